Context: an optimization exercise on an open-source flow, tuned for small area, a short achievable clock period and few clock cycles. The choices shown serve that exercise and are no tape-out recipe. Function was checked by simulation only, so behaviour that the tests miss may differ from the original. Runs are listed by start time; runs that overlapped did not see each other's results, and the first one shown may already differ from the original design. The series may have gaps, and a smaller design here may also do less where the tests do not look. Power is estimated from default activity; no workload was simulated.

===== run.sh =====
#!/bin/bash
# synth_recipe.tcl (not shown) runs the flow's synth.tcl, then flattens the netlist and writes it again
# the make line also repeats each setting of config.mk as NAME=value (left out here)
make -C /OpenROAD-flow-scripts/flow DESIGN_CONFIG=/design/flow/config.mk WORK_HOME=/design/flow/orfs CLKGATE_MAP_FILE= SYNTH_SCRIPT=/design/flow/synth_recipe.tcl finish

===== config.mk =====
export PLATFORM = sky130hd
export DESIGN_NAME = jzjpcc
export DESIGN_NICKNAME = jzjpcc
export VERILOG_FILES = /design/flow/design.v
export SDC_FILE = /design/flow/constraint.sdc
export NUM_CORES = 4
export LEC_CHECK = 0
export CAP_MARGIN = 20
export CORE_MARGIN = 2
export CORE_UTILIZATION = 35
export PLACE_DENSITY = 0.55
export SETUP_SLACK_MARGIN = 0.2
export SLEW_MARGIN = 20

===== constraint.sdc =====
create_clock -name core_clock -period 12.5 [get_ports {clock}]
set_input_delay 2.5000 -clock core_clock [delete_from_list [all_inputs] [get_ports {clock}]]
set_output_delay 2.5000 -clock core_clock [all_outputs]
set_load 0.01 [all_outputs]

===== design.v =====
module jzjpcc_alu
(
	input logic [2:0] aluOperation, 
	input logic aluMod, 
	input logic [31:0] aluOperandA, 
	input logic [31:0] aluOperandB, 
	output logic [31:0] aluResult_execute
);
logic [31:0] a;
logic [31:0] b;
assign a = aluOperandA;
assign b = aluOperandB;
always_comb
begin
	unique case (aluOperation)
		3'b000: aluResult_execute = a + (aluMod ? (~b) : b) + 32'(aluMod); 
		3'b001: aluResult_execute = a << b[4:0]; 
		3'b010: aluResult_execute = (signed'(a) < signed'(b)) ? 32'd1 : 32'd0; 
		3'b011: aluResult_execute = (a < b) ? 32'd1 : 32'd0; 
		3'b100: aluResult_execute = a ^ b; 
		3'b101: aluResult_execute = aluMod ? unsigned'(signed'(a) >>> b[4:0]) : (a >> b[4:0]); 
		3'b110: aluResult_execute = a | b;
		3'b111: aluResult_execute = a & b;
	endcase
end
endmodule
module jzjpcc_alumux
#(
	parameter int PC_MAX_B
)
(
	input logic [1:0] aluMuxMode, 
	input logic [31:0] rs1,
	input logic [PC_MAX_B:2] currentPC,
	input logic [31:0] rs2,
	input logic [31:0] immediate,
	input logic [31:0] bypassValueRS1_execute,
	input logic [31:0] bypassValueRS2_execute,
	input logic bypassRS1_execute,
	input logic bypassRS2_execute,
	output logic [31:0] aluOperandA, 
	output logic [31:0] aluOperandB 
);
logic [31:0] realRS1, realRS2;
assign realRS1 = bypassRS1_execute ? bypassValueRS1_execute : rs1;
assign realRS2 = bypassRS2_execute ? bypassValueRS2_execute : rs2;
always_comb 
begin
	unique case (aluMuxMode)
		2'b00: 
		begin
			aluOperandA = realRS1;
			aluOperandB = realRS2;
		end
		2'b01: 
		begin
			aluOperandA = realRS1;
			aluOperandB = immediate;
		end
		2'b10: 
		begin
			aluOperandA = 32'({currentPC, 2'b00});
			aluOperandB = 4;
		end
		2'b11: 
		begin
			aluOperandA = 32'({currentPC, 2'b00});
			aluOperandB = immediate;
		end
	endcase
end
endmodule
module jzjpcc_mem_processor
(
	input logic [2:0] funct3,
	input logic [31:0] rs2,
	input logic [31:0] rs1,
	input logic [31:0] immediateI,
	output logic [31:0] memDataToWrite_execute,
	output logic [31:2] memAddress_execute,
	output logic [3:0] memByteMask_execute
);
logic [31:0] bytewiseAddress;
assign bytewiseAddress = rs1 + immediateI;
assign memAddress_execute = bytewiseAddress[31:2];
logic [1:0] byteOffset;
assign byteOffset = bytewiseAddress[1:0];
always_comb
begin
	unique case (funct3[1:0]) 
		2'b00: 
		begin
			unique case (byteOffset)
				2'b00: memByteMask_execute = 4'b1000; 
				2'b01: memByteMask_execute = 4'b0100; 
				2'b10: memByteMask_execute = 4'b0010; 
				2'b11: memByteMask_execute = 4'b0001; 
			endcase
		end
		2'b01: 
		begin
			memByteMask_execute = byteOffset[1] ? 4'b0011 : 4'b1100; 
		end
		2'b10:
		begin
			memByteMask_execute = 4'b1111; 
		end
		default:
		begin
			memByteMask_execute = '0;
		end
	endcase
end
always_comb
begin
	unique case (funct3[1:0]) 
		2'b00: 
		begin
			unique case (byteOffset)
				2'b00: memDataToWrite_execute = {rs2[7:0], 24'h0}; 
				2'b01: memDataToWrite_execute = {8'h0, rs2[7:0], 16'h0}; 
				2'b10: memDataToWrite_execute = {16'h0, rs2[7:0], 8'h0}; 
				2'b11: memDataToWrite_execute = {24'h0, rs2[7:0]}; 
			endcase
		end
		2'b01: 
		begin
			memDataToWrite_execute = byteOffset[1] ? {16'h0, {rs2[7:0], rs2[15:8]}} : {{rs2[7:0], rs2[15:8]}, 16'h0}; 
		end
		2'b10: 
		begin
			memDataToWrite_execute = {rs2[7:0], rs2[15:8], rs2[23:16], rs2[31:24]}; 
		end
		default:
		begin
			memDataToWrite_execute = '0;
		end
	endcase
end
endmodule
module jzjpcc_execute
#(
	parameter int PC_MAX_B
)
(
	input logic clock,
	input logic reset,
	input logic [31:0] executeIF_immediate,
	input logic [31:0] executeIF_rs1,
	input logic [31:0] executeIF_rs2,
	input logic [PC_MAX_B:2] executeIF_currentPC,
	input logic [4:0] executeIF_rdAddr,
	input logic [2:0] executeIF_aluOperation,
	input logic executeIF_aluMod,
	input logic [1:0] executeIF_aluMuxMode,
	input logic [2:0] executeIF_funct3,
	input logic executeIF_memoryWriteEnable,
	input logic executeIF_rdSource,
	input logic executeIF_rdWriteEnable,
	output logic [31:2] memoryIF_memAddress,
	output logic [31:0] memoryIF_memDataToWrite,
	output logic [31:0] memoryIF_aluResult,
	output logic [4:0] memoryIF_rdAddr,
	output logic [3:0] memoryIF_memByteMask,
	output logic memoryIF_memoryWriteEnable,
	output logic memoryIF_rdSource,
	output logic memoryIF_rdWriteEnable,
	output logic [2:0] memoryIF_funct3,
	input logic [31:0] bypassValueRS1_execute,
	input logic [31:0] bypassValueRS2_execute,
	input logic bypassRS1_execute,
	input logic bypassRS2_execute
);
logic [31:2] memAddress_execute;
assign memoryIF_memoryWriteEnable = executeIF_memoryWriteEnable;
assign memoryIF_memAddress = memAddress_execute;
logic [31:0] aluOperandA;
logic [31:0] aluOperandB;
logic [31:0] aluResult_execute;
always_ff @(posedge clock, posedge reset)
begin
	if (reset)
	begin
		memoryIF_rdWriteEnable <= 1'b0;
	end
	else if (clock)
	begin
		memoryIF_aluResult <= aluResult_execute;
		memoryIF_rdAddr <= executeIF_rdAddr;
		memoryIF_rdSource <= executeIF_rdSource;
		memoryIF_rdWriteEnable <= executeIF_rdWriteEnable;
		memoryIF_funct3 <= executeIF_funct3;
	end
end
logic [31:0] realRS1_execute, realRS2_execute;
assign realRS1_execute = bypassRS1_execute ? bypassValueRS1_execute : executeIF_rs1;
assign realRS2_execute = bypassRS2_execute ? bypassValueRS2_execute : executeIF_rs2;
jzjpcc_alu alu (.*, .aluOperation(executeIF_aluOperation), .aluMod(executeIF_aluMod));
jzjpcc_alumux #(.PC_MAX_B(PC_MAX_B)) aluMultiplexer 	(.*, .aluMuxMode(executeIF_aluMuxMode), .rs1(executeIF_rs1), .currentPC(executeIF_currentPC),
																		.rs2(executeIF_rs2), .immediate(executeIF_immediate));
jzjpcc_mem_processor memOperandProcessor (.*, .funct3(executeIF_funct3), .rs2(realRS2_execute), .rs1(realRS1_execute), .immediateI(executeIF_immediate),
														.memDataToWrite_execute(memoryIF_memDataToWrite), .memByteMask_execute(memoryIF_memByteMask));
endmodule
module jzjpcc_immediateFormer
(
	input logic [31:2] instruction_decode,
	output logic [31:0] immediateI, 
	output logic [31:0] immediateB, 
	output logic [31:0] immediateJ, 
	output logic [31:0] immediate
);
logic signBit;
assign signBit = instruction_decode[31];
logic [31:0] immediateS;
logic [31:0] immediateU;
assign immediateI = {{21{signBit}}, instruction_decode[30:20]};
assign immediateS = {{21{signBit}}, instruction_decode[30:25], instruction_decode[11:7]};
assign immediateB = {{20{signBit}}, instruction_decode[7], instruction_decode[30:25], instruction_decode[11:8], 1'b0};
assign immediateU = {signBit, instruction_decode[30:12], 12'b0};
assign immediateJ = {{12{signBit}}, instruction_decode[19:12], instruction_decode[20], instruction_decode[30:21], 1'b0};
typedef enum logic[4:0] {LOAD = 5'b00000, OP_IMM = 5'b00100, AUIPC = 5'b00101, STORE = 5'b01000, LUI = 5'b01101} opcode_t;
opcode_t opcode;
assign opcode = opcode_t'(instruction_decode[6:2]);
always_comb
begin
	unique case (opcode)
		OP_IMM, LOAD: immediate = immediateI; 
		LUI, AUIPC: immediate = immediateU; 
		STORE: immediate = immediateS; 
		default: immediate = '0; 
	endcase
end
endmodule
module jzjpcc_control
(
	input logic [31:2] instruction_decode,
	output logic [2:0] aluOperation_decode,
	output logic aluMod_decode,
	output logic [1:0] aluMuxMode_decode, 
	output logic memoryWriteEnable_decode,
	output logic rdSource_decode,
	output logic rdWriteEnable_decode
);
logic [2:0] funct3;
logic [6:0] funct7;
assign funct3 = instruction_decode[14:12];
assign funct7 = instruction_decode[31:25];
typedef enum logic[4:0]
{
	LOAD = 5'b00000, MISC_MEM = 5'b00011, OP_IMM = 5'b00100, AUIPC = 5'b00101,
	STORE = 5'b01000, OP = 5'b01100, LUI = 5'b01101, BRANCH = 5'b11000,
	JALR = 5'b11001, JAL = 5'b11011, SYSTEM = 5'b11100
} opcode_t;
opcode_t opcode;
assign opcode = opcode_t'(instruction_decode[6:2]);
always_comb
begin
	unique case (opcode)
		LOAD:
		begin
			aluOperation_decode = 3'b000; 
			aluMod_decode = 0;
			aluMuxMode_decode = '0;
			memoryWriteEnable_decode = 1'b0;
			rdSource_decode = 1'b1; 
			rdWriteEnable_decode = 1'b1;
		end
		MISC_MEM:
		begin
			aluOperation_decode = '0;
			aluMod_decode = '0;
			aluMuxMode_decode = '0;
			memoryWriteEnable_decode = 1'b0;
			rdSource_decode = '0;
			rdWriteEnable_decode = 1'b0;
		end
		OP_IMM:
		begin
			aluOperation_decode = funct3;
			if (funct3 == 3'b101) 
				aluMod_decode = funct7[5];
			else
				aluMod_decode = 1'b0; 
			aluMuxMode_decode = 2'b01;
			memoryWriteEnable_decode = 1'b0;
			rdSource_decode = 1'b0; 
			rdWriteEnable_decode = 1'b1;
		end
		AUIPC:
		begin
			aluOperation_decode = 3'b000; 
			aluMod_decode = 0;
			aluMuxMode_decode = 2'b11;
			memoryWriteEnable_decode = 1'b0;
			rdSource_decode = 1'b0; 
			rdWriteEnable_decode = 1'b1;
		end
		STORE:
		begin
			aluOperation_decode = 3'b000; 
			aluMod_decode = 0;
			aluMuxMode_decode = '0;
			memoryWriteEnable_decode = 1'b1;
			rdSource_decode = '0;
			rdWriteEnable_decode = 1'b0;
		end
		OP:
		begin
			aluOperation_decode = funct3;
			aluMod_decode = funct7[5];
			aluMuxMode_decode = 2'b00;
			memoryWriteEnable_decode = 1'b0;
			rdSource_decode = 1'b0; 
			rdWriteEnable_decode = 1'b1;
		end
		LUI:
		begin
			aluOperation_decode = 3'b000; 
			aluMod_decode = 0;
			aluMuxMode_decode = 2'b01; 
			memoryWriteEnable_decode = 1'b0;
			rdSource_decode = 1'b0; 
			rdWriteEnable_decode = 1'b1;
		end
		BRANCH:
		begin
			aluOperation_decode = '0;
			aluMod_decode = '0;
			aluMuxMode_decode = '0;
			memoryWriteEnable_decode = 1'b0;
			rdSource_decode = '0;
			rdWriteEnable_decode = 1'b0;
		end
		JALR:
		begin
			aluOperation_decode = 3'b000;
			aluMod_decode = 1'b0;
			aluMuxMode_decode = 2'b10;
			memoryWriteEnable_decode = 1'b0;
			rdSource_decode = 1'b0; 
			rdWriteEnable_decode = 1'b1;
		end
		JAL:
		begin
			aluOperation_decode = 3'b000;
			aluMod_decode = 1'b0;
			aluMuxMode_decode = 2'b10;
			memoryWriteEnable_decode = 1'b0;
			rdSource_decode = 1'b0; 
			rdWriteEnable_decode = 1'b1;
		end
		SYSTEM:
		begin
			aluOperation_decode = '0;
			aluMod_decode = '0;
			aluMuxMode_decode = '0;
			memoryWriteEnable_decode = 1'b0;
			rdSource_decode = '0;
			rdWriteEnable_decode = 1'b0;
		end
		default:
		begin
			aluOperation_decode = '0;
			aluMod_decode = '0;
			aluMuxMode_decode = '0;
			memoryWriteEnable_decode = '0;
			rdSource_decode = '0;
			rdWriteEnable_decode = '0;
		end
	endcase
end
endmodule 
module jzjpcc_branch_unit
#(
	parameter int PC_MAX_B
)
(
	input logic [31:2] instruction_decode,
	input logic [31:0] immediateI,
	input logic [31:0] immediateB,
	input logic [31:0] immediateJ,
	input logic [31:0] realRS1,
	input logic [31:0] realRS2,
	input logic [PC_MAX_B:2] currentPC_decode,
	output logic pcCTWriteEnable, 
	output logic [PC_MAX_B:2] controlTransferNewPC,
	output logic controlTransfer_decode 
);
typedef enum logic[4:0] {BRANCH = 5'b11000, JALR = 5'b11001, JAL = 5'b11011} opcode_t;
opcode_t opcode;
logic [2:0] funct3;
assign opcode = opcode_t'(instruction_decode[6:2]);
assign funct3 = instruction_decode[14:12];
assign controlTransfer_decode = (opcode == BRANCH) || (opcode == JALR) || (opcode == JAL);
always_comb
begin
	unique case (opcode)
		BRANCH:
		begin
			unique case (funct3)
				3'b000: pcCTWriteEnable = realRS1 == realRS2; 
				3'b001: pcCTWriteEnable = realRS1 != realRS2; 
				3'b100: pcCTWriteEnable = $signed(realRS1) < $signed(realRS2); 
				3'b101: pcCTWriteEnable = $signed(realRS1) >= $signed(realRS2); 
				3'b110: pcCTWriteEnable = realRS1 < realRS2; 
				3'b111: pcCTWriteEnable = realRS1 >= realRS2; 
				default: pcCTWriteEnable = '0;
			endcase
		end
		JALR: pcCTWriteEnable = 1'b1;
		JAL: pcCTWriteEnable = 1'b1;
		default: pcCTWriteEnable = 1'b0;
	endcase
end
localparam PC_BITS = PC_MAX_B - 1;
always_comb
begin
	unique case (opcode)
		BRANCH: controlTransferNewPC = currentPC_decode + PC_BITS'(immediateB >> 2);
		JALR: controlTransferNewPC = PC_BITS'((realRS1 + immediateI) >> 2);
		JAL: controlTransferNewPC = currentPC_decode + PC_BITS'(immediateJ >> 2);
		default: controlTransferNewPC = '0;
	endcase
end
endmodule
module jzjpcc_decode
#(
	parameter int PC_MAX_B
)
(
	input logic clock,
	input logic reset,
	input logic [31:2] instruction_decode,
	input logic [PC_MAX_B:2] currentPC_decode,
	output logic [31:0] executeIF_immediate,
	output logic [31:0] executeIF_rs1,
	output logic [31:0] executeIF_rs2,
	output logic [PC_MAX_B:2] executeIF_currentPC,
	output logic [4:0] executeIF_rdAddr,
	output logic [2:0] executeIF_aluOperation,
	output logic executeIF_aluMod,
	output logic [1:0] executeIF_aluMuxMode,
	output logic [2:0] executeIF_funct3,
	output logic executeIF_memoryWriteEnable,
	output logic executeIF_rdSource,
	output logic executeIF_rdWriteEnable,
	output logic [4:0] executeIF_rs1Addr,
	output logic [4:0] executeIF_rs2Addr,
	output logic [4:0] rs1Addr_decode, 
	output logic [4:0] rs2Addr_decode, 
	input logic [31:0] rs1_decode,
	input logic [31:0] rs2_decode,
	output logic pcCTWriteEnable, 
	output logic [PC_MAX_B:2] controlTransferNewPC,
	output logic controlTransfer_decode,
	input logic flush_execute,
	input logic [31:0] bypassValueRS1_decode,
	input logic [31:0] bypassValueRS2_decode,
	input logic bypassRS1_decode,
	input logic bypassRS2_decode
);
logic [31:0] realRS1, realRS2;
assign realRS1 = bypassRS1_decode ? bypassValueRS1_decode : rs1_decode;
assign realRS2 = bypassRS2_decode ? bypassValueRS2_decode : rs2_decode;
logic [31:0] immediate;
logic [31:0] immediateI;
logic [31:0] immediateB;
logic [31:0] immediateJ;
assign rs1Addr_decode = (instruction_decode[6:2] == 5'b01101) ? 5'd0 : instruction_decode[19:15];
assign rs2Addr_decode = instruction_decode[24:20];
logic [2:0] aluOperation_decode;
logic aluMod_decode;
logic [1:0] aluMuxMode_decode; 
logic memoryWriteEnable_decode;
logic rdSource_decode;
logic rdWriteEnable_decode;
always_ff @(posedge clock, posedge reset)
begin
	if (reset)
	begin
		executeIF_rdWriteEnable <= 1'b0;
		executeIF_memoryWriteEnable <= 1'b0;
	end
	else if (clock)
	begin
		if (flush_execute)
		begin
			executeIF_rdWriteEnable <= 1'b0;
			executeIF_memoryWriteEnable <= 1'b0;
		end
		else
		begin
			executeIF_rdWriteEnable <= rdWriteEnable_decode;
			executeIF_memoryWriteEnable <= memoryWriteEnable_decode;
		end
		executeIF_aluOperation <= aluOperation_decode;
		executeIF_aluMod <= aluMod_decode;
		executeIF_aluMuxMode <= aluMuxMode_decode;
		executeIF_rdSource <= rdSource_decode;
		executeIF_rdAddr <= instruction_decode[11:7];
		executeIF_funct3 <= instruction_decode[14:12];
		executeIF_immediate <= immediate;
		executeIF_currentPC <= currentPC_decode;
		executeIF_rs1 <= realRS1;
		executeIF_rs2 <= realRS2;
		executeIF_rs1Addr <= rs1Addr_decode;
		executeIF_rs2Addr <= rs2Addr_decode;
	end
end
jzjpcc_immediateFormer immediateFormer (.*);
jzjpcc_control control (.*);
jzjpcc_branch_unit #(.PC_MAX_B(PC_MAX_B)) branchUnit (.*); 
endmodule
module jzjpcc_pc 
#(
	parameter int PC_MAX_B,
	parameter logic [31:0] RESET_VECTOR
)
(
	input logic clock,
	input logic reset,
	input logic initialize, 
	input logic stall_fetch, 
	input logic pcCTWriteEnable, 
	input logic [PC_MAX_B:2] controlTransferNewPC,
	output logic [PC_MAX_B:2] currentPC_fetch, 
	output logic [PC_MAX_B:2] nextPC 
);
localparam PC_BITS = PC_MAX_B - 1;
logic [PC_MAX_B:2] nextSequentialPC;
assign nextSequentialPC = currentPC_fetch + PC_BITS'(1); 
assign nextPC = (pcCTWriteEnable && !stall_fetch) ? controlTransferNewPC : nextSequentialPC;
always_ff @(posedge clock, posedge reset)
begin
	if (reset)
	begin
		currentPC_fetch <= 0; 
	end
	else if (clock)
	begin
		if (!(initialize || stall_fetch))
		begin
			currentPC_fetch <= nextPC;
		end 
	end
end
endmodule 
module jzjpcc_fetch
#(
	parameter int PC_MAX_B,
	parameter logic [31:0] RESET_VECTOR
)
(
	input logic clock,
	input logic reset,
	output logic [31:2] instruction_decode, 
	output logic [PC_MAX_B:2] currentPC_decode,
	input logic pcCTWriteEnable, 
	input logic [PC_MAX_B:2] controlTransferNewPC,
	input logic [31:2] instruction_fetch, 
	output logic [PC_MAX_B:2] instructionAddressToLatch,
	input logic stall_fetch, 
	input logic stall_decode, 
	input logic flush_decode
);
logic initialize; 
logic [PC_MAX_B:2] currentPC_fetch; 
logic [PC_MAX_B:2] nextPC;
localparam PC_BITS = PC_MAX_B - 1;
assign instructionAddressToLatch = initialize ? PC_BITS'(RESET_VECTOR[31:2]) : (stall_fetch ? currentPC_fetch : nextPC);
always_ff @(posedge clock, posedge reset)
begin
	if (reset)
	begin
		instruction_decode <= 30'(32'h00000013 >> 2); 
		currentPC_decode <= PC_BITS'(RESET_VECTOR[31:2]);
	end
	else if (clock)
	begin
		if (initialize | flush_decode)
		begin
			instruction_decode <= 30'(32'h00000013 >> 2); 
		end
		else if (!stall_decode)
		begin
			instruction_decode <= instruction_fetch; 
			currentPC_decode <= currentPC_fetch; 
		end
	end
end
always_ff @(posedge clock, posedge reset)
begin
	if (reset)
	begin
		initialize <= 1'b1;
	end
	else if (clock)
	begin
		initialize <= 1'b0;
	end
end
jzjpcc_pc #(.PC_MAX_B(PC_MAX_B), .RESET_VECTOR(RESET_VECTOR)) programCounter (.*);
endmodule
module jzjpcc_memory
(
	input logic clock,
	input logic reset,
	input logic [31:2] memoryIF_memAddress,
	input logic [31:0] memoryIF_memDataToWrite,
	input logic [31:0] memoryIF_aluResult,
	input logic [4:0] memoryIF_rdAddr,
	input logic [3:0] memoryIF_memByteMask,
	input logic memoryIF_memoryWriteEnable,
	input logic memoryIF_rdSource,
	input logic memoryIF_rdWriteEnable,
	input logic [2:0] memoryIF_funct3,
	output logic [4:0] writebackIF_rdAddr,
	output logic writebackIF_rdWriteEnable,
	output logic writebackIF_rdSource,
	output logic [31:0] writebackIF_memoryOut,
	output logic [31:0] writebackIF_aluResult,
	output logic [2:0] writebackIF_funct3,
	output logic [3:0] writebackIF_memByteMask,
	output logic memDataBackendIF_memWriteEnable,
	output logic [31:2] memDataBackendIF_memAddress,
	output logic [31:0] memDataBackendIF_memDataToWrite,
	output logic [3:0] memDataBackendIF_memByteMask,
	input logic [31:0] memDataBackendIF_memDataRead
);
assign memDataBackendIF_memWriteEnable = memoryIF_memoryWriteEnable;
assign memDataBackendIF_memAddress = memoryIF_memAddress;
assign memDataBackendIF_memDataToWrite = memoryIF_memDataToWrite;
assign memDataBackendIF_memByteMask = memoryIF_memByteMask;
logic [3:0] memByteMaskSync; 
always_ff @(posedge clock, posedge reset)
begin
	if (reset)
	begin
		writebackIF_rdWriteEnable <= 1'b0;
	end
	else if (clock)
	begin
		writebackIF_rdAddr <= memoryIF_rdAddr;
		writebackIF_rdWriteEnable <= memoryIF_rdWriteEnable;
		writebackIF_rdSource <= memoryIF_rdSource;
		writebackIF_memoryOut <= memDataBackendIF_memDataRead;
		writebackIF_aluResult <= memoryIF_aluResult;
		writebackIF_funct3 <= memoryIF_funct3;
		memByteMaskSync <= memoryIF_memByteMask;
		writebackIF_memByteMask <= memByteMaskSync;
	end
end
endmodule
module jzjpcc_writeback
(
	input logic [4:0] writebackIF_rdAddr,
	input logic writebackIF_rdWriteEnable,
	input logic writebackIF_rdSource,
	input logic [31:0] writebackIF_memoryOut,
	input logic [31:0] writebackIF_aluResult,
	input logic [2:0] writebackIF_funct3,
	input logic [3:0] writebackIF_memByteMask,
	output logic [4:0] rdAddr_writebackEnd,
	output logic [31:0] rd_writebackEnd, 
	output logic rdWriteEnable_writebackEnd
);
assign rdWriteEnable_writebackEnd = writebackIF_rdWriteEnable; 
assign rdAddr_writebackEnd = writebackIF_rdAddr; 
logic [31:0] processedMemoryOut;
logic [15:0] memoryHalfword;
logic [7:0] memoryByte;
always_comb
begin
	unique case (writebackIF_funct3)
		3'b000: 
		begin
			processedMemoryOut = {{24{memoryByte[7]}}, memoryByte};
		end
		3'b001: 
		begin
			processedMemoryOut = {{16{memoryHalfword[15]}}, memoryHalfword};
		end
		3'b010: 
		begin
			processedMemoryOut = {writebackIF_memoryOut[7:0], writebackIF_memoryOut[15:8], writebackIF_memoryOut[23:16], writebackIF_memoryOut[31:24]};
		end
		3'b100: 
		begin
			processedMemoryOut = {24'h0, memoryByte};
		end
		3'b101: 
		begin
			processedMemoryOut = {16'h0, memoryHalfword};
		end
		default: processedMemoryOut = '0;
	endcase
end
always_comb
begin
	unique case (writebackIF_memByteMask)
		4'b1000: memoryByte = writebackIF_memoryOut[31:24];
		4'b0100: memoryByte = writebackIF_memoryOut[23:16];
		4'b0010: memoryByte = writebackIF_memoryOut[15:8];
		4'b0001: memoryByte = writebackIF_memoryOut[7:0];
		default: memoryByte = '0;
	endcase
	unique case (writebackIF_memByteMask)
		4'b1100: memoryHalfword = {writebackIF_memoryOut[23:16], writebackIF_memoryOut[31:24]};
		4'b0011: memoryHalfword = {writebackIF_memoryOut[7:0], writebackIF_memoryOut[15:8]};
		default: memoryHalfword = '0;
	endcase
end
assign rd_writebackEnd = writebackIF_rdSource ? processedMemoryOut : writebackIF_aluResult; 
endmodule
module jzjpcc_hazard_unit
(
	input logic [4:0] rs1Addr_decode,
	input logic [4:0] rs1Addr_execute,
	input logic [4:0] rs2Addr_decode,
	input logic [4:0] rs2Addr_execute,
	input logic [4:0] rdAddr_execute,
	input logic [4:0] rdAddr_memory,
	input logic [4:0] rdAddr_writeback,
	input logic rdWriteEnable_execute,
	input logic rdWriteEnable_memory,
	input logic rdWriteEnable_writeback,
	input logic rdSource_execute,
	input logic rdSource_memory,
	input logic pcCTWriteEnable,
	input logic controlTransfer_decode, 
	output logic stall_fetch,
	output logic stall_decode,
	output logic flush_decode,
	output logic flush_execute,
	input logic [31:0] aluResult_memory,
	input logic [31:0] rd_writebackEnd,
	output logic [31:0] bypassValueRS1_decode,
	output logic [31:0] bypassValueRS1_execute,
	output logic [31:0] bypassValueRS2_decode,
	output logic [31:0] bypassValueRS2_execute,
	output logic bypassRS1_decode,
	output logic bypassRS1_execute,
	output logic bypassRS2_decode,
	output logic bypassRS2_execute
);
logic memoryStall; 
logic controlStall; 
assign stall_fetch = memoryStall | controlStall;
assign stall_decode = memoryStall | controlStall;
assign flush_execute = memoryStall | controlStall;
assign flush_decode = pcCTWriteEnable && !(memoryStall | controlStall); 
always_comb
begin
	if ((rs1Addr_execute != 0) && (rs1Addr_execute == rdAddr_memory) && rdWriteEnable_memory) 
	begin
		bypassValueRS1_execute = aluResult_memory;
		bypassRS1_execute = 1'b1;
	end
	else if ((rs1Addr_execute != 0) && (rs1Addr_execute == rdAddr_writeback) && rdWriteEnable_writeback) 
	begin
		bypassValueRS1_execute = rd_writebackEnd;
		bypassRS1_execute = 1'b1;
	end
	else
	begin
		bypassValueRS1_execute = '0;
		bypassRS1_execute = 1'b0;
	end
	if ((rs2Addr_execute != 0) && (rs2Addr_execute == rdAddr_memory) && rdWriteEnable_memory) 
	begin
		bypassValueRS2_execute = aluResult_memory;
		bypassRS2_execute = 1'b1;
	end
	else if ((rs2Addr_execute != 0) && (rs2Addr_execute == rdAddr_writeback) && rdWriteEnable_writeback) 
	begin
		bypassValueRS2_execute = rd_writebackEnd;
		bypassRS2_execute = 1'b1;
	end
	else
	begin
		bypassValueRS2_execute = '0;
		bypassRS2_execute = 1'b0;
	end
end
always_comb
begin
	bypassValueRS1_decode = aluResult_memory; 
	bypassRS1_decode = (rs1Addr_decode != 0) && (rs1Addr_decode == rdAddr_memory) && rdWriteEnable_memory; 
	bypassValueRS2_decode = aluResult_memory; 
	bypassRS2_decode = (rs2Addr_decode != 0) && (rs2Addr_decode == rdAddr_memory) && rdWriteEnable_memory; 
end
assign memoryStall = (((rs1Addr_decode != 0) && (rs1Addr_decode == rdAddr_execute)) ||
							((rs2Addr_decode != 0) && (rs2Addr_decode == rdAddr_execute)))
							&& rdSource_execute && rdWriteEnable_execute;
assign controlStall = (controlTransfer_decode && rdWriteEnable_execute && ((rs1Addr_decode == rdAddr_execute) || (rs2Addr_decode == rdAddr_execute))) ||
							 (controlTransfer_decode && rdWriteEnable_memory && rdSource_memory && ((rs1Addr_decode == rdAddr_memory) || (rs2Addr_decode == rdAddr_memory)));
endmodule
module jzjpcc_regfile
(
	input logic clock,
	input logic reset,
	input logic [4:0] rs1Addr_decode,
	input logic [4:0] rs2Addr_decode,
	output logic [31:0] rs1_decode,
	output logic [31:0] rs2_decode,
	input logic [4:0] rdAddr_writebackEnd,
	input logic [31:0] rd_writebackEnd, 
	input logic rdWriteEnable_writebackEnd
);
logic [31:0] registerFile [31:1]; 
always_comb
begin
	if (rs1Addr_decode == 0)
		rs1_decode = 0;
	else if (rdWriteEnable_writebackEnd && (rdAddr_writebackEnd == rs1Addr_decode))
		rs1_decode = rd_writebackEnd;
	else
		rs1_decode = registerFile[rs1Addr_decode];
	if (rs2Addr_decode == 0)
		rs2_decode = 0;
	else if (rdWriteEnable_writebackEnd && (rdAddr_writebackEnd == rs2Addr_decode))
		rs2_decode = rd_writebackEnd;
	else
		rs2_decode = registerFile[rs2Addr_decode];
end
always_ff @(posedge clock, posedge reset)
begin
	if (reset)
	begin
		for (int i = 1; i < 32; ++i)
		begin
			registerFile[i] <= 0;
		end
	end
	else
	begin
		if (rdWriteEnable_writebackEnd && (rdAddr_writebackEnd != 0))
			registerFile[rdAddr_writebackEnd] <= rd_writebackEnd; 
	end
end
endmodule
module jzjpcc
#(
	parameter int RAM_A_WIDTH = 12, 
	parameter logic [31:0] RESET_VECTOR = 32'h00000000 
)
(
	input logic clock,
	input logic reset, 
	output logic [RAM_A_WIDTH + 1:2] imem_addr,
	input logic [31:0] imem_data, 
	output logic [RAM_A_WIDTH + 1:2] dmem_addr,
	output logic dmem_we,
	output logic [3:0] dmem_be, 
	output logic [31:0] dmem_wdata, 
	input logic [31:0] dmem_rdata 
);
localparam int PC_MAX_B = RAM_A_WIDTH + 1; 
logic pcCTWriteEnable; 
logic [PC_MAX_B:2] controlTransferNewPC; 
logic stall_fetch;
logic stall_decode;
logic flush_decode;
logic controlTransfer_decode;
logic [31:2] instruction_decode;
logic [PC_MAX_B:2] currentPC_decode;
logic flush_execute;
logic [31:0] executeIF_immediate;
logic [31:0] executeIF_rs1;
logic [31:0] executeIF_rs2;
logic [PC_MAX_B:2] executeIF_currentPC;
logic [4:0] executeIF_rdAddr;
logic [2:0] executeIF_aluOperation;
logic executeIF_aluMod;
logic [1:0] executeIF_aluMuxMode;
logic [2:0] executeIF_funct3;
logic executeIF_memoryWriteEnable;
logic executeIF_rdSource;
logic executeIF_rdWriteEnable;
logic [4:0] executeIF_rs1Addr;
logic [4:0] executeIF_rs2Addr;
logic [31:2] memoryIF_memAddress;
logic [31:0] memoryIF_memDataToWrite;
logic [31:0] memoryIF_aluResult;
logic [4:0] memoryIF_rdAddr;
logic [3:0] memoryIF_memByteMask;
logic memoryIF_memoryWriteEnable;
logic memoryIF_rdSource;
logic memoryIF_rdWriteEnable;
logic [2:0] memoryIF_funct3;
logic [4:0] writebackIF_rdAddr;
logic writebackIF_rdWriteEnable;
logic writebackIF_rdSource;
logic [31:0] writebackIF_memoryOut;
logic [31:0] writebackIF_aluResult;
logic [2:0] writebackIF_funct3;
logic [3:0] writebackIF_memByteMask;
logic [31:2] instruction_fetch;
logic [PC_MAX_B:2] instructionAddressToLatch;
logic memDataBackendIF_memWriteEnable;
logic [31:2] memDataBackendIF_memAddress;
logic [31:0] memDataBackendIF_memDataToWrite;
logic [3:0] memDataBackendIF_memByteMask;
logic [31:0] memDataBackendIF_memDataRead;
logic [4:0] rs1Addr_decode;
logic [4:0] rs2Addr_decode;
logic [31:0] rs1_decode;
logic [31:0] rs2_decode;
logic [4:0] rdAddr_writebackEnd;
logic [31:0] rd_writebackEnd; 
logic rdWriteEnable_writebackEnd;
logic [31:0] bypassValueRS1_decode;
logic [31:0] bypassValueRS1_execute;
logic [31:0] bypassValueRS2_decode;
logic [31:0] bypassValueRS2_execute;
logic bypassRS1_decode;
logic bypassRS1_execute;
logic bypassRS2_decode;
logic bypassRS2_execute;
jzjpcc_fetch #(.PC_MAX_B(PC_MAX_B), .RESET_VECTOR(RESET_VECTOR)) fetchStage (.*);
jzjpcc_decode #(.PC_MAX_B(PC_MAX_B)) decodeStage (.*);
jzjpcc_execute #(.PC_MAX_B(PC_MAX_B)) executeStage (.*);
jzjpcc_memory memoryStage (.*);
jzjpcc_writeback writebackStage (.*);
assign imem_addr = instructionAddressToLatch;
assign instruction_fetch = imem_data[31:2];
assign dmem_addr = memDataBackendIF_memAddress[PC_MAX_B:2];
assign dmem_we = memDataBackendIF_memWriteEnable;
assign dmem_be = {memDataBackendIF_memByteMask[0], memDataBackendIF_memByteMask[1], memDataBackendIF_memByteMask[2], memDataBackendIF_memByteMask[3]};
assign dmem_wdata = {memDataBackendIF_memDataToWrite[7:0], memDataBackendIF_memDataToWrite[15:8], memDataBackendIF_memDataToWrite[23:16], memDataBackendIF_memDataToWrite[31:24]};
assign memDataBackendIF_memDataRead = {dmem_rdata[7:0], dmem_rdata[15:8], dmem_rdata[23:16], dmem_rdata[31:24]};
jzjpcc_regfile registerFile (.*);
jzjpcc_hazard_unit hazardUnit (.*, .rs1Addr_execute(executeIF_rs1Addr), .rs2Addr_execute(executeIF_rs2Addr), .rdAddr_execute(executeIF_rdAddr),
										.rdAddr_memory(memoryIF_rdAddr), .rdAddr_writeback(writebackIF_rdAddr), .aluResult_memory(memoryIF_aluResult),
										.rdWriteEnable_execute(executeIF_rdWriteEnable), .rdWriteEnable_memory(memoryIF_rdWriteEnable),
										.rdWriteEnable_writeback(writebackIF_rdWriteEnable), .rdSource_execute(executeIF_rdSource), .rdSource_memory(memoryIF_rdSource));
endmodule

==> results.cfg, run 1 <==
[global_routing]
use_met3 = 0.129
grt_use_met1 = 0.461
grt_pass1_wl_um = 529000
met2_usage = 0.484
antenna_found_initial = 27
grt_max_degree = 157
grt_most_used_layer = met2
grt-ovfl-total = 0
track_usage = 0.349
first_global_vias = 66981

[sta]
max_slew_margin = 0.137
max_freq_ghz = 0.0828
rsz0062_at_grt = no
clock_skew_ns = 0.0665
period_needed_ns = 12.08
hold_viol = 0
final_max_slew_viol_count = 0
tightest_slew_ns = 1.29
fin_tns_setup_ns = 0
finalSetupViolCount = 0
fin_crit_sh = 0.966

[finish]
final_cell_mix = nand2_1 (1499), o21ai_0 (1205), dfrtp_1 (1049)
multiInputGateArea_um2 = 36800
fillers = 20693
nNetsFinal = 8215
ff_latch_area_um2 = 34000
fin_util = 0.402
drive_gt1_frac = 0.0930
final_common_cell = nand2_1
area_delta_synth_final_pct = 14.4

[floorplanning]
pin_count = 127
dieArea_um2 = 214000
coreArea_um2 = 209000
start_util = 0.351
placement_rows = 168
fp.dieH_um = 462
fp.dieW_um = 462

[placed_design]
port_buffers = 124
gp_congestion = 0.977
dp_hpwl_um = 238000

[critical_path]
startpoint_type = flop
arrival_ns = 9.58
worstPathMaxFanout = 26
crit_top_cell = nand4_1
critPathRequiredTime_ns = 10.00
crit_path_end_kind = primary output
critical-path-slowest-cell = nor2_4
reg2reg_depth = 27
path_class = reg2out
slowest_delay_ns = 0.73

[power_and_ir_drop]
p_per_area_nw_per_um2 = 158
p_leak_nw = 34.8
ir_drop_mv = 0.155

[clock_network]
clk_pin_slew_ns = 0.06
cts.path.max_buffers = 3
numClockSinks = 1306
cts_tree = built
clock_latency_ns = 0.86
htreeDepth = 4
cts_buffers = 149
cts-root-buf = clkbuf_16

[routing]
ant_nets = 0
num_vias = 72365
wl_per_cell_um = 35.1
drc = 0
routed_via_density = 6.65
wirelength_um = 382000
drtPass1Iterations = 12
drt-initial-drc-count = 13965

[job]
cap_viol_max_count = 0

[worst_hold_path]
holdPathStages = 0
holdCritPathClass = reg2reg

[logic_synthesis]
yosys_most_used_dff = dfrtp_1
synth_edf_count = 255
yosysWarnings = 15
ys_seq_area_frac = 0.462
synth_cells = 8137
yosys_register_bits = 1306
async_flop_share = 0.805
synth_nets = 8402
synth_cell_types = 110
syn-cell-area_um2 = 73400
syn_avg_cell_area_um2 = 9.03

[status]
status = no timing/DRC/antenna violations
## final timing paths
kind / startpoint / to / slack [ns]
hold reg to reg: decodeStage.executeIF_rdWriteEnable / executeStage.memoryIF_rdWriteEnable / 0.40
setup / recovery: fetchStage.instruction_decode[2] / imem_addr[5] / 0.42
hold / removal: decodeStage.executeIF_rdWriteEnable / executeStage.memoryIF_rdWriteEnable / 0.40
min in group asynchronous: reset / registerFile.registerFile[11][2] / 2.21
max in group asynchronous: reset / memoryStage.writebackIF_rdWriteEnable / 7.82
setup reg to reg: fetchStage.instruction_decode[2] / fetchStage.programCounter.currentPC_fetch[6] / 4.22
## layer usage
metal	vias to the layer above	part of all wire
met4	26	0.072
met5	-	0.00054
li1	29678	-
met3	1593	0.14
met1	35237	0.39
met2	5831	0.40
## final cells by class
| cell class | count | share of cell area |
|---|---|---|
| Multi-Input combinational cell | 5929 | 0.438 |
| Timing Repair Buffer | 385 | 0.0454 |
| Clock inverter | 60 | 0.0104 |
| Sequential cell | 1306 | 0.404 |
| Antenna cell | 9 | 0.000268 |
| Tap cell | 2805 | 0.0418 |
| Inverter | 179 | 0.00810 |
| Clock buffer | 213 | 0.0520 |
## synth_stat cells, types with 15 or more instances
| master | count | area [um^2] |
|---|---|---|
| edfxtp_1 | 255 | 7660 |
| clkbuf_1 | 630 | 2360 |
| o211ai_1 | 46 | 345 |
| xor2_1 | 36 | 315 |
| buf_2 | 44 | 220 |
| o22ai_1 | 82 | 513 |
| a21oi_1 | 282 | 1410 |
| buf_1 | 34 | 128 |
| o21ai_0 | 1206 | 6040 |
| and2_1 | 23 | 144 |
| nand3_1 | 110 | 551 |
| xnor2_1 | 98 | 858 |
| o21ai_1 | 15 | 75.1 |
| ha_1 | 196 | 2450 |
| a221o_1 | 25 | 250 |
| nand4_1 | 149 | 932 |
| a22o_1 | 321 | 2810 |
| nor3_1 | 63 | 315 |
| a31oi_1 | 29 | 181 |
| nor2b_1 | 17 | 106 |
| a221oi_1 | 357 | 3130 |
| mux2_2 | 56 | 631 |
| a21o_1 | 58 | 435 |
| nor4_1 | 18 | 113 |
| nand2b_1 | 21 | 131 |
| nand3b_1 | 28 | 210 |
| nor2_1 | 374 | 1400 |
| a222oi_1 | 76 | 761 |
| inv_1 | 172 | 646 |
| o221ai_1 | 16 | 140 |
| dfrtp_1 | 1049 | 26300 |
| a311o_1 | 15 | 150 |
| mux2i_1 | 109 | 1090 |
| a22oi_1 | 216 | 1620 |
| nand2_1 | 1523 | 5720 |
| a211oi_1 | 58 | 435 |
| or3_1 | 16 | 100 |
| o21a_1 | 31 | 233 |
| or2_2 | 19 | 119 |
| and3_1 | 26 | 163 |
## sequential cells by signal, indices dropped and copies added, names as in the netlist, 4 cells and up
signal,cells
decodeStage.executeIF_currentPC,12
decodeStage.executeIF_immediate,32
decodeStage.executeIF_rdAddr,5
decodeStage.executeIF_rs1,32
decodeStage.executeIF_rs1Addr,5
decodeStage.executeIF_rs2,32
decodeStage.executeIF_rs2Addr,5
executeStage.memoryIF_aluResult,32
executeStage.memoryIF_rdAddr,5
fetchStage.currentPC_decode,12
fetchStage.instruction_decode,30
fetchStage.programCounter.currentPC_fetch,12
memoryStage.memByteMaskSync,4
memoryStage.writebackIF_aluResult,32
memoryStage.writebackIF_memByteMask,4
memoryStage.writebackIF_memoryOut,32
memoryStage.writebackIF_rdAddr,5
registerFile.registerFile,992
## cells by family (layout without fill, tap and decap cells)
group | Yosys count | in the layout | share of synthesized area
and+or+nand+nor | 2442 | 2442 | 0.142
other | 1 | 10 | 0.0000511
buffers and inverters | 902 | 837 | 0.0481
muxes | 173 | 173 | 0.0253
adders and majority gates | 199 | 199 | 0.0342
xor gates and xnor gates | 135 | 135 | 0.0163
AOI/OAI and AO/OA | 2979 | 2979 | 0.271
DFF | 1306 | 1306 | 0.462
## report_power, final
part	internal (mW)	leakage, nW	switching (mW)
registers	5.03	16.7	0.719
logic	0.940	15.6	1.87
clock network	2.73	2.56	2.01
total	8.70	34.8	4.60
## worst max-delay path, delay by kind of cell (launching register included)
| kind | cells | cell delay (ns) |
|---|---|---|
| compound gates | 7 | 1.78 |
| simple gates | 16 | 4.39 |
| fa+ha+maj | 1 | 0.26 |
| buf+inv | 4 | 1.77 |
| flops | 1 | 0.51 |
## per-stage QoR
| step | cells | hold WS, ns | setup slack (ns) | cell area, um^2 | total power [mW] |
|---|---|---|---|---|---|
| global route | 10878 | 0.398 | 0.270 | 84000 | 13.7 |
| CTS | 10874 | 0.398 | 0.544 | 83900 | 13.1 |
| floorplan | 8137 | 0.361 | -11.78 | 73400 | 7.25 |
| finish | 10886 | 0.403 | 0.423 | 84000 | 13.3 |
| detailed placement | 10601 | 0.382 | 1.43 | 78700 | 8.47 |
| global placement | 10597 | 0.376 | 1.47 | 78600 | 8.41 |
## what timing repair did
item                       CTS  global route
setup endpoints to repair    0             8
resized for setup            0             3
hold buffers                 0             0
setup buffers                0             0
Testbench counts, summed over its fixed seeds: cycles 61,383.
==> inputs of run 2 (changes only) <==
==> design.v (replaced) <==
module jzjpcc_alu
(
	input logic [2:0] funct3, 
	input logic subtract, 
	input logic arithmetic, 
	input logic [31:0] a,
	input logic [31:0] b,
	output logic [31:0] result,
	output logic equal, 
	output logic lessThan, 
	output logic lessThanUnsigned 
);
logic [32:0] sum;
assign sum = {1'b0, a} + {1'b0, b ^ {32{subtract}}} + 33'(subtract);
assign equal = (sum[31:0] == 32'd0);
assign lessThanUnsigned = !sum[32];
assign lessThan = (a[31] ^ b[31]) ? a[31] : sum[31];
logic [31:0] aReversed;
always_comb
	for (int i = 0; i < 32; ++i)
		aReversed[i] = a[31 - i];
logic left;
assign left = !funct3[2]; 
logic [31:0] shifterIn;
logic [31:0] shifted;
logic [31:0] shiftedReversed;
assign shifterIn = left ? aReversed : a;
assign shifted = 32'($signed({arithmetic & a[31], shifterIn}) >>> b[4:0]);
always_comb
	for (int i = 0; i < 32; ++i)
		shiftedReversed[i] = shifted[31 - i];
always_comb
begin
	unique case (funct3)
		3'b000: result = sum[31:0];
		3'b001: result = shiftedReversed;
		3'b010: result = {31'd0, lessThan};
		3'b011: result = {31'd0, lessThanUnsigned};
		3'b100: result = a ^ b;
		3'b101: result = shifted;
		3'b110: result = a | b;
		3'b111: result = a & b;
	endcase
end
endmodule
module jzjpcc_regfile
(
	input logic clock,
	input logic reset,
	input logic [4:0] rs1Addr,
	input logic [4:0] rs2Addr,
	output logic [31:0] rs1Value,
	output logic [31:0] rs2Value,
	input logic writeEnable, 
	input logic [4:0] writeAddr,
	input logic [31:0] writeData
);
logic [31:0] registers [31:1];
logic [31:1] written;
always_ff @(posedge clock)
begin
	for (int i = 1; i < 32; ++i)
		if (writeEnable && (writeAddr == 5'(i)))
			registers[i] <= writeData;
end
always_ff @(posedge clock, posedge reset)
begin
	if (reset)
		written <= '0;
	else
		for (int i = 1; i < 32; ++i)
			if (writeEnable && (writeAddr == 5'(i)))
				written[i] <= 1'b1;
end
always_comb
begin
	rs1Value = '0;
	rs2Value = '0;
	for (int i = 1; i < 32; ++i)
	begin
		rs1Value = rs1Value | ({32{(rs1Addr == 5'(i)) && written[i]}} & registers[i]);
		rs2Value = rs2Value | ({32{(rs2Addr == 5'(i)) && written[i]}} & registers[i]);
	end
end
endmodule
module jzjpcc
(
	input logic clock,
	input logic reset, 
	output logic [13:2] imem_addr,
	input logic [31:0] imem_data, 
	output logic [13:2] dmem_addr,
	output logic dmem_we,
	output logic [3:0] dmem_be, 
	output logic [31:0] dmem_wdata, 
	input logic [31:0] dmem_rdata 
);
logic started; 
logic [13:2] pcD; 
logic predictTaken; 
logic [13:2] predictPC;
logic mispredict; 
logic [13:2] mispredictPC;
logic stall; 
logic [13:2] pcPlus1D;
assign pcPlus1D = pcD + 12'd1;
always_comb
begin
	if (mispredict)
		imem_addr = mispredictPC;
	else if (predictTaken)
		imem_addr = predictPC;
	else if (stall)
		imem_addr = pcD; 
	else
		imem_addr = pcPlus1D;
end
always_ff @(posedge clock, posedge reset)
begin
	if (reset)
	begin
		started <= 1'b0;
		pcD <= '1; 
	end
	else
	begin
		started <= 1'b1;
		pcD <= imem_addr;
	end
end
logic [31:0] instr;
assign instr = imem_data;
logic validD;
assign validD = started && !predictTaken && !mispredict;
logic [4:0] opcode;
logic [2:0] funct3D;
logic [4:0] rdD, rs1D, rs2D;
assign opcode = instr[6:2];
assign funct3D = instr[14:12];
assign rdD = instr[11:7];
assign rs1D = instr[19:15];
assign rs2D = instr[24:20];
logic isLoadD, isStoreD, isBranchD, isJalD, isJalrD, isLuiD, isAuipcD, isOpImmD, isOpD;
assign isLoadD = (opcode == 5'b00000);
assign isStoreD = (opcode == 5'b01000);
assign isBranchD = (opcode == 5'b11000);
assign isJalD = (opcode == 5'b11011);
assign isJalrD = (opcode == 5'b11001);
assign isLuiD = (opcode == 5'b01101);
assign isAuipcD = (opcode == 5'b00101);
assign isOpImmD = (opcode == 5'b00100);
assign isOpD = (opcode == 5'b01100);
logic regWriteD, useRs1D, useRs2D;
assign regWriteD = (isLoadD || isOpImmD || isOpD || isLuiD || isAuipcD || isJalD || isJalrD) && (rdD != 5'd0);
assign useRs1D = isLoadD || isStoreD || isBranchD || isJalrD || isOpImmD || isOpD;
assign useRs2D = isStoreD || isBranchD || isOpD;
logic [31:0] immU;
logic [11:0] immIS; 
logic [13:2] immBJ; 
assign immU = {instr[31:12], 12'd0};
assign immIS = isStoreD ? {instr[31:25], instr[11:7]} : instr[31:20];
assign immBJ = isJalD ? {instr[13:12], instr[20], instr[30:22]} : {instr[31], instr[31], instr[7], instr[30:25], instr[11:9]};
logic predictD;
logic [13:2] targetD;
assign predictD = isJalD || (isBranchD && instr[31]);
assign targetD = pcD + immBJ;
logic weM;
logic [4:0] rdM;
logic [31:0] writeDataM;
logic [31:0] rfRs1, rfRs2, rs1ValueD, rs2ValueD;
jzjpcc_regfile registerFile (.clock, .reset, .rs1Addr(rs1D), .rs2Addr(rs2D), .rs1Value(rfRs1), .rs2Value(rfRs2),
									  .writeEnable(weM), .writeAddr(rdM), .writeData(writeDataM));
assign rs1ValueD = (weM && (rdM == rs1D)) ? writeDataM : rfRs1;
assign rs2ValueD = (weM && (rdM == rs2D)) ? writeDataM : rfRs2;
logic passD;
logic [31:0] constD;
assign passD = isJalD || isJalrD || isLuiD || isAuipcD;
always_comb
begin
	if (isJalD || isJalrD)
		constD = {18'd0, pcPlus1D, 2'b00};
	else if (isLuiD)
		constD = immU;
	else
		constD = immU + {18'd0, pcD, 2'b00};
end
logic subtractD, arithmeticD;
logic [2:0] aluFunct3D;
assign aluFunct3D = (isOpD || isOpImmD) ? funct3D : 3'b000;
assign subtractD = isBranchD || ((isOpD || isOpImmD) && (funct3D[2:1] == 2'b01)) || (isOpD && (funct3D == 3'b000) && instr[30]);
assign arithmeticD = instr[30] && funct3D[2];
logic validE;
logic regWriteE, isLoadE, isStoreE, isBranchE, isJalrE, predictE, passE, useImmE, subtractE, arithmeticE;
logic [4:0] rdE;
logic [2:0] funct3E, aluFunct3E;
logic forwardAE, forwardBE; 
logic [31:0] rs1E, rs2E;
logic [11:0] immE;
logic [13:2] altPCE; 
logic loadM;
logic [31:0] aluOutM;
assign stall = validE && loadM && (forwardAE || forwardBE);
logic [31:0] opA, rs2Forwarded, opB;
assign opA = forwardAE ? aluOutM : rs1E;
assign rs2Forwarded = forwardBE ? aluOutM : rs2E;
assign opB = useImmE ? {{20{immE[11]}}, immE} : rs2Forwarded;
logic [31:0] aluResult;
logic equal, lessThan, lessThanUnsigned;
jzjpcc_alu alu (.funct3(aluFunct3E), .subtract(subtractE), .arithmetic(arithmeticE), .a(opA), .b(opB),
					 .result(aluResult), .equal, .lessThan, .lessThanUnsigned);
logic [13:0] addressE;
assign addressE = opA[13:0] + {{2{immE[11]}}, immE};
logic takenE, mispredictE;
assign takenE = (funct3E[2] ? (funct3E[1] ? lessThanUnsigned : lessThan) : equal) ^ funct3E[0];
assign mispredictE = validE && !stall && ((isBranchE && (takenE != predictE)) || isJalrE);
assign dmem_addr = addressE[13:2];
assign dmem_we = validE && isStoreE && !stall;
always_comb
begin
	unique case (funct3E[1:0])
		2'b00:
		begin
			dmem_be = 4'b0001 << addressE[1:0];
			dmem_wdata = {4{rs2Forwarded[7:0]}};
		end
		2'b01:
		begin
			dmem_be = addressE[1] ? 4'b1100 : 4'b0011;
			dmem_wdata = {2{rs2Forwarded[15:0]}};
		end
		default:
		begin
			dmem_be = 4'b1111;
			dmem_wdata = rs2Forwarded;
		end
	endcase
end
always_ff @(posedge clock, posedge reset)
begin
	if (reset)
	begin
		validE <= 1'b0;
		predictTaken <= 1'b0;
		mispredict <= 1'b0;
	end
	else
	begin
		if (!stall)
			validE <= validD && !mispredictE;
		predictTaken <= validD && predictD && !stall && !mispredictE;
		mispredict <= mispredictE;
	end
end
always_ff @(posedge clock)
begin
	predictPC <= targetD;
	mispredictPC <= isJalrE ? addressE[13:2] : altPCE;
	if (!stall)
	begin
		regWriteE <= regWriteD;
		isLoadE <= isLoadD;
		isStoreE <= isStoreD;
		isBranchE <= isBranchD;
		isJalrE <= isJalrD;
		predictE <= predictD;
		passE <= passD;
		useImmE <= isOpImmD;
		subtractE <= subtractD;
		arithmeticE <= arithmeticD;
		rdE <= rdD;
		funct3E <= funct3D;
		aluFunct3E <= aluFunct3D;
		forwardAE <= useRs1D && validE && regWriteE && (rdE == rs1D);
		forwardBE <= useRs2D && validE && regWriteE && (rdE == rs2D);
		rs1E <= rs1ValueD;
		rs2E <= passD ? constD : rs2ValueD;
		immE <= immIS;
		altPCE <= predictD ? pcPlus1D : targetD;
	end
	else
	begin
		forwardAE <= 1'b0;
		forwardBE <= 1'b0;
		if (forwardAE)
			rs1E <= writeDataM;
		if (forwardBE)
			rs2E <= writeDataM;
	end
end
logic [2:0] funct3M;
logic [1:0] offsetM;
always_ff @(posedge clock, posedge reset)
begin
	if (reset)
		weM <= 1'b0;
	else
		weM <= validE && regWriteE && !stall;
end
always_ff @(posedge clock)
begin
	loadM <= validE && isLoadE && !stall;
	rdM <= rdE;
	aluOutM <= passE ? rs2Forwarded : aluResult;
	funct3M <= funct3E;
	offsetM <= addressE[1:0];
end
logic [7:0] loadByte;
logic [15:0] loadHalf;
logic [31:0] loadValue;
always_comb
begin
	unique case (offsetM)
		2'b00: loadByte = dmem_rdata[7:0];
		2'b01: loadByte = dmem_rdata[15:8];
		2'b10: loadByte = dmem_rdata[23:16];
		2'b11: loadByte = dmem_rdata[31:24];
	endcase
	loadHalf = offsetM[1] ? dmem_rdata[31:16] : dmem_rdata[15:0];
	unique case (funct3M[1:0])
		2'b00: loadValue = {{24{loadByte[7] & !funct3M[2]}}, loadByte};
		2'b01: loadValue = {{16{loadHalf[15] & !funct3M[2]}}, loadHalf};
		default: loadValue = dmem_rdata;
	endcase
end
assign writeDataM = loadM ? loadValue : aluOutM;
endmodule
==> run 2 against run 1 <==
  * Still clean
  * Clock-buffer cell count decreased by 63
  * Synthesized cell count decreased by 39%
  * Sequential share of layout area increased by 11 points
  * Via count decreased by 27%
  * Sequential power decreased by 13%
  * Core utilization decreased by 0.12 points
  * Largest cell class is now flip-flops and latches
==> results.cfg, run 2 <==
[logic_synthesis]
synth_cell_types = 93
yosysTopAreaCellShare = 0.543
ys_seq_area_frac = 0.586
synth_edf_count = 1101
synth_cells = 4959
yosys.area.top_type = edfxtp_1
yosys_most_used_dff = edfxtp_1
syn-cell-area_um2 = 60900
yosysMostFrequentCell = edfxtp_1
async_flop_share = 0.0394
syn_avg_cell_area_um2 = 12.3
synth.cells.most_frequent = edfxtp_1 (1101), a22oi_1 (372), clkbuf_1 (357)
synth_nets = 5151
yosysWarnings = 4
yosys-top-cells-area = edfxtp_1 (54%), a22oi_1 (4.6%), a221oi_1 (4.1%), a22o_1 (4.1%), ha_1 (2.5%)
yosys_register_bits = 1218

[critical_path]
startpoint_type = flop
critPathLaunch = forwardAE
crit_top_cell = a21oi_1
reg2reg_depth = 19
path_class = reg2out
critical-path-slowest-cell = clkdlybuf4s50_1
r2r_setup_slack_ns = 5.31
slowest_delay_ns = 0.62
cp_cell_sequence = buf_4 > mux2i_4 > inv_1 > ha_1 > fa_1 > a21o_1 > a21oi_1 > o21bai_1 > a21oi_1 > o21bai_1 > a21oi_1 > nor2_1 > o21a_1 > o41a_1 > xor2_1 > clkdlybuf4s50_1
r2r-start = forwardBE
r2r_end = mispredict
arrival_ns = 5.83
worstPathMaxFanout = 43
crit_path_end_kind = primary output
critPathRequiredTime_ns = 10.00

[power_and_ir_drop]
clkPwrFrac = 0.358
intPower_mw = 7.52
p_leak_nw = 24.3
power.combinational.fraction = 0.170
switching_power_mw = 3.05
p_sw_frac = 0.289
ir_drop_mv = 0.130
p_per_area_nw_per_um2 = 152
sequentialPowerShare = 0.473

[placed_design]
gp_congestion = 0.972
port_buffers = 124
dp_hpwl_um = 187000
dpl-instance-area_um2 = 65300

[clock_network]
cts-root-buf = clkbuf_16
cts_tree = built
cts_resized = 0
postCtsSetupBuffers = 0
cts_buffers = 120
clock_latency_ns = 0.82
htreeDepth = 3
numClockSinks = 1218
clk_pin_slew_ns = 0.06
cts.path.max_buffers = 3
hold_buffers = 0

[finish]
max_flop_register = registerFile.registers
area_delta_synth_final_pct = 14.1
final_cell_mix = edfxtp_1 (1101), a22oi_1 (372), a221oi_1 (284), a22o_1 (284), a21oi_1 (222)
ff_latch_area_um2 = 35700
nNetsFinal = 5156
fin_util = 0.400
final_common_cell = edfxtp_1
drive_gt1_frac = 0.140
multiInputGateArea_um2 = 23700
fillers = 16351
largest_register_ffs = 992
finalInstanceArea_um2 = 69500

[floorplanning]
placement_rows = 153
start_util = 0.351
pin_count = 127
dieArea_um2 = 177000
fp.dieH_um = 421
fp.dieW_um = 421
coreArea_um2 = 173000

[global_routing]
first_global_vias = 49195
grt-ovfl-total = 0
track_usage = 0.340
grt_max_degree = 50
antenna_found_initial = 16
grt_pass1_wl_um = 419000

[sta]
tightest_slew_ns = 1.18
fin_crit_sh = 0.666
hold_viol = 0
max_freq_ghz = 0.120
period_needed_ns = 8.33
max_slew_margin = 0.195
fin_tns_setup_ns = 0
clock_skew_ns = 0.0867
final_max_slew_viol_count = 0
finalSetupViolCount = 0
rsz0062_at_grt = no

[status]
status = no timing/DRC/antenna violations

[worst_hold_path]
whs_endpoint = pcD[11]
holdCritPathClass = reg2reg
holdPathStages = 2
hold_start = mispredictPC[11]

[job]
cap_viol_max_count = 0

[routing]
num_vias = 52615
wirelength_um = 313000
routed_via_density = 7.11
drt-initial-drc-count = 11699
drtPass1Iterations = 11
ant_nets = 0
wl_per_cell_um = 42.3
drc = 0
-- run 2: cell count changes after synthesis, moves of 109 or more --
cell	change
nor2_1	-109
dfrtp_1	-1013
nand2_1	-1315
edfxtp_1	+846
o21ai_0	-1011
a22oi_1	+156
clkbuf_1	-273
-- run 2: cells by family (layout without fill, tap and decap cells) --
logic type | count (synthesis) | in the layout | share of synthesized area
other | 1 | 13 | 0.0000616
adders and majority gates | 126 | 126 | 0.0264
and+or+nand+nor | 1007 | 1007 | 0.0816
muxes | 223 | 223 | 0.0434
xor gates and xnor gates | 137 | 137 | 0.0197
buffers and inverters | 548 | 656 | 0.0349
DFF | 1218 | 1218 | 0.586
AOI/OAI and AO/OA | 1699 | 1699 | 0.208
-- run 2: per-stage QoR --
| step | power (mW) | cells | hold WS (ns) | worst slack (ns) |
|---|---|---|---|---|
| finish | 10.6 | 7404 | 0.459 | 4.17 |
| global route | 10.8 | 7394 | 0.487 | 3.92 |
| CTS | 10.5 | 7390 | 0.458 | 4.16 |
| detailed placement | 6.80 | 7165 | 0.441 | 5.00 |
| global placement | 6.79 | 7163 | 0.436 | 5.01 |
| floorplan | 6.00 | 4959 | 0.346 | 6.58 |
-- run 2: metal layers --
metal  track usage  wire, um  share of wire  vias up
met3         0.135     48600           0.16     1382
met5       0.00215       164        0.00052        -
li1              -         -              -    20041
met4         0.224     26500          0.084       14
met2         0.495    130000           0.42     5185
met1         0.414    108000           0.34    25993
-- run 2: power groups by stage --
| stage | Combinational (mW) | Sequential (mW) | Clock [mW] |
|---|---|---|---|
| after floorplan | 1.01 | 5.00 | 0 |
| after global placement | 1.71 | 5.08 | 0 |
| after detailed placement | 1.72 | 5.08 | 0 |
| after CTS | 1.73 | 4.99 | 3.78 |
| after global routing | 1.89 | 5.01 | 3.94 |
| final | 1.79 | 5.00 | 3.78 |
-- run 2: how the worst max path moves through the flow --
stage	slack, ns	end	cells after the start
global route	3.92	dmem_addr[12]	16
floorplan	6.58	altPCE[13]	17
CTS	4.16	dmem_addr[12]	16
global placement	5.01	dmem_addr[12]	16
detailed placement	5.00	dmem_addr[12]	16
finish	4.17	dmem_addr[12]	16
-- run 2: layout make-up --
type,count,share of cell area
antenna,12,0.000432
clock buffer,150,0.0456
clock inverter,75,0.0123
inverter,115,0.00623
multi-input combinational,3193,0.341
sequential,1218,0.513
tap,2325,0.0419
timing repair buffer,316,0.0389
-- run 2: critical path: cells and delay by family (launching register included) --
| family | cells | cell delay, ns |
|---|---|---|
| muxes | 1 | 0.50 |
| DFF | 1 | 0.31 |
| adders and majority gates | 2 | 0.70 |
| AOI/OAI and AO/OA | 8 | 1.70 |
| xor gates and xnor gates | 1 | 0.37 |
| buffers and inverters | 3 | 1.37 |
| and+or+nand+nor | 1 | 0.07 |
Testbench counts for the RTL of run 2, summed over its fixed seeds: cycles 57,961.
==> inputs of run 3 (changes only) <==
--- a/design.v
+++ b/design.v
@@ -72,16 +72,26 @@
 			if (writeEnable && (writeAddr == 5'(i)))
 				written[i] <= 1'b1;
 end
+logic [31:0] group1 [0:3];
+logic [31:0] group2 [0:3];
 always_comb
 begin
-	rs1Value = '0;
-	rs2Value = '0;
-	for (int i = 1; i < 32; ++i)
+	for (int g = 0; g < 4; ++g)
 	begin
-		rs1Value = rs1Value | ({32{(rs1Addr == 5'(i)) && written[i]}} & registers[i]);
-		rs2Value = rs2Value | ({32{(rs2Addr == 5'(i)) && written[i]}} & registers[i]);
+		group1[g] = '0;
+		group2[g] = '0;
+		for (int j = 0; j < 8; ++j)
+		begin
+			if (g * 8 + j > 0)
+			begin
+				group1[g] = group1[g] | ({32{(rs1Addr[2:0] == 3'(j)) && written[g * 8 + j]}} & registers[g * 8 + j]);
+				group2[g] = group2[g] | ({32{(rs2Addr[2:0] == 3'(j)) && written[g * 8 + j]}} & registers[g * 8 + j]);
+			end
+		end
 	end
 end
+assign rs1Value = group1[rs1Addr[4:3]];
+assign rs2Value = group2[rs2Addr[4:3]];
 endmodule
 module jzjpcc
 (
@@ -99,14 +109,14 @@
 logic [13:2] pcD; 
 logic predictTaken; 
 logic [13:2] predictPC;
-logic mispredict; 
+logic mispredictE; 
 logic [13:2] mispredictPC;
 logic stall; 
 logic [13:2] pcPlus1D;
 assign pcPlus1D = pcD + 12'd1;
 always_comb
 begin
-	if (mispredict)
+	if (mispredictE)
 		imem_addr = mispredictPC;
 	else if (predictTaken)
 		imem_addr = predictPC;
@@ -131,7 +141,7 @@
 logic [31:0] instr;
 assign instr = imem_data;
 logic validD;
-assign validD = started && !predictTaken && !mispredict;
+assign validD = started && !predictTaken;
 logic [4:0] opcode;
 logic [2:0] funct3D;
 logic [4:0] rdD, rs1D, rs2D;
@@ -156,14 +166,16 @@
 assign useRs2D = isStoreD || isBranchD || isOpD;
 logic [31:0] immU;
 logic [11:0] immIS; 
-logic [13:2] immBJ; 
+logic [13:2] immB, immJ; 
 assign immU = {instr[31:12], 12'd0};
 assign immIS = isStoreD ? {instr[31:25], instr[11:7]} : instr[31:20];
-assign immBJ = isJalD ? {instr[13:12], instr[20], instr[30:22]} : {instr[31], instr[31], instr[7], instr[30:25], instr[11:9]};
+assign immJ = {instr[13:12], instr[20], instr[30:22]};
+assign immB = {instr[31], instr[31], instr[7], instr[30:25], instr[11:9]};
 logic predictD;
-logic [13:2] targetD;
+logic [13:2] branchTargetD, jalTargetD;
 assign predictD = isJalD || (isBranchD && instr[31]);
-assign targetD = pcD + immBJ;
+assign branchTargetD = pcD + immB;
+assign jalTargetD = pcD + immJ;
 logic weM;
 logic [4:0] rdM;
 logic [31:0] writeDataM;
@@ -210,9 +222,13 @@
 					 .result(aluResult), .equal, .lessThan, .lessThanUnsigned);
 logic [13:0] addressE;
 assign addressE = opA[13:0] + {{2{immE[11]}}, immE};
-logic takenE, mispredictE;
-assign takenE = (funct3E[2] ? (funct3E[1] ? lessThanUnsigned : lessThan) : equal) ^ funct3E[0];
+logic takenE, branchEqual, branchLess, branchLessUnsigned;
+assign branchEqual = (opA == rs2Forwarded);
+assign branchLess = $signed(opA) < $signed(rs2Forwarded);
+assign branchLessUnsigned = opA < rs2Forwarded;
+assign takenE = (funct3E[2] ? (funct3E[1] ? branchLessUnsigned : branchLess) : branchEqual) ^ funct3E[0];
 assign mispredictE = validE && !stall && ((isBranchE && (takenE != predictE)) || isJalrE);
+assign mispredictPC = isJalrE ? addressE[13:2] : altPCE;
 assign dmem_addr = addressE[13:2];
 assign dmem_we = validE && isStoreE && !stall;
 always_comb
@@ -241,20 +257,17 @@
 	begin
 		validE <= 1'b0;
 		predictTaken <= 1'b0;
-		mispredict <= 1'b0;
 	end
 	else
 	begin
 		if (!stall)
 			validE <= validD && !mispredictE;
 		predictTaken <= validD && predictD && !stall && !mispredictE;
-		mispredict <= mispredictE;
 	end
 end
 always_ff @(posedge clock)
 begin
-	predictPC <= targetD;
-	mispredictPC <= isJalrE ? addressE[13:2] : altPCE;
+	predictPC <= isJalD ? jalTargetD : branchTargetD;
 	if (!stall)
 	begin
 		regWriteE <= regWriteD;
@@ -275,7 +288,7 @@
 		rs1E <= rs1ValueD;
 		rs2E <= passD ? constD : rs2ValueD;
 		immE <= immIS;
-		altPCE <= predictD ? pcPlus1D : targetD;
+		altPCE <= instr[31] ? pcPlus1D : branchTargetD; 
 	end
 	else
 	begin
--- a/config.mk
+++ b/config.mk
@@ -9,5 +9,5 @@
 export CORE_MARGIN = 2
 export CORE_UTILIZATION = 35
 export PLACE_DENSITY = 0.55
-export SETUP_SLACK_MARGIN = 0.2
+export SETUP_SLACK_MARGIN = 5
 export SLEW_MARGIN = 20
==> run 3 against run 2 <==
  * Setup slack better by 0.85 ns
  * Clock-buffer cell count up 18
  * Critical path depth down 1
  * Clock power up 4%
  * Maximum frequency up 11%
  * Clock skew down 0.015 ns
  * Global-route usage down 5.2 points
  * Design area up 3.1%
  * Combinational power up 39%
  * Largest power group unchanged
==> results.cfg, run 3 <==
[status]
status = no timing/DRC/antenna violations

[floorplanning]
dieArea_um2 = 182000
pin_count = 127
start_util = 0.351
coreArea_um2 = 178000
placement_rows = 155
fp.dieH_um = 427
fp.dieW_um = 427

[clock_network]
numClockSinks = 1205
hold_buffers = 0
clk_pin_slew_ns = 0.07
cts-root-buf = clkbuf_16
cts_tree = built
cts_buffers = 132
htreeDepth = 4
cts.path.max_buffers = 3
clock_latency_ns = 0.83

[logic_synthesis]
syn_avg_cell_area_um2 = 12.0
synth_cell_types = 103
yosys-top-cells-area = edfxtp_1 (53%), a22oi_1 (5.2%), a221oi_1 (3.5%), a22o_1 (3.2%), ha_1 (3.2%)
synth_edf_count = 1101
async_flop_share = 0.0390
yosys_most_used_dff = edfxtp_1
ys_seq_area_frac = 0.566
yosysTopAreaCellShare = 0.529
syn-cell-area_um2 = 62500
synth_nets = 5459
yosysMostFrequentCell = edfxtp_1
yosys.area.top_type = edfxtp_1
synth.cells.most_frequent = edfxtp_1 (1101), a22oi_1 (434), nand2_1 (394)
synth_cells = 5230
yosys_register_bits = 1205
yosysWarnings = 6

[routing]
drtPass1Iterations = 12
ant_nets = 0
wirelength_um = 271000
num_vias = 51074
drc = 0
drt-initial-drc-count = 8919
wl_per_cell_um = 35.2
routed_via_density = 6.62

[finish]
nNetsFinal = 5467
largest_register_ffs = 992
final_common_cell = edfxtp_1
max_flop_register = registerFile.registers
drive_gt1_frac = 0.121
area_delta_synth_final_pct = 14.6
final_cell_mix = edfxtp_1 (1101), a22oi_1 (434), nand2_1 (393)

[sta]
max_slew_margin = 0.0848
fin_crit_sh = 0.598
hold_viol = 0
hold_ws_ns = 0.450
fin_tns_setup_ns = 0
rsz0062_at_grt = yes
clock_skew_ns = 0.0714
max_freq_ghz = 0.134
period_needed_ns = 7.48
final_max_slew_viol_count = 0
tightest_slew_ns = 1.36
finalSetupViolCount = 0

[critical_path]
startpoint_type = flop
crit_path_end_kind = primary output
arrival_ns = 4.98
path_class = reg2out
critPathRequiredTime_ns = 10.00
r2r_setup_slack_ns = 6.94
worstPathMaxFanout = 6

[power_and_ir_drop]
p_sw_frac = 0.320
sequentialPowerShare = 0.446
ir_drop_mv = 0.137
switching_power_mw = 3.70
power.combinational.fraction = 0.215
intPower_mw = 7.85
p_leak_nw = 24.5
p_per_area_nw_per_um2 = 161
clkPwrFrac = 0.340

[global_routing]
grt_pass1_wl_um = 372000
antenna_found_initial = 11
first_global_vias = 46601
grt-ovfl-total = 0
track_usage = 0.288
grt_max_degree = 62

[placed_design]
gp_congestion = 1.01
port_buffers = 124
dp_hpwl_um = 172000

[job]
cap_viol_max_count = 0

[worst_hold_path]
holdCritPathClass = reg2reg
run 3: metrics by stage:
step / instance area (um^2) / worst slack (ns) / power, mW / utilization / std cells
2_1_floorplan: 62500 / 5.49 / 6.42 / - / 5230
3_3_place_gp: 66600 / 4.06 / 7.55 / 0.374 / 7442
3_5_place_dp: 66600 / 4.07 / 7.56 / 0.374 / 7442
4_1_cts: 71500 / 4.96 / 11.5 / 0.401 / 7695
5_1_grt: 71600 / 4.97 / 11.9 / 0.402 / 7705
6_report: 71600 / 5.02 / 11.5 / 0.402 / 7711
run 3: cell families (layout without fill, tap and decap cells):
family,after synthesis,count (layout),share of synthesized area
compound gates,1755,1755,0.208
flops,1205,1205,0.566
simple gates,1130,1131,0.0876
buf+inv,587,703,0.0386
mux,234,234,0.0447
fa+ha+maj,163,163,0.0332
xor+xnor,155,155,0.0218
other cells,1,10,0.0000600
run 3: critical path, cell delays in order (launching register included):
cell	delay (ns)
dfxtp_4	0.47
clkbuf_16	0.23
mux2i_4	0.31
inv_2	0.13
ha_1	0.35
a21oi_1	0.17
o21ai_1	0.12
a2111oi_2	0.43
a211oi_2	0.14
nand2b_1	0.16
a311o_2	0.47
mux2i_4	0.24
and2_2	0.29
buf_4	0.17
a221oi_4	0.28
clkbuf_2	0.18
run 3: path summary, 6_finish.rpt:
path / start / endpoint / cells after the start
worst max-delay path: forwardAE / imem_addr[5] / 15
worst min-delay path: rdE[2] / rdM[2] / 0
worst max register to register: forwardBE / aluOutM[25] / 16
worst min register to register: rdE[2] / rdM[2] / 0
max in group asynchronous: reset / registerFile.written[7] / 3
min in group asynchronous: reset / weM / 3
run 3: repair_timing:
item	in CTS	in global routing
resized for setup	106	42
gates cloned	2	2
buffers inserted	8	4
endpoints found under the hold margin	0	0
pin swaps	2	3
endpoints found under the setup margin	18	13
run 3: layout make-up:
| class | instances | area, um^2 |
|---|---|---|
| Timing Repair Buffer | 316 | 2710 |
| Antenna cell | 9 | 22.5 |
| Clock buffer | 168 | 3520 |
| Fill cell | 16693 | 106000 |
| Inverter | 144 | 556 |
| Multi-Input combinational cell | 3439 | 25700 |
| Clock inverter | 75 | 787 |
| Sequential cell | 1205 | 35400 |
| Tap cell | 2355 | 2950 |
run 3: power groups by stage:
stage | Combinational (mW) | Sequential, mW | Clock [mW]
floorplan | 1.35 | 5.06 | 0
detailed placement | 2.37 | 5.19 | 0
CTS | 2.40 | 5.13 | 3.94
global placement | 2.36 | 5.19 | 0
finish | 2.48 | 5.14 | 3.92
global route | 2.60 | 5.15 | 4.11
run 3: routing by layer:
layer  global-route usage  share of wire  vias to the layer above
li1                     -              -                    20976
met1                0.380           0.38                    25562
met2                0.441           0.44                     3844
met3               0.0706           0.11                      680
met4                0.142          0.056                       12
met5                    0         0.0011                        -
Testbench counts for the RTL of run 3, summed over its fixed seeds: cycles 54,764.
==> inputs of run 4 (changes only) <==
--- a/design.v
+++ b/design.v
@@ -43,55 +43,13 @@
 	endcase
 end
 endmodule
-module jzjpcc_regfile
+module jzjpcc_regfile_read_bit
 (
-	input logic clock,
-	input logic reset,
-	input logic [4:0] rs1Addr,
-	input logic [4:0] rs2Addr,
-	output logic [31:0] rs1Value,
-	output logic [31:0] rs2Value,
-	input logic writeEnable, 
-	input logic [4:0] writeAddr,
-	input logic [31:0] writeData
+	input logic [31:1] select,
+	input logic [31:1] bits,
+	output logic value
 );
-logic [31:0] registers [31:1];
-logic [31:1] written;
-always_ff @(posedge clock)
-begin
-	for (int i = 1; i < 32; ++i)
-		if (writeEnable && (writeAddr == 5'(i)))
-			registers[i] <= writeData;
-end
-always_ff @(posedge clock, posedge reset)
-begin
-	if (reset)
-		written <= '0;
-	else
-		for (int i = 1; i < 32; ++i)
-			if (writeEnable && (writeAddr == 5'(i)))
-				written[i] <= 1'b1;
-end
-logic [31:0] group1 [0:3];
-logic [31:0] group2 [0:3];
-always_comb
-begin
-	for (int g = 0; g < 4; ++g)
-	begin
-		group1[g] = '0;
-		group2[g] = '0;
-		for (int j = 0; j < 8; ++j)
-		begin
-			if (g * 8 + j > 0)
-			begin
-				group1[g] = group1[g] | ({32{(rs1Addr[2:0] == 3'(j)) && written[g * 8 + j]}} & registers[g * 8 + j]);
-				group2[g] = group2[g] | ({32{(rs2Addr[2:0] == 3'(j)) && written[g * 8 + j]}} & registers[g * 8 + j]);
-			end
-		end
-	end
-end
-assign rs1Value = group1[rs1Addr[4:3]];
-assign rs2Value = group2[rs2Addr[4:3]];
+assign value = |(select & bits);
 endmodule
 module jzjpcc
 (
@@ -114,6 +72,25 @@
 logic stall; 
 logic [13:2] pcPlus1D;
 assign pcPlus1D = pcD + 12'd1;
+localparam int BTB_ENTRIES = 2;
+logic [BTB_ENTRIES-1:0] btbValid;
+logic [13:2] btbTag [BTB_ENTRIES];
+logic [13:2] btbTarget [BTB_ENTRIES];
+logic btbHit;
+logic [13:2] btbHitTarget;
+always_comb
+begin
+	btbHit = 1'b0;
+	btbHitTarget = '0;
+	for (int i = 0; i < BTB_ENTRIES; ++i)
+	begin
+		if (btbValid[i] && (btbTag[i] == pcD))
+		begin
+			btbHit = 1'b1;
+			btbHitTarget = btbHitTarget | btbTarget[i];
+		end
+	end
+end
 always_comb
 begin
 	if (mispredictE)
@@ -122,6 +99,8 @@
 		imem_addr = predictPC;
 	else if (stall)
 		imem_addr = pcD; 
+	else if (btbHit)
+		imem_addr = btbHitTarget;
 	else
 		imem_addr = pcPlus1D;
 end
@@ -176,12 +155,51 @@
 assign predictD = isJalD || (isBranchD && instr[31]);
 assign branchTargetD = pcD + immB;
 assign jalTargetD = pcD + immJ;
+logic [13:2] predictTargetD;
+assign predictTargetD = isJalD ? jalTargetD : branchTargetD;
+localparam int BTB_INDEX_BITS = 1; 
+logic [BTB_INDEX_BITS-1:0] btbNext;
+logic btbInsert;
+assign btbInsert = started && predictD && !btbHit;
 logic weM;
 logic [4:0] rdM;
 logic [31:0] writeDataM;
 logic [31:0] rfRs1, rfRs2, rs1ValueD, rs2ValueD;
-jzjpcc_regfile registerFile (.clock, .reset, .rs1Addr(rs1D), .rs2Addr(rs2D), .rs1Value(rfRs1), .rs2Value(rfRs2),
-									  .writeEnable(weM), .writeAddr(rdM), .writeData(writeDataM));
+logic [31:0] registers [31:1];
+logic [31:1] written;
+always_ff @(posedge clock)
+begin
+	for (int i = 1; i < 32; ++i)
+		if (weM && (rdM == 5'(i)))
+			registers[i] <= writeDataM;
+end
+always_ff @(posedge clock, posedge reset)
+begin
+	if (reset)
+		written <= '0;
+	else
+		for (int i = 1; i < 32; ++i)
+			if (weM && (rdM == 5'(i)))
+				written[i] <= 1'b1;
+end
+logic [31:1] select1, select2;
+logic [31:1] registerBits [0:31];
+always_comb
+begin
+	for (int i = 1; i < 32; ++i)
+	begin
+		select1[i] = (rs1D == 5'(i)) && written[i];
+		select2[i] = (rs2D == 5'(i)) && written[i];
+	end
+	for (int b = 0; b < 32; ++b)
+		for (int i = 1; i < 32; ++i)
+			registerBits[b][i] = registers[i][b];
+end
+for (genvar b = 0; b < 32; ++b)
+begin : readBits
+	jzjpcc_regfile_read_bit read1 (.select(select1), .bits(registerBits[b]), .value(rfRs1[b]));
+	jzjpcc_regfile_read_bit read2 (.select(select2), .bits(registerBits[b]), .value(rfRs2[b]));
+end
 assign rs1ValueD = (weM && (rdM == rs1D)) ? writeDataM : rfRs1;
 assign rs2ValueD = (weM && (rdM == rs2D)) ? writeDataM : rfRs2;
 logic passD;
@@ -220,8 +238,10 @@
 logic equal, lessThan, lessThanUnsigned;
 jzjpcc_alu alu (.funct3(aluFunct3E), .subtract(subtractE), .arithmetic(arithmeticE), .a(opA), .b(opB),
 					 .result(aluResult), .equal, .lessThan, .lessThanUnsigned);
-logic [13:0] addressE;
-assign addressE = opA[13:0] + {{2{immE[11]}}, immE};
+logic [13:0] addressE, addressRegisterE, addressForwardedE;
+assign addressRegisterE = rs1E[13:0] + {{2{immE[11]}}, immE};
+assign addressForwardedE = aluOutM[13:0] + {{2{immE[11]}}, immE};
+assign addressE = forwardAE ? addressForwardedE : addressRegisterE;
 logic takenE, branchEqual, branchLess, branchLessUnsigned;
 assign branchEqual = (opA == rs2Forwarded);
 assign branchLess = $signed(opA) < $signed(rs2Forwarded);
@@ -257,17 +277,29 @@
 	begin
 		validE <= 1'b0;
 		predictTaken <= 1'b0;
+		btbValid <= '0;
+		btbNext <= '0;
 	end
 	else
 	begin
 		if (!stall)
 			validE <= validD && !mispredictE;
-		predictTaken <= validD && predictD && !stall && !mispredictE;
+		predictTaken <= validD && !stall && !mispredictE && (btbHit ? !(predictD && (predictTargetD == btbHitTarget)) : predictD);
+		if (btbInsert)
+		begin
+			btbValid[btbNext] <= 1'b1;
+			btbNext <= (btbNext == BTB_INDEX_BITS'(BTB_ENTRIES - 1)) ? '0 : btbNext + 1'b1;
+		end
 	end
 end
 always_ff @(posedge clock)
 begin
-	predictPC <= isJalD ? jalTargetD : branchTargetD;
+	predictPC <= (btbHit && !predictD) ? pcPlus1D : predictTargetD;
+	if (btbInsert)
+	begin
+		btbTag[btbNext] <= pcD;
+		btbTarget[btbNext] <= predictTargetD;
+	end
 	if (!stall)
 	begin
 		regWriteE <= regWriteD;
--- a/config.mk
+++ b/config.mk
@@ -11,3 +11,5 @@
 export PLACE_DENSITY = 0.55
 export SETUP_SLACK_MARGIN = 5
 export SLEW_MARGIN = 20
+export SYNTH_HIERARCHICAL = 1
+export SYNTH_MINIMUM_KEEP_SIZE = 0
==> run 4 against run 3 <==
  * Final cell count down 0.10%
  * Clock-buffer cell count up 9
  * Hold slack worse by 0.016 ns
  * Area after synthesis up 1.1%
  * Core utilization up 0.51 points
  * Largest cell class unchanged
  * Clock power down 1%
  * Wire length down 5.7%
  * Register-to-register slack worse by 0.05 ns
  * Clock skew down 0.018 ns
  * Setup slack better by 0.076 ns
  * First-iteration DRC count down 15%
  * Sequential share of layout area up 1.2 points
==> results.cfg, run 4 <==
[placed_design]
dp_hpwl_um = 168000
port_buffers = 124
gp_congestion = 0.924
placed_cells = 7429

[sta]
clock_skew_ns = 0.0531
fin_crit_sh = 0.592
max_freq_ghz = 0.135
finalSetupViolCount = 0
period_needed_ns = 7.40
tightest_slew_ns = 1.18
rsz0062_at_grt = yes
final_max_slew_viol_count = 0
fin_tns_setup_ns = 0
hold_viol = 0
max_slew_margin = 0.215

[critical_path]
crit_path_end_kind = primary output
startpoint_type = flop
path_class = reg2out
reg2reg_depth = 18
r2r_end = aluOutM[0]
r2r_setup_slack_ns = 6.89
worstPathMaxFanout = 35
r2r-start = forwardBE
critPathRequiredTime_ns = 10.00
arrival_ns = 4.90

[clock_network]
cts.path.max_buffers = 3
hold_buffers = 0
cts-root-buf = clkbuf_16
cts_tree = built
clock_latency_ns = 0.81
cts_buffers = 134
clk_pin_slew_ns = 0.06
htreeDepth = 4
numClockSinks = 1256

[worst_hold_path]
holdPathStages = 0
whs_endpoint = rdM[3]
holdCritPathClass = reg2reg
hold_start = rdE[3]

[global_routing]
track_usage = 0.268
first_global_vias = 45824
grt_pass1_wl_um = 354000
antenna_found_initial = 21
grt_max_degree = 65
grt-ovfl-total = 0

[job]
cap_viol_max_count = 0

[finish]
nNetsFinal = 5456
instances_no_fill = 7703
final_cell_mix = edfxtp_1 (1149), a22oi_1 (791), a21oi_1 (255)
drive_gt1_frac = 0.142
largest_register_ffs = 992
max_flop_register = registers
final_common_cell = edfxtp_1
area_delta_synth_final_pct = 15.4

[power_and_ir_drop]
ir_drop_mv = 0.118
p_per_area_nw_per_um2 = 156
p_leak_nw = 25.5

[routing]
drc = 0
drt-initial-drc-count = 7586
drtPass1Iterations = 7
wirelength_um = 256000
num_vias = 49334
wl_per_cell_um = 33.2
routed_via_density = 6.40
ant_nets = 0

[floorplanning]
coreArea_um2 = 179000
placement_rows = 155
dieArea_um2 = 184000
pin_count = 127
fp.dieW_um = 429
fp.dieH_um = 429
start_util = 0.353

[logic_synthesis]
syn-cell-area_um2 = 63200
yosysWarnings = 12
synth_nets = 5222
synth_cells = 4993
syn_avg_cell_area_um2 = 12.7

[status]
status = no timing/DRC/antenna violations
==> run 4: through the flow <==
stage	power [mW]	cell area [um^2]	setup WS (ns)	util	hold slack (ns)
4_1_cts	11.3	72700	4.98	0.406	0.450
3_5_place_dp	7.47	68100	4.73	0.381	0.430
6_report	11.4	73000	5.10	0.408	0.433
2_1_floorplan	6.49	63200	6.10	-	0.386
3_3_place_gp	7.44	68100	4.78	0.381	0.440
5_1_grt	11.7	72900	4.88	0.407	0.475
==> run 4: critical path, stage by stage (launching register included) <==
cell             delay, ns
dfxtp_2               0.34
buf_12                0.28
mux2i_1               0.58
ha_1                  0.38
mux2_2                0.23
nand3b_1              0.13
o41ai_4               0.55
mux2i_2               0.34
nand2b_4              0.25
buf_4                 0.17
a211oi_1              0.05
a21oi_1               0.20
clkdlybuf4s50_1       0.57
==> run 4: final cells by class <==
cell class	instances	area, um^2
Tap cell	2355	2950
Sequential cell	1256	36900
Timing Repair Buffer	298	2670
Fill cell	16853	106000
Clock buffer	177	3570
Clock inverter	64	624
Antenna cell	16	40.0
Multi-Input combinational cell	3415	25700
Inverter	122	462
==> run 4: metal layers <==
layer / wire, um / GRT usage
met1: 102000 / 0.364
met2: 115000 / 0.414
met3: 27300 / 0.0569
met4: 12100 / 0.115
met5: 12 / 0
==> run 4: repair_timing <==
action | 4_1_cts | 5_1_grt
endpoints found under the setup margin | 15 | 12
cloned | 2 | 1
gates resized for setup | 55 | 27
pin swaps | 1 | 2
buffers inserted | 7 | 5
==> run 4: how the worst max path moves through the flow <==
stage,depth (start not counted),to,startpoint
floorplan,15,imem_addr[7],forwardBE
global placement,13,imem_addr[3],forwardBE
detailed placement,13,imem_addr[3],forwardBE
CTS,13,imem_addr[4],forwardAE
global route,14,imem_addr[10],forwardAE
finish,12,imem_addr[10],forwardBE
==> run 4: report_power, final <==
group | internal (mW) | leakage [nW] | switching [mW]
Sequential | 5.02 | 11.8 | 0.205
Combinational | 0.748 | 11.6 | 1.53
Clock | 2.13 | 2.05 | 1.74
Testbench counts for the RTL of run 4, summed over its fixed seeds: cycles 51,324.
==> inputs of run 5 (changes only) <==
--- a/design.v
+++ b/design.v
@@ -68,7 +68,6 @@
 logic predictTaken; 
 logic [13:2] predictPC;
 logic mispredictE; 
-logic [13:2] mispredictPC;
 logic stall; 
 logic [13:2] pcPlus1D;
 assign pcPlus1D = pcD + 12'd1;
@@ -91,18 +90,30 @@
 		end
 	end
 end
+logic [13:2] nextFetch;
 always_comb
 begin
-	if (mispredictE)
-		imem_addr = mispredictPC;
-	else if (predictTaken)
-		imem_addr = predictPC;
+	if (predictTaken)
+		nextFetch = predictPC;
 	else if (stall)
-		imem_addr = pcD; 
+		nextFetch = pcD; 
 	else if (btbHit)
-		imem_addr = btbHitTarget;
+		nextFetch = btbHitTarget;
 	else
-		imem_addr = pcPlus1D;
+		nextFetch = pcPlus1D;
+end
+logic branchInE, jalrInE, takenE;
+logic [13:2] fetchIfTaken, fetchIfNotTaken;
+assign fetchIfTaken = predictE ? nextFetch : altPCE;
+assign fetchIfNotTaken = predictE ? altPCE : nextFetch;
+always_comb
+begin
+	if (branchInE)
+		imem_addr = takenE ? fetchIfTaken : fetchIfNotTaken;
+	else if (jalrInE)
+		imem_addr = addressE[13:2];
+	else
+		imem_addr = nextFetch;
 end
 always_ff @(posedge clock, posedge reset)
 begin
@@ -241,14 +252,30 @@
 logic [13:0] addressE, addressRegisterE, addressForwardedE;
 assign addressRegisterE = rs1E[13:0] + {{2{immE[11]}}, immE};
 assign addressForwardedE = aluOutM[13:0] + {{2{immE[11]}}, immE};
-assign addressE = forwardAE ? addressForwardedE : addressRegisterE;
-logic takenE, branchEqual, branchLess, branchLessUnsigned;
-assign branchEqual = (opA == rs2Forwarded);
-assign branchLess = $signed(opA) < $signed(rs2Forwarded);
-assign branchLessUnsigned = opA < rs2Forwarded;
+assign addressE = ({14{forwardAE}} & addressForwardedE) | ({14{!forwardAE}} & addressRegisterE);
+logic equalRR, lessRR, lessUnsignedRR, equalMR, lessMR, lessUnsignedMR, equalRM, lessRM, lessUnsignedRM;
+assign equalRR = (rs1E == rs2E);
+assign lessRR = $signed(rs1E) < $signed(rs2E);
+assign lessUnsignedRR = rs1E < rs2E;
+assign equalMR = (aluOutM == rs2E);
+assign lessMR = $signed(aluOutM) < $signed(rs2E);
+assign lessUnsignedMR = aluOutM < rs2E;
+assign equalRM = (rs1E == aluOutM);
+assign lessRM = $signed(rs1E) < $signed(aluOutM);
+assign lessUnsignedRM = rs1E < aluOutM;
+logic useRR, useMR, useRM, useMM;
+assign useRR = !forwardAE && !forwardBE;
+assign useMR = forwardAE && !forwardBE;
+assign useRM = !forwardAE && forwardBE;
+assign useMM = forwardAE && forwardBE;
+logic branchEqual, branchLess, branchLessUnsigned;
+assign branchEqual = (useRR && equalRR) || (useMR && equalMR) || (useRM && equalRM) || useMM;
+assign branchLess = (useRR && lessRR) || (useMR && lessMR) || (useRM && lessRM);
+assign branchLessUnsigned = (useRR && lessUnsignedRR) || (useMR && lessUnsignedMR) || (useRM && lessUnsignedRM);
 assign takenE = (funct3E[2] ? (funct3E[1] ? branchLessUnsigned : branchLess) : branchEqual) ^ funct3E[0];
-assign mispredictE = validE && !stall && ((isBranchE && (takenE != predictE)) || isJalrE);
-assign mispredictPC = isJalrE ? addressE[13:2] : altPCE;
+assign branchInE = validE && !stall && isBranchE;
+assign jalrInE = validE && !stall && isJalrE;
+assign mispredictE = (branchInE && (takenE != predictE)) || jalrInE;
 assign dmem_addr = addressE[13:2];
 assign dmem_we = validE && isStoreE && !stall;
 always_comb
==> flow/run.sh (new file) <==
#!/bin/bash
set -euo pipefail
export BUFFER_PORTS_ARGS="-buffer_cell sky130_fd_sc_hd__buf_4"
export SETUP_SLACK_MARGIN=7
bash standard.sh > standard.log 2>&1
==> standard.sh (new file) <==
#!/bin/bash
# synth_recipe.tcl (not shown) runs the flow's synth.tcl, then flattens the netlist and writes it again
# the make line also repeats each setting of config.mk as NAME=value (left out here)
make -C /OpenROAD-flow-scripts/flow DESIGN_CONFIG=/design/flow/config.mk WORK_HOME=/design/flow/orfs CLKGATE_MAP_FILE= SYNTH_SCRIPT=/design/flow/synth_recipe.tcl "${@:-finish}"
--- a/config.mk
+++ b/config.mk
@@ -9,7 +9,6 @@
 export CORE_MARGIN = 2
 export CORE_UTILIZATION = 35
 export PLACE_DENSITY = 0.55
-export SETUP_SLACK_MARGIN = 5
 export SLEW_MARGIN = 20
 export SYNTH_HIERARCHICAL = 1
 export SYNTH_MINIMUM_KEEP_SIZE = 0
removed: run.sh
==> run 5 against run 4 <==
  * Still clean on timing, DRC and antenna
  * First-iteration DRC count increased by 3.6%
  * Design area increased by 5.5%
  * Critical path type unchanged
  * Largest cell class unchanged
  * Sequential share of layout area decreased by 2.5 points
  * Register-to-register slack improved by 0.26 ns
  * Global-route usage decreased by 0.20 points
  * Area after synthesis increased by 4.0%
  * Wire length increased by 3.4%
  * Critical path depth increased by 2
  * Clock skew decreased by 0.022 ns
==> results.cfg, run 5 <==
[critical_path]
reg2reg_depth = 14
r2r-start = forwardBE
arrival_ns = 4.30
critPathRequiredTime_ns = 10.00
critPathLaunch = aluOutM[13]
r2r_end = aluOutM[25]
crit_path_end_kind = primary output
worstPathMaxFanout = 6
path_class = reg2out
startpoint_type = flop
critical_path.endpoint = imem_addr[11]
r2r_setup_slack_ns = 7.15

[clock_network]
clock_latency_ns = 0.81
hold_buffers = 0
cts-root-buf = clkbuf_16
htreeDepth = 4
numClockSinks = 1256
cts_tree = built
cts_buffers = 137
clk_pin_slew_ns = 0.06
cts.path.max_buffers = 3

[finish]
largest_register_ffs = 992
nNetsFinal = 6003
fillers = 17506
final_common_cell = edfxtp_1
max_flop_register = registers
area_delta_synth_final_pct = 17.1
final_cell_mix = edfxtp_1 (1149), a22oi_1 (786), buf_4 (361)
drive_gt1_frac = 0.189

[routing]
routed_via_density = 6.30
ant_nets = 0
drc = 0
wl_per_cell_um = 31.8
drt-initial-drc-count = 7861
drtPass1Iterations = 9
num_vias = 52430
wirelength_um = 265000

[logic_synthesis]
yosysWarnings = 12
synth_cells = 5380
synth_nets = 5687
syn-cell-area_um2 = 65700
syn_avg_cell_area_um2 = 12.2

[sta]
finalSetupViolCount = 0
max_freq_ghz = 0.147
tightest_slew_ns = 1.19
hold_viol = 0
hold_ws_ns = 0.465
fin_crit_sh = 0.544
final_max_slew_viol_count = 0
max_slew_margin = 0.205
rsz0062_at_grt = yes
clock_skew_ns = 0.0306
layout_setup_ws_ns = 5.70
period_needed_ns = 6.80
fin_tns_setup_ns = 0

[global_routing]
grt-ovfl-total = 0
antenna_found_initial = 44
grt_max_degree = 65
track_usage = 0.266
grt_pass1_wl_um = 368000
first_global_vias = 48651

[placed_design]
port_buffers = 124
post-place-ws_ns = 5.51
gp_congestion = 0.961
dp_hpwl_um = 177000

[floorplanning]
dieArea_um2 = 191000
start_util = 0.351
pin_count = 127
coreArea_um2 = 187000
fp.dieH_um = 437
fp.dieW_um = 437
placement_rows = 159

[power_and_ir_drop]
ir_drop_mv = 0.123
p_per_area_nw_per_um2 = 157
p_leak_nw = 27.3

[job]
cap_viol_max_count = 0

[worst_hold_path]
holdCritPathClass = reg2reg

[status]
status = no timing/DRC/antenna violations
[run 5: area by class of cell]
type / instances / area [um^2] / share of cell area
diodes: 19 / 47.5 / 0.000618
clock inverters: 83 / 774 / 0.0101
flip-flops and latches: 1256 / 37000 / 0.481
repair buffers: 380 / 2980 / 0.0387
multi-input cells: 3716 / 28600 / 0.372
clock buffers: 171 / 3650 / 0.0474
inverters: 205 / 779 / 0.0101
well taps: 2495 / 3120 / 0.0406
[run 5: metal layers]
metal / up-vias / wire length (um) / global-route usage / part of all wire
li1: 22479 / - / - / -
met1: 26313 / 108000 / 0.365 / 0.41
met2: 3098 / 115000 / 0.393 / 0.43
met3: 522 / 26900 / 0.0591 / 0.10
met4: 18 / 14800 / 0.139 / 0.056
met5: - / 230 / 0.00504 / 0.00087
[run 5: worst max-delay path, cell delays in order (launching register included)]
cell,delay [ns]
dfxtp_4,0.44
inv_1,0.12
ha_1,0.31
nand4_1,0.13
nor3_2,0.07
a21boi_0,0.13
o41a_1,0.49
o211ai_1,0.29
o31ai_4,0.13
o31ai_4,0.29
buf_12,0.17
a21oi_4,0.09
or2_4,0.34
o311a_4,0.33
buf_4,0.15
[run 5: worst min-delay path by stage]
stage                start          end  cells after the start
3_5_place_dp        rdE[2]       rdM[2]                      0
4_1_cts             rdE[2]       rdM[2]                      0
6_report            rdE[2]       rdM[2]                      0
2_1_floorplan   funct3E[1]   funct3M[1]                      0
3_3_place_gp        rdE[3]       rdM[3]                      0
5_1_grt        btbValid[1]  btbValid[1]                      1
[run 5: timing repair]
item / CTS / global route
pin swaps: 63 / 49
setup buffers: 77 / 30
endpoints found under the setup margin: 48 / 37
cloned: 3 / 1
resized for setup: 162 / 62
[run 5: power breakdown]
group          internal, mW  switching (mW)
Sequential             5.03           0.251
Clock                  2.28            1.76
Combinational         0.985            1.76
[run 5: through the flow]
stage          instances  power [mW]  utilization  cell area (um^2)
2_1_floorplan       5380        6.76            -             65800
6_report            8325        12.1        0.411             77000
3_5_place_dp        7941        7.78        0.377             70700
5_1_grt             8320        12.5        0.411             76900
4_1_cts             8275        12.0        0.408             76400
3_3_place_gp        7941        7.76        0.377             70600
Testbench counts for the RTL of run 5, summed over its fixed seeds: cycles 51,324.
==> inputs of run 6 (changes only) <==
--- a/design.v
+++ b/design.v
@@ -43,6 +43,35 @@
 	endcase
 end
 endmodule
+module jzjpcc_address_adder
+(
+	input logic [13:0] a,
+	input logic [13:0] b,
+	output logic [13:0] sum
+);
+logic [13:0] generateBits [0:4];
+logic [13:0] propagateBits [0:4];
+assign generateBits[0] = a & b;
+assign propagateBits[0] = a ^ b;
+for (genvar level = 1; level <= 4; ++level)
+begin : prefixLevels
+	localparam int SPAN = 1 << (level - 1);
+	for (genvar i = 0; i < 14; ++i)
+	begin : prefixBits
+		if (i >= SPAN)
+		begin : combine
+			assign generateBits[level][i] = generateBits[level - 1][i] | (propagateBits[level - 1][i] & generateBits[level - 1][i - SPAN]);
+			assign propagateBits[level][i] = propagateBits[level - 1][i] & propagateBits[level - 1][i - SPAN];
+		end
+		else
+		begin : pass
+			assign generateBits[level][i] = generateBits[level - 1][i];
+			assign propagateBits[level][i] = propagateBits[level - 1][i];
+		end
+	end
+end
+assign sum = propagateBits[0] ^ {generateBits[4][12:0], 1'b0};
+endmodule
 module jzjpcc_regfile_read_bit
 (
 	input logic [31:1] select,
@@ -65,12 +94,13 @@
 );
 logic started; 
 logic [13:2] pcD; 
+logic [13:2] pcCopyD; 
 logic predictTaken; 
 logic [13:2] predictPC;
 logic mispredictE; 
 logic stall; 
 logic [13:2] pcPlus1D;
-assign pcPlus1D = pcD + 12'd1;
+assign pcPlus1D = pcD + {11'd0, started}; 
 localparam int BTB_ENTRIES = 2;
 logic [BTB_ENTRIES-1:0] btbValid;
 logic [13:2] btbTag [BTB_ENTRIES];
@@ -83,7 +113,7 @@
 	btbHitTarget = '0;
 	for (int i = 0; i < BTB_ENTRIES; ++i)
 	begin
-		if (btbValid[i] && (btbTag[i] == pcD))
+		if (btbValid[i] && (btbTag[i] == pcCopyD))
 		begin
 			btbHit = 1'b1;
 			btbHitTarget = btbHitTarget | btbTarget[i];
@@ -102,25 +132,37 @@
 	else
 		nextFetch = pcPlus1D;
 end
-logic branchInE, jalrInE, takenE;
-logic [13:2] fetchIfTaken, fetchIfNotTaken;
+logic branchInE, equalityBranchInE, jalrInE, takenEqualityE, branchEqual;
+logic lateRedirect; 
+logic [13:2] lateRedirectPC;
+logic [13:2] fetchIfTaken, fetchIfNotTaken, fetchIfEqual, fetchIfNotEqual;
 assign fetchIfTaken = predictE ? nextFetch : altPCE;
 assign fetchIfNotTaken = predictE ? altPCE : nextFetch;
 always_comb
 begin
-	if (branchInE)
-		imem_addr = takenE ? fetchIfTaken : fetchIfNotTaken;
-	else if (jalrInE)
-		imem_addr = addressE[13:2];
+	if (lateRedirect)
+	begin
+		fetchIfEqual = lateRedirectPC;
+		fetchIfNotEqual = lateRedirectPC;
+	end
+	else if (equalityBranchInE)
+	begin
+		fetchIfEqual = funct3E[0] ? fetchIfNotTaken : fetchIfTaken;
+		fetchIfNotEqual = funct3E[0] ? fetchIfTaken : fetchIfNotTaken;
+	end
 	else
-		imem_addr = nextFetch;
+	begin
+		fetchIfEqual = nextFetch;
+		fetchIfNotEqual = nextFetch;
+	end
 end
+assign imem_addr = branchEqual ? fetchIfEqual : fetchIfNotEqual;
 always_ff @(posedge clock, posedge reset)
 begin
 	if (reset)
 	begin
 		started <= 1'b0;
-		pcD <= '1; 
+		pcD <= '0;
 	end
 	else
 	begin
@@ -128,10 +170,12 @@
 		pcD <= imem_addr;
 	end
 end
+always_ff @(posedge clock)
+	pcCopyD <= imem_addr;
 logic [31:0] instr;
 assign instr = imem_data;
 logic validD;
-assign validD = started && !predictTaken;
+assign validD = started && !predictTaken && !lateRedirect;
 logic [4:0] opcode;
 logic [2:0] funct3D;
 logic [4:0] rdD, rs1D, rs2D;
@@ -250,32 +294,25 @@
 jzjpcc_alu alu (.funct3(aluFunct3E), .subtract(subtractE), .arithmetic(arithmeticE), .a(opA), .b(opB),
 					 .result(aluResult), .equal, .lessThan, .lessThanUnsigned);
 logic [13:0] addressE, addressRegisterE, addressForwardedE;
-assign addressRegisterE = rs1E[13:0] + {{2{immE[11]}}, immE};
-assign addressForwardedE = aluOutM[13:0] + {{2{immE[11]}}, immE};
+jzjpcc_address_adder addressRegisterAdder (.a(rs1E[13:0]), .b({{2{immE[11]}}, immE}), .sum(addressRegisterE));
+jzjpcc_address_adder addressForwardedAdder (.a(aluOutM[13:0]), .b({{2{immE[11]}}, immE}), .sum(addressForwardedE));
 assign addressE = ({14{forwardAE}} & addressForwardedE) | ({14{!forwardAE}} & addressRegisterE);
-logic equalRR, lessRR, lessUnsignedRR, equalMR, lessMR, lessUnsignedMR, equalRM, lessRM, lessUnsignedRM;
+logic equalRR, equalMR, equalRM;
 assign equalRR = (rs1E == rs2E);
-assign lessRR = $signed(rs1E) < $signed(rs2E);
-assign lessUnsignedRR = rs1E < rs2E;
 assign equalMR = (aluOutM == rs2E);
-assign lessMR = $signed(aluOutM) < $signed(rs2E);
-assign lessUnsignedMR = aluOutM < rs2E;
 assign equalRM = (rs1E == aluOutM);
-assign lessRM = $signed(rs1E) < $signed(aluOutM);
-assign lessUnsignedRM = rs1E < aluOutM;
-logic useRR, useMR, useRM, useMM;
-assign useRR = !forwardAE && !forwardBE;
-assign useMR = forwardAE && !forwardBE;
-assign useRM = !forwardAE && forwardBE;
-assign useMM = forwardAE && forwardBE;
-logic branchEqual, branchLess, branchLessUnsigned;
-assign branchEqual = (useRR && equalRR) || (useMR && equalMR) || (useRM && equalRM) || useMM;
-assign branchLess = (useRR && lessRR) || (useMR && lessMR) || (useRM && lessRM);
-assign branchLessUnsigned = (useRR && lessUnsignedRR) || (useMR && lessUnsignedMR) || (useRM && lessUnsignedRM);
-assign takenE = (funct3E[2] ? (funct3E[1] ? branchLessUnsigned : branchLess) : branchEqual) ^ funct3E[0];
+assign branchEqual = (!forwardAE && !forwardBE && equalRR) || (forwardAE && !forwardBE && equalMR) ||
+							(!forwardAE && forwardBE && equalRM) || (forwardAE && forwardBE);
+assign takenEqualityE = branchEqual ^ funct3E[0];
+logic takenLessE;
+assign takenLessE = (funct3E[1] ? lessThanUnsigned : lessThan) ^ funct3E[0];
 assign branchInE = validE && !stall && isBranchE;
+assign equalityBranchInE = branchInE && !funct3E[2];
 assign jalrInE = validE && !stall && isJalrE;
-assign mispredictE = (branchInE && (takenE != predictE)) || jalrInE;
+assign mispredictE = equalityBranchInE && (takenEqualityE != predictE);
+logic mispredictLateE, killD;
+assign mispredictLateE = (branchInE && funct3E[2] && (takenLessE != predictE)) || jalrInE;
+assign killD = mispredictE || mispredictLateE; 
 assign dmem_addr = addressE[13:2];
 assign dmem_we = validE && isStoreE && !stall;
 always_comb
@@ -304,14 +341,16 @@
 	begin
 		validE <= 1'b0;
 		predictTaken <= 1'b0;
+		lateRedirect <= 1'b0;
 		btbValid <= '0;
 		btbNext <= '0;
 	end
 	else
 	begin
 		if (!stall)
-			validE <= validD && !mispredictE;
-		predictTaken <= validD && !stall && !mispredictE && (btbHit ? !(predictD && (predictTargetD == btbHitTarget)) : predictD);
+			validE <= validD && !killD;
+		lateRedirect <= mispredictLateE;
+		predictTaken <= validD && !stall && !killD && (btbHit ? !(predictD && (predictTargetD == btbHitTarget)) : predictD);
 		if (btbInsert)
 		begin
 			btbValid[btbNext] <= 1'b1;
@@ -322,6 +361,7 @@
 always_ff @(posedge clock)
 begin
 	predictPC <= (btbHit && !predictD) ? pcPlus1D : predictTargetD;
+	lateRedirectPC <= isJalrE ? addressE[13:2] : altPCE;
 	if (btbInsert)
 	begin
 		btbTag[btbNext] <= pcD;
--- a/config.mk
+++ b/config.mk
@@ -7,8 +7,8 @@
 export LEC_CHECK = 0
 export CAP_MARGIN = 20
 export CORE_MARGIN = 2
-export CORE_UTILIZATION = 35
-export PLACE_DENSITY = 0.55
+export CORE_UTILIZATION = 60
+export PLACE_DENSITY = 0.75
 export SLEW_MARGIN = 20
 export SYNTH_HIERARCHICAL = 1
 export SYNTH_MINIMUM_KEEP_SIZE = 0
==> run 6 against run 5 <==
  * Still clean on timing, DRC and antenna
  * First-iteration DRC count grew 35%
  * Clock-buffer cell count shrank 1
  * Clock skew grew 0.015 ns
  * Area after synthesis shrank 0.39%
  * Non-clock buffer count shrank 27
  * Maximum frequency grew 11%
  * Sequential share of layout area grew 2.1 points
  * Clock power shrank 2%
  * Setup slack gained 0.67 ns
  * Combinational power shrank 8.4%
  * Critical path depth shrank 4
  * Critical endpoint is now imem_addr[4]
==> results.cfg, run 6 <==
[floorplanning]
fp.dieH_um = 334
coreArea_um2 = 109000
placement_rows = 121
dieArea_um2 = 112000
start_util = 0.603
fp.dieW_um = 334
pin_count = 127

[finish]
max_flop_register = registers
drive_gt1_frac = 0.192
nNetsFinal = 5725
ff_latch_area_um2 = 37400
final_common_cell = edfxtp_1
final_cell_mix = edfxtp_1 (1149), a22oi_1 (782), buf_4 (322)
multiInputGateArea_um2 = 27800
fin_util = 0.687
area_delta_synth_final_pct = 14.0
largest_register_ffs = 992
fillers = 7617

[critical_path]
reg2reg_depth = 21
path_class = reg2out
crit_path_end_kind = primary output
crit_top_cell = o221ai_2
r2r_end = predictTaken
cp_cell_sequence = xnor2_1 > nand4_1 > nor4_2 > a21oi_1 > o221ai_2 > xnor2_2 > buf_6 > or2_4 > o221ai_2 > buf_4
slowest_delay_ns = 0.56
r2r_setup_slack_ns = 7.19
worstPathMaxFanout = 7
critical-path-slowest-cell = edfxtp_1
r2r-start = useImmE
startpoint_type = flop
arrival_ns = 3.63
critPathRequiredTime_ns = 10.00
critPathLaunch = rs1E[6]

[placed_design]
port_buffers = 124
dp_hpwl_um = 162000
gp_congestion = 1.01
post-place-ws_ns = 6.12

[routing]
routed_via_density = 7.68
drtPass1Iterations = 9
drc = 0
wl_per_cell_um = 35.8
wirelength_um = 252000
drt-initial-drc-count = 10605
num_vias = 54065
ant_nets = 0

[sta]
layout_setup_ws_ns = 6.37
hold_viol = 0
clock_skew_ns = 0.0461
max_freq_ghz = 0.163
fin_crit_sh = 0.490
rsz0062_at_grt = yes
fin_tns_setup_ns = 0
tightest_slew_ns = 1.18
period_needed_ns = 6.13
finalSetupViolCount = 0
max_slew_margin = 0.210
final_max_slew_viol_count = 0

[logic_synthesis]
yosysWarnings = 15
syn_avg_cell_area_um2 = 12.5
synth_cells = 5217
syn-cell-area_um2 = 65500
synth_nets = 5429

[status]
status = no timing/DRC/antenna violations

[global_routing]
grt-ovfl-total = 0
grt_max_degree = 65
first_global_vias = 50295
track_usage = 0.440
antenna_found_initial = 13
grt_pass1_wl_um = 353000

[clock_network]
htreeDepth = 4
cts_buffers = 132
clock_latency_ns = 0.80
numClockSinks = 1281
cts.path.max_buffers = 3
cts_tree = built
clk_pin_slew_ns = 0.06
cts-root-buf = clkbuf_16

[worst_hold_path]
holdPathStages = 0
hold_start = funct3E[2]
whs_endpoint = funct3M[2]
holdCritPathClass = reg2reg

[power_and_ir_drop]
ir_drop_mv = 0.140
power_mw = 11.9
p_per_area_nw_per_um2 = 159
p_leak_nw = 26.4

[job]
cap_viol_max_count = 0
==> run 6: stage by stage <==
stage                     instance area, um^2  instances  hold slack, ns
after floorplan                         65500       5217           0.362
final                                   74600       7037           0.402
after CTS                               73900       7002           0.400
after detailed placement                68800       6708           0.390
after global placement                  68800       6708           0.382
after global routing                    74600       7034           0.409
==> run 6: repair_timing <==
item / in CTS / in global routing
hold buffers: 0 / 0
pin swaps: 18 / 36
setup buffers: 51 / 31
resized for setup: 104 / 93
gates cloned: 2 / 1
endpoints found under the setup margin: 27 / 26
==> run 6: critical path: cells and delay by family, from the launching register on <==
| kind | cells | cell delay, ns |
|---|---|---|
| buf+inv | 2 | 0.36 |
| compound gates | 3 | 0.79 |
| flops | 1 | 0.56 |
| xor+xnor | 2 | 0.38 |
| simple gates | 3 | 0.74 |
==> run 6: power by group <==
group	leakage, nW	switching, mW	internal (mW)	total [mW]
clock network	2.08	1.74	2.21	3.95
logic	12.3	1.59	0.925	2.52
registers	12.1	0.291	5.11	5.40
total	26.4	3.62	8.24	11.9
==> run 6: how the worst max path moves through the flow <==
stage	endpoint	depth (start not counted)	slack, ns
after floorplan	rs2E[2]	11	7.02
after global placement	rs2E[2]	11	6.10
after detailed placement	rs2E[2]	11	6.12
after CTS	imem_addr[4]	10	6.43
after global routing	imem_addr[4]	10	6.27
final	imem_addr[4]	10	6.37
==> run 6: final cells by class <==
| class | instances | share of cell area |
|---|---|---|
| antenna | 3 | 0.000101 |
| clock buffer | 170 | 0.0488 |
| clock inverter | 71 | 0.00897 |
| inverter | 119 | 0.00610 |
| multi-input combinational | 3626 | 0.373 |
| sequential | 1281 | 0.502 |
| tap | 1414 | 0.0237 |
| timing repair buffer | 353 | 0.0375 |
==> run 6: routing by layer <==
layer / vias up / track usage / wire length (um)
li1: 21845 / - / -
met1: 26089 / 0.575 / 85800
met2: 5027 / 0.652 / 108000
met3: 1088 / 0.136 / 39200
met4: 16 / 0.254 / 18600
met5: - / 0 / 112
Testbench counts for the RTL of run 6, summed over its fixed seeds: cycles 53,324.
==> inputs of run 7 (changes only) <==
==> flow/run.sh (replaced) <==
#!/bin/bash
set -euo pipefail
export BUFFER_PORTS_ARGS="-buffer_cell sky130_fd_sc_hd__buf_4"
export SETUP_SLACK_MARGIN=6.5
bash standard.sh > standard.log 2>&1
--- a/config.mk
+++ b/config.mk
@@ -8,6 +8,8 @@
 export CAP_MARGIN = 20
 export CORE_MARGIN = 2
 export CORE_UTILIZATION = 60
+export CTS_CLUSTER_DIAMETER = 80
+export CTS_CLUSTER_SIZE = 30
 export PLACE_DENSITY = 0.75
 export SLEW_MARGIN = 20
 export SYNTH_HIERARCHICAL = 1
==> run 7 against run 6 <==
  * Maximum frequency is 1.8% higher
  * Area after synthesis is the same
  * Core utilization shrank 3.1 points
  * Synthesized cell count stayed put
  * Design area shrank 4.6%
  * Global-route usage shrank 2.6 points
  * Final cell count shrank 2.6%
  * Flip-flop and latch count unchanged
  * Sequential share of layout area grew 2.4 points
  * Die area did not move
  * Total power fell by 16%
  * Critical endpoint is now imem_addr[3]
==> results.cfg, run 7 <==
[clock_network]
cts.path.max_buffers = 3
clock_latency_ns = 0.76
cts-root-buf = clkbuf_16
cts_buffers = 54
cts_tree = built
numClockSinks = 1281
htreeDepth = 2
hold_buffers = 0
clk_pin_slew_ns = 0.10

[job]
cap_viol_max_count = 0

[sta]
final_max_slew_viol_count = 0
fin_crit_sh = 0.481
clock_skew_ns = 0.0878
fin_tns_setup_ns = 0
rsz0062_at_grt = yes
hold_ws_ns = 0.410
finalSetupViolCount = 0
period_needed_ns = 6.02
layout_setup_ws_ns = 6.48
tightest_slew_ns = 1.12
hold_viol = 0
max_slew_margin = 0.252
max_freq_ghz = 0.166

[finish]
largest_register_ffs = 992
max_flop_register = registers
final_common_cell = edfxtp_1
drive_gt1_frac = 0.161
area_delta_synth_final_pct = 8.78
nNetsFinal = 5610
final_cell_mix = edfxtp_1 (1149), a22oi_1 (782), buf_4 (308)

[floorplanning]
coreArea_um2 = 109000
fp.dieW_um = 334
pin_count = 127
start_util = 0.603
fp.dieH_um = 334
placement_rows = 121
dieArea_um2 = 112000

[status]
status = no timing/DRC/antenna violations

[routing]
wl_per_cell_um = 34.9
drc = 0
num_vias = 52590
drtPass1Iterations = 9
ant_nets = 0
wirelength_um = 239000
drt-initial-drc-count = 9681
routed_via_density = 7.68

[power_and_ir_drop]
ir_drop_mv = 0.125
p_per_area_nw_per_um2 = 141
p_leak_nw = 24.9

[global_routing]
grt-ovfl-total = 0
antenna_found_initial = 22
grt_max_degree = 88
grt_pass1_wl_um = 335000
track_usage = 0.414
first_global_vias = 48238

[placed_design]
port_buffers = 124
gp_congestion = 1.03
post-place-ws_ns = 6.11
dp_hpwl_um = 156000

[logic_synthesis]
synth_nets = 5429
syn-cell-area_um2 = 65500
syn_avg_cell_area_um2 = 12.5
synth_cells = 5217
yosysWarnings = 15

[critical_path]
path_class = reg2out
startpoint_type = flop
critPathRequiredTime_ns = 10.00
worstPathMaxFanout = 16
arrival_ns = 3.52
crit_path_end_kind = primary output

[worst_hold_path]
holdCritPathClass = reg2reg
## run 7: layer usage
layer,GRT usage,routed length [um]
met1,0.548,82400
met2,0.633,106000
met3,0.121,36500
met4,0.188,13800
met5,0.00738,237
## run 7: repair_timing
item,CTS,global route
resized for setup,35,40
pin swaps,6,10
buffers inserted,28,21
setup endpoints to repair,16,17
cloned,1,2
## run 7: layout make-up
class / count / area (um^2)
inverters: 119 / 450
repair buffers: 317 / 2400
diodes: 7 / 17.5
flip-flops and latches: 1281 / 37400
multi-input cells: 3625 / 27400
fillers: 7986 / 37300
well taps: 1414 / 1770
clock inverters: 20 / 318
clock buffers: 68 / 1400
## run 7: worst paths after layout
check	startpoint	end	slack, ns	depth (start not counted)
worst max register to register	forwardBE	predictTaken	6.69	22
worst min register to register	funct3E[2]	funct3M[2]	0.41	0
worst min-delay path	funct3E[2]	funct3M[2]	0.41	0
min in group asynchronous	reset	written[5]	2.00	3
worst max-delay path	rs1E[13]	imem_addr[3]	6.48	10
max in group asynchronous	reset	pcD[12]	9.90	3
## run 7: stage by stage
step / cell area [um^2] / util / instances / power, mW
after floorplan: 65500 / - / 5217 / 6.77
after global placement: 68700 / 0.633 / 6704 / 7.59
after detailed placement: 68700 / 0.633 / 6704 / 7.63
after CTS: 70800 / 0.652 / 6821 / 9.82
after global routing: 71200 / 0.656 / 6844 / 10.3
final: 71200 / 0.656 / 6851 / 10.0
## run 7: where the power goes
part	leakage [nW]	switching (mW)	total, mW	internal [mW]
clock network	0.828	1.38	2.25	0.866
logic	12.0	1.52	2.39	0.866
registers	12.1	0.271	5.37	5.10
total	24.9	3.18	10.0	6.83
## run 7: worst max-delay path: stages (launching register included)
cell and delay, ns:
edfxtp_1 0.63, xnor2_1 0.24, nand4_1 0.14, nor4_1 0.25
a21oi_1 0.13, o221ai_2 0.31, xnor2_1 0.12, buf_6 0.18
or2_4 0.32, o311a_4 0.36, buf_4 0.15
==> inputs of run 8 (changes only) <==
--- a/design.v
+++ b/design.v
@@ -72,6 +72,31 @@
 end
 assign sum = propagateBits[0] ^ {generateBits[4][12:0], 1'b0};
 endmodule
+module jzjpcc_branch_equal
+(
+	input logic [31:0] rs1,
+	input logic [31:0] rs2,
+	input logic [31:0] forwarded,
+	input logic forwardA,
+	input logic forwardB,
+	output logic equal
+);
+logic equalRR, equalFR, equalRF;
+assign equalRR = (rs1 == rs2);
+assign equalFR = (forwarded == rs2);
+assign equalRF = (rs1 == forwarded);
+assign equal = (!forwardA && !forwardB && equalRR) || (forwardA && !forwardB && equalFR) ||
+					(!forwardA && forwardB && equalRF) || (forwardA && forwardB);
+endmodule
+module jzjpcc_fetch_select
+(
+	input logic equal,
+	input logic [13:2] addressIfEqual,
+	input logic [13:2] addressIfNotEqual,
+	output logic [13:2] address
+);
+assign address = equal ? addressIfEqual : addressIfNotEqual;
+endmodule
 module jzjpcc_regfile_read_bit
 (
 	input logic [31:1] select,
@@ -94,17 +119,16 @@
 );
 logic started; 
 logic [13:2] pcD; 
-logic [13:2] pcCopyD; 
 logic predictTaken; 
 logic [13:2] predictPC;
 logic mispredictE; 
 logic stall; 
-logic [13:2] pcPlus1D;
-assign pcPlus1D = pcD + {11'd0, started}; 
+logic [13:2] pcPlus1D; 
 localparam int BTB_ENTRIES = 2;
 logic [BTB_ENTRIES-1:0] btbValid;
 logic [13:2] btbTag [BTB_ENTRIES];
 logic [13:2] btbTarget [BTB_ENTRIES];
+logic [BTB_ENTRIES-1:0] btbMatch; 
 logic btbHit;
 logic [13:2] btbHitTarget;
 always_comb
@@ -113,7 +137,7 @@
 	btbHitTarget = '0;
 	for (int i = 0; i < BTB_ENTRIES; ++i)
 	begin
-		if (btbValid[i] && (btbTag[i] == pcCopyD))
+		if (btbMatch[i])
 		begin
 			btbHit = 1'b1;
 			btbHitTarget = btbHitTarget | btbTarget[i];
@@ -156,22 +180,23 @@
 		fetchIfNotEqual = nextFetch;
 	end
 end
-assign imem_addr = branchEqual ? fetchIfEqual : fetchIfNotEqual;
+jzjpcc_fetch_select fetchSelect (.equal(branchEqual), .addressIfEqual(fetchIfEqual), .addressIfNotEqual(fetchIfNotEqual),
+											  .address(imem_addr));
 always_ff @(posedge clock, posedge reset)
 begin
 	if (reset)
 	begin
 		started <= 1'b0;
-		pcD <= '0;
+		pcPlus1D <= '0;
 	end
 	else
 	begin
 		started <= 1'b1;
-		pcD <= imem_addr;
+		pcPlus1D <= imem_addr + 12'd1;
 	end
 end
 always_ff @(posedge clock)
-	pcCopyD <= imem_addr;
+	pcD <= imem_addr;
 logic [31:0] instr;
 assign instr = imem_data;
 logic validD;
@@ -284,7 +309,9 @@
 logic [13:2] altPCE; 
 logic loadM;
 logic [31:0] aluOutM;
-assign stall = validE && loadM && (forwardAE || forwardBE);
+logic liveE;
+assign liveE = validE && !lateRedirect;
+assign stall = liveE && loadM && (forwardAE || forwardBE);
 logic [31:0] opA, rs2Forwarded, opB;
 assign opA = forwardAE ? aluOutM : rs1E;
 assign rs2Forwarded = forwardBE ? aluOutM : rs2E;
@@ -297,24 +324,20 @@
 jzjpcc_address_adder addressRegisterAdder (.a(rs1E[13:0]), .b({{2{immE[11]}}, immE}), .sum(addressRegisterE));
 jzjpcc_address_adder addressForwardedAdder (.a(aluOutM[13:0]), .b({{2{immE[11]}}, immE}), .sum(addressForwardedE));
 assign addressE = ({14{forwardAE}} & addressForwardedE) | ({14{!forwardAE}} & addressRegisterE);
-logic equalRR, equalMR, equalRM;
-assign equalRR = (rs1E == rs2E);
-assign equalMR = (aluOutM == rs2E);
-assign equalRM = (rs1E == aluOutM);
-assign branchEqual = (!forwardAE && !forwardBE && equalRR) || (forwardAE && !forwardBE && equalMR) ||
-							(!forwardAE && forwardBE && equalRM) || (forwardAE && forwardBE);
+jzjpcc_branch_equal branchEqualUnit (.rs1(rs1E), .rs2(rs2E), .forwarded(aluOutM), .forwardA(forwardAE), .forwardB(forwardBE),
+												.equal(branchEqual));
 assign takenEqualityE = branchEqual ^ funct3E[0];
 logic takenLessE;
 assign takenLessE = (funct3E[1] ? lessThanUnsigned : lessThan) ^ funct3E[0];
-assign branchInE = validE && !stall && isBranchE;
+assign branchInE = liveE && !stall && isBranchE;
 assign equalityBranchInE = branchInE && !funct3E[2];
-assign jalrInE = validE && !stall && isJalrE;
+assign jalrInE = liveE && !stall && isJalrE;
 assign mispredictE = equalityBranchInE && (takenEqualityE != predictE);
 logic mispredictLateE, killD;
 assign mispredictLateE = (branchInE && funct3E[2] && (takenLessE != predictE)) || jalrInE;
-assign killD = mispredictE || mispredictLateE; 
+assign killD = mispredictE; 
 assign dmem_addr = addressE[13:2];
-assign dmem_we = validE && isStoreE && !stall;
+assign dmem_we = liveE && isStoreE && !stall;
 always_comb
 begin
 	unique case (funct3E[1:0])
@@ -344,6 +367,7 @@
 		lateRedirect <= 1'b0;
 		btbValid <= '0;
 		btbNext <= '0;
+		btbMatch <= '0;
 	end
 	else
 	begin
@@ -351,6 +375,13 @@
 			validE <= validD && !killD;
 		lateRedirect <= mispredictLateE;
 		predictTaken <= validD && !stall && !killD && (btbHit ? !(predictD && (predictTargetD == btbHitTarget)) : predictD);
+		for (int i = 0; i < BTB_ENTRIES; ++i)
+		begin
+			if (btbInsert && (btbNext == BTB_INDEX_BITS'(i)))
+				btbMatch[i] <= (imem_addr == pcD); 
+			else
+				btbMatch[i] <= btbValid[i] && (btbTag[i] == imem_addr);
+		end
 		if (btbInsert)
 		begin
 			btbValid[btbNext] <= 1'b1;
@@ -382,8 +413,8 @@
 		rdE <= rdD;
 		funct3E <= funct3D;
 		aluFunct3E <= aluFunct3D;
-		forwardAE <= useRs1D && validE && regWriteE && (rdE == rs1D);
-		forwardBE <= useRs2D && validE && regWriteE && (rdE == rs2D);
+		forwardAE <= useRs1D && liveE && regWriteE && (rdE == rs1D);
+		forwardBE <= useRs2D && liveE && regWriteE && (rdE == rs2D);
 		rs1E <= rs1ValueD;
 		rs2E <= passD ? constD : rs2ValueD;
 		immE <= immIS;
@@ -406,11 +437,11 @@
 	if (reset)
 		weM <= 1'b0;
 	else
-		weM <= validE && regWriteE && !stall;
+		weM <= liveE && regWriteE && !stall;
 end
 always_ff @(posedge clock)
 begin
-	loadM <= validE && isLoadE && !stall;
+	loadM <= liveE && isLoadE && !stall;
 	rdM <= rdE;
 	aluOutM <= passE ? rs2Forwarded : aluResult;
 	funct3M <= funct3E;
==> flow/run.sh (replaced) <==
#!/bin/bash
set -euo pipefail
export BUFFER_PORTS_ARGS="-buffer_cell sky130_fd_sc_hd__buf_4"
export SETUP_SLACK_MARGIN=7
bash standard.sh > standard.log 2>&1
--- a/config.mk
+++ b/config.mk
@@ -8,7 +8,7 @@
 export CAP_MARGIN = 20
 export CORE_MARGIN = 2
 export CORE_UTILIZATION = 60
-export CTS_CLUSTER_DIAMETER = 80
+export CTS_CLUSTER_DIAMETER = 70
 export CTS_CLUSTER_SIZE = 30
 export PLACE_DENSITY = 0.75
 export SLEW_MARGIN = 20
==> run 8 against run 7 <==
  * Clock power up 24%
  * Global-route usage rose by 2.8 points
  * Flip-flop and latch count increased by 2
  * Largest cell class unchanged
  * Core utilization is 1.2 points higher
  * Still clean
  * Sequential share of layout area fell by 0.88 points
==> results.cfg, run 8 <==
[status]
status = no timing/DRC/antenna violations

[sta]
fin_tns_setup_ns = 0
layout_setup_ws_ns = 6.84
max_freq_ghz = 0.177
fin_crit_sh = 0.453
clock_skew_ns = 0.0885
final_max_slew_viol_count = 0
finalSetupViolCount = 0
max_slew_margin = 0.131
rsz0062_at_grt = yes
tightest_slew_ns = 1.30
hold_ws_ns = 0.433
period_needed_ns = 5.66
hold_viol = 0

[floorplanning]
pin_count = 127
coreArea_um2 = 109000
fp.dieH_um = 335
start_util = 0.604
placement_rows = 121
fp.dieW_um = 335
dieArea_um2 = 112000

[global_routing]
grt-ovfl-total = 0
grt_use_met1 = 0.547
grt_most_used_layer = met2
grt_pass1_wl_um = 351000
met2_usage = 0.660
antenna_found_initial = 19
first_global_vias = 48464
track_usage = 0.442
use_met3 = 0.137
grt_max_degree = 89

[placed_design]
dp_hpwl_um = 163000
gp_congestion = 1.09
port_buffers = 124
post-place-ws_ns = 6.37

[routing]
routed_via_density = 7.57
num_vias = 52792
wirelength_um = 254000
ant_nets = 0
drc = 0
drt-initial-drc-count = 9447
drtPass1Iterations = 12
wl_per_cell_um = 36.4

[power_and_ir_drop]
p_leak_nw = 26.2
p_per_area_nw_per_um2 = 148
power.combinational.fraction = 0.239
p_sw_frac = 0.327
clkPwrFrac = 0.260
sequentialPowerShare = 0.501
ir_drop_mv = 0.156
intPower_mw = 7.24
switching_power_mw = 3.52

[clock_network]
clock_latency_ns = 0.73
cts-root-buf = clkbuf_16
htreeDepth = 3
clk_pin_slew_ns = 0.10
hold_buffers = 0
numClockSinks = 1283
cts_tree = built
cts.path.max_buffers = 3
cts_buffers = 73

[critical_path]
startpoint_type = flop
r2r-start = forwardBE
arrival_ns = 3.16
path_class = reg2out
critPathLaunch = rs1E[8]
worstPathMaxFanout = 13
crit_path_end_kind = primary output
critPathRequiredTime_ns = 10.00

[job]
cap_viol_max_count = 0

[logic_synthesis]
syn-cell-area_um2 = 65600
syn_avg_cell_area_um2 = 12.4
yosysWarnings = 15
synth_nets = 5487
synth_cells = 5276

[worst_hold_path]
hold_start = funct3E[2]
holdCritPathClass = reg2reg

[finish]
max_flop_register = registers
final_common_cell = edfxtp_1
nNetsFinal = 5703
final_cell_mix = edfxtp_1 (1149), a22oi_1 (809), buf_4 (331)
largest_register_ffs = 992
drive_gt1_frac = 0.165
area_delta_synth_final_pct = 10.6
run 8: final cells by class:
cell class,count,area (um^2)
Tap cell,1414,1770
Clock inverter,50,676
Inverter,135,519
Fill cell,7975,36000
Timing Repair inverter,1,8.76
Multi-Input combinational cell,3653,27400
Sequential cell,1283,37500
Clock buffer,77,1850
Timing Repair Buffer,345,2770
Antenna cell,15,37.5
run 8: repair_timing:
action / in CTS / in global routing
setup endpoints to repair: 21 / 32
resized for setup: 79 / 46
gates cloned: 0 / 7
buffers inserted: 54 / 18
pin swaps: 17 / 14
hold endpoints to repair: 0 / 0
run 8: final timing paths:
| path | to | slack, ns | cells past startpoint |
|---|---|---|---|
| max in group asynchronous | lateRedirect | 9.76 | 3 |
| min | funct3M[2] | 0.43 | 0 |
| max reg2reg | lateRedirect | 7.12 | 19 |
| min reg2reg | funct3M[2] | 0.43 | 0 |
| min in group asynchronous | written[20] | 2.07 | 3 |
| max | imem_addr[11] | 6.84 | 8 |
run 8: worst max-delay path, cell delays in order (launching register included):
cell	delay, ns
edfxtp_1	0.58
xor2_1	0.22
nor4_1	0.38
nand4_1	0.14
nor3_1	0.23
a221o_2	0.19
buf_12	0.17
mux2_4	0.37
buf_4	0.16
run 8: routing by layer:
metal	wire length, um	share of wire	up-vias
met5	132	0.00052	-
met4	23200	0.091	18
met3	34400	0.14	920
met2	111000	0.44	4312
met1	85200	0.34	25784
li1	-	-	21758
run 8: power by group through the flow:
stage	clock (mW)	sequential [mW]	combinational (mW)
2_1_floorplan	0	5.32	1.54
3_3_place_gp	0	5.47	2.28
3_5_place_dp	0	5.48	2.33
4_1_cts	2.78	5.37	2.44
5_1_grt	2.93	5.39	2.72
6_report	2.79	5.39	2.57
run 8: stage by stage:
step	cell area, um^2	power, mW	util	cells
2_1_floorplan	65600	6.86	-	5276
3_3_place_gp	68800	7.76	0.634	6752
3_5_place_dp	68800	7.81	0.634	6752
6_report	72500	10.8	0.668	6973
4_1_cts	72000	10.6	0.663	6933
5_1_grt	72500	11.0	0.668	6959
Testbench counts for the RTL of run 8, summed over its fixed seeds: cycles 53,324.
==> inputs of run 9 (changes only) <==
--- a/design.v
+++ b/design.v
@@ -49,10 +49,31 @@
 	input logic [13:0] b,
 	output logic [13:0] sum
 );
-logic [13:0] generateBits [0:4];
-logic [13:0] propagateBits [0:4];
-assign generateBits[0] = a & b;
-assign propagateBits[0] = a ^ b;
+logic [13:0] generateBits, propagateBits, carries;
+jzjpcc_address_adder_bits bits (.a, .b, .generateBits, .propagateBits);
+jzjpcc_address_adder_prefix prefix (.generateBits, .propagateBits, .carries);
+assign sum = propagateBits ^ {carries[12:0], 1'b0};
+endmodule
+module jzjpcc_address_adder_bits
+(
+	input logic [13:0] a,
+	input logic [13:0] b,
+	output logic [13:0] generateBits,
+	output logic [13:0] propagateBits
+);
+assign generateBits = a & b;
+assign propagateBits = a ^ b;
+endmodule
+module jzjpcc_address_adder_prefix
+(
+	input logic [13:0] generateBits,
+	input logic [13:0] propagateBits,
+	output logic [13:0] carries
+);
+logic [13:0] g [0:4];
+logic [13:0] p [0:4];
+assign g[0] = generateBits;
+assign p[0] = propagateBits;
 for (genvar level = 1; level <= 4; ++level)
 begin : prefixLevels
 	localparam int SPAN = 1 << (level - 1);
@@ -60,17 +81,17 @@
 	begin : prefixBits
 		if (i >= SPAN)
 		begin : combine
-			assign generateBits[level][i] = generateBits[level - 1][i] | (propagateBits[level - 1][i] & generateBits[level - 1][i - SPAN]);
-			assign propagateBits[level][i] = propagateBits[level - 1][i] & propagateBits[level - 1][i - SPAN];
+			assign g[level][i] = g[level - 1][i] | (p[level - 1][i] & g[level - 1][i - SPAN]);
+			assign p[level][i] = p[level - 1][i] & p[level - 1][i - SPAN];
 		end
 		else
 		begin : pass
-			assign generateBits[level][i] = generateBits[level - 1][i];
-			assign propagateBits[level][i] = propagateBits[level - 1][i];
+			assign g[level][i] = g[level - 1][i];
+			assign p[level][i] = p[level - 1][i];
 		end
 	end
 end
-assign sum = propagateBits[0] ^ {generateBits[4][12:0], 1'b0};
+assign carries = g[4];
 endmodule
 module jzjpcc_branch_equal
 (
==> run 9 against run 8 <==
  * Clock-buffer cell count decreased by 3
  * Hold slack improved by 0.0060 ns
  * Area after synthesis about the same
  * Final cell count decreased by 0.29%
  * Critical path type unchanged
  * Largest power group unchanged
  * Highest routed layer unchanged
==> results.cfg, run 9 <==
[floorplanning]
placement_rows = 121
start_util = 0.603
dieArea_um2 = 112000
fp.dieH_um = 334
pin_count = 127
coreArea_um2 = 109000
fp.dieW_um = 334

[finish]
drive_gt1_frac = 0.165
nNetsFinal = 5693
final_common_cell = edfxtp_1
fillers = 7831
max_flop_register = registers
largest_register_ffs = 992
final_cell_mix = edfxtp_1 (1149), a22oi_1 (810), buf_4 (319)
area_delta_synth_final_pct = 10.6

[sta]
max_slew_margin = 0.121
clock_skew_ns = 0.0502
tightest_slew_ns = 1.30
rsz0062_at_grt = yes
period_needed_ns = 5.63
hold_viol = 0
fin_crit_sh = 0.450
finalSetupViolCount = 0
layout_setup_ws_ns = 6.87
max_freq_ghz = 0.178
fin_tns_setup_ns = 0
final_max_slew_viol_count = 0

[placed_design]
post-place-ws_ns = 6.35
gp_congestion = 1.05
port_buffers = 124
dp_hpwl_um = 152000

[clock_network]
clk_pin_slew_ns = 0.11
cts.path.max_buffers = 3
cts-root-buf = clkbuf_16
clock_latency_ns = 0.71
hold_buffers = 0
cts_buffers = 70
htreeDepth = 3
cts_tree = built
numClockSinks = 1283

[critical_path]
r2r_setup_slack_ns = 7.12
critPathRequiredTime_ns = 10.00
startpoint_type = flop
worstPathMaxFanout = 3
path_class = reg2out
crit_path_end_kind = primary output
arrival_ns = 3.13

[status]
status = no timing/DRC/antenna violations

[routing]
drt-initial-drc-count = 10174
drtPass1Iterations = 12
drc = 0
routed_via_density = 7.74
wl_per_cell_um = 35.5
num_vias = 53812
wirelength_um = 247000
ant_nets = 0

[logic_synthesis]
synth_cells = 5274
syn_avg_cell_area_um2 = 12.4
syn-cell-area_um2 = 65500
yosysWarnings = 15
synth_nets = 5485

[power_and_ir_drop]
ir_drop_mv = 0.168
p_leak_nw = 26.3
p_per_area_nw_per_um2 = 148

[job]
cap_viol_max_count = 0

[global_routing]
grt-ovfl-total = 0
track_usage = 0.428
first_global_vias = 50031
grt_pass1_wl_um = 344000
antenna_found_initial = 10
grt_max_degree = 87

[worst_hold_path]
holdCritPathClass = reg2reg
run 9: path summary, 6_finish.rpt:
path | start | to | cells past startpoint
min reg2reg | funct3E[2] | funct3M[2] | 0
min in group asynchronous | reset | written[5] | 3
min | funct3E[2] | funct3M[2] | 0
max | immE[1] | dmem_addr[9] | 11
max in group asynchronous | reset | lateRedirect | 3
max reg2reg | forwardBE | lateRedirect | 19
run 9: worst max-delay path, cell delays in order, from the launching register on:
cell      delay [ns]
edfxtp_1        0.54
buf_6           0.19
ha_4            0.28
a21oi_4         0.08
buf_6           0.13
o21ai_2         0.17
a21oi_2         0.11
buf_4           0.15
o31ai_2         0.24
xor2_1          0.11
mux2_4          0.30
buf_4           0.15
run 9: metrics by stage:
| stage | power, mW | utilization | hold slack (ns) | cell area (um^2) | instances |
|---|---|---|---|---|---|
| after global routing | 11.0 | 0.668 | 0.462 | 72500 | 6948 |
| after floorplan | 6.85 | - | 0.362 | 65500 | 5274 |
| after global placement | 7.65 | 0.633 | 0.394 | 68700 | 6744 |
| after detailed placement | 7.71 | 0.633 | 0.417 | 68700 | 6745 |
| after CTS | 10.5 | 0.663 | 0.441 | 72000 | 6928 |
| final | 10.7 | 0.668 | 0.439 | 72500 | 6953 |
run 9: per-layer routing:
layer	vias up	share of wire	global-route usage
met4	14	0.079	0.269
li1	21735	-	-
met5	-	0.00078	0.00868
met1	25993	0.34	0.542
met2	4945	0.43	0.629
met3	1125	0.16	0.152
run 9: repair_timing:
action                                 CTS  global route
endpoints found under the hold margin    0             0
setup endpoints to repair               23            24
gates cloned                             0             5
buffers inserted                        59            14
resized for setup                       53            57
pin swaps                               14            16
run 9: cell type report:
class                   count  area [um^2]  area share
flip-flops and latches   1283        37500       0.517
multi-input cells        3652        27400       0.378
repair buffers            340         2760      0.0381
clock buffers              74         1830      0.0253
well taps                1414         1770      0.0244
clock inverters            50          753      0.0104
inverters                 135          514     0.00710
diodes                      5         12.5    0.000173
run 9: where the power goes:
group / internal, mW / total [mW] / switching [mW]
clock: 1.24 / 2.84 / 1.59
sequential: 5.10 / 5.39 / 0.291
combinational: 0.903 / 2.48 / 1.58
Testbench counts for the RTL of run 9, summed over its fixed seeds: cycles 53,324.
==> inputs of run 10 (changes only) <==
--- a/design.v
+++ b/design.v
@@ -93,6 +93,26 @@
 end
 assign carries = g[4];
 endmodule
+module jzjpcc_operand_next
+(
+	input logic hold,
+	input logic capture,
+	input logic [31:0] current,
+	input logic [31:0] decoded,
+	input logic [31:0] captured,
+	output logic [31:0] next
+);
+assign next = hold ? (capture ? captured : current) : decoded;
+endmodule
+module jzjpcc_immediate_next
+(
+	input logic hold,
+	input logic [11:0] current,
+	input logic [11:0] decoded,
+	output logic [11:0] next
+);
+assign next = hold ? current : decoded;
+endmodule
 module jzjpcc_branch_equal
 (
 	input logic [31:0] rs1,
@@ -436,21 +456,27 @@
 		aluFunct3E <= aluFunct3D;
 		forwardAE <= useRs1D && liveE && regWriteE && (rdE == rs1D);
 		forwardBE <= useRs2D && liveE && regWriteE && (rdE == rs2D);
-		rs1E <= rs1ValueD;
-		rs2E <= passD ? constD : rs2ValueD;
-		immE <= immIS;
 		altPCE <= instr[31] ? pcPlus1D : branchTargetD; 
 	end
 	else
 	begin
 		forwardAE <= 1'b0;
 		forwardBE <= 1'b0;
-		if (forwardAE)
-			rs1E <= writeDataM;
-		if (forwardBE)
-			rs2E <= writeDataM;
 	end
 end
+logic [31:0] rs1NextE, rs2NextE;
+logic [11:0] immNextE;
+jzjpcc_operand_next rs1Next (.hold(stall), .capture(forwardAE), .current(rs1E), .decoded(rs1ValueD),
+									  .captured(writeDataM), .next(rs1NextE));
+jzjpcc_operand_next rs2Next (.hold(stall), .capture(forwardBE), .current(rs2E), .decoded(passD ? constD : rs2ValueD),
+									  .captured(writeDataM), .next(rs2NextE));
+jzjpcc_immediate_next immNext (.hold(stall), .current(immE), .decoded(immIS), .next(immNextE));
+always_ff @(posedge clock)
+begin
+	rs1E <= rs1NextE;
+	rs2E <= rs2NextE;
+	immE <= immNextE;
+end
 logic [2:0] funct3M;
 logic [1:0] offsetM;
 always_ff @(posedge clock, posedge reset)
==> run 10 against run 9 <==
  * Still clean
  * Final cell count rose by 3.2%
  * Clock-buffer cell count rose by 3
  * Register-to-register slack got worse by 0.09 ns
  * Synthesized cell count rose by 4.2%
  * Maximum frequency rose by 2.5%
==> results.cfg, run 10 <==
[routing]
ant_nets = 0
num_vias = 54145
drtPass1Iterations = 9
drt-initial-drc-count = 9745
drc = 0
wl_per_cell_um = 34.0
wirelength_um = 244000
routed_via_density = 7.55

[clock_network]
htreeDepth = 3
cts-root-buf = clkbuf_16
numClockSinks = 1283
cts.path.max_buffers = 3
cts_tree = built
hold_buffers = 0
clock_latency_ns = 0.71
cts_buffers = 68
clk_pin_slew_ns = 0.12

[finish]
multiInputGateArea_um2 = 29100
final_cell_mix = edfxtp_1 (1073), a22oi_1 (795), nor2_1 (301)
fin_util = 0.663
ff_latch_area_um2 = 36800
max_flop_register = registers
nNetsFinal = 5848
area_delta_synth_final_pct = 9.85
largest_register_ffs = 992
drive_gt1_frac = 0.166
final_common_cell = edfxtp_1
fillers = 8127
finalInstanceArea_um2 = 73100

[status]
status = no timing/DRC/antenna violations

[logic_synthesis]
synth_nets = 5707
syn-cell-area_um2 = 66600
syn_avg_cell_area_um2 = 12.1
yosysWarnings = 15
synth_cells = 5496

[power_and_ir_drop]
p_leak_nw = 26.3
ir_drop_mv = 0.150
p_per_area_nw_per_um2 = 145

[floorplanning]
pin_count = 127
start_util = 0.603
fp.dieH_um = 337
coreArea_um2 = 110000
placement_rows = 122
fp.dieW_um = 337
dieArea_um2 = 114000

[critical_path]
worstPathMaxFanout = 6
cp_cell_sequence = xor2_1 > nor4_4 > nand2_1 > nor4_2 > a221o_2 > buf_12 > buf_16 > mux2_4 > buf_6
arrival_ns = 2.99
critPathRequiredTime_ns = 10.00
critical-path-slowest-cell = dfxtp_4
startpoint_type = flop
crit_path_end_kind = primary output
critical-path-top-delay-family = simple AND/OR/NAND/NOR gates
slowest_delay_ns = 0.41
path_class = reg2out
worst-path-buf-inv = 3

[global_routing]
first_global_vias = 50877
grt-ovfl-total = 0
antenna_found_initial = 3
grt_pass1_wl_um = 344000
grt_max_degree = 94
track_usage = 0.418

[sta]
max_slew_margin = 0.217
max_freq_ghz = 0.182
fin_crit_sh = 0.439
clock_skew_ns = 0.0739
hold_ws_ns = 0.456
hold_viol = 0
fin_tns_setup_ns = 0
rsz0062_at_grt = yes
finalSetupViolCount = 0
period_needed_ns = 5.49
tightest_slew_ns = 1.17
final_max_slew_viol_count = 0

[placed_design]
port_buffers = 124
dpl-instance-area_um2 = 69700
gp_congestion = 1.05
dp_hpwl_um = 155000

[job]
cap_viol_max_count = 0

[worst_hold_path]
holdCritPathClass = reg2reg
run 10: path summary, 6_finish.rpt:
check                          from  cells after the start            to  slack, ns
min reg2reg                  rdE[0]                      0        rdM[0]       0.46
max in group asynchronous     reset                      3   btbMatch[1]       9.85
min in group asynchronous     reset                      3   written[27]       2.04
min                          rdE[0]                      0        rdM[0]       0.46
max reg2reg                 useImmE                     17  lateRedirect       7.03
max                        rs2E[13]                      9  imem_addr[2]       7.01
run 10: power by group:
part           leakage [nW]  internal (mW)  switching, mW
clock                  1.13           1.15           1.54
combinational          13.3          0.964           1.63
sequential             11.9           5.07          0.282
total                  26.3           7.18           3.45
run 10: metal layers:
| metal | GRT usage | part of all wire | up-vias |
|---|---|---|---|
| met4 | 0.259 | 0.074 | 4 |
| met5 | 0 | 0.00011 | - |
| met2 | 0.610 | 0.43 | 4685 |
| met3 | 0.114 | 0.15 | 937 |
| li1 | - | - | 22264 |
| met1 | 0.556 | 0.35 | 26255 |
run 10: area by class of cell:
class / instances / area share
multi-input cells: 3853 / 0.397
inverters: 128 / 0.00662
well taps: 1488 / 0.0255
flip-flops and latches: 1283 / 0.503
repair buffers: 303 / 0.0349
clock inverters: 41 / 0.00797
diodes: 2 / 0.0000684
clock buffers: 77 / 0.0242
run 10: metrics by stage:
step,power (mW),cells,setup WS (ns)
2_1_floorplan,6.91,5496,7.04
3_3_place_gp,7.72,7011,6.22
3_5_place_dp,7.78,7011,6.13
4_1_cts,10.5,7160,6.94
5_1_grt,10.9,7174,6.92
6_report,10.6,7175,7.01
run 10: timing repair:
| action | in CTS | in global routing |
|---|---|---|
| resized for setup | 114 | 68 |
| setup endpoints to repair | 38 | 19 |
| setup buffers | 28 | 12 |
| pin swaps | 6 | 10 |
| gates cloned | 3 | 0 |
Testbench counts for the RTL of run 10, summed over its fixed seeds: cycles 53,324.
==> inputs of run 11 (changes only) <==
--- a/design.v
+++ b/design.v
@@ -190,7 +190,7 @@
 begin
 	if (predictTaken)
 		nextFetch = predictPC;
-	else if (stall)
+	else if (stallForFetch)
 		nextFetch = pcD; 
 	else if (btbHit)
 		nextFetch = btbHitTarget;
@@ -210,7 +210,7 @@
 		fetchIfEqual = lateRedirectPC;
 		fetchIfNotEqual = lateRedirectPC;
 	end
-	else if (equalityBranchInE)
+	else if (equalityBranchForFetch)
 	begin
 		fetchIfEqual = funct3E[0] ? fetchIfNotTaken : fetchIfTaken;
 		fetchIfNotEqual = funct3E[0] ? fetchIfTaken : fetchIfNotTaken;
@@ -336,14 +336,12 @@
 		constD = immU + {18'd0, pcD, 2'b00};
 end
 logic subtractD, arithmeticD;
-logic [2:0] aluFunct3D;
-assign aluFunct3D = (isOpD || isOpImmD) ? funct3D : 3'b000;
 assign subtractD = isBranchD || ((isOpD || isOpImmD) && (funct3D[2:1] == 2'b01)) || (isOpD && (funct3D == 3'b000) && instr[30]);
 assign arithmeticD = instr[30] && funct3D[2];
 logic validE;
 logic regWriteE, isLoadE, isStoreE, isBranchE, isJalrE, predictE, passE, useImmE, subtractE, arithmeticE;
 logic [4:0] rdE;
-logic [2:0] funct3E, aluFunct3E;
+logic [2:0] funct3E;
 logic forwardAE, forwardBE; 
 logic [31:0] rs1E, rs2E;
 logic [11:0] immE;
@@ -353,13 +351,16 @@
 logic liveE;
 assign liveE = validE && !lateRedirect;
 assign stall = liveE && loadM && (forwardAE || forwardBE);
+logic stallForFetch, equalityBranchForFetch;
+assign stallForFetch = validE && loadM && (forwardAE || forwardBE);
+assign equalityBranchForFetch = validE && !stallForFetch && isBranchE && !funct3E[2];
 logic [31:0] opA, rs2Forwarded, opB;
 assign opA = forwardAE ? aluOutM : rs1E;
 assign rs2Forwarded = forwardBE ? aluOutM : rs2E;
 assign opB = useImmE ? {{20{immE[11]}}, immE} : rs2Forwarded;
 logic [31:0] aluResult;
 logic equal, lessThan, lessThanUnsigned;
-jzjpcc_alu alu (.funct3(aluFunct3E), .subtract(subtractE), .arithmetic(arithmeticE), .a(opA), .b(opB),
+jzjpcc_alu alu (.funct3(funct3E), .subtract(subtractE), .arithmetic(arithmeticE), .a(opA), .b(opB),
 					 .result(aluResult), .equal, .lessThan, .lessThanUnsigned);
 logic [13:0] addressE, addressRegisterE, addressForwardedE;
 jzjpcc_address_adder addressRegisterAdder (.a(rs1E[13:0]), .b({{2{immE[11]}}, immE}), .sum(addressRegisterE));
@@ -453,7 +454,6 @@
 		arithmeticE <= arithmeticD;
 		rdE <= rdD;
 		funct3E <= funct3D;
-		aluFunct3E <= aluFunct3D;
 		forwardAE <= useRs1D && liveE && regWriteE && (rdE == rs1D);
 		forwardBE <= useRs2D && liveE && regWriteE && (rdE == rs2D);
 		altPCE <= instr[31] ? pcPlus1D : branchTargetD; 
--- a/config.mk
+++ b/config.mk
@@ -9,7 +9,7 @@
 export CORE_MARGIN = 2
 export CORE_UTILIZATION = 60
 export CTS_CLUSTER_DIAMETER = 70
-export CTS_CLUSTER_SIZE = 30
+export CTS_CLUSTER_SIZE = 24
 export PLACE_DENSITY = 0.75
 export SLEW_MARGIN = 20
 export SYNTH_HIERARCHICAL = 1
==> run 11 against run 10 <==
  * Still clean on timing, DRC and antenna
  * Via count is essentially flat
  * Combinational power fell by 8%
  * Maximum frequency is 0.47% lower
  * Non-clock buffer count grew 12
  * Area after synthesis is 0.58% lower
  * Design area decreased by 0.41%
  * Critical path depth fell by 1
  * Setup slack lost 0.026 ns
  * Final cell count hardly changed
  * Flip-flop and latch count shrank 3
  * Core utilization is 0.46 points higher
  * Critical path type unchanged
  * Critical endpoint is now imem_addr[3]
  * Largest cell class unchanged
==> results.cfg, run 11 <==
[sta]
fin_crit_sh = 0.442
rsz0062_at_grt = yes
clock_skew_ns = 0.0740
finalSetupViolCount = 0
tightest_slew_ns = 1.31
period_needed_ns = 5.52
hold_viol = 0
final_max_slew_viol_count = 0
fin_tns_setup_ns = 0
layout_setup_ws_ns = 6.98
max_freq_ghz = 0.181
max_slew_margin = 0.128

[finish]
area_delta_synth_final_pct = 10.0
final_cell_mix = edfxtp_1 (1070), a22oi_1 (795), nor2_1 (303)
ff_latch_area_um2 = 36700
drive_gt1_frac = 0.165
max_flop_register = registers
final_common_cell = edfxtp_1
fillers = 8014
largest_register_ffs = 992
nNetsFinal = 5842
multiInputGateArea_um2 = 28800

[global_routing]
antenna_found_initial = 17
grt_max_degree = 106
first_global_vias = 50162
grt_pass1_wl_um = 351000
track_usage = 0.433
grt-ovfl-total = 0

[placed_design]
dp_hpwl_um = 161000
gp_congestion = 1.04
port_buffers = 124
post-place-ws_ns = 6.60

[routing]
drc = 0
routed_via_density = 7.56
drt-initial-drc-count = 10564
wirelength_um = 252000
drtPass1Iterations = 10
wl_per_cell_um = 35.1
ant_nets = 0
num_vias = 54189

[job]
cap_viol_max_count = 0

[floorplanning]
coreArea_um2 = 109000
placement_rows = 121
dieArea_um2 = 113000
start_util = 0.606
fp.dieH_um = 336
fp.dieW_um = 336
pin_count = 127

[clock_network]
cts_tree = built
cts_buffers = 74
clock_latency_ns = 0.73
hold_buffers = 0
cts.path.max_buffers = 3
htreeDepth = 3
clk_pin_slew_ns = 0.09
cts-root-buf = clkbuf_16
numClockSinks = 1280

[logic_synthesis]
synth_nets = 5678
syn_avg_cell_area_um2 = 12.1
yosysWarnings = 15
syn-cell-area_um2 = 66200
synth_cells = 5467

[power_and_ir_drop]
p_leak_nw = 26.1
power_mw = 10.4
ir_drop_mv = 0.110
p_per_area_nw_per_um2 = 142

[critical_path]
arrival_ns = 3.02
critPathRequiredTime_ns = 10.00
startpoint_type = flop
r2r_end = lateRedirect
r2r_setup_slack_ns = 7.14
reg2reg_depth = 18
critical-path-slowest-cell = mux2_4
crit_top_cell = nor4_2
cp_cell_sequence = xor2_1 > nor4_2 > nand2_1 > nor4_2 > a221o_2 > buf_12 > mux2_4 > buf_4
r2r-start = forwardBE
slowest_delay_ns = 0.40
worstPathMaxFanout = 13
crit_path_end_kind = primary output
path_class = reg2out

[worst_hold_path]
holdCritPathClass = reg2reg
whs_endpoint = rdM[4]
hold_start = rdE[4]
holdPathStages = 0

[status]
status = no timing/DRC/antenna violations
-- run 11: area by class of cell --
| class | instances | share of cell area |
|---|---|---|
| Clock buffer | 94 | 0.0267 |
| Antenna cell | 8 | 0.000275 |
| Timing Repair Buffer | 315 | 0.0351 |
| Tap cell | 1476 | 0.0254 |
| Inverter | 126 | 0.00653 |
| Clock inverter | 36 | 0.00706 |
| Multi-Input combinational cell | 3834 | 0.395 |
| Sequential cell | 1280 | 0.504 |
-- run 11: worst max-delay path by stage --
stage	from	to	slack, ns	cells past startpoint
3_3_place_gp	imem_data[21]	rs2E[2]	6.59	11
5_1_grt	btbMatch[0]	imem_addr[5]	6.90	8
2_1_floorplan	imem_data[17]	rs1E[2]	7.01	9
6_report	rs2E[8]	imem_addr[3]	6.98	8
4_1_cts	forwardAE	imem_addr[4]	6.97	11
3_5_place_dp	forwardBE	lateRedirect	6.60	19
-- run 11: repair_timing --
action / in CTS / in global routing
pin swaps: 9 / 8
buffers inserted: 17 / 17
resized for setup: 87 / 56
gates cloned: 4 / 3
endpoints found under the setup margin: 29 / 19
-- run 11: where the power goes --
group	leakage, nW	internal, mW	total [mW]	switching (mW)
Clock	1.19	1.24	2.77	1.53
Sequential	11.8	4.96	5.22	0.264
Combinational	13.0	0.864	2.39	1.52
-- run 11: worst max-delay path: cells and delay by family, from the launching register on --
kind	cells	cell delay, ns
compound gates	1	0.22
flops	1	0.37
xor+xnor	1	0.19
buf+inv	2	0.34
mux	1	0.40
simple gates	3	0.79
-- run 11: metal layers --
layer / part of all wire / global-route usage / up-vias
li1: - / - / 22178
met1: 0.35 / 0.579 / 26343
met2: 0.41 / 0.608 / 4797
met3: 0.17 / 0.175 / 853
met4: 0.063 / 0.220 / 18
met5: 0.0013 / 0 / -
-- run 11: stage by stage --
step	hold WS [ns]	utilization	area [um^2]	cells
after global routing	0.485	0.667	72800	7161
final	0.462	0.667	72800	7169
after CTS	0.458	0.663	72400	7139
after floorplan	0.404	-	66200	5467
after detailed placement	0.433	0.636	69500	6988
after global placement	0.432	0.636	69500	6988
Testbench counts for the RTL of run 11, summed over its fixed seeds: cycles 53,324.
==> inputs of run 12 (changes only) <==
--- a/design.v
+++ b/design.v
@@ -43,6 +43,44 @@
 	endcase
 end
 endmodule
+module jzjpcc_less_than
+(
+	input logic [31:0] a,
+	input logic [31:0] b,
+	output logic lessSigned,
+	output logic lessUnsigned
+);
+logic [31:0] lessBits [0:5];
+logic [31:0] equalBits [0:5];
+always_comb
+begin
+	for (int i = 0; i < 31; ++i)
+	begin
+		lessBits[0][i] = !a[i] && b[i];
+		equalBits[0][i] = (a[i] == b[i]);
+	end
+	lessBits[0][31] = 1'b0; 
+	equalBits[0][31] = 1'b1;
+	for (int level = 1; level <= 5; ++level)
+	begin
+		for (int i = 0; i < 32; ++i)
+		begin
+			if (i < (32 >> level))
+			begin
+				lessBits[level][i] = lessBits[level - 1][2 * i + 1] || (equalBits[level - 1][2 * i + 1] && lessBits[level - 1][2 * i]);
+				equalBits[level][i] = equalBits[level - 1][2 * i + 1] && equalBits[level - 1][2 * i];
+			end
+			else
+			begin
+				lessBits[level][i] = 1'b0;
+				equalBits[level][i] = 1'b0;
+			end
+		end
+	end
+	lessUnsigned = (!a[31] && b[31]) || ((a[31] == b[31]) && lessBits[5][0]);
+	lessSigned = (a[31] && !b[31]) || ((a[31] == b[31]) && lessBits[5][0]);
+end
+endmodule
 module jzjpcc_address_adder
 (
 	input logic [13:0] a,
@@ -369,8 +407,9 @@
 jzjpcc_branch_equal branchEqualUnit (.rs1(rs1E), .rs2(rs2E), .forwarded(aluOutM), .forwardA(forwardAE), .forwardB(forwardBE),
 												.equal(branchEqual));
 assign takenEqualityE = branchEqual ^ funct3E[0];
-logic takenLessE;
-assign takenLessE = (funct3E[1] ? lessThanUnsigned : lessThan) ^ funct3E[0];
+logic takenLessE, branchLess, branchLessUnsigned;
+jzjpcc_less_than branchLessThan (.a(opA), .b(rs2Forwarded), .lessSigned(branchLess), .lessUnsigned(branchLessUnsigned));
+assign takenLessE = (funct3E[1] ? branchLessUnsigned : branchLess) ^ funct3E[0];
 assign branchInE = liveE && !stall && isBranchE;
 assign equalityBranchInE = branchInE && !funct3E[2];
 assign jalrInE = liveE && !stall && isJalrE;
==> run 12 against run 11 <==
  * Sequential share of layout area is 0.81 points lower
  * Sequential power barely moved
  * Synthesized cell count is 2.3% higher
  * Register-to-register slack better by 0.02 ns
  * Non-clock buffer count increased by 4
  * Die area increased by 1.8%
  * Total power grew 0.42%
  * Maximum frequency increased by 0.47%
  * Hold slack gained 0.0055 ns
  * Critical endpoint is now imem_addr[7]
  * Design area is 1.7% higher
==> results.cfg, run 12 <==
[status]
status = no timing/DRC/antenna violations

[critical_path]
reg2reg_depth = 18
arrival_ns = 2.99
crit_path_end_kind = primary output
path_class = reg2out
critPathRequiredTime_ns = 10.00
startpoint_type = flop
worstPathMaxFanout = 5

[finish]
area_delta_synth_final_pct = 9.96
fillers = 8218
instances_no_fill = 7299
final_common_cell = edfxtp_1
ff_latch_area_um2 = 36700
final_cell_mix = edfxtp_1 (1070), a22oi_1 (803), nor2_1 (324)
largest_register_ffs = 992
multiInputGateArea_um2 = 29600
drive_gt1_frac = 0.167
max_flop_register = registers
finalInstanceArea_um2 = 74100
fin_util = 0.668
nNetsFinal = 5999

[logic_synthesis]
syn_avg_cell_area_um2 = 12.0
yosysWarnings = 18
synth_nets = 5838
synth_cells = 5595
syn-cell-area_um2 = 67400

[sta]
fin_tns_setup_ns = 0
period_needed_ns = 5.49
max_slew_margin = 0.202
hold_ws_ns = 0.468
clock_skew_ns = 0.0430
rsz0062_at_grt = yes
layout_setup_ws_ns = 7.01
final_max_slew_viol_count = 0
hold_viol = 0
fin_crit_sh = 0.439
tightest_slew_ns = 1.19
finalSetupViolCount = 0
max_freq_ghz = 0.182

[floorplanning]
fp.dieH_um = 339
coreArea_um2 = 111000
pin_count = 127
start_util = 0.607
placement_rows = 122
fp.dieW_um = 339
dieArea_um2 = 115000

[clock_network]
htreeDepth = 3
hold_buffers = 0
cts_tree = built
cts_buffers = 77
clk_pin_slew_ns = 0.09
numClockSinks = 1280
clock_latency_ns = 0.72
cts-root-buf = clkbuf_16
cts.path.max_buffers = 3

[placed_design]
post-place-ws_ns = 6.70
gp_congestion = 1.02
dp_hpwl_um = 163000
port_buffers = 124
placed_cells = 7122
dpl-instance-area_um2 = 70600

[power_and_ir_drop]
p_per_area_nw_per_um2 = 141
clkPwrFrac = 0.270
switching_power_mw = 3.27
power_mw = 10.4
p_leak_nw = 26.7
sequentialPowerShare = 0.499
power.combinational.fraction = 0.231
p_sw_frac = 0.314
ir_drop_mv = 0.116
intPower_mw = 7.15

[job]
cap_viol_max_count = 0

[routing]
wirelength_um = 252000
num_vias = 54901
routed_via_density = 7.52
ant_nets = 0
wl_per_cell_um = 34.5
drt-initial-drc-count = 10263
drc = 0
drtPass1Iterations = 9

[global_routing]
track_usage = 0.423
first_global_vias = 49760
antenna_found_initial = 30
grt_pass1_wl_um = 354000
grt-ovfl-total = 0
grt_max_degree = 94

[worst_hold_path]
holdCritPathClass = reg2reg
holdPathStages = 0
-- run 12: cell type report --
class                   instances  area share
multi-input cells            3912       0.400
diodes                          4    0.000135
clock buffers                  92      0.0275
flip-flops and latches       1280       0.496
repair buffers                319      0.0362
inverters                     166     0.00841
well taps                    1488      0.0251
clock inverters                38     0.00670
-- run 12: power by group through the flow --
| stage | clock [mW] | combinational, mW | sequential (mW) |
|---|---|---|---|
| after global placement | 0 | 2.15 | 5.26 |
| after CTS | 2.81 | 2.27 | 5.18 |
| after floorplan | 0 | 1.50 | 5.16 |
| final | 2.82 | 2.40 | 5.20 |
| after global routing | 2.96 | 2.54 | 5.21 |
| after detailed placement | 0 | 2.20 | 5.27 |
-- run 12: repair_timing --
item	CTS	global route
buffers inserted	21	15
resized for setup	83	69
gates cloned	1	4
endpoints found under the setup margin	27	21
endpoints found under the hold margin	0	0
pin swaps	6	21
-- run 12: critical path, stage by stage (launching register included) --
cell     delay [ns]
dfxtp_4        0.41
xnor2_1        0.23
nand4_1        0.25
nor4_2         0.27
a41o_1         0.21
a221o_2        0.18
buf_12         0.14
buf_12         0.13
mux2_4         0.33
buf_6          0.13
-- run 12: routing by layer --
layer	GRT usage	vias to the layer above	share of wire
met5	0	-	0.00064
met4	0.195	24	0.058
met3	0.183	819	0.17
met2	0.593	4624	0.41
met1	0.567	26745	0.36
li1	-	22689	-
-- run 12: final timing paths --
kind                       startpoint            to  slack, ns
max reg2reg                 forwardBE    aluOutM[0]       7.16
max in group asynchronous       reset  lateRedirect       9.83
max                          rs1E[20]  imem_addr[7]       7.01
min in group asynchronous       reset   pcPlus1D[5]       2.01
min                            rdE[0]        rdM[0]       0.47
min reg2reg                    rdE[0]        rdM[0]       0.47
Testbench counts for the RTL of run 12, summed over its fixed seeds: cycles 53,324.
==> inputs of run 13 (changes only) <==
--- a/design.v
+++ b/design.v
@@ -43,44 +43,6 @@
 	endcase
 end
 endmodule
-module jzjpcc_less_than
-(
-	input logic [31:0] a,
-	input logic [31:0] b,
-	output logic lessSigned,
-	output logic lessUnsigned
-);
-logic [31:0] lessBits [0:5];
-logic [31:0] equalBits [0:5];
-always_comb
-begin
-	for (int i = 0; i < 31; ++i)
-	begin
-		lessBits[0][i] = !a[i] && b[i];
-		equalBits[0][i] = (a[i] == b[i]);
-	end
-	lessBits[0][31] = 1'b0; 
-	equalBits[0][31] = 1'b1;
-	for (int level = 1; level <= 5; ++level)
-	begin
-		for (int i = 0; i < 32; ++i)
-		begin
-			if (i < (32 >> level))
-			begin
-				lessBits[level][i] = lessBits[level - 1][2 * i + 1] || (equalBits[level - 1][2 * i + 1] && lessBits[level - 1][2 * i]);
-				equalBits[level][i] = equalBits[level - 1][2 * i + 1] && equalBits[level - 1][2 * i];
-			end
-			else
-			begin
-				lessBits[level][i] = 1'b0;
-				equalBits[level][i] = 1'b0;
-			end
-		end
-	end
-	lessUnsigned = (!a[31] && b[31]) || ((a[31] == b[31]) && lessBits[5][0]);
-	lessSigned = (a[31] && !b[31]) || ((a[31] == b[31]) && lessBits[5][0]);
-end
-endmodule
 module jzjpcc_address_adder
 (
 	input logic [13:0] a,
@@ -202,6 +164,17 @@
 logic [13:2] predictPC;
 logic mispredictE; 
 logic stall; 
+logic validE;
+logic regWriteE, isLoadE, isStoreE, isBranchE, isJalrE, predictE, passE, useImmE, subtractE, arithmeticE;
+logic [4:0] rdE;
+logic [2:0] funct3E;
+logic forwardAE, forwardBE; 
+logic [31:0] rs1E, rs2E;
+logic [11:0] immE;
+logic [13:2] altPCE; 
+logic loadM;
+logic [31:0] aluOutM;
+logic stallForFetch, equalityBranchForFetch;
 logic [13:2] pcPlus1D; 
 localparam int BTB_ENTRIES = 2;
 logic [BTB_ENTRIES-1:0] btbValid;
@@ -376,20 +349,9 @@
 logic subtractD, arithmeticD;
 assign subtractD = isBranchD || ((isOpD || isOpImmD) && (funct3D[2:1] == 2'b01)) || (isOpD && (funct3D == 3'b000) && instr[30]);
 assign arithmeticD = instr[30] && funct3D[2];
-logic validE;
-logic regWriteE, isLoadE, isStoreE, isBranchE, isJalrE, predictE, passE, useImmE, subtractE, arithmeticE;
-logic [4:0] rdE;
-logic [2:0] funct3E;
-logic forwardAE, forwardBE; 
-logic [31:0] rs1E, rs2E;
-logic [11:0] immE;
-logic [13:2] altPCE; 
-logic loadM;
-logic [31:0] aluOutM;
 logic liveE;
 assign liveE = validE && !lateRedirect;
 assign stall = liveE && loadM && (forwardAE || forwardBE);
-logic stallForFetch, equalityBranchForFetch;
 assign stallForFetch = validE && loadM && (forwardAE || forwardBE);
 assign equalityBranchForFetch = validE && !stallForFetch && isBranchE && !funct3E[2];
 logic [31:0] opA, rs2Forwarded, opB;
@@ -407,9 +369,8 @@
 jzjpcc_branch_equal branchEqualUnit (.rs1(rs1E), .rs2(rs2E), .forwarded(aluOutM), .forwardA(forwardAE), .forwardB(forwardBE),
 												.equal(branchEqual));
 assign takenEqualityE = branchEqual ^ funct3E[0];
-logic takenLessE, branchLess, branchLessUnsigned;
-jzjpcc_less_than branchLessThan (.a(opA), .b(rs2Forwarded), .lessSigned(branchLess), .lessUnsigned(branchLessUnsigned));
-assign takenLessE = (funct3E[1] ? branchLessUnsigned : branchLess) ^ funct3E[0];
+logic takenLessE;
+assign takenLessE = (funct3E[1] ? lessThanUnsigned : lessThan) ^ funct3E[0];
 assign branchInE = liveE && !stall && isBranchE;
 assign equalityBranchInE = branchInE && !funct3E[2];
 assign jalrInE = liveE && !stall && isJalrE;
==> run 13 against run 12 <==
  * Synthesized cell count is 1.6% lower
  * Highest routed layer unchanged
  * Still clean
  * First-iteration DRC count increased by 2.6%
  * Design area fell by 1.3%
  * Critical path type is now in2reg
==> results.cfg, run 13 <==
[global_routing]
grt_max_degree = 98
track_usage = 0.430
grt_pass1_wl_um = 349000
first_global_vias = 50334
grt-ovfl-total = 0
antenna_found_initial = 28

[sta]
layout_setup_ws_ns = 6.92
max_freq_ghz = 0.179
fin_tns_setup_ns = 0
fin_crit_sh = 0.447
finalSetupViolCount = 0
tightest_slew_ns = 1.23
final_max_slew_viol_count = 0
hold_viol = 0
rsz0062_at_grt = yes
period_needed_ns = 5.58
max_slew_margin = 0.177
clock_skew_ns = 0.0456

[placed_design]
gp_congestion = 1.01
port_buffers = 124
dp_hpwl_um = 162000
dpl-instance-area_um2 = 69700
post-place-ws_ns = 6.06

[critical_path]
arrival_ns = 6.23
critical-path-top-delay-family = simple AND/OR/NAND/NOR gates
critPathRequiredTime_ns = 13.15
r2r-start = forwardBE
slowest_delay_ns = 0.95
path_class = in2reg
worstPathMaxFanout = 19
critical-path-slowest-cell = and3_1
crit_path_end_kind = flop
startpoint_type = primary input
cp_cell_sequence = buf_4 > nor2b_1 > and3_1 > buf_4 > a22oi_1 > nand4_1 > or4_1 > mux2_2 > nor2_1 > a21oi_1
crit_top_cell = buf_4
critPathLaunch = imem_data[16]
worst-path-buf-inv = 2

[clock_network]
clock_latency_ns = 0.71
cts_tree = built
htreeDepth = 3
numClockSinks = 1280
clk_pin_slew_ns = 0.09
cts-root-buf = clkbuf_16
cts.path.max_buffers = 3
cts_buffers = 76

[floorplanning]
placement_rows = 122
pin_count = 127
fp.dieW_um = 337
fp.dieH_um = 337
coreArea_um2 = 110000
start_util = 0.603
dieArea_um2 = 113000

[logic_synthesis]
syn_avg_cell_area_um2 = 12.1
synth_cells = 5507
syn-cell-area_um2 = 66400
synth_nets = 5718
yosysWarnings = 15

[finish]
final_cell_mix = edfxtp_1 (1070), a22oi_1 (798), nor2_1 (302)
drive_gt1_frac = 0.164
fillers = 8305
finalInstanceArea_um2 = 73100
nNetsFinal = 5865
area_delta_synth_final_pct = 10.0
final_common_cell = edfxtp_1
max_flop_register = registers
largest_register_ffs = 992

[power_and_ir_drop]
ir_drop_mv = 0.153
p_per_area_nw_per_um2 = 143
p_leak_nw = 26.0
power_mw = 10.4

[worst_hold_path]
holdCritPathClass = reg2reg
hold_start = rdE[0]

[routing]
drt-initial-drc-count = 10530
drtPass1Iterations = 10
wl_per_cell_um = 34.8
num_vias = 54769
ant_nets = 0
routed_via_density = 7.61
wirelength_um = 251000
drc = 0

[status]
status = no timing/DRC/antenna violations

[job]
cap_viol_max_count = 0
==> run 13: cell type report <==
| type | count | area [um^2] | share of cell area |
|---|---|---|---|
| diodes | 5 | 12.5 | 0.000171 |
| clock buffers | 90 | 1990 | 0.0272 |
| clock inverters | 41 | 515 | 0.00705 |
| inverters | 129 | 488 | 0.00668 |
| multi-input cells | 3866 | 29000 | 0.397 |
| flip-flops and latches | 1280 | 36700 | 0.502 |
| well taps | 1488 | 1860 | 0.0255 |
| repair buffers | 301 | 2480 | 0.0339 |
==> run 13: report_power, final <==
group	leakage, nW	internal [mW]	total, mW	switching [mW]
clock	1.20	1.29	2.80	1.51
sequential	11.8	4.96	5.21	0.257
combinational	13.0	0.875	2.41	1.54
==> run 13: final timing paths <==
path	slack (ns)	depth (start not counted)	endpoint
max in group asynchronous	9.89	3	written[20]
min in group asynchronous	2.02	3	pcPlus1D[9]
min reg2reg	0.46	0	rdM[0]
max reg2reg	7.03	20	lateRedirect
max	6.92	10	rs1E[19]
min	0.46	0	rdM[0]
==> run 13: timing repair <==
action | in CTS | in global routing
buffers inserted | 23 | 8
setup endpoints to repair | 44 | 30
hold buffers | 0 | 0
resized for setup | 72 | 69
pin swaps | 7 | 6
cloned | 4 | 0
==> run 13: layer usage <==
metal  share of wire  vias to the layer above  GRT usage
li1                -                    22326          -
met1            0.35                    26608      0.570
met2            0.42                     4836      0.620
met3            0.17                      967      0.159
met4           0.064                       32      0.220
met5         0.00087                        -    0.00128
==> run 13: per-stage QoR <==
step,hold slack (ns),utilization,std cells
final,0.458,0.663,7200
after global routing,0.477,0.663,7195
after CTS,0.461,0.660,7183
after detailed placement,0.436,0.633,7025
after global placement,0.445,0.633,7025
after floorplan,0.395,-,5507
Testbench counts for the RTL of run 13, summed over its fixed seeds: cycles 53,324.

re-timing with driven ports:
In the flow no input, the clock included, has a driving cell. The finished layouts below were timed again as built, in two steps. Step 1 sets driving cells, clkbuf_16 on the clock port and buf_2 on the other inputs (assumed; they add their load-dependent delay and slew). Step 2 adds t to the input delays and takes it off the output delays; t is the mean of the earliest and latest rising clock arrival at the registers after step 1. Input paths then give back, and output paths get back, about the clock's delay inside the block. Slacks: ideal ports / drivers / drivers and shift; pairs: ideal ports / drivers.
run	t, ns	setup slack, ns	worst hold slack (ns)	worst setup path at the end	cell pins on the clock port's net
run 1	0.923	0.423 / 0.328 / 1.251	0.403 / 0.403 / 0.403	register to output	1
run 2	0.863	4.171 / 4.085 / 4.824	0.459 / 0.459 / 0.459	input to register	1
run 3	0.869	5.024 / 4.944 / 4.777	0.450 / 0.450 / 0.450	input to register	1
run 4	0.867	5.099 / 5.018 / 5.377	0.433 / 0.433 / 0.433	input to register	1
run 5	0.869	5.705 / 5.625 / 6.132	0.465 / 0.465 / 0.465	input to register	1
run 6	0.845	6.374 / 6.302 / 6.122	0.402 / 0.402 / 0.402	input to register	1
run 7	0.792	6.482 / 6.401 / 5.791	0.410 / 0.410 / 0.410	input to register	1
run 8	0.766	6.840 / 6.764 / 6.217	0.433 / 0.433 / 0.433	input to register	1
run 9	0.764	6.869 / 6.789 / 6.303	0.439 / 0.439 / 0.439	input to register	1
run 10	0.766	7.007 / 6.924 / 6.654	0.456 / 0.456 / 0.456	input to register	1
run 11	0.768	6.981 / 6.901 / 6.297	0.462 / 0.462 / 0.462	input to register	1
run 12	0.767	7.007 / 6.932 / 6.414	0.468 / 0.468 / 0.468	input to register	1
run 13	0.762	6.917 / 6.914 / 6.205	0.458 / 0.458 / 0.458	input to register	1
After both steps setup and hold are still met in every run listed. The setup slack of run 13, which loses most, moves by -0.003 ns with the drivers and by -0.712 ns with both steps.
